What follows belongs to an exercise in optimizing a design on an open flow for small area; a production flow would make more cautious choices.
RTL that was checked went through simulation tests only; none was proved equivalent to the original.
Order is by start time. A run may have started before the one above it ended, and the first run may already hold edits.
The series may have gaps, and a smaller design here may also do less where the tests do not look.
The RTL of runs 2 to 6 and 8 was laid out without a check of its function.
Power figures rest on the tool's default switching activity, not on a simulated workload.

[design/flow/config.mk]
export PLATFORM = sky130hd
export DESIGN_NAME = i2c_regs
export DESIGN_NICKNAME = i2c_regs
export VERILOG_FILES = /design/flow/design.v
export SDC_FILE = /design/flow/constraint.sdc
export NUM_CORES = 4
export LEC_CHECK = 0
export CAP_MARGIN = 20
export CORE_MARGIN = 2
export CORE_UTILIZATION = 40
export SLEW_MARGIN = 20
[design/flow/constraint.sdc]
create_clock -name core_clock -period 10.0 [get_ports {clk}]
set_input_delay 2.0000 -clock core_clock [delete_from_list [all_inputs] [get_ports {clk}]]
set_output_delay 2.0000 -clock core_clock [all_outputs]
set_load 0.01 [all_outputs]
[design/flow/design.v]
`timescale 1ns / 1ps
module i2c_slave #(
    parameter FILTER_LEN = 4
)
(
    input wire         clk,
    input wire         rst,
    input  wire        release_bus,
    input  wire [7:0]  s_axis_data_tdata,
    input  wire        s_axis_data_tvalid,
    output wire        s_axis_data_tready,
    input  wire        s_axis_data_tlast,
    output wire [7:0]  m_axis_data_tdata,
    output wire        m_axis_data_tvalid,
    input  wire        m_axis_data_tready,
    output wire        m_axis_data_tlast,
    input  wire        scl_i,
    output wire        scl_o,
    output wire        scl_t,
    input  wire        sda_i,
    output wire        sda_o,
    output wire        sda_t,
    output wire        busy,
    output wire [6:0]  bus_address,
    output wire        bus_addressed,
    output wire        bus_active,
    input  wire        enable,
    input  wire [6:0]  device_address,
    input  wire [6:0]  device_address_mask
);
localparam [4:0]
    STATE_IDLE = 4'd0,
    STATE_ADDRESS = 4'd1,
    STATE_ACK = 4'd2,
    STATE_WRITE_1 = 4'd3,
    STATE_WRITE_2 = 4'd4,
    STATE_READ_1 = 4'd5,
    STATE_READ_2 = 4'd6,
    STATE_READ_3 = 4'd7;
reg [4:0] state_reg, state_next;
reg [6:0] addr_reg, addr_next;
reg [7:0] data_reg, data_next;
reg data_valid_reg, data_valid_next;
reg data_out_reg_valid_reg, data_out_reg_valid_next;
reg last_reg, last_next;
reg mode_read_reg, mode_read_next;
reg [3:0] bit_count_reg, bit_count_next;
reg s_axis_data_tready_reg, s_axis_data_tready_next;
reg [7:0] m_axis_data_tdata_reg, m_axis_data_tdata_next;
reg m_axis_data_tvalid_reg, m_axis_data_tvalid_next;
reg m_axis_data_tlast_reg, m_axis_data_tlast_next;
reg [FILTER_LEN-1:0] scl_i_filter;
reg [FILTER_LEN-1:0] sda_i_filter;
reg scl_i_reg;
reg sda_i_reg;
reg scl_o_reg, scl_o_next;
reg sda_o_reg, sda_o_next;
reg last_scl_i_reg;
reg last_sda_i_reg;
reg busy_reg;
reg bus_active_reg;
reg bus_addressed_reg, bus_addressed_next;
assign bus_address = addr_reg;
assign s_axis_data_tready = s_axis_data_tready_reg;
assign m_axis_data_tdata = m_axis_data_tdata_reg;
assign m_axis_data_tvalid = m_axis_data_tvalid_reg;
assign m_axis_data_tlast = m_axis_data_tlast_reg;
assign scl_o = scl_o_reg;
assign scl_t = scl_o_reg;
assign sda_o = sda_o_reg;
assign sda_t = sda_o_reg;
assign busy = busy_reg;
assign bus_active = bus_active_reg;
assign bus_addressed = bus_addressed_reg;
wire scl_posedge, scl_negedge, sda_posedge, sda_negedge, start_bit, stop_bit;
assign scl_posedge = scl_i_reg && !last_scl_i_reg;
assign scl_negedge = !scl_i_reg && last_scl_i_reg;
assign sda_posedge = sda_i_reg && !last_sda_i_reg;
assign sda_negedge = !sda_i_reg && last_sda_i_reg;
assign start_bit = sda_negedge && scl_i_reg;
assign stop_bit = sda_posedge && scl_i_reg;
always @* begin
    state_next = STATE_IDLE;
    addr_next = addr_reg;
    data_next = data_reg;
    data_valid_next = data_valid_reg;
    data_out_reg_valid_next = data_out_reg_valid_reg;
    last_next = last_reg;
    mode_read_next = mode_read_reg;
    bit_count_next = bit_count_reg;
    s_axis_data_tready_next = 1'b0;
    m_axis_data_tdata_next = m_axis_data_tdata_reg;
    m_axis_data_tvalid_next = m_axis_data_tvalid_reg && !m_axis_data_tready;
    m_axis_data_tlast_next = m_axis_data_tlast_reg;
    scl_o_next = scl_o_reg;
    sda_o_next = sda_o_reg;
    bus_addressed_next = bus_addressed_reg;
    if (start_bit) begin
        data_valid_next = 1'b0;
        data_out_reg_valid_next = 1'b0;
        bit_count_next = 4'd7;
        m_axis_data_tlast_next = 1'b1;
        m_axis_data_tvalid_next = data_out_reg_valid_reg;
        bus_addressed_next = 1'b0;
        state_next = STATE_ADDRESS;
    end else if (release_bus || stop_bit) begin
        data_valid_next = 1'b0;
        data_out_reg_valid_next = 1'b0;
        m_axis_data_tlast_next = 1'b1;
        m_axis_data_tvalid_next = data_out_reg_valid_reg;
        bus_addressed_next = 1'b0;
        state_next = STATE_IDLE;
    end else begin
        case (state_reg)
            STATE_IDLE: begin
                data_valid_next = 1'b0;
                data_out_reg_valid_next = 1'b0;
                bus_addressed_next = 1'b0;
                state_next = STATE_IDLE;
            end
            STATE_ADDRESS: begin
                if (scl_posedge) begin
                    if (bit_count_reg > 0) begin
                        bit_count_next = bit_count_reg-1;
                        data_next = {data_reg[6:0], sda_i_reg};
                        state_next = STATE_ADDRESS;
                    end else begin
                        if (enable && (device_address & device_address_mask) == (data_reg[6:0] & device_address_mask)) begin
                            addr_next = data_reg[6:0];
                            mode_read_next = sda_i_reg;
                            bus_addressed_next = 1'b1;
                            state_next = STATE_ACK;
                        end else begin
                            state_next = STATE_IDLE;
                        end
                    end
                end else begin
                    state_next = STATE_ADDRESS;
                end
            end
            STATE_ACK: begin
                if (scl_negedge) begin
                    sda_o_next = 1'b0;
                    bit_count_next = 4'd7;
                    if (mode_read_reg) begin
                        s_axis_data_tready_next = 1'b1;
                        data_valid_next = 1'b0;
                        state_next = STATE_READ_1;
                    end else begin
                        state_next = STATE_WRITE_1;
                    end
                end else begin
                    state_next = STATE_ACK;
                end
            end
            STATE_WRITE_1: begin
                if (scl_negedge || !scl_o_reg) begin
                    sda_o_next = 1'b1;
                    if (m_axis_data_tvalid && !m_axis_data_tready) begin
                        scl_o_next = 1'b0;
                        state_next = STATE_WRITE_1;
                    end else begin
                        scl_o_next = 1'b1;
                        if (data_valid_reg) begin
                            m_axis_data_tdata_next = data_reg;
                            m_axis_data_tlast_next = 1'b0;
                        end
                        data_valid_next = 1'b0;
                        data_out_reg_valid_next = data_valid_reg;
                        state_next = STATE_WRITE_2;
                    end
                end else begin
                    state_next = STATE_WRITE_1;
                end
            end
            STATE_WRITE_2: begin
                if (scl_posedge) begin
                    data_next = {data_reg[6:0], sda_i_reg};
                    if (bit_count_reg > 0) begin
                        bit_count_next = bit_count_reg-1;
                        state_next = STATE_WRITE_2;
                    end else begin
                        m_axis_data_tvalid_next = data_out_reg_valid_reg;
                        data_out_reg_valid_next = 1'b0;
                        data_valid_next = 1'b1;
                        state_next = STATE_ACK;
                    end
                end else begin
                    state_next = STATE_WRITE_2;
                end
            end
            STATE_READ_1: begin
                if (s_axis_data_tready && s_axis_data_tvalid) begin
                    s_axis_data_tready_next = 1'b0;
                    data_next = s_axis_data_tdata;
                    data_valid_next = 1'b1;
                end else begin
                    s_axis_data_tready_next = !data_valid_reg;
                end
                if (scl_negedge || !scl_o_reg) begin
                    if (!data_valid_reg) begin
                        scl_o_next = 1'b0;
                        state_next = STATE_READ_1;
                    end else begin
                        scl_o_next = 1'b1;
                        {sda_o_next, data_next} = {data_reg, 1'b0};
                        if (bit_count_reg > 0) begin
                            bit_count_next = bit_count_reg-1;
                            state_next = STATE_READ_1;
                        end else begin
                            state_next = STATE_READ_2;
                        end
                    end
                end else begin
                    state_next = STATE_READ_1;
                end
            end
            STATE_READ_2: begin
                if (scl_negedge) begin
                    sda_o_next = 1'b1;
                    state_next = STATE_READ_3;
                end else begin
                    state_next = STATE_READ_2;
                end
            end
            STATE_READ_3: begin
                if (scl_posedge) begin
                    if (sda_i_reg) begin
                        state_next = STATE_IDLE;
                    end else begin
                        bit_count_next = 4'd7;
                        s_axis_data_tready_next = 1'b1;
                        data_valid_next = 1'b0;
                        state_next = STATE_READ_1;
                    end
                end else begin
                    state_next = STATE_READ_3;
                end
            end
        endcase
    end
end
always @(posedge clk) begin
    state_reg <= state_next;
    addr_reg <= addr_next;
    data_reg <= data_next;
    data_valid_reg <= data_valid_next;
    data_out_reg_valid_reg <= data_out_reg_valid_next;
    last_reg <= last_next;
    mode_read_reg <= mode_read_next;
    bit_count_reg <= bit_count_next;
    s_axis_data_tready_reg <= s_axis_data_tready_next;
    m_axis_data_tdata_reg <= m_axis_data_tdata_next;
    m_axis_data_tvalid_reg <= m_axis_data_tvalid_next;
    m_axis_data_tlast_reg <= m_axis_data_tlast_next;
    scl_i_filter <= (scl_i_filter << 1) | scl_i;
    sda_i_filter <= (sda_i_filter << 1) | sda_i;
    if (scl_i_filter == {FILTER_LEN{1'b1}}) begin
        scl_i_reg <= 1'b1;
    end else if (scl_i_filter == {FILTER_LEN{1'b0}}) begin
        scl_i_reg <= 1'b0;
    end
    if (sda_i_filter == {FILTER_LEN{1'b1}}) begin
        sda_i_reg <= 1'b1;
    end else if (sda_i_filter == {FILTER_LEN{1'b0}}) begin
        sda_i_reg <= 1'b0;
    end
    scl_o_reg <= scl_o_next;
    sda_o_reg <= sda_o_next;
    last_scl_i_reg <= scl_i_reg;
    last_sda_i_reg <= sda_i_reg;
    busy_reg <= !(state_reg == STATE_IDLE);
    if (start_bit) begin
        bus_active_reg <= 1'b1;
    end else if (stop_bit) begin
        bus_active_reg <= 1'b0;
    end else begin
        bus_active_reg <= bus_active_reg;
    end
    bus_addressed_reg <= bus_addressed_next;
    if (rst) begin
        state_reg <= STATE_IDLE;
        addr_reg <= 7'd0;
        data_reg <= 8'd0;
        data_valid_reg <= 1'b0;
        data_out_reg_valid_reg <= 1'b0;
        last_reg <= 1'b0;
        mode_read_reg <= 1'b0;
        bit_count_reg <= 4'd0;
        s_axis_data_tready_reg <= 1'b0;
        m_axis_data_tdata_reg <= 8'd0;
        m_axis_data_tvalid_reg <= 1'b0;
        m_axis_data_tlast_reg <= 1'b0;
        scl_i_filter <= {FILTER_LEN{1'b1}};
        sda_i_filter <= {FILTER_LEN{1'b1}};
        scl_i_reg <= 1'b1;
        sda_i_reg <= 1'b1;
        scl_o_reg <= 1'b1;
        sda_o_reg <= 1'b1;
        last_scl_i_reg <= 1'b1;
        last_sda_i_reg <= 1'b1;
        busy_reg <= 1'b0;
        bus_active_reg <= 1'b0;
        bus_addressed_reg <= 1'b0;
    end
end
endmodule
`timescale 1ns / 1ps
module i2c_slave_wbm #
(
    parameter FILTER_LEN = 4,
    parameter WB_DATA_WIDTH = 32,                   
    parameter WB_ADDR_WIDTH = 32,                   
    parameter WB_SELECT_WIDTH = (WB_DATA_WIDTH/8)   
)
(
    input wire                        clk,
    input wire                        rst,
    input  wire                       i2c_scl_i,
    output wire                       i2c_scl_o,
    output wire                       i2c_scl_t,
    input  wire                       i2c_sda_i,
    output wire                       i2c_sda_o,
    output wire                       i2c_sda_t,
    output wire [WB_ADDR_WIDTH-1:0]   wb_adr_o,    
    input  wire [WB_DATA_WIDTH-1:0]   wb_dat_i,    
    output wire [WB_DATA_WIDTH-1:0]   wb_dat_o,    
    output wire                       wb_we_o,     
    output wire [WB_SELECT_WIDTH-1:0] wb_sel_o,    
    output wire                       wb_stb_o,    
    input  wire                       wb_ack_i,    
    input  wire                       wb_err_i,    
    output wire                       wb_cyc_o,    
    output wire                       busy,
    output wire                       bus_addressed,
    output wire                       bus_active,
    input  wire                       enable,
    input  wire [6:0]                 device_address
);
parameter WB_VALID_ADDR_WIDTH = WB_ADDR_WIDTH - $clog2(WB_SELECT_WIDTH);
parameter WB_WORD_WIDTH = WB_SELECT_WIDTH;
parameter WB_WORD_SIZE = WB_DATA_WIDTH/WB_WORD_WIDTH;
parameter WORD_PART_ADDR_WIDTH = $clog2(WB_WORD_SIZE/8);
parameter ADDR_WIDTH_ADJ = WB_ADDR_WIDTH+WORD_PART_ADDR_WIDTH;
parameter ADDR_WORD_WIDTH = (ADDR_WIDTH_ADJ+7)/8;
localparam [2:0]
    STATE_IDLE = 3'd0,
    STATE_ADDRESS = 3'd1,
    STATE_READ_1 = 3'd2,
    STATE_READ_2 = 3'd3,
    STATE_WRITE_1 = 3'd4,
    STATE_WRITE_2 = 3'd5;
reg [2:0] state_reg, state_next;
reg [7:0] count_reg, count_next;
reg last_cycle_reg;
reg [ADDR_WIDTH_ADJ-1:0] addr_reg, addr_next;
reg [WB_DATA_WIDTH-1:0] data_reg, data_next;
reg wb_we_o_reg, wb_we_o_next;
reg [WB_SELECT_WIDTH-1:0] wb_sel_o_reg, wb_sel_o_next;
reg wb_stb_o_reg, wb_stb_o_next;
reg wb_cyc_o_reg, wb_cyc_o_next;
reg busy_reg;
reg [7:0] data_in_reg, data_in_next;
reg data_in_valid_reg, data_in_valid_next;
wire data_in_ready;
wire [7:0] data_out;
wire data_out_valid;
wire data_out_last;
reg data_out_ready_reg, data_out_ready_next;
assign wb_adr_o = {addr_reg[ADDR_WIDTH_ADJ-1:ADDR_WIDTH_ADJ-WB_VALID_ADDR_WIDTH], {WB_ADDR_WIDTH-WB_VALID_ADDR_WIDTH{1'b0}}};
assign wb_dat_o = data_reg;
assign wb_we_o = wb_we_o_reg;
assign wb_sel_o = wb_sel_o_reg;
assign wb_stb_o = wb_stb_o_reg;
assign wb_cyc_o = wb_cyc_o_reg;
assign busy = busy_reg;
always @* begin
    state_next = STATE_IDLE;
    count_next = count_reg;
    data_in_next = 8'd0;
    data_in_valid_next = 1'b0;
    data_out_ready_next = 1'b0;
    addr_next = addr_reg;
    data_next = data_reg;
    wb_we_o_next = wb_we_o_reg;
    wb_sel_o_next = wb_sel_o_reg;
    wb_stb_o_next = 1'b0;
    wb_cyc_o_next = 1'b0;
    case (state_reg)
        STATE_IDLE: begin
            wb_we_o_next = 1'b0;
            if (data_out_valid) begin
                count_next = ADDR_WORD_WIDTH-1;
                state_next = STATE_ADDRESS;
            end else if (data_in_ready & ~data_in_valid_reg) begin
                wb_cyc_o_next = 1'b1;
                wb_stb_o_next = 1'b1;
                wb_sel_o_next = {WB_SELECT_WIDTH{1'b1}};
                state_next = STATE_READ_1;
            end
        end
        STATE_ADDRESS: begin
            data_out_ready_next = 1'b1;
            if (data_out_ready_reg & data_out_valid) begin
                addr_next[8*count_reg +: 8] = data_out;
                count_next = count_reg - 1;
                if (count_reg == 0) begin
                    if (WB_ADDR_WIDTH == WB_VALID_ADDR_WIDTH && WORD_PART_ADDR_WIDTH == 0) begin
                        count_next = 0;
                    end else begin
                        count_next = addr_next[ADDR_WIDTH_ADJ-WB_VALID_ADDR_WIDTH-1:0];
                    end
                    wb_sel_o_next = {WB_SELECT_WIDTH{1'b0}};
                    data_next = {WB_DATA_WIDTH{1'b0}};
                    if (data_out_last) begin
                        state_next = STATE_IDLE;
                    end else begin
                        state_next = STATE_WRITE_1;
                    end
                end else begin
                    if (data_out_last) begin
                        state_next = STATE_IDLE;
                    end else begin
                        state_next = STATE_ADDRESS;
                    end
                end
            end else begin
                state_next = STATE_ADDRESS;
            end
        end
        STATE_READ_1: begin
            wb_cyc_o_next = 1'b1;
            wb_stb_o_next = 1'b1;
            if (wb_ack_i || wb_err_i) begin
                data_next = wb_dat_i;
                addr_next = addr_reg + (1 << (WB_ADDR_WIDTH-WB_VALID_ADDR_WIDTH+WORD_PART_ADDR_WIDTH));
                wb_cyc_o_next = 1'b0;
                wb_stb_o_next = 1'b0;
                wb_sel_o_next = {WB_SELECT_WIDTH{1'b0}};
                state_next = STATE_READ_2;
            end else begin
                state_next = STATE_READ_1;
            end
        end
        STATE_READ_2: begin
            if (data_out_valid | !bus_addressed) begin
                state_next = STATE_IDLE;
            end else if (data_in_ready & ~data_in_valid_reg) begin
                data_in_next = data_reg[8*count_reg +: 8];
                data_in_valid_next = 1'b1;
                count_next = count_reg + 1;
                if (count_reg == (WB_SELECT_WIDTH*WB_WORD_SIZE/8)-1) begin
                    count_next = 0;
                    state_next = STATE_IDLE;
                end else begin
                    state_next = STATE_READ_2;
                end
            end else begin
                state_next = STATE_READ_2;
            end
        end
        STATE_WRITE_1: begin
            data_out_ready_next = 1'b1;
            if (data_out_ready_reg & data_out_valid) begin
                data_next[8*count_reg +: 8] = data_out;
                count_next = count_reg + 1;
                wb_sel_o_next[count_reg >> ((WB_WORD_SIZE/8)-1)] = 1'b1;
                if (count_reg == (WB_SELECT_WIDTH*WB_WORD_SIZE/8)-1 || data_out_last) begin
                    count_next = 0;
                    wb_we_o_next = 1'b1;
                    wb_cyc_o_next = 1'b1;
                    wb_stb_o_next = 1'b1;
                    state_next = STATE_WRITE_2;
                end else begin
                    state_next = STATE_WRITE_1;
                end
            end else begin
                state_next = STATE_WRITE_1;
            end
        end
        STATE_WRITE_2: begin
            wb_cyc_o_next = 1'b1;
            wb_stb_o_next = 1'b1;
            if (wb_ack_i || wb_err_i) begin
                data_next = {WB_DATA_WIDTH{1'b0}};
                addr_next = addr_reg + (1 << (WB_ADDR_WIDTH-WB_VALID_ADDR_WIDTH+WORD_PART_ADDR_WIDTH));
                wb_cyc_o_next = 1'b0;
                wb_stb_o_next = 1'b0;
                wb_sel_o_next = {WB_SELECT_WIDTH{1'b0}};
                if (last_cycle_reg) begin
                    state_next = STATE_IDLE;
                end else begin
                    state_next = STATE_WRITE_1;
                end
            end else begin
                state_next = STATE_WRITE_2;
            end
        end
    endcase
end
always @(posedge clk) begin
    state_reg <= state_next;
    count_reg <= count_next;
    if (data_out_ready_reg & data_out_valid) begin
        last_cycle_reg <= data_out_last;
    end
    addr_reg <= addr_next;
    data_reg <= data_next;
    wb_we_o_reg <= wb_we_o_next;
    wb_sel_o_reg <= wb_sel_o_next;
    wb_stb_o_reg <= wb_stb_o_next;
    wb_cyc_o_reg <= wb_cyc_o_next;
    busy_reg <= state_next != STATE_IDLE;
    data_in_reg <= data_in_next;
    data_in_valid_reg <= data_in_valid_next;
    data_out_ready_reg <= data_out_ready_next;
    if (rst) begin
        state_reg <= STATE_IDLE;
        count_reg <= 8'd0;
        last_cycle_reg <= 1'b0;
        addr_reg <= {ADDR_WIDTH_ADJ{1'b0}};
        data_reg <= {WB_DATA_WIDTH{1'b0}};
        wb_we_o_reg <= 1'b0;
        wb_sel_o_reg <= {WB_SELECT_WIDTH{1'b0}};
        data_in_reg <= 8'd0;
        data_in_valid_reg <= 1'b0;
        data_out_ready_reg <= 1'b0;
        wb_stb_o_reg <= 1'b0;
        wb_cyc_o_reg <= 1'b0;
        busy_reg <= 1'b0;
    end
end
i2c_slave #(
    .FILTER_LEN(FILTER_LEN)
)
i2c_slave_inst (
    .clk(clk),
    .rst(rst),
    .release_bus(1'b0),
    .s_axis_data_tdata(data_in_reg),
    .s_axis_data_tvalid(data_in_valid_reg),
    .s_axis_data_tready(data_in_ready),
    .s_axis_data_tlast(1'b0),
    .m_axis_data_tdata(data_out),
    .m_axis_data_tvalid(data_out_valid),
    .m_axis_data_tready(data_out_ready_reg),
    .m_axis_data_tlast(data_out_last),
    .scl_i(i2c_scl_i),
    .scl_o(i2c_scl_o),
    .scl_t(i2c_scl_t),
    .sda_i(i2c_sda_i),
    .sda_o(i2c_sda_o),
    .sda_t(i2c_sda_t),
    .busy(),
    .bus_address(),
    .bus_addressed(bus_addressed),
    .bus_active(bus_active),
    .enable(enable),
    .device_address(device_address),
    .device_address_mask(7'h7f)
);
endmodule
`timescale 1ns / 1ps
module i2c_regs (
	input  wire        clk,
	input  wire        rst_n,               
	input  wire        scl_i,
	output wire        scl_o,
	output wire        scl_t,
	input  wire        sda_i,
	output wire        sda_o,
	output wire        sda_t,
	input  wire        pll_lock,
	input  wire        second_pll_lock,
	input  wire        subg_delay_cflag,
	output wire        i2c_busy,
	output wire        i2c_addressed,
	output wire        i2c_bus_active,
	output reg         internal_rst,
	output reg         led_rst,
	output reg  [7:0]  ufl_p7_sel,
	output reg  [7:0]  ufl_p8_sel,
	output reg         subg_rx_invert,
	output reg         wifi_rx_invert,
	output reg         subg_sync_check_enable,
	output reg         wifi_sync_check_enable,
	output reg  [15:0] spi1_test_pattern,
	output reg  [15:0] spi2_test_pattern,
	output reg  [15:0] spi3_test_pattern,
	output reg  [15:0] spi4_test_pattern,
	output reg  [3:0]  spi_test_pattern_enable,
	output reg  [31:0] tx_lvds_test_pattern,
	output reg         tx_lvds_test_pattern_enable,
	output reg         subg_delay_loadn,
	output reg         subg_delay_move,
	output reg         subg_delay_direction
);
wire [7:0] wb_dat_o;
wire [15:0] wb_adr_o;
wire wb_we_o, wb_stb_o, wb_cyc_o, wb_sel_o;
reg [7:0] wb_dat_i;
reg wb_ack_i;
wire wb_err_i = 1'b0;
i2c_slave_wbm  #(
	.FILTER_LEN(4),
	.WB_DATA_WIDTH(8),
	.WB_ADDR_WIDTH(16),
	.WB_SELECT_WIDTH(1)
	) i2c_slave (
	.clk(clk),
	.rst(!rst_n),
	.i2c_scl_i(scl_i),
	.i2c_scl_o(scl_o),
	.i2c_scl_t(scl_t),
	.i2c_sda_i(sda_i),
	.i2c_sda_o(sda_o),
	.i2c_sda_t(sda_t),
    .wb_adr_o(wb_adr_o),    
    .wb_dat_i(wb_dat_i),    
    .wb_dat_o(wb_dat_o),    
    .wb_we_o(wb_we_o),     
    .wb_sel_o(wb_sel_o),    
    .wb_stb_o(wb_stb_o),    
    .wb_ack_i(wb_ack_i),    
    .wb_err_i(wb_err_i),    
    .wb_cyc_o(wb_cyc_o),    
    .busy(i2c_busy),
    .bus_addressed(i2c_addressed),
    .bus_active(i2c_bus_active),
    .enable(1'b1),
    .device_address(7'h10)
);
reg [7:0] reg0,reg1,reg2;
always @(posedge clk) begin
	if (!rst_n) begin
	  reg0 <= 8'h00;
	  reg1 <= 8'h00;
	  reg2 <= 8'h00;
	  internal_rst <= 1'b0;
	  led_rst <= 1'b0;  
	  ufl_p7_sel <= 8'd7;
	  ufl_p8_sel <= 8'd8;
	  subg_rx_invert <= 1'b1;
	  wifi_rx_invert <= 1'b1;
	  spi1_test_pattern <= 16'hdead;
	  spi2_test_pattern <= 16'hbeef;
	  spi3_test_pattern <= 16'ha5a5;
	  spi4_test_pattern <= 16'h5a5a;
	  spi_test_pattern_enable <= 4'd0;
	  tx_lvds_test_pattern <= { 2'b10, 14'h3ffe, 2'b01, 14'h3fff };
	  tx_lvds_test_pattern_enable <= 1'b1;
	  subg_sync_check_enable <= 1'b1;
	  wifi_sync_check_enable <= 1'b1;
	  subg_delay_loadn <= 1'b0;
	  subg_delay_move <= 1'b0;
	  subg_delay_direction <= 1'b0;
	end
	else if (wb_cyc_o && wb_stb_o && wb_we_o) begin
	  case (wb_adr_o)
		16'h0000: reg0 <= wb_dat_o;
		16'h0001: reg1 <= wb_dat_o;
		16'h0002: reg2 <= wb_dat_o;
		16'h0004: begin
			internal_rst <= wb_dat_o[0];
			led_rst <= wb_dat_o[1];
		end
		16'h0005: ufl_p7_sel <= wb_dat_o;
		16'h0006: ufl_p8_sel <= wb_dat_o;
		16'h0007: begin
			subg_rx_invert <= wb_dat_o[0];
			wifi_rx_invert <= wb_dat_o[1];
			subg_sync_check_enable <= wb_dat_o[2];
			wifi_sync_check_enable <= wb_dat_o[3];
		end
		16'h0008: spi1_test_pattern[15:8] <= wb_dat_o;
		16'h0009: spi1_test_pattern[7:0] <= wb_dat_o;
		16'h000A: spi2_test_pattern[15:8] <= wb_dat_o;
		16'h000B: spi2_test_pattern[7:0] <= wb_dat_o;
		16'h000C: spi3_test_pattern[15:8] <= wb_dat_o;
		16'h000D: spi3_test_pattern[7:0] <= wb_dat_o;
		16'h000E: spi4_test_pattern[15:8] <= wb_dat_o;
		16'h000F: spi4_test_pattern[7:0] <= wb_dat_o;
		16'h0010: spi_test_pattern_enable <= wb_dat_o[3:0];
		16'h0011: tx_lvds_test_pattern[31:24] <= wb_dat_o;
		16'h0012: tx_lvds_test_pattern[23:16] <= wb_dat_o;
		16'h0013: tx_lvds_test_pattern[15:8] <= wb_dat_o;
		16'h0014: tx_lvds_test_pattern[7:0] <= wb_dat_o;
		16'h0015: tx_lvds_test_pattern_enable <= wb_dat_o[0];
		16'h0016: begin
			subg_delay_loadn <= wb_dat_o[0];
			subg_delay_move <= wb_dat_o[1];
			subg_delay_direction <= wb_dat_o[2];
		end
		default: ;  
	  endcase
	end
end
reg [7:0] data_mux;
always @* begin
	case (wb_adr_o)
	  16'h0000: data_mux = reg0;
	  16'h0001: data_mux = reg1;
	  16'h0002: data_mux = reg2;
	  16'h0003: data_mux = { 6'b0, second_pll_lock, pll_lock };
	  16'h0004: data_mux = { 6'b0, led_rst, internal_rst };
	  16'h0005: data_mux = ufl_p7_sel;
	  16'h0006: data_mux = ufl_p8_sel;
	  16'h0007: data_mux = { 4'b0, wifi_sync_check_enable, subg_sync_check_enable, wifi_rx_invert, subg_rx_invert };
	  16'h0008: data_mux = spi1_test_pattern[15:8];
	  16'h0009: data_mux = spi1_test_pattern[7:0];
	  16'h000A: data_mux = spi2_test_pattern[15:8];
	  16'h000B: data_mux = spi2_test_pattern[7:0];
	  16'h000C: data_mux = spi3_test_pattern[15:8];
	  16'h000D: data_mux = spi3_test_pattern[7:0];
	  16'h000E: data_mux = spi4_test_pattern[15:8];
	  16'h000F: data_mux = spi4_test_pattern[7:0];
	  16'h0010: data_mux = { 4'b0, spi_test_pattern_enable };
	  16'h0011: data_mux = tx_lvds_test_pattern[31:24];
	  16'h0012: data_mux = tx_lvds_test_pattern[23:16];
	  16'h0013: data_mux = tx_lvds_test_pattern[15:8];
	  16'h0014: data_mux = tx_lvds_test_pattern[7:0];
	  16'h0015: data_mux = {7'b0, tx_lvds_test_pattern_enable};
	  16'h0016: data_mux = {4'b0, subg_delay_cflag, subg_delay_direction, subg_delay_move, subg_delay_loadn};
	  default: data_mux = 8'hFF;  
	endcase
end
always @(posedge clk) begin
	if (!rst_n) begin
	  wb_dat_i <= 8'h00;
	  wb_ack_i <= 1'b0;
	end
	else begin
	  wb_dat_i <= data_mux;
	  wb_ack_i <= (wb_cyc_o && wb_stb_o);
	end
end
endmodule
[design/flow/run.sh]
#!/bin/bash
# synth_recipe.tcl (not shown) runs the flow's synth.tcl, then flattens the netlist and writes it again
# the make line also repeats each setting of config.mk as NAME=value (left out here)
make -C /OpenROAD-flow-scripts/flow DESIGN_CONFIG=/design/flow/config.mk WORK_HOME=/design/flow/orfs CLKGATE_MAP_FILE= SYNTH_SCRIPT=/design/flow/synth_recipe.tcl finish
==> results of run 1 <==
[critical path, cell delays in order]
cell                       delay (ns)
sky130_fd_sc_hd__buf_4           0.46
sky130_fd_sc_hd__clkinv_2        0.77
sky130_fd_sc_hd__buf_4           0.60
sky130_fd_sc_hd__a211o_1         0.33
sky130_fd_sc_hd__a311oi_1        0.20
[cell families after synthesis]
| group | count (synthesis) | share of synthesized area |
|---|---|---|
| AOI/OAI and AO/OA | 367 | 0.195 |
| xor gates and xnor gates | 5 | 0.00348 |
| adders and majority gates | 9 | 0.00895 |
| buffers and inverters | 150 | 0.0520 |
| DFF | 253 | 0.402 |
| muxes | 56 | 0.0450 |
| and+or+nand+nor | 737 | 0.293 |
[final timing paths]
kind	from	endpoint	slack, ns	depth (start not counted)
max	rst_n	i2c_slave.addr_reg[1]$_SDFFE_PN0P_	6.01	5
min	i2c_slave.i2c_slave_inst.scl_i_filter[1]$_SDFF_PN1_	i2c_slave.i2c_slave_inst.scl_i_filter[2]$_SDFF_PN1_	0.45	1
max reg2reg	i2c_slave.addr_reg[3]$_SDFFE_PN0P_	tx_lvds_test_pattern[10]$_SDFFE_PN1P_	6.62	7
min reg2reg	i2c_slave.i2c_slave_inst.scl_i_filter[1]$_SDFF_PN1_	i2c_slave.i2c_slave_inst.scl_i_filter[2]$_SDFF_PN1_	0.45	1
[routing by layer]
metal	up-vias	GRT usage	wire length (um)
met1	6018	0.381	20300
li1	5818	-	-
met4	0	0.0702	1120
met5	-	0	0
met2	636	0.412	20100
met3	79	0.0493	3950
[stage by stage]
stage | hold slack [ns] | instances | utilization | setup slack [ns]
6_report | 0.450 | 2052 | 0.490 | 6.01
5_1_grt | 0.474 | 2052 | 0.490 | 5.84
4_1_cts | 0.453 | 2051 | 0.489 | 6.04
3_5_place_dp | 0.435 | 1999 | 0.456 | 5.48
3_3_place_gp | 0.428 | 1999 | 0.456 | 5.49
2_1_floorplan | 0.412 | 1577 | - | 6.92
[layout make-up]
class / instances / area, um2
Inverter: 17 / 65.1
Multi-Input combinational cell: 1174 / 6870
Clock inverter: 13 / 223
Tap cell: 396 / 495
Sequential cell: 253 / 5070
Clock buffer: 39 / 792
Timing Repair Buffer: 160 / 1540
Fill cell: 3032 / 15700
[layout by cell type (no fill, tap or decap), types with 21 or more instances in the layout]
| cell | instances |
|---|---|
| sky130_fd_sc_hd__nand2b_1 | 27 |
| sky130_fd_sc_hd__o21ai_0 | 48 |
| sky130_fd_sc_hd__nand4_1 | 21 |
| sky130_fd_sc_hd__buf_4 | 21 |
| sky130_fd_sc_hd__dfxtp_1 | 251 |
| sky130_fd_sc_hd__clkbuf_16 | 28 |
| sky130_fd_sc_hd__clkdlybuf4s50_1 | 138 |
| sky130_fd_sc_hd__a21oi_1 | 105 |
| sky130_fd_sc_hd__mux2i_1 | 51 |
| sky130_fd_sc_hd__nor3_1 | 29 |
| sky130_fd_sc_hd__nand2_1 | 291 |
| sky130_fd_sc_hd__a22oi_1 | 47 |
| sky130_fd_sc_hd__nor2_1 | 88 |
| sky130_fd_sc_hd__nand3_1 | 149 |
==> impl.org, run 1 <==
** Run status
- Status :: timing/DRC/antenna clean

** Timing
- Setup TNS :: 0 ns
- The worst pin sits at a relative slew slack of 0.222.
- Number of max-slew violations in the final report :: 0
- Setup repair after global routing left no endpoint under its margin.
- The hold violation count in the final report was 0.
- Crit share post-route :: 0.399
- Subtracting the final worst setup slack from the clock period gives between 3 and 4 ns.
- Final setup viols :: 0
- On the final layout, the worst clock skew is 0.0528 ns.
- Based on the critical path, the design can be clocked at up to 251 MHz.
- For the pin with the worst max-slew slack, the measured transition is roughly 1.2 ns.

** Routing
- The first detailed-routing pass took 5 iterations.
- Detailed router's first-iteration violation count :: 1290
- Using the TritonRoute via totals, the vias-per-cell ratio works out to a little over 6.
- After detailed routing, the number of remaining DRC violations is 0.
- Dividing the detail-routed wire length by the instance count gives about 22 um.
- For this block, the routed nets add up to between 40000 and 50000 um of wire.
- Remaining number of nets flagged by the antenna check after routing :: 0
- Across all layers, the routed design uses about 13k vias.

** Synthesis
- The synthesized netlist contains between 80 and 90 unique library cells.
- Synthesized cell area :: 0.0126 mm2
- Mean post-synth cell area :: between 7 and 8 um2
- Most area-consuming cells after synthesis :: sky130_fd_sc_hd__dfxtp_1, sky130_fd_sc_hd__nand2_1, sky130_fd_sc_hd__nand3_1
- In this run, synthesis inferred 0 flip-flops with an integrated enable.
- Share of the yosys chip area belonging to registers :: 0.402
- During synthesis, Yosys emitted a total of 3 warnings.
- Primary flip-flop cell chosen by synthesis mapping :: sky130_fd_sc_hd__dfxtp_1
- sky130_fd_sc_hd__nand2_1 is the most common cell in the netlist.
- Counting flops with an async set or reset pin after synthesis yields a share of 0.
- Post-synthesis net count :: roughly 1.6k
- Ranking of synthesized cells by instance count :: sky130_fd_sc_hd__nand2_1, sky130_fd_sc_hd__dfxtp_1, sky130_fd_sc_hd__nand3_1
- After technology mapping, the gate count stands at ~1.6k.
- Area share of the leading cell type in the synthesized netlist :: 0.402
- sky130_fd_sc_hd__dfxtp_1 takes more of the synthesized area than any other cell.
- Post-synthesis sequential element count :: approximately 250

** Placement
- RePlAce Congestion :: about 0.92
- Post-Place Cell Area :: 0.0140 mm2
- Detailed placement ended at an HPWL of slightly above 30000 um.
- IO Port Bufs :: between 100 and 150

** Finish
- In the final layout, the share of cells above drive strength 1 is 0.0610.
- The area growth from synthesis to layout is 19.6%.
- At the end of the flow, the number of nets in the layout was between 1.5k and 2k.
- Largest register FFs :: 32
- Register containing the most flip-flops in the final layout :: tx_lvds_test_pattern
- The repair_antennas step left the layout with diodes totalling 0.
- The finished cells cover roughly 0.015 mm2.

** Floorplan
- Floorplan row count :: 64
- The core region is roughly 0.031 mm2.
- Count of pins on the block boundary :: 140
- Initial Utilization :: 0.409
- Die extent in y :: between 150 and 200 um
- In this run the horizontal extent of the chip is around 180 um.
- The die covers 0.0329 mm2.

** Clocking
- Hold buffers post-CTS :: 0
- At the later pin of the worst-skew pair, clock insertion delay measures roughly 0.59 ns.
- Number of clock sinks seen by CTS :: 253
- CTS placed an instance of sky130_fd_sc_hd__clkbuf_16 at the clock tree root.
- Post-CTS repair changed the size of 0 cells.
- Number of buffers created by CTS :: 28
- TritonCTS built the clock tree.
- CTS H-Tree Depth :: 1
- In this run the post-CTS setup repair buffer count came out at 0.
- Clk slew on worst S/H paths :: 0.06 ns
- Number of buffers on the longest clock path :: 3

** Critical path
- Data required time of the worst path :: 10.44 ns
- Worst Setup Start Kind :: input port
- Worst Path Max Fanout :: between 60 and 70
- The worst setup path is captured at a flip-flop.
- Critical path type :: in2reg
- Critical path data arrival time :: 4.43 ns

** GRT
- For this run, the total global-route usage over all layers was measured as 0.267.
- Maximum number of pins on one net before global-route repair :: slightly above 90
- Summed over all layers, the global routing overflow is 0.
- Wire length of the first global-routing pass :: approximately 70000 um
- Number of global-route vias before repair :: between 10k and 15k
- The initial antenna violation count is 0.

** Hold path
- The tightest min-delay check is of the reg2reg type.

** Flow run
- The tool flagged a number of max-cap violations equal to 0.
Power of run 1 is not shown: the default activity estimate is doubtful for this run.
==> run 2, diff against run 1 <==
==> design/flow/design.v (replaced) <==
`timescale 1ns / 1ps
module i2c_regs (
	input  wire        clk,
	input  wire        rst_n,               
	input  wire        scl_i,
	output wire        scl_o,
	output wire        scl_t,
	input  wire        sda_i,
	output wire        sda_o,
	output wire        sda_t,
	input  wire        pll_lock,
	input  wire        second_pll_lock,
	input  wire        subg_delay_cflag,
	output wire        i2c_busy,
	output wire        i2c_addressed,
	output wire        i2c_bus_active,
	output reg         internal_rst,
	output reg         led_rst,
	output reg  [7:0]  ufl_p7_sel,
	output reg  [7:0]  ufl_p8_sel,
	output reg         subg_rx_invert,
	output reg         wifi_rx_invert,
	output reg         subg_sync_check_enable,
	output reg         wifi_sync_check_enable,
	output reg  [15:0] spi1_test_pattern,
	output reg  [15:0] spi2_test_pattern,
	output reg  [15:0] spi3_test_pattern,
	output reg  [15:0] spi4_test_pattern,
	output reg  [3:0]  spi_test_pattern_enable,
	output reg  [31:0] tx_lvds_test_pattern,
	output reg         tx_lvds_test_pattern_enable,
	output reg         subg_delay_loadn,
	output reg         subg_delay_move,
	output reg         subg_delay_direction
);
wire rst = !rst_n;
localparam [2:0]
    S_IDLE    = 3'd0,
    S_ADDRESS = 3'd1,
    S_ACK     = 3'd2,
    S_WRITE_1 = 3'd3,
    S_WRITE_2 = 3'd4,
    S_READ_1  = 3'd5,
    S_READ_2  = 3'd6,
    S_READ_3  = 3'd7;
reg [2:0] s_state, s_state_next;
reg [7:0] s_data, s_data_next;
reg s_data_valid, s_data_valid_next;
reg s_out_valid, s_out_valid_next;        
reg s_mode_read, s_mode_read_next;
reg [2:0] s_bit_count, s_bit_count_next;
reg s_tready, s_tready_next;              
reg [7:0] m_tdata, m_tdata_next;          
reg m_tvalid, m_tvalid_next;
reg m_tlast, m_tlast_next;
reg [3:0] scl_filter, sda_filter;
reg scl_reg, sda_reg, last_scl_reg, last_sda_reg;
reg scl_o_reg, scl_o_next, sda_o_reg, sda_o_next;
reg bus_active_reg;
reg bus_addressed_reg, bus_addressed_next;
assign scl_o = scl_o_reg;
assign scl_t = scl_o_reg;
assign sda_o = sda_o_reg;
assign sda_t = sda_o_reg;
assign i2c_bus_active = bus_active_reg;
assign i2c_addressed = bus_addressed_reg;
wire scl_posedge = scl_reg && !last_scl_reg;
wire scl_negedge = !scl_reg && last_scl_reg;
wire start_bit = !sda_reg && last_sda_reg && scl_reg;
wire stop_bit = sda_reg && !last_sda_reg && scl_reg;
wire       m_tready;      
wire       rd_valid;      
wire [7:0] rd_data;
always @* begin
    s_state_next = S_IDLE;
    s_data_next = s_data;
    s_data_valid_next = s_data_valid;
    s_out_valid_next = s_out_valid;
    s_mode_read_next = s_mode_read;
    s_bit_count_next = s_bit_count;
    s_tready_next = 1'b0;
    m_tdata_next = m_tdata;
    m_tvalid_next = m_tvalid && !m_tready;
    m_tlast_next = m_tlast;
    scl_o_next = scl_o_reg;
    sda_o_next = sda_o_reg;
    bus_addressed_next = bus_addressed_reg;
    if (start_bit || stop_bit) begin
        s_data_valid_next = 1'b0;
        s_out_valid_next = 1'b0;
        if (start_bit) s_bit_count_next = 3'd7;
        m_tlast_next = 1'b1;
        m_tvalid_next = s_out_valid;
        bus_addressed_next = 1'b0;
        s_state_next = start_bit ? S_ADDRESS : S_IDLE;
    end else begin
        case (s_state)
            S_IDLE: begin
                s_data_valid_next = 1'b0;
                s_out_valid_next = 1'b0;
                bus_addressed_next = 1'b0;
                s_state_next = S_IDLE;
            end
            S_ADDRESS: begin
                if (scl_posedge) begin
                    if (s_bit_count != 0) begin
                        s_bit_count_next = s_bit_count - 1;
                        s_data_next = {s_data[6:0], sda_reg};
                        s_state_next = S_ADDRESS;
                    end else if (s_data[6:0] == 7'h10) begin
                        s_mode_read_next = sda_reg;
                        bus_addressed_next = 1'b1;
                        s_state_next = S_ACK;
                    end else begin
                        s_state_next = S_IDLE;
                    end
                end else begin
                    s_state_next = S_ADDRESS;
                end
            end
            S_ACK: begin
                if (scl_negedge) begin
                    sda_o_next = 1'b0;
                    s_bit_count_next = 3'd7;
                    if (s_mode_read) begin
                        s_tready_next = 1'b1;
                        s_data_valid_next = 1'b0;
                        s_state_next = S_READ_1;
                    end else begin
                        s_state_next = S_WRITE_1;
                    end
                end else begin
                    s_state_next = S_ACK;
                end
            end
            S_WRITE_1: begin
                if (scl_negedge || !scl_o_reg) begin
                    sda_o_next = 1'b1;
                    if (m_tvalid && !m_tready) begin
                        scl_o_next = 1'b0;
                        s_state_next = S_WRITE_1;
                    end else begin
                        scl_o_next = 1'b1;
                        if (s_data_valid) begin
                            m_tdata_next = s_data;
                            m_tlast_next = 1'b0;
                        end
                        s_data_valid_next = 1'b0;
                        s_out_valid_next = s_data_valid;
                        s_state_next = S_WRITE_2;
                    end
                end else begin
                    s_state_next = S_WRITE_1;
                end
            end
            S_WRITE_2: begin
                if (scl_posedge) begin
                    s_data_next = {s_data[6:0], sda_reg};
                    if (s_bit_count != 0) begin
                        s_bit_count_next = s_bit_count - 1;
                        s_state_next = S_WRITE_2;
                    end else begin
                        m_tvalid_next = s_out_valid;
                        s_out_valid_next = 1'b0;
                        s_data_valid_next = 1'b1;
                        s_state_next = S_ACK;
                    end
                end else begin
                    s_state_next = S_WRITE_2;
                end
            end
            S_READ_1: begin
                if (s_tready && rd_valid) begin
                    s_data_next = rd_data;
                    s_data_valid_next = 1'b1;
                end else begin
                    s_tready_next = !s_data_valid;
                end
                if (scl_negedge || !scl_o_reg) begin
                    if (!s_data_valid) begin
                        scl_o_next = 1'b0;
                        s_state_next = S_READ_1;
                    end else begin
                        scl_o_next = 1'b1;
                        {sda_o_next, s_data_next} = {s_data, 1'b0};
                        if (s_bit_count != 0) begin
                            s_bit_count_next = s_bit_count - 1;
                            s_state_next = S_READ_1;
                        end else begin
                            s_state_next = S_READ_2;
                        end
                    end
                end else begin
                    s_state_next = S_READ_1;
                end
            end
            S_READ_2: begin
                if (scl_negedge) begin
                    sda_o_next = 1'b1;
                    s_state_next = S_READ_3;
                end else begin
                    s_state_next = S_READ_2;
                end
            end
            S_READ_3: begin
                if (scl_posedge) begin
                    if (sda_reg) begin
                        s_state_next = S_IDLE;
                    end else begin
                        s_bit_count_next = 3'd7;
                        s_tready_next = 1'b1;
                        s_data_valid_next = 1'b0;
                        s_state_next = S_READ_1;
                    end
                end else begin
                    s_state_next = S_READ_3;
                end
            end
        endcase
    end
end
always @(posedge clk) begin
    s_state <= s_state_next;
    s_data <= s_data_next;
    s_data_valid <= s_data_valid_next;
    s_out_valid <= s_out_valid_next;
    s_mode_read <= s_mode_read_next;
    s_bit_count <= s_bit_count_next;
    s_tready <= s_tready_next;
    m_tdata <= m_tdata_next;
    m_tvalid <= m_tvalid_next;
    m_tlast <= m_tlast_next;
    scl_filter <= {scl_filter[2:0], scl_i};
    sda_filter <= {sda_filter[2:0], sda_i};
    if (scl_filter == 4'b1111) scl_reg <= 1'b1;
    else if (scl_filter == 4'b0000) scl_reg <= 1'b0;
    if (sda_filter == 4'b1111) sda_reg <= 1'b1;
    else if (sda_filter == 4'b0000) sda_reg <= 1'b0;
    last_scl_reg <= scl_reg;
    last_sda_reg <= sda_reg;
    scl_o_reg <= scl_o_next;
    sda_o_reg <= sda_o_next;
    if (start_bit) bus_active_reg <= 1'b1;
    else if (stop_bit) bus_active_reg <= 1'b0;
    bus_addressed_reg <= bus_addressed_next;
    if (rst) begin
        s_state <= S_IDLE;
        s_data <= 8'd0;
        s_data_valid <= 1'b0;
        s_out_valid <= 1'b0;
        s_mode_read <= 1'b0;
        s_bit_count <= 3'd0;
        s_tready <= 1'b0;
        m_tdata <= 8'd0;
        m_tvalid <= 1'b0;
        m_tlast <= 1'b0;
        scl_filter <= 4'b1111;
        sda_filter <= 4'b1111;
        scl_reg <= 1'b1;
        sda_reg <= 1'b1;
        scl_o_reg <= 1'b1;
        sda_o_reg <= 1'b1;
        last_scl_reg <= 1'b1;
        last_sda_reg <= 1'b1;
        bus_active_reg <= 1'b0;
        bus_addressed_reg <= 1'b0;
    end
end
localparam [2:0]
    B_IDLE     = 3'd0,
    B_ADDRESS  = 3'd1,
    B_READ_1A  = 3'd2,    
    B_READ_1B  = 3'd3,    
    B_READ_2   = 3'd4,
    B_WRITE_1  = 3'd5,
    B_WRITE_2A = 3'd6,    
    B_WRITE_2B = 3'd7;    
reg [2:0] b_state, b_state_next;
reg b_count, b_count_next;                
reg b_last;
reg [15:0] b_addr, b_addr_next;
reg [7:0] b_data, b_data_next;
reg b_ready, b_ready_next;
reg b_rd_valid, b_rd_valid_next;
reg [7:0] data_mux;
assign m_tready = b_ready;
assign rd_valid = b_rd_valid;
assign rd_data = b_data;
assign i2c_busy = b_state != B_IDLE;
wire b_take = b_ready && m_tvalid;
always @* begin
    b_state_next = B_IDLE;
    b_count_next = b_count;
    b_rd_valid_next = 1'b0;
    b_ready_next = 1'b0;
    b_addr_next = b_addr;
    b_data_next = b_data;
    case (b_state)
        B_IDLE: begin
            if (m_tvalid) begin
                b_count_next = 1'b1;
                b_state_next = B_ADDRESS;
            end else if (s_tready && !b_rd_valid) begin
                b_state_next = B_READ_1A;
            end
        end
        B_ADDRESS: begin
            b_ready_next = 1'b1;
            if (b_take) begin
                if (b_count) b_addr_next[15:8] = m_tdata;
                else b_addr_next[7:0] = m_tdata;
                b_count_next = 1'b0;
                if (!b_count) b_data_next = 8'd0;
                if (m_tlast) b_state_next = B_IDLE;
                else if (!b_count) b_state_next = B_WRITE_1;
                else b_state_next = B_ADDRESS;
            end else begin
                b_state_next = B_ADDRESS;
            end
        end
        B_READ_1A: begin
            b_data_next = data_mux;
            b_state_next = B_READ_1B;
        end
        B_READ_1B: begin
            b_addr_next = b_addr + 16'd1;
            b_state_next = B_READ_2;
        end
        B_READ_2: begin
            if (m_tvalid || !bus_addressed_reg) begin
                b_state_next = B_IDLE;
            end else if (s_tready && !b_rd_valid) begin
                b_rd_valid_next = 1'b1;
                b_state_next = B_IDLE;
            end else begin
                b_state_next = B_READ_2;
            end
        end
        B_WRITE_1: begin
            b_ready_next = 1'b1;
            if (b_take) begin
                b_data_next = m_tdata;
                b_state_next = B_WRITE_2A;
            end else begin
                b_state_next = B_WRITE_1;
            end
        end
        B_WRITE_2A: begin
            b_state_next = B_WRITE_2B;
        end
        B_WRITE_2B: begin
            b_data_next = 8'd0;
            b_addr_next = b_addr + 16'd1;
            b_state_next = b_last ? B_IDLE : B_WRITE_1;
        end
    endcase
end
always @(posedge clk) begin
    b_state <= b_state_next;
    b_count <= b_count_next;
    if (b_take) b_last <= m_tlast;
    b_addr <= b_addr_next;
    b_data <= b_data_next;
    b_ready <= b_ready_next;
    b_rd_valid <= b_rd_valid_next;
    if (rst) begin
        b_state <= B_IDLE;
        b_count <= 1'b0;
        b_last <= 1'b0;
        b_addr <= 16'd0;
        b_data <= 8'd0;
        b_ready <= 1'b0;
        b_rd_valid <= 1'b0;
    end
end
reg [7:0] reg0, reg1, reg2;
wire wr = (b_state == B_WRITE_2A) || (b_state == B_WRITE_2B);
wire [7:0] wdat = b_data;
always @(posedge clk) begin
	if (rst) begin
	  reg0 <= 8'h00;
	  reg1 <= 8'h00;
	  reg2 <= 8'h00;
	  internal_rst <= 1'b0;
	  led_rst <= 1'b0;
	  ufl_p7_sel <= 8'd7;
	  ufl_p8_sel <= 8'd8;
	  subg_rx_invert <= 1'b1;
	  wifi_rx_invert <= 1'b1;
	  spi1_test_pattern <= 16'hdead;
	  spi2_test_pattern <= 16'hbeef;
	  spi3_test_pattern <= 16'ha5a5;
	  spi4_test_pattern <= 16'h5a5a;
	  spi_test_pattern_enable <= 4'd0;
	  tx_lvds_test_pattern <= { 2'b10, 14'h3ffe, 2'b01, 14'h3fff };
	  tx_lvds_test_pattern_enable <= 1'b1;
	  subg_sync_check_enable <= 1'b1;
	  wifi_sync_check_enable <= 1'b1;
	  subg_delay_loadn <= 1'b0;
	  subg_delay_move <= 1'b0;
	  subg_delay_direction <= 1'b0;
	end
	else if (wr) begin
	  case (b_addr)
		16'h0000: reg0 <= wdat;
		16'h0001: reg1 <= wdat;
		16'h0002: reg2 <= wdat;
		16'h0004: begin
			internal_rst <= wdat[0];
			led_rst <= wdat[1];
		end
		16'h0005: ufl_p7_sel <= wdat;
		16'h0006: ufl_p8_sel <= wdat;
		16'h0007: begin
			subg_rx_invert <= wdat[0];
			wifi_rx_invert <= wdat[1];
			subg_sync_check_enable <= wdat[2];
			wifi_sync_check_enable <= wdat[3];
		end
		16'h0008: spi1_test_pattern[15:8] <= wdat;
		16'h0009: spi1_test_pattern[7:0] <= wdat;
		16'h000A: spi2_test_pattern[15:8] <= wdat;
		16'h000B: spi2_test_pattern[7:0] <= wdat;
		16'h000C: spi3_test_pattern[15:8] <= wdat;
		16'h000D: spi3_test_pattern[7:0] <= wdat;
		16'h000E: spi4_test_pattern[15:8] <= wdat;
		16'h000F: spi4_test_pattern[7:0] <= wdat;
		16'h0010: spi_test_pattern_enable <= wdat[3:0];
		16'h0011: tx_lvds_test_pattern[31:24] <= wdat;
		16'h0012: tx_lvds_test_pattern[23:16] <= wdat;
		16'h0013: tx_lvds_test_pattern[15:8] <= wdat;
		16'h0014: tx_lvds_test_pattern[7:0] <= wdat;
		16'h0015: tx_lvds_test_pattern_enable <= wdat[0];
		16'h0016: begin
			subg_delay_loadn <= wdat[0];
			subg_delay_move <= wdat[1];
			subg_delay_direction <= wdat[2];
		end
		default: ;
	  endcase
	end
end
always @* begin
	case (b_addr)
	  16'h0000: data_mux = reg0;
	  16'h0001: data_mux = reg1;
	  16'h0002: data_mux = reg2;
	  16'h0003: data_mux = { 6'b0, second_pll_lock, pll_lock };
	  16'h0004: data_mux = { 6'b0, led_rst, internal_rst };
	  16'h0005: data_mux = ufl_p7_sel;
	  16'h0006: data_mux = ufl_p8_sel;
	  16'h0007: data_mux = { 4'b0, wifi_sync_check_enable, subg_sync_check_enable, wifi_rx_invert, subg_rx_invert };
	  16'h0008: data_mux = spi1_test_pattern[15:8];
	  16'h0009: data_mux = spi1_test_pattern[7:0];
	  16'h000A: data_mux = spi2_test_pattern[15:8];
	  16'h000B: data_mux = spi2_test_pattern[7:0];
	  16'h000C: data_mux = spi3_test_pattern[15:8];
	  16'h000D: data_mux = spi3_test_pattern[7:0];
	  16'h000E: data_mux = spi4_test_pattern[15:8];
	  16'h000F: data_mux = spi4_test_pattern[7:0];
	  16'h0010: data_mux = { 4'b0, spi_test_pattern_enable };
	  16'h0011: data_mux = tx_lvds_test_pattern[31:24];
	  16'h0012: data_mux = tx_lvds_test_pattern[23:16];
	  16'h0013: data_mux = tx_lvds_test_pattern[15:8];
	  16'h0014: data_mux = tx_lvds_test_pattern[7:0];
	  16'h0015: data_mux = {7'b0, tx_lvds_test_pattern_enable};
	  16'h0016: data_mux = {4'b0, subg_delay_cflag, subg_delay_direction, subg_delay_move, subg_delay_loadn};
	  default: data_mux = 8'hFF;
	endcase
end
endmodule
==> impl.org, run 2 <==
** Synthesis
- The adder and majority gate portion of the synthesized area was 0.00914 (+0.000195).
- The xor/xnor share of the synthesized area was 0.000800 (-0.00268).
- Synthesized cell area :: 0.0109 mm2 (-13%)
- The commonest cells after synthesis are sky130_fd_sc_hd__nand2_1, sky130_fd_sc_hd__dfxtp_1, sky130_fd_sc_hd__nand3_1.
- After synthesis, the largest family of logic cells by area is simple AND/OR/NAND/NOR gates.
- Post-synthesis net count :: 1396 (-12%)
- The post-synthesis async set-or-reset flop share was 0 (unchanged).
- The number of synthesis warnings came to 1 (-2).
- The number of instances in the synthesized netlist is 1381 (-12%).
- Share of the yosys chip area belonging to registers :: 0.411 (+0.00900)
- The post-synthesis simple-gate area fraction came to 0.279 (-0.0140).
- Among all cell types in the netlist, the one instantiated most often is sky130_fd_sc_hd__nand2_1.
- Area fraction in compound gates after synthesis :: 0.198 (+0.00279)
- The multiplexer fraction of the synthesized cell area came to 0.0541 (+0.00902).
- Post-synthesis sequential element count :: 225 (-11%)
- Most area-consuming cells after synthesis :: sky130_fd_sc_hd__dfxtp_1, sky130_fd_sc_hd__nand2_1, sky130_fd_sc_hd__nand3_1
- Primary flip-flop cell chosen by synthesis mapping :: sky130_fd_sc_hd__dfxtp_1
- The number of synthesized flops with an enable pin is 0 (unchanged).
- The synthesized design spends more area on one cell type than any other, namely sky130_fd_sc_hd__dfxtp_1.
- Count of unique library cells instantiated by Yosys :: 76 (-7.3%)
- The post-synthesis average cell area came to 7.93 um2 (-0.67%).
- Area share of the leading cell type in the synthesized netlist :: 0.411 (+0.00900)

** Placement
- The count of buffers from port buffering is 139 (unchanged).
- RePlAce Congestion :: 0.910 (-1.5%)
- The sum of net half-perimeters after detailed placement is 27000 um (-12%).

** Timing
- Max Clock Freq :: 254 MHz (+1.4%)
- Final setup viols :: 0 (unchanged)
- The post-route clock period utilization was 0.393 (-0.00538).
- Final worst clock skew :: 0.0333 ns (-0.0195 ns)
- The total count of max-transition violations in the final report is 0 (unchanged).
- Setup repair after global routing left no endpoint under its margin.
- Relative slew margins :: 0.214 (-0.00757)
- Time the worst path needs with I/O delays and setup :: 3.93 ns (-0.0538 ns)
- Actual slew at the worst max-slew pin :: 1.18 ns (+0.0113 ns)
- The final total negative setup slack is 0 ns (unchanged).
- Final Hold Violating Endpoints :: 0 (unchanged)

** Critical path
- The critical-path maximum fanout came to 20 (-69%).
- Cell class contributing the biggest share of worst-path delay :: flip-flops
- Data required time of the worst path :: 8.00 ns (-2.44 ns)
- The arrival time at the worst endpoint was 1.93 ns (-2.50 ns).
- The number of buffers and inverters on the critical path is 1 (-2).
- STA classifies the critical path endpoint as an output port.
- Critical path type :: reg2out
- The critical path goes through or3_1, clkdlybuf4s50_1.
- The worst setup path is launched from a flip-flop.
- The slowest stage of the critical path belongs to the cell sky130_fd_sc_hd__dfxtp_1.
- The delay of the slowest critical-path stage is 0.68 ns (-0.09 ns).

** Routing
- The total number of vias came to 11.1k (-12%).
- The count of antenna-violating nets left after detailed routing is 0 (unchanged).
- The total detailed-routing wirelength was 40200 um (-11%).
- The average vias per placed instance was 6.12 (+0.12%).
- The remaining design rule violation count was 0 (unchanged).
- The wire length per cell after detailed routing is 22.3 um (+0.62%).
- Detailed router's first-iteration violation count :: 1425 (+10%)
- First drt pass iteration count :: 8 (+3)

** Floorplan
- Initial Utilization :: 0.406 (-0.00308)
- Floorplan row count :: 60 (-6.3%)
- DIE WIDTH :: 169 um (-6.6%)
- Core area :: 0.0270 mm2 (-12%)
- The overall die area was 0.0287 mm2 (-13%).
- The number of top-level design ports came to 140 (unchanged).
- Die extent in y :: 169 um (-6.6%)

** Clocking
- The clock sink count was 225 (-11%).
- Clk slew on worst S/H paths :: 0.07 ns (about the same)
- The hold buffer count at cts came to 0 (unchanged).
- Number of buffers created by CTS :: 25 (-11%)
- Clock tree from TritonCTS :: yes
- Post-CTS resize count :: 0 (unchanged)
- Library cell used as clock root buffer :: sky130_fd_sc_hd__clkbuf_16
- The CTS H-tree depth came to 1 (unchanged).
- Buffers inserted during post-CTS setup optimization :: 0 (unchanged)
- The clock latency of the later-clocked register in the worst-skew pair was 0.55 ns (-0.04 ns).
- The maximum buffer depth of the clock tree was 3 (unchanged).

** Run status
- The flow ran to the end and the layout has no timing, DRC or antenna violations.

** Finish
- Net count of the finished layout :: 1463 (-11%)
- The top cell types in the final layout, fill and taps aside, are sky130_fd_sc_hd__nand2_1, sky130_fd_sc_hd__dfxtp_1, sky130_fd_sc_hd__clkdlybuf4s50_1.
- Compared with the post-synthesis result, the final layout area differs by 21.0%.
- The proportion of layout cells with a drive suffix above 1 was 0.0574 (-0.00361).
- Number of inserted filler cells in the final layout :: 2586 (-15%)
- The register with the most flip-flops in the final layout is tx_lvds_test_pattern.
- The count of antenna diodes in the layout was 0 (unchanged).
- Largest register FFs :: 32 (unchanged)
- Leading cell type in the layout, fill and taps excluded :: sky130_fd_sc_hd__nand2_1

** GRT
- The initial antenna violation count was 1 (+1).
- The global-route wire length before repair came to 61300 um (-12%).
- GRT Overall Usage :: 0.273 (+0.00691)
- Number of global-route vias before repair :: 10.1k (-13%)
- The largest net degree at the start of global routing is 88 (-3.3%).
- The leftover overflow at the end of global routing came to 0 (unchanged).

** Flow run
- Max-cap violation count :: 0 (unchanged)

** Hold path
- The path class of the tightest hold or removal check is reg2reg.
## run 2: changes by cell type after synthesis, moves of 10 or more
cell,change
sky130_fd_sc_hd__o21ai_0,+10
sky130_fd_sc_hd__buf_2,-15
sky130_fd_sc_hd__nand4_1,-10
sky130_fd_sc_hd__and3_1,-10
sky130_fd_sc_hd__nand2_1,-28
sky130_fd_sc_hd__a22oi_1,-14
sky130_fd_sc_hd__nand3_1,-29
sky130_fd_sc_hd__dfxtp_1,-28
sky130_fd_sc_hd__nor3_1,-12
## run 2: area by class of cell
type	instances	area (um2)	area share
inverter	11	42.5	0.00321
multi-input combinational	1026	5950	0.449
sequential	225	4510	0.340
tap	341	427	0.0322
clock inverter	8	71.3	0.00538
clock buffer	35	713	0.0538
timing repair buffer	159	1540	0.116
## run 2: metal layers
metal	routed length (um)	track usage	vias up
met5	0	0	-
met4	1040	0.0773	0
met3	3840	0.0532	82
met2	17600	0.412	611
met1	17800	0.397	5241
li1	-	-	5120
## run 2: metrics by stage
stage | instances | cell area (um2) | worst slack, ns | hold slack [ns] | util
after floorplan | 1381 | 10900 | 6.93 | 0.412 | -
after global placement | 1762 | 12500 | 6.11 | 0.428 | 0.462
after detailed placement | 1762 | 12500 | 6.08 | 0.428 | 0.462
after CTS | 1805 | 13200 | 6.06 | 0.452 | 0.492
after global routing | 1805 | 13200 | 5.99 | 0.471 | 0.492
final | 1805 | 13200 | 6.07 | 0.454 | 0.492
## run 2: worst paths after layout
| check | from | depth (start not counted) | end | slack, ns |
|---|---|---|---|---|
| hold / removal | reg1[5]$_SDFFE_PN0P_ | 2 | reg1[5]$_SDFFE_PN0P_ | 0.45 |
| hold reg to reg | reg1[5]$_SDFFE_PN0P_ | 2 | reg1[5]$_SDFFE_PN0P_ | 0.45 |
| setup / recovery | b_state[1]$_SDFF_PN0_ | 2 | i2c_busy | 6.07 |
| setup reg to reg | b_addr[12]$_SDFFE_PN0P_ | 6 | spi3_test_pattern[7]$_SDFFE_PN1P_ | 6.50 |
## run 2: worst register-to-register path, cell delays in order, from the launching register on
cell                      delay, ns
sky130_fd_sc_hd__dfxtp_1       0.35
sky130_fd_sc_hd__or4_1         0.86
sky130_fd_sc_hd__or3_1         0.78
sky130_fd_sc_hd__nor2_4        0.67
sky130_fd_sc_hd__nand3_1       0.44
sky130_fd_sc_hd__nand2_1       0.17
sky130_fd_sc_hd__nand3_1       0.09
## run 2: cells by family after synthesis
group,after synthesis
AO/OA/AOI/OAI,329
XOR/XNOR,1
adder cells (fa/ha/maj),8
buffers and inverters,130
flip-flops,225
multiplexers,59
AND/OR/NAND/NOR,629
Power of run 2 is not shown: the default activity estimate is doubtful for this run.
==> run 3, diff against run 2 <==
==> design/flow/flow/run.sh (new file) <==
#!/bin/bash
# Standard ORFS layout (standard synthesis unchanged), with smaller port
# buffers and a clock tree without dummy loads. Each tool's output is kept
# in a log file in the work folder.
set -euo pipefail
bash standard.sh \
  "BUFFER_PORTS_ARGS=-buffer_cell sky130_fd_sc_hd__buf_1" \
  "CTS_ARGS=-sink_clustering_enable -repair_clock_nets -buf_list sky130_fd_sc_hd__clkbuf_8 -dont_use_dummy_load" \
  finish > flow_make.log 2>&1
cp -r orfs/logs/. logs_orfs 2>/dev/null || true
==> design/flow/standard.sh (new file) <==
#!/bin/bash
# synth_recipe.tcl (not shown) runs the flow's synth.tcl, then flattens the netlist and writes it again
# the make line also repeats each setting of config.mk as NAME=value (left out here)
make -C /OpenROAD-flow-scripts/flow DESIGN_CONFIG=/design/flow/config.mk WORK_HOME=/design/flow/orfs CLKGATE_MAP_FILE= SYNTH_SCRIPT=/design/flow/synth_recipe.tcl "${@:-finish}"
removed: design/flow/run.sh
==> impl.org, run 3 <==
** Run status
- Status :: timing/DRC/antenna clean

** Finish
- The total area of multi-input combinational cells was 0.00595 mm2 (unchanged).
- Sequential cell area :: 0.00451 mm2 (unchanged)
- Compared with the post-synthesis result, the final layout area differs by 11.0%.
- In the layout the commonest cells are sky130_fd_sc_hd__nand2_1, sky130_fd_sc_hd__dfxtp_1, sky130_fd_sc_hd__buf_1.
- The number of nets in the finished design is 1479 (+1.1%).
- Largest register FFs :: 32 (unchanged)
- The count of fill cells added during filler insertion came to 2721 (+5.2%).
- Leaving out fill and tap cells, the most frequent cell in the layout is sky130_fd_sc_hd__nand2_1.
- The area of all placed cells without fillers came to 0.0122 mm2 (-8.2%).
- Count of inserted antenna diode cells :: 0 (unchanged)
- The register with the most flip-flops in the final layout is tx_lvds_test_pattern.
- The proportion of layout cells with a drive suffix above 1 was 0.0595 (+0.00213).
- The final standard cell utilization of the core was 0.451 (-0.0404).

** GRT
- Overflow after GRT :: 0 (unchanged)
- The global-route wire length before repair is 60000 um (-2.1%).
- Maximum number of pins on one net before global-route repair :: 65 (-26%)
- The global-route total usage across every layer was 0.267 (-0.00633).
- Number of global-route vias before repair :: 10.2k (+0.82%)
- The initial antenna violation count came to 0 (-1).

** Synthesis
- The register area share after synthesis is 0.411 (unchanged).
- The synthesized area came to 0.0109 mm2 (unchanged).
- The commonest cells after synthesis are sky130_fd_sc_hd__nand2_1, sky130_fd_sc_hd__dfxtp_1, sky130_fd_sc_hd__nand3_1.
- Primary flip-flop cell chosen by synthesis mapping :: sky130_fd_sc_hd__dfxtp_1
- Post-synthesis net count :: 1396 (unchanged)
- The number of synthesized flops with an enable pin was 0 (unchanged).
- Area share of the leading cell type in the synthesized netlist :: 0.411 (unchanged)
- Of all cell types, the one taking the most synthesized area is sky130_fd_sc_hd__dfxtp_1.
- The post-synthesis async set-or-reset flop share was 0 (unchanged).
- The post-synthesis average cell area came to 7.93 um2 (unchanged).
- The number of synthesis warnings is 1 (unchanged).
- The number of instances in the synthesized netlist came to 1381 (unchanged).
- Yosys instantiated no cell more often than sky130_fd_sc_hd__nand2_1.
- The flop and latch count out of synthesis is 225 (unchanged).
- The distinct cell type count of the synthesized netlist was 76 (unchanged).
- Sorting the synthesized cells by area gives the leading types as sky130_fd_sc_hd__dfxtp_1, sky130_fd_sc_hd__nand2_1, sky130_fd_sc_hd__nand3_1.

** Routing
- The met2 wire length was 16800 um (-4.4%).
- The total number of vias came to 11.0k (-0.063%).
- The remaining design rule violation count is 0 (unchanged).
- The count of antenna-violating nets left after detailed routing came to 0 (unchanged).
- Total wirelength of the detailed-routed design :: 39100 um (-2.9%)
- Vias/cell :: 6.13 (about the same)
- Met3 wire length :: 3930 um (+2.2%)
- The number of detailed-route iterations in the first pass came to 6 (-2).
- Detailed router's first-iteration violation count :: 1350 (-5.3%)
- The detailed router used layers up to and including met4.
- The wire length per cell after detailed routing is 21.7 um (-2.8%).
- The routed length on met1 was 17000 um (-4.3%).

** Clocking
- Buffers inserted during post-CTS setup optimization :: 0 (unchanged)
- Post-CTS resize count :: 0 (unchanged)
- The CTS H-tree depth is 2 (+1).
- The maximum buffer depth of the clock tree was 3 (unchanged).
- The hold buffer count at cts was 0 (unchanged).
- The clock sink count was 225 (unchanged).
- Number of buffers created by CTS :: 40 (+60%)
- The clock latency of the later-clocked register in the worst-skew pair is 0.54 ns (about the same).
- Clock tree from TritonCTS :: yes
- Clk slew on worst S/H paths :: 0.06 ns (about the same)
- Library cell used as clock root buffer :: sky130_fd_sc_hd__clkbuf_8

** Timing
- The total count of max-transition violations in the final report is 0 (unchanged).
- Setup repair after global routing left no endpoint under its margin.
- The worst hold margin is 0.439 ns (-0.0148 ns).
- Max Clock Freq :: 248 MHz (-2.4%)
- Final worst clock skew :: 0.0481 ns (+0.0148 ns)
- The post-route clock period utilization is 0.403 (+0.00987).
- Final Hold Violating Endpoints :: 0 (unchanged)
- The time the worst path needs with I/O delays and setup was 4.03 ns (+0.0987 ns).
- The relative max-transition margin came to 0.236 (+0.0217).
- Final setup viols :: 0 (unchanged)
- The transition at the pin with the smallest max-transition slack is 1.14 ns (-0.0326 ns).
- The final total negative setup slack is 0 ns (unchanged).

** Flow run
- Max-cap violation count :: 0 (unchanged)

** Critical path
- The critical-path maximum fanout is 61 (+200%).
- Nature of the critical path endpoint :: flip-flop
- STA classifies the critical path startpoint as an input port.
- Critical path data arrival time :: 4.47 ns (+2.54 ns)
- Data required time of the worst path :: 10.44 ns (+2.44 ns)
- Critical path type :: in2reg
- The cell count of the worst reg-to-reg path is 7 (+1).

** Placement
- The placed standard-cell area came to 0.0116 mm2 (-6.9%).
- RePlAce Congestion :: 0.923 (+1.4%)
- The sum of net half-perimeters after detailed placement came to 26200 um (-2.9%).
- The count of buffers from port buffering came to 139 (unchanged).

** Floorplan
- Die extent in y :: 169 um (unchanged)
- The die span in x is 169 um (unchanged).
- Count of pins on the block boundary :: 140 (unchanged)
- Core area :: 0.0270 mm2 (unchanged)
- The overall die area is 0.0287 mm2 (unchanged).
- The effective utilization at floorplan was 0.406 (unchanged).
- Floorplan row count :: 60 (unchanged)

** Hold path
- The path class of the tightest hold or removal check is reg2reg.
- Hold path cells :: 1 (-1)
## run 3: cell counts after synthesis
No cell type changed its count.
## run 3: logic make-up after synthesis
family	synth area share
multiplexers	0.0541
XOR/XNOR	0.000800
flip-flops	0.411
AO/OA/AOI/OAI	0.198
AND/OR/NAND/NOR	0.279
buffers and inverters	0.0477
adder cells (fa/ha/maj)	0.00914
## run 3: through the flow
stage,cells,worst slack (ns)
after floorplan,1381,6.93
final,1803,5.97
after CTS,1803,6.04
after detailed placement,1763,5.49
after global routing,1803,5.88
after global placement,1763,5.50
## run 3: per-layer routing
| layer | vias to the layer above | global-route usage |
|---|---|---|
| met4 | 0 | 0.0951 |
| met1 | 5255 | 0.378 |
| li1 | 5110 | - |
| met5 | - | 0 |
| met3 | 98 | 0.0637 |
| met2 | 584 | 0.396 |
## run 3: cell type report
type	instances	area share
inverters	11	0.00350
well taps	341	0.0351
repair buffers	160	0.0562
multi-input cells	1026	0.489
flip-flops and latches	225	0.371
clock buffers	40	0.0453
## run 3: worst paths after layout
| kind | slack [ns] | startpoint | endpoint |
|---|---|---|---|
| max | 5.97 | rst_n | b_state[2]$_SDFF_PN0_ |
| min | 0.44 | sda_filter[1]$_SDFF_PN1_ | sda_filter[2]$_SDFF_PN1_ |
| max reg2reg | 6.51 | b_addr[12]$_SDFFE_PN0P_ | ufl_p7_sel[7]$_SDFFE_PN0P_ |
| min reg2reg | 0.44 | sda_filter[1]$_SDFF_PN1_ | sda_filter[2]$_SDFF_PN1_ |
## run 3: critical path, stage by stage
cell                       delay (ns)
sky130_fd_sc_hd__clkbuf_4        0.45
sky130_fd_sc_hd__clkinv_2        0.84
sky130_fd_sc_hd__buf_4           0.62
sky130_fd_sc_hd__a311o_1         0.35
sky130_fd_sc_hd__a21oi_1         0.11
Power of run 3 is not shown: the default activity estimate is doubtful for this run.
==> run 4, diff against run 3 <==
--- a/design/flow/design.v
+++ b/design/flow/design.v
@@ -375,2 +375,10 @@
 end
+wire hi_zero = b_addr[15:5] == 11'd0;
+wire [22:0] dec;
+genvar gi;
+generate
+	for (gi = 0; gi < 23; gi = gi + 1) begin : g_dec
+		assign dec[gi] = hi_zero && b_addr[4:0] == gi;
+	end
+endgenerate
 reg [7:0] reg0, reg1, reg2;
@@ -403,39 +411,24 @@
 	else if (wr) begin
-	  case (b_addr)
-		16'h0000: reg0 <= wdat;
-		16'h0001: reg1 <= wdat;
-		16'h0002: reg2 <= wdat;
-		16'h0004: begin
-			internal_rst <= wdat[0];
-			led_rst <= wdat[1];
-		end
-		16'h0005: ufl_p7_sel <= wdat;
-		16'h0006: ufl_p8_sel <= wdat;
-		16'h0007: begin
-			subg_rx_invert <= wdat[0];
-			wifi_rx_invert <= wdat[1];
-			subg_sync_check_enable <= wdat[2];
-			wifi_sync_check_enable <= wdat[3];
-		end
-		16'h0008: spi1_test_pattern[15:8] <= wdat;
-		16'h0009: spi1_test_pattern[7:0] <= wdat;
-		16'h000A: spi2_test_pattern[15:8] <= wdat;
-		16'h000B: spi2_test_pattern[7:0] <= wdat;
-		16'h000C: spi3_test_pattern[15:8] <= wdat;
-		16'h000D: spi3_test_pattern[7:0] <= wdat;
-		16'h000E: spi4_test_pattern[15:8] <= wdat;
-		16'h000F: spi4_test_pattern[7:0] <= wdat;
-		16'h0010: spi_test_pattern_enable <= wdat[3:0];
-		16'h0011: tx_lvds_test_pattern[31:24] <= wdat;
-		16'h0012: tx_lvds_test_pattern[23:16] <= wdat;
-		16'h0013: tx_lvds_test_pattern[15:8] <= wdat;
-		16'h0014: tx_lvds_test_pattern[7:0] <= wdat;
-		16'h0015: tx_lvds_test_pattern_enable <= wdat[0];
-		16'h0016: begin
-			subg_delay_loadn <= wdat[0];
-			subg_delay_move <= wdat[1];
-			subg_delay_direction <= wdat[2];
-		end
-		default: ;
-	  endcase
+		if (dec[0]) reg0 <= wdat;
+		if (dec[1]) reg1 <= wdat;
+		if (dec[2]) reg2 <= wdat;
+		if (dec[4]) {led_rst, internal_rst} <= wdat[1:0];
+		if (dec[5]) ufl_p7_sel <= wdat;
+		if (dec[6]) ufl_p8_sel <= wdat;
+		if (dec[7]) {wifi_sync_check_enable, subg_sync_check_enable, wifi_rx_invert, subg_rx_invert} <= wdat[3:0];
+		if (dec[8]) spi1_test_pattern[15:8] <= wdat;
+		if (dec[9]) spi1_test_pattern[7:0] <= wdat;
+		if (dec[10]) spi2_test_pattern[15:8] <= wdat;
+		if (dec[11]) spi2_test_pattern[7:0] <= wdat;
+		if (dec[12]) spi3_test_pattern[15:8] <= wdat;
+		if (dec[13]) spi3_test_pattern[7:0] <= wdat;
+		if (dec[14]) spi4_test_pattern[15:8] <= wdat;
+		if (dec[15]) spi4_test_pattern[7:0] <= wdat;
+		if (dec[16]) spi_test_pattern_enable <= wdat[3:0];
+		if (dec[17]) tx_lvds_test_pattern[31:24] <= wdat;
+		if (dec[18]) tx_lvds_test_pattern[23:16] <= wdat;
+		if (dec[19]) tx_lvds_test_pattern[15:8] <= wdat;
+		if (dec[20]) tx_lvds_test_pattern[7:0] <= wdat;
+		if (dec[21]) tx_lvds_test_pattern_enable <= wdat[0];
+		if (dec[22]) {subg_delay_direction, subg_delay_move, subg_delay_loadn} <= wdat[2:0];
 	end
@@ -443,28 +436,26 @@
 always @* begin
-	case (b_addr)
-	  16'h0000: data_mux = reg0;
-	  16'h0001: data_mux = reg1;
-	  16'h0002: data_mux = reg2;
-	  16'h0003: data_mux = { 6'b0, second_pll_lock, pll_lock };
-	  16'h0004: data_mux = { 6'b0, led_rst, internal_rst };
-	  16'h0005: data_mux = ufl_p7_sel;
-	  16'h0006: data_mux = ufl_p8_sel;
-	  16'h0007: data_mux = { 4'b0, wifi_sync_check_enable, subg_sync_check_enable, wifi_rx_invert, subg_rx_invert };
-	  16'h0008: data_mux = spi1_test_pattern[15:8];
-	  16'h0009: data_mux = spi1_test_pattern[7:0];
-	  16'h000A: data_mux = spi2_test_pattern[15:8];
-	  16'h000B: data_mux = spi2_test_pattern[7:0];
-	  16'h000C: data_mux = spi3_test_pattern[15:8];
-	  16'h000D: data_mux = spi3_test_pattern[7:0];
-	  16'h000E: data_mux = spi4_test_pattern[15:8];
-	  16'h000F: data_mux = spi4_test_pattern[7:0];
-	  16'h0010: data_mux = { 4'b0, spi_test_pattern_enable };
-	  16'h0011: data_mux = tx_lvds_test_pattern[31:24];
-	  16'h0012: data_mux = tx_lvds_test_pattern[23:16];
-	  16'h0013: data_mux = tx_lvds_test_pattern[15:8];
-	  16'h0014: data_mux = tx_lvds_test_pattern[7:0];
-	  16'h0015: data_mux = {7'b0, tx_lvds_test_pattern_enable};
-	  16'h0016: data_mux = {4'b0, subg_delay_cflag, subg_delay_direction, subg_delay_move, subg_delay_loadn};
-	  default: data_mux = 8'hFF;
-	endcase
+	data_mux = ({8{dec[0]}} & reg0)
+	         | ({8{dec[1]}} & reg1)
+	         | ({8{dec[2]}} & reg2)
+	         | ({8{dec[3]}} & { 6'b0, second_pll_lock, pll_lock })
+	         | ({8{dec[4]}} & { 6'b0, led_rst, internal_rst })
+	         | ({8{dec[5]}} & ufl_p7_sel)
+	         | ({8{dec[6]}} & ufl_p8_sel)
+	         | ({8{dec[7]}} & { 4'b0, wifi_sync_check_enable, subg_sync_check_enable, wifi_rx_invert, subg_rx_invert })
+	         | ({8{dec[8]}} & spi1_test_pattern[15:8])
+	         | ({8{dec[9]}} & spi1_test_pattern[7:0])
+	         | ({8{dec[10]}} & spi2_test_pattern[15:8])
+	         | ({8{dec[11]}} & spi2_test_pattern[7:0])
+	         | ({8{dec[12]}} & spi3_test_pattern[15:8])
+	         | ({8{dec[13]}} & spi3_test_pattern[7:0])
+	         | ({8{dec[14]}} & spi4_test_pattern[15:8])
+	         | ({8{dec[15]}} & spi4_test_pattern[7:0])
+	         | ({8{dec[16]}} & { 4'b0, spi_test_pattern_enable })
+	         | ({8{dec[17]}} & tx_lvds_test_pattern[31:24])
+	         | ({8{dec[18]}} & tx_lvds_test_pattern[23:16])
+	         | ({8{dec[19]}} & tx_lvds_test_pattern[15:8])
+	         | ({8{dec[20]}} & tx_lvds_test_pattern[7:0])
+	         | ({8{dec[21]}} & {7'b0, tx_lvds_test_pattern_enable})
+	         | ({8{dec[22]}} & {4'b0, subg_delay_cflag, subg_delay_direction, subg_delay_move, subg_delay_loadn})
+	         | {8{~|dec}};
 end
==> design/flow/flow/run.sh (replaced) <==
#!/bin/bash
# Own layout flow: the standard synthesis, unchanged; then the
# combinational logic between the registers is re-mapped for area with ABC
# (registers, their names and cell types are kept; the new netlist is
# proven combinationally equivalent to the standard one with Yosys before it
# is used); then the standard ORFS layout with small port buffers and a
# clock tree with larger sink clusters and no dummy loads.
# Each tool's full output goes to a log file of its own in this folder.
set -euo pipefail
WORK=$(pwd)
FLOWDIR=$WORK/flow
YOSYS=$(command -v yosys || echo /OpenROAD-flow-scripts/tools/install/yosys/bin/yosys)
LIB=$FLOW_HOME/platforms/sky130hd/lib/sky130_fd_sc_hd__tt_025C_1v80.lib
RES=$WORK/orfs/results/$FLOW_PLATFORM/i2c_regs/base
source $FLOWDIR/knobs.sh

# 1. standard synthesis
bash standard.sh synth > log_1_synth.log 2>&1

# 2. area re-mapping of the combinational logic
cp $RES/1_2_yosys.v $WORK/std_synth.v
sed -e "s#@LIB@#$LIB#g" -e "s#@IN@#$WORK/std_synth.v#g" -e "s#@OUT@#$WORK/remap.v#g" \
    -e "s#@ABC@#$FLOWDIR/remap.abc#g" $FLOWDIR/remap.ys > $WORK/remap_run.ys
sed -e "s#@LIB@#$LIB#g" -e "s#@A@#$WORK/std_synth.v#g" -e "s#@B@#$WORK/remap.v#g" \
    $FLOWDIR/cec.ys > $WORK/cec_run.ys
if timeout 2400 $YOSYS -s $WORK/remap_run.ys > log_2_remap.log 2>&1 \
   && timeout 1200 $YOSYS -s $WORK/cec_run.ys > log_3_cec.log 2>&1; then
  echo "remapped netlist proven equivalent; using it" > remap_status.txt
  cp $WORK/remap.v $RES/1_2_yosys.v
  rm -f $RES/1_synth.odb
else
  echo "remap failed or not proven; keeping the standard netlist" > remap_status.txt
fi

# 3. layout
bash standard.sh "${KNOBS[@]}" finish > log_4_layout.log 2>&1
==> design/flow/flow/cec.ys (new file) <==
# Combinational equivalence of the re-mapped netlist with the standard one,
# with the flip-flops (same names in both) as cut points.
read_liberty -ignore_miss_func @LIB@
read_verilog @A@
rename i2c_regs gold
read_verilog @B@
rename i2c_regs gate
hierarchy -check
flatten -noscopeinfo
opt_clean
rename -hide w:_*
equiv_make gold gate equiv
hierarchy -top equiv
equiv_simple
equiv_status -assert
==> design/flow/flow/knobs.sh (new file) <==
KNOBS=(
  "BUFFER_PORTS_ARGS=-buffer_cell sky130_fd_sc_hd__buf_1"
  "CTS_ARGS=-sink_clustering_enable -repair_clock_nets -buf_list sky130_fd_sc_hd__clkbuf_16 -dont_use_dummy_load -sink_clustering_size 24 -sink_clustering_max_diameter 70"
)
==> design/flow/flow/remap.abc (new file) <==
strash
&get -n
&deepsyn -T 120
&put
&get -n
&dch -f
&nf -p -R 1000
&put
topo
==> design/flow/flow/remap.ys (new file) <==
# Re-map the combinational cells of the standard synthesis for area.
# Flip-flop cells are black boxes, so they keep their instance names and types.
read_liberty -ignore_miss_func @LIB@
read_verilog @IN@
hierarchy -top i2c_regs
blackbox sky130_fd_sc_hd__dfxtp_1 sky130_fd_sc_hd__dfxtp_2 sky130_fd_sc_hd__dfxtp_4 sky130_fd_sc_hd__edfxtp_1 sky130_fd_sc_hd__dfrtp_1 sky130_fd_sc_hd__dfstp_1 sky130_fd_sc_hd__dfxbp_1 sky130_fd_sc_hd__sdfxtp_1
flatten -noscopeinfo
opt_clean
abc -liberty @LIB@ -dont_use sky130_fd_sc_hd__probe_p_8 -dont_use sky130_fd_sc_hd__probec_p_8 -dont_use *lpflow* -script @ABC@ -D 10000
splitnets
opt_clean -purge
hilomap -singleton -hicell sky130_fd_sc_hd__conb_1 HI -locell sky130_fd_sc_hd__conb_1 LO
insbuf -buf sky130_fd_sc_hd__buf_4 A X
check -assert
tee -o remap_stat.txt stat -liberty @LIB@
write_verilog -noattr -nohex -nodec @OUT@
==> impl.org, run 4 <==
** Run status
- The flow ran to the end and the layout has no timing, DRC or antenna violations.

** Routing
- The average vias per placed instance is 6.05 (-1.2%).
- Number of design rule violations left after detail routing :: 0 (unchanged)
- The total detailed-routing wirelength is 37600 um (-3.7%).
- Routed len/inst :: 21.7 um (+0.39%)
- Remaining number of nets flagged by the antenna check after routing :: 0 (unchanged)
- The count of routing violations after the opening detailed-route iteration came to 946 (-30%).
- The total number of vias came to 10.5k (-5.2%).
- The number of detailed-route iterations in the first pass is 5 (-1).

** Clocking
- Number of buffers on the longest clock path :: 3 (unchanged)
- Buffers inserted during post-CTS setup optimization :: 0 (unchanged)
- Number of buffers created by CTS :: 15 (-63%)
- The clock sink count is 225 (unchanged).
- Worst-Skew Late Latency :: 0.51 ns (-0.03 ns)
- Hold buffers post-CTS :: 0 (unchanged)
- Clock tree from TritonCTS :: yes
- CTS H-Tree Depth :: 1 (-1)
- The quantity of gates resized following cts is 0 (unchanged).
- Clock tree synthesis selected as its root buffer the cell sky130_fd_sc_hd__clkbuf_16.
- Clk slew on worst S/H paths :: 0.08 ns (+0.02 ns)

** Critical path
- The required time at the worst-slack endpoint was 10.39 ns (-0.05 ns).
- The setup path with the least slack is of type in2reg.
- The critical-path maximum fanout was 66 (+8.2%).
- Worst Setup Start Kind :: input port
- Traced cell by cell, the critical path runs through clkbuf_4, clkinv_2, buf_4, or3_1, nor4b_1.
- The delay of the slowest critical-path stage was 0.57 ns (-0.27 ns).
- The most critical setup path has its startpoint at rst_n.
- Slowest stage cell on the critical path :: sky130_fd_sc_hd__buf_4
- Critical path data arrival time :: 4.13 ns (-0.34 ns)
- STA classifies the critical path endpoint as a flip-flop.
- In this run the critical register-to-register path is launched from b_addr[14]$_SDFFE_PN0P_.

** Synthesis
- Area share of the leading cell type in the synthesized netlist :: 0.414 (+0.00241)
- Number of warnings issued by yosys :: 1 (unchanged)
- Cell count after synthesis :: 1332 (-3.5%)
- The post-synthesis async set-or-reset flop share is 0 (unchanged).
- Most area-consuming cells after synthesis :: sky130_fd_sc_hd__dfxtp_1, sky130_fd_sc_hd__nand2_1, sky130_fd_sc_hd__mux2i_1
- Share of the yosys chip area belonging to registers :: 0.414 (+0.00241)
- The distinct cell type count of the synthesized netlist was 80 (+5.3%).
- For this run, the leading register cell type out of synthesis is sky130_fd_sc_hd__dfxtp_1.
- Synthesized cell area :: 0.0109 mm2 (-0.58%)
- The synthesized net count was 1346 (-3.6%).
- Yosys top cell by area :: sky130_fd_sc_hd__dfxtp_1
- The number of synthesized flops with an enable pin was 0 (unchanged).
- Mean post-synth cell area :: 8.17 um2 (+3.1%)
- Yosys instantiated no cell more often than sky130_fd_sc_hd__nand2_1.
- Ranking of synthesized cells by instance count :: sky130_fd_sc_hd__nand2_1, sky130_fd_sc_hd__dfxtp_1, sky130_fd_sc_hd__nand3_1
- The flop and latch count out of synthesis is 225 (unchanged).

** GRT
- GRT Overall Usage :: 0.256 (-0.0110)
- Number of global-route vias before repair :: 9594 (-5.9%)
- Overflow after GRT :: 0 (unchanged)
- Wire length of the first global-routing pass :: 57700 um (-3.8%)
- Maximum number of pins on one net before global-route repair :: 101 (+55%)
- Antenna violations before repair :: 0 (unchanged)

** Timing
- Crit share post-route :: 0.374 (-0.0292)
- Relative slew margins :: 0.229 (-0.00670)
- The final total negative setup slack is 0 ns (unchanged).
- Max Clock Freq :: 267 MHz (+7.8%)
- Final worst clock skew :: 0.0663 ns (+0.0182 ns)
- Final setup viols :: 0 (unchanged)
- The time the worst path needs with I/O delays and setup was 3.74 ns (-0.292 ns).
- Unrepaired setup endpoints after global routing :: no
- The transition at the pin with the smallest max-transition slack came to 1.15 ns (+0.0100 ns).
- The hold violation count in the final report is 0 (unchanged).
- The total count of max-transition violations in the final report came to 0 (unchanged).

** Placement
- The final RePlAce weighted congestion was 0.928 (+0.54%).
- The count of buffers from port buffering is 139 (unchanged).
- Post-Place Cell Area :: 0.0115 mm2 (-1.1%)
- The sum of net half-perimeters after detailed placement came to 25500 um (-2.6%).

** Flow run
- The number of maximum-capacitance violations came to 0 (unchanged).

** Floorplan
- The vertical die dimension is 169 um (-0.29%).
- The overall die area was 0.0285 mm2 (-0.57%).
- The number of top-level design ports is 140 (unchanged).
- Initial Utilization :: 0.406 (about the same)
- The number of rows created at floorplan came to 60 (unchanged).
- The core footprint was 0.0268 mm2 (-0.56%).
- DIE WIDTH :: 169 um (-0.29%)

** Finish
- Largest register FFs :: 32 (unchanged)
- The number of nets in the finished design was 1405 (-5.0%).
- Area growth syn-to-layout :: 8.93%
- Cell area after layout :: 0.0119 mm2 (-2.5%)
- Count of inserted antenna diode cells :: 0 (unchanged)
- In the layout the commonest cells are sky130_fd_sc_hd__nand2_1, sky130_fd_sc_hd__dfxtp_1, sky130_fd_sc_hd__buf_1.
- The library cell used most frequently in the layout, excluding fill and tap cells, is sky130_fd_sc_hd__nand2_1.
- Register containing the most flip-flops in the final layout :: tx_lvds_test_pattern
- Proportion of layout cells with a drive suffix above 1 :: 0.0490 (-0.0106)
- Final design utilization :: 0.442 (-0.00863)

** Hold path
- The path class of the tightest hold or removal check is reg2reg.
- The worst hold path begins at scl_filter[1]$_SDFF_PN1_.
[run 4: cell count changes after synthesis, moves of 6 or more]
cell,change
sky130_fd_sc_hd__clkbuf_1,-18
sky130_fd_sc_hd__nor3_1,-8
sky130_fd_sc_hd__mux2i_1,+14
sky130_fd_sc_hd__nand2_1,-29
sky130_fd_sc_hd__a21oi_1,-11
sky130_fd_sc_hd__buf_2,+7
sky130_fd_sc_hd__o22ai_1,+9
sky130_fd_sc_hd__a32o_1,+6
sky130_fd_sc_hd__o211ai_1,-9
sky130_fd_sc_hd__a22oi_1,-16
[run 4: worst paths after layout]
path / end / slack [ns] / cells after the start
min: scl_filter[2]$_SDFF_PN1_ / 0.45 / 1
min reg2reg: scl_filter[2]$_SDFF_PN1_ / 0.45 / 1
max: b_rd_valid$_SDFF_PP0_ / 6.26 / 5
max reg2reg: spi2_test_pattern[13]$_SDFFE_PN1P_ / 6.50 / 6
[run 4: cell type report]
cell class              count  area, um2
clock buffers              15        375
fillers                  2707      14900
inverters                  15       57.6
multi-input cells         979       5850
flip-flops and latches    225       4510
well taps                 341        427
repair buffers            155        646
[run 4: per-stage QoR]
step                hold slack [ns]  setup WS, ns  cells
finish                        0.450          6.26   1730
global placement              0.426          5.78   1715
detailed placement            0.429          5.76   1715
floorplan                     0.412          6.78   1332
global route                  0.477          6.09   1730
CTS                           0.449          6.26   1730
[run 4: cell families after synthesis]
logic type / Yosys count / share of synthesized area
xor+xnor: 4 / 0.00322
compound gates: 307 / 0.189
simple gates: 587 / 0.266
buf+inv: 128 / 0.0515
fa+ha+maj: 7 / 0.00805
flops: 225 / 0.414
mux: 74 / 0.0683
[run 4: layer usage]
layer | vias up | track usage | wire length [um]
met5 | - | 0 | 0
met4 | 0 | 0.0933 | 1370
met3 | 71 | 0.0337 | 2690
met2 | 476 | 0.413 | 17200
met1 | 5046 | 0.351 | 16400
li1 | 4877 | - | -
[run 4: critical path: cells and delay by family]
family	cells	cell delay [ns]
buffers and inverters	3	1.33
AND/OR/NAND/NOR	2	0.73
Power of run 4 is not shown: the default activity estimate is doubtful for this run.
==> run 5, diff against run 4 <==
==> design/flow/flow/knobs.sh (replaced) <==
KNOBS=(
  "BUFFER_PORTS_ARGS=-buffer_cell sky130_fd_sc_hd__buf_1"
  "CTS_ARGS=-sink_clustering_enable -repair_clock_nets -buf_list sky130_fd_sc_hd__clkbuf_8 -dont_use_dummy_load -sink_clustering_size 16 -sink_clustering_max_diameter 60"
)
==> impl.org, run 5 <==
** Finish
- The post-layout instance count excluding filler cells is 1734 (+0.23%).
- The number of flip-flops under the largest register name came to 32 (unchanged).
- In the layout the commonest cells are sky130_fd_sc_hd__nand2_1, sky130_fd_sc_hd__dfxtp_1, sky130_fd_sc_hd__buf_1.
- From synthesis to final layout, the design area changed by 7.89%.
- Register containing the most flip-flops in the final layout :: tx_lvds_test_pattern
- Leading cell type in the layout, fill and taps excluded :: sky130_fd_sc_hd__nand2_1
- Net count of the finished layout :: 1409 (+0.28%)
- Count of inserted antenna diode cells :: 0 (unchanged)
- The proportion of layout cells with a drive suffix above 1 was 0.0517 (+0.00273).

** Floorplan
- Initial Utilization :: 0.406 (unchanged)
- The core footprint was 0.0268 mm2 (unchanged).
- DIE WIDTH :: 169 um (unchanged)
- Die Area :: 0.0285 mm2 (unchanged)
- The number of rows created at floorplan is 60 (unchanged).
- The number of top-level design ports was 140 (unchanged).
- Die extent in y :: 169 um (unchanged)

** Synthesis
- The synthesized area came to 0.0109 mm2 (unchanged).
- Area share of the leading cell type in the synthesized netlist :: 0.414 (unchanged)
- Adder-cell area share of the yosys netlist :: 0.00805 (unchanged)
- Post-synthesis sequential element count :: 225 (unchanged)
- The xor/xnor share of the synthesized area was 0.00322 (unchanged).
- Mux share of post-synthesis cell area :: 0.0683 (unchanged)
- Yosys top cell by area :: sky130_fd_sc_hd__dfxtp_1
- The distinct cell type count of the synthesized netlist came to 80 (unchanged).
- Number of warnings issued by yosys :: 1 (unchanged)
- Ranking of synthesized cells by instance count :: sky130_fd_sc_hd__nand2_1, sky130_fd_sc_hd__dfxtp_1, sky130_fd_sc_hd__nand3_1
- The number of instances in the synthesized netlist was 1332 (unchanged).
- The synthesized-area fraction occupied by ao, oa, aoi and oai cells came to 0.189 (unchanged).
- Number of synthesized flops with an enable pin :: 0 (unchanged)
- The most used flip-flop cell after synthesis is sky130_fd_sc_hd__dfxtp_1.
- The post-synthesis average cell area is 8.17 um2 (unchanged).
- The post-synthesis simple-gate area fraction came to 0.266 (unchanged).
- The post-synthesis async set-or-reset flop share is 0 (unchanged).
- Most area-consuming cells after synthesis :: sky130_fd_sc_hd__dfxtp_1, sky130_fd_sc_hd__nand2_1, sky130_fd_sc_hd__mux2i_1
- By area, the combinational part of the netlist is dominated by simple AND/OR/NAND/NOR gates.
- The register area share after synthesis came to 0.414 (unchanged).
- Post-synthesis net count :: 1346 (unchanged)
- By instance count, the leading cell after synthesis is sky130_fd_sc_hd__nand2_1.

** Critical path
- The number of stages on the worst setup path is 3 (-2).
- The critical-path maximum fanout came to 16 (-76%).
- Cell class contributing the biggest share of worst-path delay :: flip-flops
- Critical path data arrival time :: 1.77 ns (-2.36 ns)
- The cell count of the worst reg-to-reg path is 6 (unchanged).
- Data required time of the worst path :: 8.00 ns (-2.39 ns)
- Nature of the critical path endpoint :: output port
- Worst setup slack for register-to-register paths :: 6.50 ns (about the same)
- Capture instance of the worst register-to-register path :: spi2_test_pattern[10]$_SDFFE_PN1P_
- Cells along the critical path :: inv_1, nand2_1, buf_1
- The delay of the slowest critical-path stage was 0.65 ns (+0.08 ns).
- The worst setup path is launched from a flip-flop.
- The setup path with the least slack is of type reg2out.
- Launch instance of the worst register-to-register path :: b_addr[14]$_SDFFE_PN0P_
- Slowest stage cell on the critical path :: sky130_fd_sc_hd__dfxtp_1
- Number of buffer and inverter stages on the critical path :: 2 (-1)

** Clocking
- Buffers inserted during post-CTS setup optimization :: 0 (unchanged)
- The clock latency of the later-clocked register in the worst-skew pair came to 0.54 ns (+0.03 ns).
- Library cell used as clock root buffer :: sky130_fd_sc_hd__clkbuf_8
- Clk slew on worst S/H paths :: 0.10 ns (+0.02 ns)
- Post-CTS resize count :: 0 (unchanged)
- TritonCTS built the clock tree.
- Number of buffers created by CTS :: 19 (+4)
- Hold buffers post-CTS :: 0 (unchanged)
- The clock sink count was 225 (unchanged).
- The maximum buffer depth of the clock tree was 3 (unchanged).
- CTS H-Tree Depth :: 1 (unchanged)

** Timing
- The setup clock skew after layout came to 0.0352 ns (-0.0311 ns).
- Final setup viols :: 0 (unchanged)
- Final Hold Violating Endpoints :: 0 (unchanged)
- Max Clock Freq :: 265 MHz (-0.79%)
- Number of max-slew violations in the final report :: 0 (unchanged)
- Unrepaired setup endpoints after global routing :: no
- The transition at the pin with the smallest max-transition slack is 1.15 ns (-0.00673 ns).
- The relative max-transition margin is 0.234 (+0.00449).
- PnR worst setup slack :: 6.23 ns (-0.0298 ns)
- The final total negative setup slack is 0 ns (unchanged).
- Time the worst path needs with I/O delays and setup :: 3.77 ns (+0.0298 ns)
- The post-route clock period utilization came to 0.377 (+0.00298).

** GRT
- Antenna violations before repair :: 0 (unchanged)
- The global-route wire length before repair is 57700 um (about the same).
- Overflow after GRT :: 0 (unchanged)
- Number of global-route vias before repair :: 9602 (+0.083%)
- GRT Overall Usage :: 0.257 (+0.000513)
- The largest net degree at the start of global routing was 101 (unchanged).

** Hold path
- Endpoint of the worst hold path :: scl_filter[2]$_SDFF_PN1_
- Hold path cells :: 1 (unchanged)
- Worst hold path startpoint :: scl_filter[1]$_SDFF_PN1_
- The worst hold path belongs to the class reg2reg.

** Run status
- The flow ran to the end and the layout has no timing, DRC or antenna violations.

** Routing
- Number of design rule violations left after detail routing :: 0 (unchanged)
- Via count of the routed design :: 10.5k (-0.11%)
- Routed len/inst :: 21.8 um (+0.20%)
- Detailed router's first-iteration violation count :: 926 (-2.1%)
- The number of detailed-route iterations in the first pass was 8 (+3).
- The count of antenna-violating nets left after detailed routing was 0 (unchanged).
- The average vias per placed instance was 6.03 (-0.35%).
- Total wirelength of the detailed-routed design :: 37800 um (+0.44%)

** Placement
- The count of buffers from port buffering was 139 (unchanged).
- RePlAce Congestion :: 0.928 (unchanged)
- Pre-CTS setup slack :: 5.76 ns (unchanged)
- Number of placed instances with taps included :: 1715 (unchanged)
- The sum of net half-perimeters after detailed placement was 25500 um (unchanged).

** Flow run
- Max-cap violation count :: 0 (unchanged)
-- run 5: changes by cell type in the layout (fill, tap and decap cells not counted) --
cell	delta
sky130_fd_sc_hd__clkbuf_16	-15
sky130_fd_sc_hd__clkbuf_8	+19
-- run 5: kinds of logic (layout without fill, tap and decap cells) --
| family | count (synthesis) | count (layout) |
|---|---|---|
| flops | 225 | 225 |
| buf+inv | 128 | 189 |
| xor+xnor | 4 | 4 |
| mux | 74 | 74 |
| compound gates | 307 | 307 |
| fa+ha+maj | 7 | 7 |
| simple gates | 587 | 587 |
-- run 5: metrics by stage --
stage / instance area (um2) / utilization / hold slack (ns)
2_1_floorplan: 10900 / - / 0.412
3_3_place_gp: 11500 / 0.428 / 0.426
3_5_place_dp: 11500 / 0.428 / 0.429
4_1_cts: 11700 / 0.438 / 0.448
5_1_grt: 11700 / 0.438 / 0.480
6_report: 11700 / 0.438 / 0.443
-- run 5: cell type report --
class / instances / area, um2
fillers: 2711 / 15100
multi-input cells: 979 / 5850
flip-flops and latches: 225 / 4510
repair buffers: 155 / 646
well taps: 341 / 427
clock buffers: 19 / 262
inverters: 15 / 57.6
-- run 5: metal layers --
| layer | up-vias | routed length (um) | track usage |
|---|---|---|---|
| li1 | 4896 | - | - |
| met1 | 5017 | 16300 | 0.348 |
| met4 | 0 | 1480 | 0.102 |
| met5 | - | 0 | 0 |
| met3 | 82 | 2870 | 0.0402 |
| met2 | 463 | 17200 | 0.410 |
-- run 5: worst max path at each step --
stage | slack (ns) | endpoint | startpoint
after global routing | 6.10 | i2c_busy | b_state[1]$_SDFF_PN0_
after global placement | 5.78 | b_rd_valid$_SDFF_PP0_ | rst_n
after CTS | 6.23 | i2c_busy | b_state[1]$_SDFF_PN0_
final | 6.23 | i2c_busy | b_state[1]$_SDFF_PN0_
after detailed placement | 5.76 | b_rd_valid$_SDFF_PP0_ | rst_n
after floorplan | 6.78 | b_data[1]$_SDFFE_PN0P_ | second_pll_lock
Power of run 5 is not shown: the default activity estimate is doubtful for this run.
==> run 6, diff against run 5 <==
--- a/design/flow/flow/remap.ys
+++ b/design/flow/flow/remap.ys
@@ -7,3 +7,8 @@
 flatten -noscopeinfo
-opt_clean
+rename -hide w:*.*
+opt_clean -purge
+# library cells back to black boxes with port directions for the mapped netlist
+delete =sky130_fd_sc_hd__*
+read_liberty -lib -ignore_miss_func @LIB@
+hierarchy -top i2c_regs
 abc -liberty @LIB@ -dont_use sky130_fd_sc_hd__probe_p_8 -dont_use sky130_fd_sc_hd__probec_p_8 -dont_use *lpflow* -script @ABC@ -D 10000
==> impl.org, run 6 <==
** Run status
- Status :: timing/DRC/antenna clean

** Critical path
- Worst Path Max Fanout :: 60 (+44)
- The cell count of the worst reg-to-reg path is 11 (+5).
- Cells along the critical path :: clkbuf_2, buf_4, clkinv_1, nor2_1, nand2_1, nor3_1, nor3_1, a222oi_1, clkinv_1
- Data required time of the worst path :: 10.40 ns (+2.40 ns)
- Capture instance of the worst register-to-register path :: b_addr[15]$_SDFFE_PN0P_
- Nature of the critical path endpoint :: flip-flop
- The largest individual stage delay along the critical path comes from the cell sky130_fd_sc_hd__clkinv_1.
- Critical path type :: in2reg
- The flop-to-flop setup slack is 6.59 ns (+0.09 ns).
- Critical path data arrival time :: 5.80 ns (+4.03 ns)
- Worst Setup Start Kind :: input port
- Launch instance of the worst register-to-register path :: b_addr[0]$_SDFFE_PN0P_
- Largest stage delay on the critical path :: 1.05 ns (+0.40 ns)

** Finish
- The area used by sequential logic in the layout came to 0.00450 mm2 (about the same).
- Multi-input gate area :: 0.00410 mm2 (-30%)
- Net count of the finished layout :: 1199 (-15%)
- The number of flip-flops under the largest register name was 32 (unchanged).
- The count of fill cells added during filler insertion came to 2186 (-19%).
- Count of inserted antenna diode cells :: 0 (unchanged)
- Relative to the synthesized area, the layout overhead comes to 13.5%.
- Register containing the most flip-flops in the final layout :: tx_lvds_test_pattern
- The final standard cell utilization of the core was 0.466 (+0.0276).
- The proportion of layout cells with a drive suffix above 1 came to 0.0235 (-0.0282).
- In the layout the commonest cells are sky130_fd_sc_hd__dfxtp_1, sky130_fd_sc_hd__nor2_1, sky130_fd_sc_hd__nand2_1.
- Leading cell type in the layout, fill and taps excluded :: sky130_fd_sc_hd__dfxtp_1

** Routing
- Number of design rule violations left after detail routing :: 0 (unchanged)
- Detailed-routing wirelength on met1 :: 14400 um (-11%)
- Vias/cell :: 6.05 (+0.38%)
- Detailed router's first-iteration violation count :: 1076 (+16%)
- First drt pass iteration count :: 7 (-1)
- The met2 wire length is 14400 um (-16%).
- Via count of the routed design :: 8869 (-15%)
- Total wirelength of the detailed-routed design :: 32700 um (-13%)
- Highest metal used :: met4
- Routed len/inst :: 22.3 um (+2.5%)
- The count of antenna-violating nets left after detailed routing came to 0 (unchanged).
- Met3 wire length :: 3120 um (+8.5%)

** Pwr
- Clock Power Share :: 0.326
- The analysis attributes to net switching a power of 316 uW.
- Of the total power, the share spent switching nets is 0.229.
- Pwr/cell area :: between 100 and 150 mW/mm2
- Internal power component :: approximately 1100 uW
- LEAKAGE :: ~0.0033 uW
- Combinational Power Share :: 0.024
- The worst-case IR drop observed on VDD is 0.0914 mV.
- Sequential cell fraction of total power :: 0.650
- After layout, the design draws a total of ~1400 uW.

** Flow run
- Max-cap violation count :: 0 (unchanged)

** Placement
- Dpl hpwl :: 23500 um (-8.1%)
- The count of buffers from port buffering came to 139 (unchanged).
- The final RePlAce weighted congestion is 0.943 (+1.6%).

** Timing
- Time the worst path needs with I/O delays and setup :: 5.40 ns (+1.63 ns)
- The final total negative setup slack was 0 ns (unchanged).
- Unrepaired setup endpoints after global routing :: no
- Relative slew margins :: 0.205 (-0.0286)
- The maximum clock frequency came to 185 MHz (-30%).
- Final Hold Violating Endpoints :: 0 (unchanged)
- The final-report setup violation count came to 0 (unchanged).
- Final worst clock skew :: 0.0288 ns (-0.00647 ns)
- The worst hold margin came to 0.463 ns (+0.0200 ns).
- Number of max-slew violations in the final report :: 0 (unchanged)
- Crit share post-route :: 0.540 (+0.163)
- The transition at the pin with the smallest max-transition slack was 1.19 ns (+0.0401 ns).

** Clocking
- Clk slew on worst S/H paths :: 0.09 ns (about the same)
- Buffers inserted during post-CTS setup optimization :: 0 (unchanged)
- Library cell used as clock root buffer :: sky130_fd_sc_hd__clkbuf_8
- CTS H-Tree Depth :: 1 (unchanged)
- The number of CTS-inserted buffers came to 18 (-1).
- The clock latency of the later-clocked register in the worst-skew pair was 0.52 ns (-0.02 ns).
- The maximum buffer depth of the clock tree came to 3 (unchanged).
- Clock tree from TritonCTS :: yes
- The hold buffer count at cts came to 0 (unchanged).
- The quantity of gates resized following cts is 0 (unchanged).
- The clock sink count is 225 (unchanged).

** Floorplan
- The number of top-level design ports came to 140 (unchanged).
- The effective utilization at floorplan was 0.410 (+0.00414).
- Floorplan row count :: 53 (-12%)
- Die Area :: 0.0229 mm2 (-20%)
- Die extent in y :: 151 um (-10%)
- The core footprint is 0.0212 mm2 (-21%).
- The die span in x came to 151 um (-10%).

** GRT
- The global-route wire length before repair is 48600 um (-16%).
- The largest net degree at the start of global routing was 61 (-40%).
- The initial antenna violation count came to 0 (unchanged).
- GRT Overall Usage :: 0.281 (+0.0246)
- The leftover overflow at the end of global routing is 0 (unchanged).
- The number of global-route vias before repair is 7926 (-17%).

** Hold path
- Hold Crit Class :: reg2reg
- The number of instances on the worst hold path is 2 (+1).
- Endpoint of the worst hold path :: reg1[6]$_SDFFE_PN0P_
- In this run the most critical hold path is launched from reg1[6]$_SDFFE_PN0P_.

** Synthesis
- Cell count after synthesis :: 1028 (-23%)
- The number of synthesis warnings was 1 (unchanged).
- The post-synthesis average cell area was 8.44 um2 (+3.3%).
- The synthesized net count came to 1035 (-23%).
- The synthesized area was 0.00868 mm2 (-20%).
==> run 6: worst max-delay path: cells and delay by family <==
kind	cells	cell delay [ns]
buf+inv	4	1.76
simple gates	4	1.58
compound gates	1	0.40
==> run 6: layout make-up <==
class,instances,area share
inverters,21,0.00800
well taps,275,0.0349
clock buffers,18,0.0251
repair buffers,146,0.0584
flip-flops and latches,225,0.457
multi-input cells,780,0.416
==> run 6: per-stage QoR <==
stage	instance area [um2]	cells	setup slack (ns)
detailed placement	9590	1447	4.23
global placement	9590	1447	4.34
floorplan	8680	1028	5.91
CTS	9840	1465	4.79
finish	9850	1465	4.60
global route	9850	1465	4.30
==> run 6: how the worst max path moves through the flow <==
| stage | slack [ns] | depth (start not counted) | start | end |
|---|---|---|---|---|
| final | 4.60 | 9 | rst_n | s_data[3]$_SDFFE_PN0P_ |
| after global routing | 4.30 | 9 | rst_n | s_data[7]$_SDFFE_PN0P_ |
| after CTS | 4.79 | 9 | rst_n | s_data[1]$_SDFFE_PN0P_ |
| after detailed placement | 4.23 | 9 | rst_n | s_data[1]$_SDFFE_PN0P_ |
| after global placement | 4.34 | 9 | rst_n | s_data[5]$_SDFFE_PN0P_ |
| after floorplan | 5.91 | 7 | rst_n | s_data[1]$_SDFFE_PN0P_ |
==> run 6: power by group through the flow <==
stage / Clock, uW / Combinational, uW / Sequential (uW)
floorplan: 0 / 15.6 / 918
global placement: 0 / 32.3 / 918
detailed placement: 0 / 32.4 / 918
CTS: 458 / 32.6 / 897
global route: 494 / 35.2 / 897
finish: 450 / 33.5 / 897
==> run 6: routing by layer <==
| layer | global-route usage | vias up |
|---|---|---|
| met5 | 0 | - |
| met1 | 0.413 | 4220 |
| met3 | 0.0437 | 62 |
| li1 | - | 4087 |
| met2 | 0.429 | 500 |
| met4 | 0.0766 | 0 |
==> run 7, diff against run 6 <==
--- a/design/flow/design.v
+++ b/design/flow/design.v
@@ -37,2 +37,12 @@
 localparam [2:0]
+    B_IDLE     = 3'd0,
+    B_ADDRESS  = 3'd1,
+    B_READ_1A  = 3'd2,    
+    B_READ_1B  = 3'd3,    
+    B_READ_2   = 3'd4,
+    B_WRITE_1  = 3'd5,
+    B_WRITE_2A = 3'd6,    
+    B_WRITE_2B = 3'd7;    
+reg [2:0] b_state, b_state_next;
+localparam [2:0]
     S_IDLE    = 3'd0,
@@ -70,2 +80,3 @@
 wire stop_bit = sda_reg && !last_sda_reg && scl_reg;
+reg [7:0] data_mux;                       
 wire       m_tready;      
@@ -229,3 +240,3 @@
     s_tready <= s_tready_next;
-    m_tdata <= m_tdata_next;
+    m_tdata <= (b_state == B_READ_1A) ? data_mux : m_tdata_next;
     m_tvalid <= m_tvalid_next;
@@ -268,12 +279,2 @@
 end
-localparam [2:0]
-    B_IDLE     = 3'd0,
-    B_ADDRESS  = 3'd1,
-    B_READ_1A  = 3'd2,    
-    B_READ_1B  = 3'd3,    
-    B_READ_2   = 3'd4,
-    B_WRITE_1  = 3'd5,
-    B_WRITE_2A = 3'd6,    
-    B_WRITE_2B = 3'd7;    
-reg [2:0] b_state, b_state_next;
 reg b_count, b_count_next;                
@@ -281,9 +282,7 @@
 reg [15:0] b_addr, b_addr_next;
-reg [7:0] b_data, b_data_next;
 reg b_ready, b_ready_next;
 reg b_rd_valid, b_rd_valid_next;
-reg [7:0] data_mux;
 assign m_tready = b_ready;
 assign rd_valid = b_rd_valid;
-assign rd_data = b_data;
+assign rd_data = m_tdata;
 assign i2c_busy = b_state != B_IDLE;
@@ -296,3 +295,2 @@
     b_addr_next = b_addr;
-    b_data_next = b_data;
     case (b_state)
@@ -312,3 +310,2 @@
                 b_count_next = 1'b0;
-                if (!b_count) b_data_next = 8'd0;
                 if (m_tlast) b_state_next = B_IDLE;
@@ -321,3 +318,2 @@
         B_READ_1A: begin
-            b_data_next = data_mux;
             b_state_next = B_READ_1B;
@@ -341,3 +337,2 @@
             if (b_take) begin
-                b_data_next = m_tdata;
                 b_state_next = B_WRITE_2A;
@@ -351,3 +346,2 @@
         B_WRITE_2B: begin
-            b_data_next = 8'd0;
             b_addr_next = b_addr + 16'd1;
@@ -362,3 +356,2 @@
     b_addr <= b_addr_next;
-    b_data <= b_data_next;
     b_ready <= b_ready_next;
@@ -370,3 +363,2 @@
         b_addr <= 16'd0;
-        b_data <= 8'd0;
         b_ready <= 1'b0;
@@ -385,3 +377,3 @@
 wire wr = (b_state == B_WRITE_2A) || (b_state == B_WRITE_2B);
-wire [7:0] wdat = b_data;
+wire [7:0] wdat = m_tdata;
 always @(posedge clk) begin
==> impl.org, run 7 <==
** Synthesis
- The synthesized area was 0.00842 mm2 (-3.0%).
- The post-synthesis average cell area is 8.77 um2 (+3.9%).
- The synthesized net count is 967 (-6.6%).
- Number of warnings issued by yosys :: 1 (unchanged)
- Cell count after synthesis :: 960 (-6.6%)

** Finish
- The number of flip-flops under the largest register name came to 32 (unchanged).
- Sequential cell area :: 0.00434 mm2 (-3.6%)
- The final standard cell utilization of the core is 0.463 (-0.00322).
- The post-layout instance count excluding filler cells came to 1401 (-4.4%).
- The count of fill cells added during filler insertion is 2141 (-2.1%).
- Compared with the post-synthesis result, the final layout area differs by 14.3%.
- Proportion of layout cells with a drive suffix above 1 :: 0.0266 (+0.00311)
- Multi-input gate area :: 0.00401 mm2 (-2.2%)
- Register containing the most flip-flops in the final layout :: tx_lvds_test_pattern
- Leaving out fill and tap cells, the most frequent cell in the layout is sky130_fd_sc_hd__dfxtp_1.
- Leaving out fill and tap cells, the most frequent cells in the layout are sky130_fd_sc_hd__dfxtp_1, sky130_fd_sc_hd__buf_1, sky130_fd_sc_hd__nor2_1.
- The number of nets in the finished design was 1135 (-5.3%).
- The count of antenna diodes in the layout is 0 (unchanged).

** Pwr
- The leakage component of the power came to 0.00316 uW (-4.1%).
- Total power after layout :: 1350 uW (-2.0%)
- VDD IR-drop max :: 0.115 mV (+26%)
- Pwr/cell area :: 140 mW/mm2 (+0.26%)

** Timing
- The setup clock skew after layout was 0.0494 ns (+0.0206 ns).
- The hold violation count in the final report came to 0 (unchanged).
- Actual slew at the worst max-slew pin :: 0.990 ns (-0.198 ns)
- The post-route clock period utilization is 0.362 (-0.177).
- The relative max-transition margin was 0.335 (+0.130).
- The time the worst path needs with I/O delays and setup is 3.62 ns (-1.77 ns).
- Max Clock Freq :: 276 MHz (+49%)
- The final-report setup violation count is 0 (unchanged).
- Setup repair after global routing left no endpoint under its margin.
- Setup TNS :: 0 ns (unchanged)
- Number of max-slew violations in the final report :: 0 (unchanged)

** Routing
- The average vias per placed instance was 5.99 (-1.1%).
- Number of design rule violations left after detail routing :: 0 (unchanged)
- The wire length per cell after detailed routing is 21.2 um (-4.9%).
- The count of routing violations after the opening detailed-route iteration is 877 (-18%).
- Via count of the routed design :: 8385 (-5.5%)
- The count of antenna-violating nets left after detailed routing came to 0 (unchanged).
- The number of detailed-route iterations in the first pass came to 5 (-2).
- Total wirelength of the detailed-routed design :: 29700 um (-9.1%)

** Placement
- IO Port Bufs :: 139 (unchanged)
- The total placed cells including tap cells came to 1381 (-4.6%).
- RePlAce Congestion :: 0.905 (-4.0%)
- The sum of net half-perimeters after detailed placement was 21600 um (-8.0%).

** Floorplan
- Die Area :: 0.0222 mm2 (-2.9%)
- Floorplan row count :: 53 (unchanged)
- Initial Utilization :: 0.405 (-0.00578)
- The die span in x was 149 um (-1.5%).
- Die extent in y :: 149 um (-1.5%)
- Core area :: 0.0208 mm2 (-1.6%)
- Count of pins on the block boundary :: 140 (unchanged)

** Clocking
- The quantity of gates resized following cts is 0 (unchanged).
- Number of buffers created by CTS :: 19 (+1)
- CTS placed an instance of sky130_fd_sc_hd__clkbuf_8 at the clock tree root.
- Buffers inserted during post-CTS setup optimization :: 0 (unchanged)
- The CTS H-tree depth was 1 (unchanged).
- Clk slew on worst S/H paths :: 0.10 ns (about the same)
- The hold buffer count at cts was 0 (unchanged).
- The clock sink count came to 217 (-3.6%).
- Clock tree from TritonCTS :: yes
- Number of buffers on the longest clock path :: 3 (unchanged)
- The clock latency of the later-clocked register in the worst-skew pair came to 0.53 ns (about the same).

** Critical path
- Nature of the critical path endpoint :: output port
- Data required time of the worst path :: 8.00 ns (-2.40 ns)
- Worst Path Max Fanout :: 10 (-83%)
- Worst Setup Start Kind :: flip-flop
- By startpoint and endpoint, the worst setup path is classified as reg2out.
- Critical path data arrival time :: 1.62 ns (-4.18 ns)

** GRT
- GRT Overall Usage :: 0.258 (-0.0228)
- Maximum number of pins on one net before global-route repair :: 79 (+30%)
- The initial antenna violation count came to 0 (unchanged).
- Number of global-route vias before repair :: 7566 (-4.5%)
- Overflow after GRT :: 0 (unchanged)
- Wire length of the first global-routing pass :: 44700 um (-8.1%)

** Hold path
- The worst hold path belongs to the class reg2reg.

** Run status
- Status :: timing/DRC/antenna clean

** Flow run
- Max-cap violation count :: 0 (unchanged)
run 7: metrics by stage:
step                      setup slack (ns)  hold WS [ns]  cell area (um2)
after floorplan                       6.64         0.420             8420
after global placement                5.79         0.435             9340
after detailed placement              5.74         0.442             9340
after CTS                             6.29         0.454             9600
after global routing                  6.22         0.482             9630
final                                 6.38         0.462             9630
run 7: layer usage:
layer	GRT usage	vias up	wire length, um
met5	0	-	0
met4	0.0852	0	969
met3	0.0373	58	2280
met2	0.417	398	13800
met1	0.357	4008	12700
li1	-	3921	-
run 7: final cells by class:
class	instances	area share
flip-flops and latches	217	0.451
multi-input cells	727	0.416
repair buffers	149	0.0642
well taps	275	0.0357
clock buffers	19	0.0271
inverters	14	0.00546
run 7: report_power, final:
group          switching (uW)  total (uW)  leakage [uW]  internal, uW
combinational            26.7        34.0       0.00127          7.37
clock                     282         453      0.000137           171
sequential               1.08         866       0.00175           865
run 7: path summary, 6_finish.rpt:
check                          from                 endpoint  slack [ns]  cells after the start
max           b_state[2]$_SDFF_PN0_                 i2c_busy        6.38                      3
min            reg2[0]$_SDFFE_PN0P_     reg2[0]$_SDFFE_PN0P_        0.46                      2
max reg2reg  b_addr[0]$_SDFFE_PN0P_  b_addr[15]$_SDFFE_PN0P_        6.81                     12
min reg2reg    reg2[0]$_SDFFE_PN0P_     reg2[0]$_SDFFE_PN0P_        0.46                      2
run 7: worst max-delay path, cell delays in order (launching register included):
cell                       delay, ns
sky130_fd_sc_hd__dfxtp_1        0.42
sky130_fd_sc_hd__nor3_1         0.41
sky130_fd_sc_hd__clkinv_1       0.14
sky130_fd_sc_hd__buf_1          0.15
==> run 8, diff against run 7 <==
--- a/design/flow/design.v
+++ b/design/flow/design.v
@@ -376,52 +376,29 @@
 reg [7:0] reg0, reg1, reg2;
-wire wr = (b_state == B_WRITE_2A) || (b_state == B_WRITE_2B);
-wire [7:0] wdat = m_tdata;
+wire wr = b_state == B_WRITE_2A;
+wire [7:0] dz = m_tdata & {8{rst_n}};    
+wire [7:0] dn = m_tdata | {8{rst}};      
+wire [22:0] ld = {23{rst}} | ({23{wr}} & dec);
 always @(posedge clk) begin
-	if (rst) begin
-	  reg0 <= 8'h00;
-	  reg1 <= 8'h00;
-	  reg2 <= 8'h00;
-	  internal_rst <= 1'b0;
-	  led_rst <= 1'b0;
-	  ufl_p7_sel <= 8'd7;
-	  ufl_p8_sel <= 8'd8;
-	  subg_rx_invert <= 1'b1;
-	  wifi_rx_invert <= 1'b1;
-	  spi1_test_pattern <= 16'hdead;
-	  spi2_test_pattern <= 16'hbeef;
-	  spi3_test_pattern <= 16'ha5a5;
-	  spi4_test_pattern <= 16'h5a5a;
-	  spi_test_pattern_enable <= 4'd0;
-	  tx_lvds_test_pattern <= { 2'b10, 14'h3ffe, 2'b01, 14'h3fff };
-	  tx_lvds_test_pattern_enable <= 1'b1;
-	  subg_sync_check_enable <= 1'b1;
-	  wifi_sync_check_enable <= 1'b1;
-	  subg_delay_loadn <= 1'b0;
-	  subg_delay_move <= 1'b0;
-	  subg_delay_direction <= 1'b0;
-	end
-	else if (wr) begin
-		if (dec[0]) reg0 <= wdat;
-		if (dec[1]) reg1 <= wdat;
-		if (dec[2]) reg2 <= wdat;
-		if (dec[4]) {led_rst, internal_rst} <= wdat[1:0];
-		if (dec[5]) ufl_p7_sel <= wdat;
-		if (dec[6]) ufl_p8_sel <= wdat;
-		if (dec[7]) {wifi_sync_check_enable, subg_sync_check_enable, wifi_rx_invert, subg_rx_invert} <= wdat[3:0];
-		if (dec[8]) spi1_test_pattern[15:8] <= wdat;
-		if (dec[9]) spi1_test_pattern[7:0] <= wdat;
-		if (dec[10]) spi2_test_pattern[15:8] <= wdat;
-		if (dec[11]) spi2_test_pattern[7:0] <= wdat;
-		if (dec[12]) spi3_test_pattern[15:8] <= wdat;
-		if (dec[13]) spi3_test_pattern[7:0] <= wdat;
-		if (dec[14]) spi4_test_pattern[15:8] <= wdat;
-		if (dec[15]) spi4_test_pattern[7:0] <= wdat;
-		if (dec[16]) spi_test_pattern_enable <= wdat[3:0];
-		if (dec[17]) tx_lvds_test_pattern[31:24] <= wdat;
-		if (dec[18]) tx_lvds_test_pattern[23:16] <= wdat;
-		if (dec[19]) tx_lvds_test_pattern[15:8] <= wdat;
-		if (dec[20]) tx_lvds_test_pattern[7:0] <= wdat;
-		if (dec[21]) tx_lvds_test_pattern_enable <= wdat[0];
-		if (dec[22]) {subg_delay_direction, subg_delay_move, subg_delay_loadn} <= wdat[2:0];
-	end
+	if (ld[0]) reg0 <= dz;
+	if (ld[1]) reg1 <= dz;
+	if (ld[2]) reg2 <= dz;
+	if (ld[4]) {led_rst, internal_rst} <= dz[1:0];
+	if (ld[5]) ufl_p7_sel <= {dz[7:3], dn[2:0]};   
+	if (ld[6]) ufl_p8_sel <= {dz[7:4], dn[3], dz[2:0]};   
+	if (ld[7]) {wifi_sync_check_enable, subg_sync_check_enable, wifi_rx_invert, subg_rx_invert} <= dn[3:0];
+	if (ld[8]) spi1_test_pattern[15:8] <= {dn[7:6], dz[5], dn[4:1], dz[0]};   
+	if (ld[9]) spi1_test_pattern[7:0] <= {dn[7], dz[6], dn[5], dz[4], dn[3:2], dz[1], dn[0]};   
+	if (ld[10]) spi2_test_pattern[15:8] <= {dn[7], dz[6], dn[5:1], dz[0]};   
+	if (ld[11]) spi2_test_pattern[7:0] <= {dn[7:5], dz[4], dn[3:0]};   
+	if (ld[12]) spi3_test_pattern[15:8] <= {dn[7], dz[6], dn[5], dz[4:3], dn[2], dz[1], dn[0]};   
+	if (ld[13]) spi3_test_pattern[7:0] <= {dn[7], dz[6], dn[5], dz[4:3], dn[2], dz[1], dn[0]};   
+	if (ld[14]) spi4_test_pattern[15:8] <= {dz[7], dn[6], dz[5], dn[4:3], dz[2], dn[1], dz[0]};   
+	if (ld[15]) spi4_test_pattern[7:0] <= {dz[7], dn[6], dz[5], dn[4:3], dz[2], dn[1], dz[0]};   
+	if (ld[16]) spi_test_pattern_enable <= dz[3:0];
+	if (ld[17]) tx_lvds_test_pattern[31:24] <= {dn[7], dz[6], dn[5:0]};   
+	if (ld[18]) tx_lvds_test_pattern[23:16] <= {dn[7:1], dz[0]};   
+	if (ld[19]) tx_lvds_test_pattern[15:8] <= {dz[7], dn[6:0]};   
+	if (ld[20]) tx_lvds_test_pattern[7:0] <= dn[7:0];   
+	if (ld[21]) tx_lvds_test_pattern_enable <= dn[0];
+	if (ld[22]) {subg_delay_direction, subg_delay_move, subg_delay_loadn} <= dz[2:0];
 end
==> impl.org, run 8 <==
** GRT
- Maximum number of pins on one net before global-route repair :: 73 (-7.6%)
- The leftover overflow at the end of global routing was 0 (unchanged).
- The initial antenna violation count was 0 (unchanged).
- Number of global-route vias before repair :: 6251 (-17%)
- The global-route wire length before repair came to 37700 um (-16%).
- GRT Overall Usage :: 0.226 (-0.0325)

** Pwr
- The fraction of power spent switching nets came to 0.225 (-0.00377).
- Pwr/cell area :: 155 mW/mm2 (+10%)
- LEAKAGE :: 0.00331 uW (+4.6%)
- Internal power component :: 1170 uW (+12%)
- The net switching power is 340 uW (+9.8%).
- VDD IR-drop max :: 0.0788 mV (-32%)
- The part of the total power dissipated in combinational logic was 0.047 (+0.022).
- The clock share of power is 0.285 (-0.050).
- The sequential cell fraction of total power came to 0.668 (+0.028).

** Timing
- The setup clock skew after layout was 0.0618 ns (+0.0124 ns).
- The final-report setup violation count came to 0 (unchanged).
- The time the worst path needs with I/O delays and setup came to 3.52 ns (-0.0982 ns).
- The post-route clock period utilization came to 0.352 (-0.00982).
- Actual slew at the worst max-slew pin :: 1.09 ns (+0.100 ns)
- Final Hold Violating Endpoints :: 0 (unchanged)
- PnR worst setup slack :: 6.48 ns (+0.0982 ns)
- The relative max-transition margin is 0.270 (-0.0645).
- The total count of max-transition violations in the final report is 0 (unchanged).
- Setup repair after global routing left no endpoint under its margin.
- Setup TNS :: 0 ns (unchanged)
- The maximum clock frequency was 284 MHz (+2.8%).

** Finish
- Count of inserted antenna diode cells :: 0 (unchanged)
- Multi-input gate area :: 0.00258 mm2 (-36%)
- The count of fill cells added during filler insertion is 1914 (-11%).
- Counting flops per register, the top entry is tx_lvds_test_pattern.
- The post-layout instance count excluding filler cells came to 1117 (-20%).
- Net count of the finished layout :: 851 (-25%)
- The area growth from synthesis to layout is 15.0%.
- The number of flip-flops under the largest register name is 32 (unchanged).
- The area used by sequential logic in the layout is 0.00585 mm2 (+35%).
- Cell area after layout :: 0.00974 mm2 (+1.2%)
- Leading cell type in the layout, fill and taps excluded :: sky130_fd_sc_hd__edfxtp_1
- The proportion of layout cells with a drive suffix above 1 came to 0.0475 (+0.0209).
- The library cells used most frequently in the layout, excluding fill and tap cells, are sky130_fd_sc_hd__edfxtp_1, sky130_fd_sc_hd__buf_1, sky130_fd_sc_hd__nand2_1.

** Critical path
- The signal on the critical path passes through clkbuf_2, and2_0, o21ai_0, nor3_1, nor3b_1, nand2_1, nand2_1.
- Among the stages of the critical path, the cell type that occurs most often is sky130_fd_sc_hd__nand2_1.
- The most critical setup path has its startpoint at rst_n.
- The arrival time at the worst endpoint was 3.92 ns (+2.30 ns).
- Capture instance of the worst register-to-register path :: b_addr[15]$_SDFFE_PN0P_
- Launch instance of the worst register-to-register path :: b_state[0]$_SDFF_PN0_
- Data required time of the worst path :: 10.40 ns (+2.40 ns)
- The slowest stage of the critical path belongs to the cell sky130_fd_sc_hd__nor3_1.
- The cell count of the worst reg-to-reg path is 12 (unchanged).
- The flop-to-flop setup slack is 6.60 ns (-0.21 ns).
- Critical Path Sink :: s_data[0]$_SDFFE_PN0P_
- Critical path type :: in2reg
- The delay of the slowest critical-path stage was 0.87 ns (+0.45 ns).
- STA classifies the critical path startpoint as an input port.
- The worst setup path is captured at a flip-flop.
- The critical-path maximum fanout was 9 (-1).

** Synthesis
- Cell count after synthesis :: 667 (-31%)
- The post-synthesis average cell area was 12.7 um2 (+45%).
- Number of warnings issued by yosys :: 1 (unchanged)
- Post-synthesis net count :: 674 (-30%)
- The synthesized area is 0.00847 mm2 (+0.61%).

** Placement
- Post-Place Cell Area :: 0.00950 mm2 (+1.6%)
- Number of placed instances with taps included :: 1099 (-20%)
- The sum of net half-perimeters after detailed placement is 18300 um (-15%).
- Pre-CTS setup slack :: 5.97 ns (+0.231 ns)
- The count of buffers from port buffering was 139 (unchanged).
- RePlAce Congestion :: 0.898 (-0.74%)

** Floorplan
- The overall die area was 0.0224 mm2 (+0.60%).
- The die span in x was 150 um (+0.30%).
- Initial Utilization :: 0.406 (+0.00117)
- Core area :: 0.0209 mm2 (+0.32%)
- The number of rows created at floorplan was 53 (unchanged).
- Count of pins on the block boundary :: 140 (unchanged)
- Die extent in y :: 150 um (+0.30%)

** Clocking
- Clock tree synthesis selected as its root buffer the cell sky130_fd_sc_hd__clkbuf_8.
- Clock tree from TritonCTS :: yes
- The CTS H-tree depth is 1 (unchanged).
- Number of buffers created by CTS :: 18 (-1)
- Buffers inserted during post-CTS setup optimization :: 0 (unchanged)
- Hold buffers post-CTS :: 0 (unchanged)
- The clock latency of the later-clocked register in the worst-skew pair was 0.49 ns (-0.04 ns).
- Post-CTS resize count :: 0 (unchanged)
- The clock transition time at the flip-flop clock pins of the worst setup and hold paths came to 0.10 ns (about the same).
- The clock sink count came to 217 (unchanged).
- Number of buffers on the longest clock path :: 3 (unchanged)

** Routing
- Total wirelength of the detailed-routed design :: 25800 um (-13%)
- The remaining design rule violation count came to 0 (unchanged).
- Via count of the routed design :: 6600 (-21%)
- The number of detailed-route iterations in the first pass came to 6 (+1).
- The count of antenna-violating nets left after detailed routing was 0 (unchanged).
- The count of routing violations after the opening detailed-route iteration came to 724 (-17%).
- The wire length per cell after detailed routing was 23.1 um (+9.0%).
- Vias/cell :: 5.91 (-1.3%)

** Hold path
- The tightest min-delay check is of the reg2reg type.

** Run status
- Status :: timing/DRC/antenna clean

** Flow run
- Max-cap violation count :: 0 (unchanged)
run 8: cell count changes in the layout (fill, tap and decap cells not counted), sizes merged, moves of 10 or more:
| cell | previous run | this run |
|---|---|---|
| dfxtp | 217 | 67 |
| a22o | 24 | 13 |
| o22ai | 25 | 9 |
| a21oi | 78 | 24 |
| o21ai | 95 | 43 |
| a22oi | 12 | 26 |
| nand3 | 29 | 17 |
| nor2 | 133 | 43 |
| buf | 148 | 158 |
| nand2 | 105 | 70 |
| edfxtp | 0 | 150 |
| nor3 | 30 | 11 |
| o22a | 32 | 0 |
run 8: layout make-up:
| cell class | instances | share of cell area |
|---|---|---|
| Clock buffer | 18 | 0.0254 |
| Inverter | 15 | 0.00578 |
| Sequential cell | 217 | 0.600 |
| Timing Repair Buffer | 159 | 0.0691 |
| Tap cell | 275 | 0.0353 |
| Multi-Input combinational cell | 433 | 0.264 |
run 8: worst min path at each step:
stage / cells past startpoint / to / startpoint / slack [ns]
3_5_place_dp: 1 / sda_filter[3]$_SDFF_PN1_ / sda_filter[2]$_SDFF_PN1_ / 0.46
2_1_floorplan: 2 / s_data[7]$_SDFFE_PN0P_ / s_data[7]$_SDFFE_PN0P_ / 0.43
4_1_cts: 2 / sda_reg$_SDFFE_PP1N_ / sda_filter[3]$_SDFF_PN1_ / 0.41
5_1_grt: 2 / sda_reg$_SDFFE_PP1N_ / sda_filter[3]$_SDFF_PN1_ / 0.42
3_3_place_gp: 1 / sda_filter[1]$_SDFF_PN1_ / sda_filter[0]$_SDFF_PN1_ / 0.45
6_report: 2 / sda_reg$_SDFFE_PP1N_ / sda_filter[3]$_SDFF_PN1_ / 0.40
run 8: through the flow:
step	util	total power [uW]	hold WS, ns
floorplan	-	1050	0.428
finish	0.466	1510	0.404
CTS	0.466	1520	0.407
global placement	0.454	1100	0.452
global route	0.466	1560	0.422
detailed placement	0.455	1100	0.456
run 8: layer usage:
| metal | up-vias | global-route usage | routed length (um) |
|---|---|---|---|
| li1 | 2968 | - | - |
| met1 | 3221 | 0.328 | 11100 |
| met2 | 365 | 0.346 | 11700 |
| met3 | 46 | 0.0421 | 2370 |
| met4 | 0 | 0.0671 | 599 |
| met5 | - | 0 | 0 |
run 8: critical path, delay by kind of cell:
kind                   cells  cell delay (ns)
and+or+nand+nor            5             1.61
buffers and inverters      1             0.11
AOI/OAI and AO/OA          1             0.18
run 8: power by group through the flow:
| stage | registers [uW] | clock network (uW) | logic (uW) |
|---|---|---|---|
| 2_1_floorplan | 1030 | 0 | 17.7 |
| 3_3_place_gp | 1030 | 0 | 69.3 |
| 3_5_place_dp | 1030 | 0 | 70.0 |
| 4_1_cts | 1010 | 438 | 70.6 |
| 5_1_grt | 1010 | 470 | 76.4 |
| 6_report | 1010 | 430 | 70.7 |
==> run 9, diff against run 8 <==
--- a/design/flow/design.v
+++ b/design/flow/design.v
@@ -61,3 +61,2 @@
 reg [2:0] s_bit_count, s_bit_count_next;
-reg s_tready, s_tready_next;              
 reg [7:0] m_tdata, m_tdata_next;          
@@ -65,4 +64,5 @@
 reg m_tlast, m_tlast_next;
-reg [3:0] scl_filter, sda_filter;
-reg scl_reg, sda_reg, last_scl_reg, last_sda_reg;
+reg scl_reg, sda_reg;
+reg scl_n, sda_n;
+reg [1:0] scl_c, sda_c;
 reg scl_o_reg, scl_o_next, sda_o_reg, sda_o_next;
@@ -76,7 +76,12 @@
 assign i2c_addressed = bus_addressed_reg;
-wire scl_posedge = scl_reg && !last_scl_reg;
-wire scl_negedge = !scl_reg && last_scl_reg;
-wire start_bit = !sda_reg && last_sda_reg && scl_reg;
-wire stop_bit = sda_reg && !last_sda_reg && scl_reg;
+wire scl_new = scl_n && !scl_c[1];
+wire sda_new = sda_n && !sda_c[1];
+wire scl_posedge = scl_reg && scl_new;
+wire scl_negedge = !scl_reg && scl_new;
+wire start_bit = !sda_reg && sda_new && scl_reg;
+wire stop_bit = sda_reg && sda_new && scl_reg;
+wire scl_e = scl_i ^ scl_reg, scl_sw = scl_n && scl_c[1];
+wire sda_e = sda_i ^ sda_reg, sda_sw = sda_n && sda_c[1];
 reg [7:0] data_mux;                       
+wire s_tready = s_state == S_READ_1 && !s_data_valid;
 wire       m_tready;      
@@ -91,3 +96,2 @@
     s_bit_count_next = s_bit_count;
-    s_tready_next = 1'b0;
     m_tdata_next = m_tdata;
@@ -136,3 +140,2 @@
                     if (s_mode_read) begin
-                        s_tready_next = 1'b1;
                         s_data_valid_next = 1'b0;
@@ -186,4 +189,2 @@
                     s_data_valid_next = 1'b1;
-                end else begin
-                    s_tready_next = !s_data_valid;
                 end
@@ -221,3 +222,2 @@
                         s_bit_count_next = 3'd7;
-                        s_tready_next = 1'b1;
                         s_data_valid_next = 1'b0;
@@ -239,3 +239,2 @@
     s_bit_count <= s_bit_count_next;
-    s_tready <= s_tready_next;
     m_tdata <= (b_state == B_READ_1A) ? data_mux : m_tdata_next;
@@ -243,10 +242,8 @@
     m_tlast <= m_tlast_next;
-    scl_filter <= {scl_filter[2:0], scl_i};
-    sda_filter <= {sda_filter[2:0], sda_i};
-    if (scl_filter == 4'b1111) scl_reg <= 1'b1;
-    else if (scl_filter == 4'b0000) scl_reg <= 1'b0;
-    if (sda_filter == 4'b1111) sda_reg <= 1'b1;
-    else if (sda_filter == 4'b0000) sda_reg <= 1'b0;
-    last_scl_reg <= scl_reg;
-    last_sda_reg <= sda_reg;
+    scl_reg <= scl_reg ^ scl_sw;
+    scl_n <= scl_sw || (scl_e && scl_c == 2'b11);
+    scl_c <= {!scl_sw && scl_e && scl_c != 2'b00, scl_sw ? !scl_e : scl_e && !scl_c[0]};
+    sda_reg <= sda_reg ^ sda_sw;
+    sda_n <= sda_sw || (sda_e && sda_c == 2'b11);
+    sda_c <= {!sda_sw && sda_e && sda_c != 2'b00, sda_sw ? !sda_e : sda_e && !sda_c[0]};
     scl_o_reg <= scl_o_next;
@@ -263,3 +260,2 @@
         s_bit_count <= 3'd0;
-        s_tready <= 1'b0;
         m_tdata <= 8'd0;
@@ -267,10 +263,10 @@
         m_tlast <= 1'b0;
-        scl_filter <= 4'b1111;
-        sda_filter <= 4'b1111;
         scl_reg <= 1'b1;
         sda_reg <= 1'b1;
+        scl_n <= 1'b0;
+        sda_n <= 1'b0;
+        scl_c <= 2'b00;
+        sda_c <= 2'b00;
         scl_o_reg <= 1'b1;
         sda_o_reg <= 1'b1;
-        last_scl_reg <= 1'b1;
-        last_sda_reg <= 1'b1;
         bus_active_reg <= 1'b0;
@@ -376,29 +372,52 @@
 reg [7:0] reg0, reg1, reg2;
-wire wr = b_state == B_WRITE_2A;
-wire [7:0] dz = m_tdata & {8{rst_n}};    
-wire [7:0] dn = m_tdata | {8{rst}};      
-wire [22:0] ld = {23{rst}} | ({23{wr}} & dec);
+wire wr = (b_state == B_WRITE_2A) || (b_state == B_WRITE_2B);
+wire [7:0] wdat = m_tdata;
 always @(posedge clk) begin
-	if (ld[0]) reg0 <= dz;
-	if (ld[1]) reg1 <= dz;
-	if (ld[2]) reg2 <= dz;
-	if (ld[4]) {led_rst, internal_rst} <= dz[1:0];
-	if (ld[5]) ufl_p7_sel <= {dz[7:3], dn[2:0]};   
-	if (ld[6]) ufl_p8_sel <= {dz[7:4], dn[3], dz[2:0]};   
-	if (ld[7]) {wifi_sync_check_enable, subg_sync_check_enable, wifi_rx_invert, subg_rx_invert} <= dn[3:0];
-	if (ld[8]) spi1_test_pattern[15:8] <= {dn[7:6], dz[5], dn[4:1], dz[0]};   
-	if (ld[9]) spi1_test_pattern[7:0] <= {dn[7], dz[6], dn[5], dz[4], dn[3:2], dz[1], dn[0]};   
-	if (ld[10]) spi2_test_pattern[15:8] <= {dn[7], dz[6], dn[5:1], dz[0]};   
-	if (ld[11]) spi2_test_pattern[7:0] <= {dn[7:5], dz[4], dn[3:0]};   
-	if (ld[12]) spi3_test_pattern[15:8] <= {dn[7], dz[6], dn[5], dz[4:3], dn[2], dz[1], dn[0]};   
-	if (ld[13]) spi3_test_pattern[7:0] <= {dn[7], dz[6], dn[5], dz[4:3], dn[2], dz[1], dn[0]};   
-	if (ld[14]) spi4_test_pattern[15:8] <= {dz[7], dn[6], dz[5], dn[4:3], dz[2], dn[1], dz[0]};   
-	if (ld[15]) spi4_test_pattern[7:0] <= {dz[7], dn[6], dz[5], dn[4:3], dz[2], dn[1], dz[0]};   
-	if (ld[16]) spi_test_pattern_enable <= dz[3:0];
-	if (ld[17]) tx_lvds_test_pattern[31:24] <= {dn[7], dz[6], dn[5:0]};   
-	if (ld[18]) tx_lvds_test_pattern[23:16] <= {dn[7:1], dz[0]};   
-	if (ld[19]) tx_lvds_test_pattern[15:8] <= {dz[7], dn[6:0]};   
-	if (ld[20]) tx_lvds_test_pattern[7:0] <= dn[7:0];   
-	if (ld[21]) tx_lvds_test_pattern_enable <= dn[0];
-	if (ld[22]) {subg_delay_direction, subg_delay_move, subg_delay_loadn} <= dz[2:0];
+	if (rst) begin
+	  reg0 <= 8'h00;
+	  reg1 <= 8'h00;
+	  reg2 <= 8'h00;
+	  internal_rst <= 1'b0;
+	  led_rst <= 1'b0;
+	  ufl_p7_sel <= 8'd7;
+	  ufl_p8_sel <= 8'd8;
+	  subg_rx_invert <= 1'b1;
+	  wifi_rx_invert <= 1'b1;
+	  spi1_test_pattern <= 16'hdead;
+	  spi2_test_pattern <= 16'hbeef;
+	  spi3_test_pattern <= 16'ha5a5;
+	  spi4_test_pattern <= 16'h5a5a;
+	  spi_test_pattern_enable <= 4'd0;
+	  tx_lvds_test_pattern <= { 2'b10, 14'h3ffe, 2'b01, 14'h3fff };
+	  tx_lvds_test_pattern_enable <= 1'b1;
+	  subg_sync_check_enable <= 1'b1;
+	  wifi_sync_check_enable <= 1'b1;
+	  subg_delay_loadn <= 1'b0;
+	  subg_delay_move <= 1'b0;
+	  subg_delay_direction <= 1'b0;
+	end
+	else if (wr) begin
+		if (dec[0]) reg0 <= wdat;
+		if (dec[1]) reg1 <= wdat;
+		if (dec[2]) reg2 <= wdat;
+		if (dec[4]) {led_rst, internal_rst} <= wdat[1:0];
+		if (dec[5]) ufl_p7_sel <= wdat;
+		if (dec[6]) ufl_p8_sel <= wdat;
+		if (dec[7]) {wifi_sync_check_enable, subg_sync_check_enable, wifi_rx_invert, subg_rx_invert} <= wdat[3:0];
+		if (dec[8]) spi1_test_pattern[15:8] <= wdat;
+		if (dec[9]) spi1_test_pattern[7:0] <= wdat;
+		if (dec[10]) spi2_test_pattern[15:8] <= wdat;
+		if (dec[11]) spi2_test_pattern[7:0] <= wdat;
+		if (dec[12]) spi3_test_pattern[15:8] <= wdat;
+		if (dec[13]) spi3_test_pattern[7:0] <= wdat;
+		if (dec[14]) spi4_test_pattern[15:8] <= wdat;
+		if (dec[15]) spi4_test_pattern[7:0] <= wdat;
+		if (dec[16]) spi_test_pattern_enable <= wdat[3:0];
+		if (dec[17]) tx_lvds_test_pattern[31:24] <= wdat;
+		if (dec[18]) tx_lvds_test_pattern[23:16] <= wdat;
+		if (dec[19]) tx_lvds_test_pattern[15:8] <= wdat;
+		if (dec[20]) tx_lvds_test_pattern[7:0] <= wdat;
+		if (dec[21]) tx_lvds_test_pattern_enable <= wdat[0];
+		if (dec[22]) {subg_delay_direction, subg_delay_move, subg_delay_loadn} <= wdat[2:0];
+	end
 end
==> impl.org, run 9 <==
** Finish
- Largest register FFs :: 32 (unchanged)
- The number of nets in the finished design is 1139 (+34%).
- Register containing the most flip-flops in the final layout :: tx_lvds_test_pattern
- Leading cell type in the layout, fill and taps excluded :: sky130_fd_sc_hd__dfxtp_1
- In the layout the commonest cells are sky130_fd_sc_hd__dfxtp_1, sky130_fd_sc_hd__buf_1, sky130_fd_sc_hd__nor2_1.
- The final standard cell utilization of the core was 0.465 (-0.00105).
- Count of inserted antenna diode cells :: 0 (unchanged)
- Relative to the synthesized area, the layout overhead comes to 14.3%.
- The proportion of layout cells with a drive suffix above 1 was 0.0265 (-0.0210).
- Cell Count, Final, Fillers Out :: 1400 (+25%)
- Number of inserted filler cells in the final layout :: 2084 (+8.9%)

** Critical path
- Critical path data arrival time :: 4.25 ns (+0.33 ns)
- Worst Reg-to-Reg Cells :: 11 (-1)
- The cell that appears most often on the critical path is sky130_fd_sc_hd__and3_1.
- Launch instance of the worst register-to-register path :: b_addr[0]$_SDFFE_PN0P_
- The delay of the slowest critical-path stage came to 0.60 ns (-0.27 ns).
- The critical path in this run is classified as reg2reg.
- The most critical setup path has its startpoint at b_addr[0]$_SDFFE_PN0P_.
- The required time at the worst-slack endpoint is 10.42 ns (+0.02 ns).
- Capture instance of the worst register-to-register path :: b_addr[15]$_SDFFE_PN0P_
- Worst setup slack for register-to-register paths :: 6.17 ns (-0.43 ns)
- The slowest stage of the critical path is the sky130_fd_sc_hd__dfxtp_1 cell.
- Nature of the critical path endpoint :: flip-flop
- Worst Setup Start Kind :: flip-flop
- Critical Path Sink :: b_addr[15]$_SDFFE_PN0P_
- Worst Path Max Fanout :: 17 (+8)
- Cells along the critical path :: nand2_1, nor3_1, and3_1, and2_0, and3_1, and2_0, and3_1, and2_0, and3_1, nor3_1, a221oi_1

** GRT
- GRT Overall Usage :: 0.280 (+0.0538)
- The number of global-route vias before repair was 7768 (+24%).
- Wire length of the first global-routing pass :: 47400 um (+26%)
- The largest net degree at the start of global routing was 79 (+8.2%).
- The initial antenna violation count came to 0 (unchanged).
- Overflow after GRT :: 0 (unchanged)

** Timing
- The final total negative setup slack came to 0 ns (unchanged).
- Actual slew at the worst max-slew pin :: 1.22 ns (+0.128 ns)
- Final worst clock skew :: 0.0645 ns (+0.00267 ns)
- PnR worst setup slack :: 6.17 ns (-0.305 ns)
- The maximum clock frequency was 261 MHz (-8.0%).
- Crit share post-route :: 0.383 (+0.0305)
- Time the worst path needs with I/O delays and setup :: 3.83 ns (+0.305 ns)
- The final-report setup violation count came to 0 (unchanged).
- Number of max-slew violations in the final report :: 0 (unchanged)
- The hold violation count in the final report came to 0 (unchanged).
- Unrepaired setup endpoints after global routing :: no
- Relative slew margins :: 0.179 (-0.0913)

** Placement
- The total placed cells including tap cells came to 1381 (+26%).
- The count of buffers from port buffering was 139 (unchanged).
- The sum of net half-perimeters after detailed placement was 22000 um (+20%).
- Pre-CTS setup slack :: 5.70 ns (-0.267 ns)
- The final RePlAce weighted congestion came to 0.923 (+2.8%).

** Synthesis
- The synthesized net count came to 973 (+44%).
- The synthesized area was 0.00824 mm2 (-2.8%).
- Cell count after synthesis :: 966 (+45%)
- The post-synthesis average cell area was 8.53 um2 (-33%).
- Number of warnings issued by yosys :: 1 (unchanged)

** Clocking
- The tree is rooted in a sky130_fd_sc_hd__clkbuf_8.
- The clock latency of the later-clocked register in the worst-skew pair came to 0.56 ns (+0.07 ns).
- The buffers inserted during post-CTS setup optimization is 0 (unchanged).
- The quantity of gates resized following cts is 0 (unchanged).
- The CTS H-tree depth was 1 (unchanged).
- Number of buffers created by CTS :: 19 (+1)
- Number of buffers on the longest clock path :: 3 (unchanged)
- The clock sink count is 212 (-2.3%).
- Clock tree from TritonCTS :: yes
- The clock transition time at the flip-flop clock pins of the worst setup and hold paths was 0.09 ns (about the same).
- Hold buffers post-CTS :: 0 (unchanged)

** Routing
- Number of design rule violations left after detail routing :: 0 (unchanged)
- Via count of the routed design :: 8584 (+30%)
- The count of antenna-violating nets left after detailed routing came to 0 (unchanged).
- Total wirelength of the detailed-routed design :: 31500 um (+22%)
- Routed len/inst :: 22.5 um (-2.6%)
- The number of detailed-route iterations in the first pass is 6 (unchanged).
- The count of routing violations after the opening detailed-route iteration came to 1040 (+44%).
- The average vias per placed instance came to 6.13 (+3.8%).

** Pwr
- Total power after layout :: 1380 uW (-8.8%)
- The highest ir drop seen on vdd was 0.0944 mV (+20%).
- The power density relative to cell area is 146 mW/mm2 (-5.6%).
- The part of the total power dissipated in combinational logic came to 0.046 (about the same).
- The leakage component of the power was 0.00309 uW (-6.5%).
- Internal power component :: 1030 uW (-12%)
- The sequential cell fraction of total power came to 0.621 (-0.047).
- Switching Share :: 0.250 (+0.0250)
- The clock share of power is 0.333 (+0.048).
- Total net switching power :: 344 uW (+1.4%)

** Flow run
- The number of maximum-capacitance violations was 0 (unchanged).

** Floorplan
- The number of rows created at floorplan came to 52 (-1.9%).
- The vertical die dimension was 148 um (-1.4%).
- Die Area :: 0.0218 mm2 (-2.7%)
- The die span in x is 148 um (-1.4%).
- The effective utilization at floorplan was 0.407 (+0.00149).
- Core area :: 0.0202 mm2 (-3.1%)
- The number of top-level design ports was 140 (unchanged).

** Run status
- Status :: timing/DRC/antenna clean

** Hold path
- In this run the worst hold path is classified as reg2reg.
run 9: cell count changes in the layout (fill, tap and decap cells not counted), moves of 9 or more:
cell / previous run / this run
sky130_fd_sc_hd__nor2_1: 43 / 130
sky130_fd_sc_hd__nand2_1: 70 / 126
sky130_fd_sc_hd__a21oi_1: 24 / 106
sky130_fd_sc_hd__buf_4: 20 / 8
sky130_fd_sc_hd__nor3_1: 11 / 21
sky130_fd_sc_hd__o22ai_1: 9 / 21
sky130_fd_sc_hd__o31ai_1: 12 / 3
sky130_fd_sc_hd__nand2b_1: 26 / 15
sky130_fd_sc_hd__o21ai_0: 43 / 93
sky130_fd_sc_hd__dfxtp_1: 67 / 212
sky130_fd_sc_hd__edfxtp_1: 150 / 0
run 9: final cells by class:
cell class / count / area (um2) / area share
clock buffer: 19 / 262 / 0.0278
inverter: 18 / 67.6 / 0.00718
multi-input combinational: 734 / 3920 / 0.417
sequential: 212 / 4240 / 0.451
tap: 270 / 338 / 0.0359
timing repair buffer: 147 / 583 / 0.0619
run 9: how the worst min path moves through the flow:
stage	start	end	cells past startpoint
final	scl_c[0]$_SDFF_PN0_	scl_c[0]$_SDFF_PN0_	1
after global routing	scl_c[0]$_SDFF_PN0_	scl_c[0]$_SDFF_PN0_	1
after CTS	scl_c[0]$_SDFF_PN0_	scl_c[0]$_SDFF_PN0_	1
after detailed placement	sda_c[0]$_SDFF_PN0_	sda_c[0]$_SDFF_PN0_	1
after global placement	reg0[2]$_SDFFE_PN0P_	reg0[2]$_SDFFE_PN0P_	2
after floorplan	reg0[0]$_SDFFE_PN0P_	reg0[0]$_SDFFE_PN0P_	2
run 9: worst max-delay path, delay by kind of cell, from the launching register on:
family | cells | cell delay, ns
DFF | 1 | 0.60
and+or+nand+nor | 10 | 2.92
AOI/OAI and AO/OA | 1 | 0.19
run 9: through the flow:
| stage | hold WS [ns] | cell area (um2) |
|---|---|---|
| after global routing | 0.475 | 9420 |
| final | 0.463 | 9420 |
| after CTS | 0.463 | 9410 |
| after global placement | 0.435 | 9150 |
| after detailed placement | 0.443 | 9150 |
| after floorplan | 0.424 | 8240 |
run 9: power by group through the flow:
| stage | sequential, uW | combinational, uW | clock (uW) |
|---|---|---|---|
| after floorplan | 872 | 30.8 | 0 |
| after global routing | 856 | 65.3 | 492 |
| after detailed placement | 875 | 60.6 | 0 |
| after CTS | 856 | 60.7 | 460 |
| after global placement | 875 | 60.5 | 0 |
| final | 856 | 63.1 | 458 |
run 9: metal layers:
metal | GRT usage | share of wire
met2 | 0.411 | 0.43
met5 | 0 | 0
met1 | 0.423 | 0.44
met3 | 0.0414 | 0.099
met4 | 0.0841 | 0.030
==> run 10, diff against run 9 <==
--- a/design/flow/design.v
+++ b/design/flow/design.v
@@ -372,3 +372,3 @@
 reg [7:0] reg0, reg1, reg2;
-wire wr = (b_state == B_WRITE_2A) || (b_state == B_WRITE_2B);
+wire wr = b_state == B_WRITE_2A;
 wire [7:0] wdat = m_tdata;
==> design/flow/flow/run.sh (replaced) <==
#!/bin/bash
# Own layout flow: the standard synthesis, unchanged; then the
# combinational logic between the registers is re-mapped for area with ABC,
# several scripts in parallel (registers, their names and cell types are
# kept; each new netlist is proven combinationally equivalent to the
# standard one with Yosys, and the smallest proven one is used); then the
# standard ORFS layout with small port buffers and a clock tree with larger
# sink clusters and no dummy loads.
# Each tool's full output goes to a log file of its own in this folder.
set -euo pipefail
WORK=$(pwd)
FLOWDIR=$WORK/flow
YOSYS=$(command -v yosys || echo /OpenROAD-flow-scripts/tools/install/yosys/bin/yosys)
LIB=$FLOW_HOME/platforms/sky130hd/lib/sky130_fd_sc_hd__tt_025C_1v80.lib
RES=$WORK/orfs/results/$FLOW_PLATFORM/i2c_regs/base
source $FLOWDIR/knobs.sh

# 1. standard synthesis
bash standard.sh synth > log_1_synth.log 2>&1
cp $RES/1_2_yosys.v $WORK/std_synth.v

# 2. area re-mapping of the combinational logic, one ABC script per job
remap_one() {
  local i=$1
  sed -e "s#@LIB@#$LIB#g" -e "s#@IN@#$WORK/std_synth.v#g" -e "s#@OUT@#$WORK/remap_$i.v#g" \
      -e "s#@ABC@#$FLOWDIR/remap_$i.abc#g" -e "s#@STAT@#$WORK/remap_stat_$i.txt#g" \
      $FLOWDIR/remap.ys > $WORK/remap_run_$i.ys
  sed -e "s#@LIB@#$LIB#g" -e "s#@A@#$WORK/std_synth.v#g" -e "s#@B@#$WORK/remap_$i.v#g" \
      $FLOWDIR/cec.ys > $WORK/cec_run_$i.ys
  if timeout 1800 $YOSYS -s $WORK/remap_run_$i.ys > log_2_remap_$i.log 2>&1 \
     && timeout 1200 $YOSYS -s $WORK/cec_run_$i.ys > log_3_cec_$i.log 2>&1; then
    awk '/Chip area/ {print $NF}' $WORK/remap_stat_$i.txt > $WORK/remap_area_$i.txt
  fi
}
for i in 1 2 3 4; do remap_one $i & done
wait
best=""; best_area=""
for i in 1 2 3 4; do
  if [[ -s $WORK/remap_area_$i.txt ]]; then
    a=$(cat $WORK/remap_area_$i.txt)
    if [[ -z "$best" ]] || awk -v a="$a" -v b="$best_area" 'BEGIN {exit !(a < b)}'; then
      best=$i; best_area=$a
    fi
  fi
done
if [[ -n "$best" ]]; then
  echo "using remap_$best.v (area $best_area), proven equivalent" > remap_status.txt
  cp $WORK/remap_$best.v $RES/1_2_yosys.v
  rm -f $RES/1_synth.odb
else
  echo "no remap proven; keeping the standard netlist" > remap_status.txt
fi

# 3. layout
bash standard.sh "${KNOBS[@]}" finish > log_4_layout.log 2>&1
--- a/design/flow/flow/remap.ys
+++ b/design/flow/flow/remap.ys
@@ -19,3 +19,3 @@
 check -assert
-tee -o remap_stat.txt stat -liberty @LIB@
+tee -o @STAT@ stat -liberty @LIB@
 write_verilog -noattr -nohex -nodec @OUT@
==> design/flow/flow/remap_1.abc (new file) <==
strash
&get -n
&deepsyn -T 150 -S 1
&put
&get -n
&dch -f
&nf -p -R 1000
&put
topo
==> design/flow/flow/remap_2.abc (new file) <==
strash
dc2
&get -n
&deepsyn -T 150 -S 7
&put
&get -n
&dch -f
&nf -p -R 1000
&put
topo
==> design/flow/flow/remap_3.abc (new file) <==
strash
&get -n
&deepsyn -T 150 -S 13
&put
dch -f
amap -m
topo
==> design/flow/flow/remap_4.abc (new file) <==
strash
&get -n
&deepsyn -T 150 -S 21
&put
&get -n
&dch -f
&nf -p -a -R 1000
&put
topo
removed: design/flow/flow/remap.abc
==> impl.org, run 10 <==
** Pwr
- The clock share of power is 0.327 (-0.006).
- The fraction of power spent switching nets was 0.239 (-0.0114).
- VDD IR-drop max :: 0.106 mV (+12%)
- Sequential cell fraction of total power :: 0.642 (+0.021)
- The power density relative to cell area is 140 mW/mm2 (-4.2%).
- LEAKAGE :: 0.00307 uW (-0.65%)
- Internal power component :: 1010 uW (-2.5%)
- Total net switching power :: 316 uW (-8.3%)
- The part of the total power dissipated in combinational logic is 0.030 (-0.016).

** Floorplan
- Die extent in y :: 148 um (+0.37%)
- Die Area :: 0.0219 mm2 (+0.74%)
- DIE WIDTH :: 148 um (+0.37%)
- The number of top-level design ports came to 140 (unchanged).
- Initial Utilization :: 0.409 (+0.00178)
- The core footprint came to 0.0203 mm2 (+0.32%).
- Floorplan row count :: 52 (unchanged)

** Timing
- The relative max-transition margin was 0.181 (+0.00221).
- Final setup viols :: 0 (unchanged)
- Actual slew at the worst max-slew pin :: 1.22 ns (+0.00504 ns)
- Setup TNS :: 0 ns (unchanged)
- Max Clock Freq :: 261 MHz (about the same)
- Number of max-slew violations in the final report :: 0 (unchanged)
- Crit share post-route :: 0.383 (about the same)
- Unrepaired setup endpoints after global routing :: no
- Final Hold Violating Endpoints :: 0 (unchanged)
- Final worst clock skew :: 0.0484 ns (-0.0161 ns)
- Time the worst path needs with I/O delays and setup :: 3.83 ns (-0.000740 ns)

** Run status
- The run finished with no timing, DRC or antenna violations.

** Routing
- The count of routing violations after the opening detailed-route iteration came to 818 (-21%).
- Total wirelength of the detailed-routed design :: 32200 um (+2.0%)
- First drt pass iteration count :: 7 (+1)
- The average vias per placed instance came to 6.19 (+0.96%).
- Routed len/inst :: 23.5 um (+4.1%)
- The remaining design rule violation count is 0 (unchanged).
- The total number of vias was 8493 (-1.1%).
- Remaining number of nets flagged by the antenna check after routing :: 0 (unchanged)

** Critical path
- Critical path type :: reg2reg
- STA classifies the critical path endpoint as a flip-flop.
- Number of buffer and inverter stages on the critical path :: 0 (unchanged)
- Most Frequent Cell on Critical Path :: sky130_fd_sc_hd__and3_1
- Cell class contributing the biggest share of worst-path delay :: simple AND/OR/NAND/NOR gates
- Launch instance of the worst register-to-register path :: b_addr[1]$_SDFFE_PN0P_
- The flop-to-flop setup slack was 6.17 ns (about the same).
- Critical path data arrival time :: 4.24 ns (about the same)
- The delay of the slowest critical-path stage came to 0.62 ns (+0.02 ns).
- Worst Path Max Fanout :: 15 (-2)
- Startpoint of the most critical setup path :: b_addr[1]$_SDFFE_PN0P_
- Traced cell by cell, the critical path runs through nand2_1, nor3_1, and3_1, and2_0, and3_1, and2_0, and3_1, and3_1, and2_0, nor3_1, a221oi_1.
- The required time at the worst-slack endpoint came to 10.41 ns (about the same).
- Slowest stage cell on the critical path :: sky130_fd_sc_hd__dfxtp_1
- STA classifies the critical path startpoint as a flip-flop.

** Placement
- The final RePlAce weighted congestion was 0.957 (+3.6%).
- IO Port Bufs :: 139 (unchanged)
- The sum of net half-perimeters after detailed placement was 22600 um (+2.7%).
- Number of placed instances with taps included :: 1355 (-1.9%)

** GRT
- The largest net degree at the start of global routing is 71 (-10%).
- The global-route wire length before repair was 47700 um (+0.51%).
- The global-route total usage across every layer is 0.284 (+0.00466).
- Antenna violations before repair :: 0 (unchanged)
- The leftover overflow at the end of global routing came to 0 (unchanged).
- The number of global-route vias before repair is 7709 (-0.76%).

** Finish
- Largest register FFs :: 32 (unchanged)
- The count of fill cells added during filler insertion was 2106 (+1.1%).
- The count of antenna diodes in the layout came to 0 (unchanged).
- Leaving out fill and tap cells, the most frequent cell in the layout is sky130_fd_sc_hd__dfxtp_1.
- Area growth syn-to-layout :: 13.8%
- Net count of the finished layout :: 1111 (-2.5%)
- The proportion of layout cells with a drive suffix above 1 is 0.0245 (-0.00205).
- The top cell types in the final layout, fill and taps aside, are sky130_fd_sc_hd__dfxtp_1, sky130_fd_sc_hd__nand2_1, sky130_fd_sc_hd__buf_1.
- Final design utilization :: 0.465 (about the same)
- The post-layout instance count excluding filler cells is 1372 (-2.0%).
- Register containing the most flip-flops in the final layout :: tx_lvds_test_pattern

** Clocking
- The clock transition time at the flip-flop clock pins of the worst setup and hold paths was 0.11 ns (+0.02 ns).
- Clock tree from TritonCTS :: yes
- Buffers inserted during post-CTS setup optimization :: 0 (unchanged)
- Hold buffers post-CTS :: 0 (unchanged)
- Library cell used as clock root buffer :: sky130_fd_sc_hd__clkbuf_8
- Number of buffers created by CTS :: 17 (-2)
- Number of clock sinks seen by CTS :: 212 (unchanged)
- The maximum buffer depth of the clock tree is 3 (unchanged).
- The CTS H-tree depth came to 1 (unchanged).
- The quantity of gates resized following cts came to 0 (unchanged).
- The clock latency of the later-clocked register in the worst-skew pair is 0.54 ns (-0.02 ns).

** Synthesis
- The number of instances in the synthesized netlist came to 939 (-2.8%).
- Number of warnings issued by yosys :: 1 (unchanged)
- The synthesized net count came to 946 (-2.8%).
- Synthesized cell area :: 0.00830 mm2 (+0.76%)
- Mean post-synth cell area :: 8.84 um2 (+3.7%)

** Hold path
- Worst hold path startpoint :: reg0[2]$_SDFFE_PN0P_
- Hold Crit Class :: reg2reg

** Flow run
- The number of maximum-capacitance violations was 0 (unchanged).
-- run 10: cell count changes in the layout (fill, tap and decap cells not counted), moves of 8 or more --
cell,before,now
sky130_fd_sc_hd__a21oi_1,106,70
sky130_fd_sc_hd__a22o_1,12,2
sky130_fd_sc_hd__a22oi_1,23,15
sky130_fd_sc_hd__and2_0,17,8
sky130_fd_sc_hd__nand2_1,126,148
sky130_fd_sc_hd__nand4_1,13,4
sky130_fd_sc_hd__nor2_1,130,76
sky130_fd_sc_hd__o21ai_0,93,105
sky130_fd_sc_hd__o22a_1,0,69
-- run 10: metrics by stage --
stage / cell area [um2] / power, uW / setup slack, ns / hold WS [ns]
4_1_cts: 9450 / 1330 / 6.22 / 0.464
2_1_floorplan: 8300 / 888 / 6.60 / 0.420
3_5_place_dp: 9220 / 908 / 5.86 / 0.442
6_report: 9450 / 1320 / 6.17 / 0.465
5_1_grt: 9450 / 1360 / 5.78 / 0.485
3_3_place_gp: 9220 / 908 / 5.91 / 0.431
-- run 10: path summary, 6_finish.rpt --
check                            endpoint  cells past startpoint
setup / recovery  b_addr[15]$_SDFFE_PN0P_                     11
hold / removal       reg0[2]$_SDFFE_PN0P_                      2
setup reg to reg  b_addr[15]$_SDFFE_PN0P_                     11
hold reg to reg      reg0[2]$_SDFFE_PN0P_                      2
-- run 10: cell type report --
cell class	instances	area, um2	area share
flip-flops and latches	212	4240	0.449
well taps	270	338	0.0358
multi-input cells	706	3970	0.420
inverters	19	71.3	0.00755
repair buffers	148	591	0.0625
clock buffers	17	234	0.0248
-- run 10: per-layer routing --
| layer | up-vias | wire length (um) | GRT usage |
|---|---|---|---|
| met1 | 4052 | 13500 | 0.390 |
| met4 | 0 | 1220 | 0.0967 |
| met3 | 86 | 3620 | 0.0853 |
| li1 | 3877 | - | - |
| met2 | 478 | 13800 | 0.429 |
| met5 | - | 0 | 0 |
-- run 10: worst min-delay path: stages, from the launching register on --
cell	delay [ns]
sky130_fd_sc_hd__dfxtp_1	0.34
sky130_fd_sc_hd__nand2_1	0.05
sky130_fd_sc_hd__o21ai_0	0.05
-- run 10: power by group through the flow --
stage               registers (uW)  logic (uW)  clock network [uW]
finish                         850        40.0                 433
CTS                            850        38.6                 437
floorplan                      869        19.2                   0
detailed placement             869        38.6                   0
global placement               869        38.8                   0
global route                   851        42.6                 466
==> run 11, diff against run 10 <==
--- a/design/flow/design.v
+++ b/design/flow/design.v
@@ -372,3 +372,3 @@
 reg [7:0] reg0, reg1, reg2;
-wire wr = b_state == B_WRITE_2A;
+wire wr = (b_state == B_WRITE_2A) || (b_state == B_WRITE_2B);
 wire [7:0] wdat = m_tdata;
==> design/flow/flow/run.sh (replaced) <==
#!/bin/bash
# Own layout flow: the standard synthesis, unchanged; then the
# combinational logic between the registers is re-mapped for area with ABC
# (registers, their names and cell types are kept; the new netlist is
# proven combinationally equivalent to the standard one with Yosys before it
# is used); then the standard ORFS layout with small port buffers and a
# clock tree with larger sink clusters and no dummy loads.
# Each tool's full output goes to a log file of its own in this folder.
set -euo pipefail
WORK=$(pwd)
FLOWDIR=$WORK/flow
YOSYS=$(command -v yosys || echo /OpenROAD-flow-scripts/tools/install/yosys/bin/yosys)
LIB=$FLOW_HOME/platforms/sky130hd/lib/sky130_fd_sc_hd__tt_025C_1v80.lib
RES=$WORK/orfs/results/$FLOW_PLATFORM/i2c_regs/base
source $FLOWDIR/knobs.sh

# 1. standard synthesis
bash standard.sh synth > log_1_synth.log 2>&1

# 2. area re-mapping of the combinational logic
cp $RES/1_2_yosys.v $WORK/std_synth.v
sed -e "s#@LIB@#$LIB#g" -e "s#@IN@#$WORK/std_synth.v#g" -e "s#@OUT@#$WORK/remap.v#g" \
    -e "s#@ABC@#$FLOWDIR/remap.abc#g" $FLOWDIR/remap.ys > $WORK/remap_run.ys
sed -e "s#@LIB@#$LIB#g" -e "s#@A@#$WORK/std_synth.v#g" -e "s#@B@#$WORK/remap.v#g" \
    $FLOWDIR/cec.ys > $WORK/cec_run.ys
if timeout 2400 $YOSYS -s $WORK/remap_run.ys > log_2_remap.log 2>&1 \
   && timeout 1200 $YOSYS -s $WORK/cec_run.ys > log_3_cec.log 2>&1; then
  echo "remapped netlist proven equivalent; using it" > remap_status.txt
  cp $WORK/remap.v $RES/1_2_yosys.v
  rm -f $RES/1_synth.odb
else
  echo "remap failed or not proven; keeping the standard netlist" > remap_status.txt
fi

# 3. layout
bash standard.sh "${KNOBS[@]}" finish > log_4_layout.log 2>&1
==> design/flow/flow/knobs.sh (replaced) <==
KNOBS=(
  "BUFFER_PORTS_ARGS=-buffer_cell sky130_fd_sc_hd__buf_1"
  "CTS_ARGS=-sink_clustering_enable -repair_clock_nets -buf_list sky130_fd_sc_hd__clkbuf_16 -dont_use_dummy_load -sink_clustering_size 30 -sink_clustering_max_diameter 60"
)
==> design/flow/flow/remap.abc (new file) <==
strash
&get -n
&deepsyn -T 120
&put
&get -n
&dch -f
&nf -p -R 1000
&put
topo
--- a/design/flow/flow/remap.ys
+++ b/design/flow/flow/remap.ys
@@ -19,3 +19,3 @@
 check -assert
-tee -o @STAT@ stat -liberty @LIB@
+tee -o remap_stat.txt stat -liberty @LIB@
 write_verilog -noattr -nohex -nodec @OUT@
removed: design/flow/flow/remap_1.abc
removed: design/flow/flow/remap_2.abc
removed: design/flow/flow/remap_3.abc
removed: design/flow/flow/remap_4.abc
==> impl.org, run 11 <==
** Finish
- Most used cells in the layout excluding fill and tap cells :: sky130_fd_sc_hd__dfxtp_1, sky130_fd_sc_hd__buf_1, sky130_fd_sc_hd__nor2_1
- The area used by sequential logic in the layout was 0.00424 mm2 (unchanged).
- Proportion of layout cells with a drive suffix above 1 :: 0.0257 (+0.00119)
- The area growth from synthesis to layout is 16.6%.
- Largest register FFs :: 32 (unchanged)
- Count of inserted antenna diode cells :: 0 (unchanged)
- The count of fill cells added during filler insertion is 2068 (-1.8%).
- Net count of the finished layout :: 1138 (+2.4%)
- The library cell used most frequently in the layout, excluding fill and tap cells, is sky130_fd_sc_hd__dfxtp_1.
- The area of all placed cells without fillers was 0.00961 mm2 (+1.7%).
- Register containing the most flip-flops in the final layout :: tx_lvds_test_pattern
- Multi-input gate area :: 0.00392 mm2 (-1.2%)

** Critical path
- Critical path data arrival time :: 4.21 ns (-0.03 ns)
- Worst Path Max Fanout :: 17 (+2)
- STA classifies the critical path endpoint as a flip-flop.
- The worst setup path is launched from a flip-flop.
- The cell count of the worst reg-to-reg path was 11 (unchanged).
- The required time at the worst-slack endpoint is 10.38 ns (-0.03 ns).
- The critical path is of the reg2reg type.

** Pwr
- The leakage component of the power came to 0.00317 uW (+3.4%).
- The highest ir drop seen on vdd came to 0.0938 mV (-11%).
- Pwr/cell area :: 161 mW/mm2 (+15%)

** Routing
- The count of antenna-violating nets left after detailed routing is 0 (unchanged).
- The total detailed-routing wirelength was 31600 um (-1.9%).
- Vias/cell :: 6.10 (-1.4%)
- The wire length per cell after detailed routing came to 22.6 um (-3.8%).
- The remaining design rule violation count was 0 (unchanged).
- The count of routing violations after the opening detailed-route iteration is 1048 (+28%).
- The total number of vias came to 8536 (+0.51%).
- First drt pass iteration count :: 6 (-1)

** GRT
- Number of global-route vias before repair :: 7759 (+0.65%)
- Wire length of the first global-routing pass :: 47700 um (about the same)
- GRT Overall Usage :: 0.282 (-0.00271)
- The leftover overflow at the end of global routing came to 0 (unchanged).
- The initial antenna violation count came to 0 (unchanged).
- Maximum number of pins on one net before global-route repair :: 79 (+11%)

** Clocking
- Clk slew on worst S/H paths :: 0.07 ns (-0.04 ns)
- CTS H-Tree Depth :: 1 (unchanged)
- The buffers inserted during post-CTS setup optimization is 0 (unchanged).
- The clock sink count was 212 (unchanged).
- The tree is rooted in a sky130_fd_sc_hd__clkbuf_16.
- TritonCTS built the clock tree.
- Number of buffers on the longest clock path :: 3 (unchanged)
- The quantity of gates resized following cts is 0 (unchanged).
- Number of buffers created by CTS :: 18 (+1)
- The hold buffer count at cts came to 0 (unchanged).
- Worst-Skew Late Latency :: 0.53 ns (about the same)

** Flow run
- Max-cap violation count :: 0 (unchanged)

** Synthesis
- Post-synthesis net count :: 973 (+2.9%)
- Cell count after synthesis :: 966 (+2.9%)
- Number of warnings issued by yosys :: 1 (unchanged)
- The synthesized area was 0.00824 mm2 (-0.75%).
- The post-synthesis average cell area is 8.53 um2 (-3.5%).

** Timing
- Setup repair after global routing left no endpoint under its margin.
- The hold violation count in the final report is 0 (unchanged).
- The relative max-transition margin is 0.187 (+0.00608).
- The final-report setup violation count is 0 (unchanged).
- Crit share post-route :: 0.383 (about the same)
- The final setup slack of the worst path came to 6.17 ns (-0.00164 ns).
- Final worst clock skew :: 0.0615 ns (+0.0131 ns)
- The maximum clock frequency came to 261 MHz (about the same).
- The time the worst path needs with I/O delays and setup came to 3.83 ns (+0.00164 ns).
- Number of max-slew violations in the final report :: 0 (unchanged)
- The final total negative setup slack is 0 ns (unchanged).
- The transition at the pin with the smallest max-transition slack came to 1.21 ns (-0.0174 ns).

** Hold path
- The number of instances on the worst hold path came to 1 (-1).
- Hold Crit Class :: reg2reg

** Placement
- The final RePlAce weighted congestion is 0.923 (-3.5%).
- Pre-CTS setup slack :: 5.70 ns (-0.159 ns)
- The count of buffers from port buffering was 139 (unchanged).
- The placed standard-cell area is 0.00915 mm2 (-0.76%).
- The sum of net half-perimeters after detailed placement was 22000 um (-2.6%).

** Floorplan
- Count of pins on the block boundary :: 140 (unchanged)
- The number of rows created at floorplan is 52 (unchanged).
- DIE WIDTH :: 148 um (-0.37%)
- The overall die area came to 0.0218 mm2 (-0.73%).
- The core footprint was 0.0202 mm2 (-0.32%).
- The vertical die dimension came to 148 um (-0.37%).
- The effective utilization at floorplan came to 0.407 (-0.00178).

** Run status
- Status :: timing/DRC/antenna clean
==> run 11: final cells by class <==
class                   instances  area share
flip-flops and latches        212       0.442
multi-input cells             734       0.408
repair buffers                147      0.0607
clock buffers                  18      0.0469
well taps                     270      0.0352
inverters                      18     0.00703
==> run 11: through the flow <==
stage	power (uW)	std cells	util	hold slack [ns]
global placement	936	1381	0.452	0.435
global route	1580	1399	0.475	0.471
detailed placement	936	1381	0.452	0.443
floorplan	903	966	-	0.424
CTS	1550	1399	0.474	0.459
finish	1540	1399	0.475	0.460
==> run 11: worst paths after layout <==
check	start	slack, ns	to
worst min register to register	scl_c[0]$_SDFF_PN0_	0.46	scl_c[0]$_SDFF_PN0_
worst max register to register	b_addr[0]$_SDFFE_PN0P_	6.17	b_addr[15]$_SDFFE_PN0P_
worst max-delay path	b_addr[0]$_SDFFE_PN0P_	6.17	b_addr[15]$_SDFFE_PN0P_
worst min-delay path	scl_c[0]$_SDFF_PN0_	0.46	scl_c[0]$_SDFF_PN0_
==> run 11: layer usage <==
metal	track usage	share of wire
met5	0	0
met4	0.0899	0.031
met3	0.0466	0.098
met2	0.411	0.43
met1	0.423	0.44
==> run 11: critical path: stages, from the launching register on <==
cell	delay, ns
sky130_fd_sc_hd__dfxtp_1	0.58
sky130_fd_sc_hd__nand2_1	0.59
sky130_fd_sc_hd__nor3_1	0.59
sky130_fd_sc_hd__and3_1	0.26
sky130_fd_sc_hd__and2_0	0.25
sky130_fd_sc_hd__and3_1	0.23
sky130_fd_sc_hd__and2_0	0.26
sky130_fd_sc_hd__and3_1	0.23
sky130_fd_sc_hd__and2_0	0.25
sky130_fd_sc_hd__and3_1	0.24
sky130_fd_sc_hd__nor3_1	0.06
sky130_fd_sc_hd__a221oi_1	0.19
==> run 11: report_power, final <==
part	internal, uW	leakage [uW]	switching [uW]
clock	319	0.000222	308
combinational	13.4	0.00124	49.1
sequential	849	0.00171	7.14
total	1180	0.00317	364
==> run 12, diff against run 11 <==
==> design/flow/flow/knobs.sh (replaced) <==
KNOBS=(
  "BUFFER_PORTS_ARGS=-buffer_cell sky130_fd_sc_hd__buf_1"
  "CTS_ARGS=-sink_clustering_enable -repair_clock_nets -buf_list sky130_fd_sc_hd__clkbuf_8 -dont_use_dummy_load -sink_clustering_size 18 -sink_clustering_max_diameter 60"
)
==> impl.org, run 12 <==
** Run status
- The flow ran to the end and the layout has no timing, DRC or antenna violations.

** Timing
- Final worst clock skew :: 0.0740 ns (+0.0125 ns)
- Actual slew at the worst max-slew pin :: 1.18 ns (-0.0217 ns)
- Unrepaired setup endpoints after global routing :: no
- Relative slew margins :: 0.202 (+0.0146)
- The final total negative setup slack was 0 ns (unchanged).
- The time the worst path needs with I/O delays and setup was 3.83 ns (+0.00537 ns).
- Number of max-slew violations in the final report :: 0 (unchanged)
- The final-report setup violation count came to 0 (unchanged).
- The maximum clock frequency was 261 MHz (-0.14%).
- Crit share post-route :: 0.383 (+0.000537)
- The hold violation count in the final report is 0 (unchanged).
- The final setup slack of the worst path is 6.17 ns (-0.00537 ns).

** Placement
- The sum of net half-perimeters after detailed placement was 22000 um (unchanged).
- The final RePlAce weighted congestion was 0.923 (unchanged).
- Number of placed instances with taps included :: 1381 (unchanged)
- The count of buffers from port buffering is 139 (unchanged).
- Pre-CTS setup slack :: 5.70 ns (unchanged)
- Post-Place Cell Area :: 0.00915 mm2 (unchanged)

** Finish
- The count of fill cells added during filler insertion came to 2086 (+0.87%).
- The area of all placed cells without fillers is 0.00940 mm2 (-2.1%).
- Count of inserted antenna diode cells :: 0 (unchanged)
- Cell Count, Final, Fillers Out :: 1399 (unchanged)
- The number of nets in the finished design came to 1138 (unchanged).
- Compared with the post-synthesis result, the final layout area differs by 14.1%.
- Leaving out fill and tap cells, the most frequent cell in the layout is sky130_fd_sc_hd__dfxtp_1.
- Proportion of layout cells with a drive suffix above 1 :: 0.0257 (unchanged)
- The number of flip-flops under the largest register name is 32 (unchanged).
- In the layout the commonest cells are sky130_fd_sc_hd__dfxtp_1, sky130_fd_sc_hd__buf_1, sky130_fd_sc_hd__nor2_1.
- The register with the most flip-flops in the final layout is tx_lvds_test_pattern.

** Critical path
- Nature of the critical path endpoint :: flip-flop
- Critical path data arrival time :: 4.23 ns (+0.02 ns)
- The critical-path maximum fanout was 17 (unchanged).
- The cell count of the worst reg-to-reg path is 11 (unchanged).
- Data required time of the worst path :: 10.40 ns (+0.02 ns)
- Worst setup slack for register-to-register paths :: 6.17 ns (about the same)
- Worst Setup Start Kind :: flip-flop
- Critical path type :: reg2reg

** Routing
- The total detailed-routing wirelength was 31500 um (-0.18%).
- Remaining number of nets flagged by the antenna check after routing :: 0 (unchanged)
- The wire length per cell after detailed routing was 22.5 um (-0.18%).
- The average vias per placed instance came to 6.16 (+0.93%).
- Detailed router's first-iteration violation count :: 983 (-6.2%)
- First drt pass iteration count :: 7 (+1)
- The remaining design rule violation count is 0 (unchanged).
- Via count of the routed design :: 8615 (+0.93%)

** Floorplan
- Core area :: 0.0202 mm2 (unchanged)
- DIE WIDTH :: 148 um (unchanged)
- The effective utilization at floorplan is 0.407 (unchanged).
- The number of rows created at floorplan is 52 (unchanged).
- Die Area :: 0.0218 mm2 (unchanged)
- The vertical die dimension was 148 um (unchanged).
- The number of top-level design ports is 140 (unchanged).

** GRT
- Maximum number of pins on one net before global-route repair :: 79 (unchanged)
- The global-route total usage across every layer was 0.280 (-0.00143).
- The initial antenna violation count was 0 (unchanged).
- The leftover overflow at the end of global routing came to 0 (unchanged).
- The global-route wire length before repair came to 47500 um (-0.30%).
- Number of global-route vias before repair :: 7764 (+0.064%)

** Clocking
- The CTS H-tree depth was 1 (unchanged).
- The maximum buffer depth of the clock tree came to 3 (unchanged).
- Clock tree from TritonCTS :: yes
- CTS placed an instance of sky130_fd_sc_hd__clkbuf_8 at the clock tree root.
- The buffers inserted during post-CTS setup optimization is 0 (unchanged).
- The clock latency of the later-clocked register in the worst-skew pair was 0.56 ns (+0.03 ns).
- The clock sink count came to 212 (unchanged).
- Hold buffers post-CTS :: 0 (unchanged)
- Post-CTS resize count :: 0 (unchanged)
- Clk slew on worst S/H paths :: 0.09 ns (+0.02 ns)
- The number of CTS-inserted buffers is 18 (unchanged).

** Synthesis
- The post-synthesis average cell area was 8.53 um2 (unchanged).
- Post-synthesis net count :: 973 (unchanged)
- The number of synthesis warnings came to 1 (unchanged).
- The number of instances in the synthesized netlist is 966 (unchanged).
- Synthesized cell area :: 0.00824 mm2 (unchanged)

** Flow run
- Max-cap violation count :: 0 (unchanged)

** Pwr
- The power density relative to cell area is 145 mW/mm2 (-9.8%).
- The leakage component of the power is 0.00308 uW (-2.9%).
- VDD IR-drop max :: 0.0832 mV (-11%)

** Hold path
- Hold Crit Class :: reg2reg
- The number of instances on the worst hold path came to 1 (unchanged).
==> run 12: routing by layer <==
metal  GRT usage  vias up  routed length [um]
met5           0        -                   0
met4      0.0889        0                 960
met3      0.0407       75                3100
met2       0.411      466               13600
met1       0.423     4188               13900
li1            -     3886                   -
==> run 12: report_power, final <==
part / switching [uW] / leakage (uW) / total, uW / internal, uW
clock: 283 / 0.000129 / 445 / 162
sequential: 7.02 / 0.00171 / 856 / 849
combinational: 49.2 / 0.00124 / 62.6 / 13.4
total: 339 / 0.00308 / 1360 / 1020
==> run 12: critical path, stage by stage (launching register included) <==
cell and delay (ns):
sky130_fd_sc_hd__dfxtp_1 0.59, sky130_fd_sc_hd__nand2_1 0.58, sky130_fd_sc_hd__nor3_1 0.59, sky130_fd_sc_hd__and3_1 0.26, sky130_fd_sc_hd__and2_0 0.25, sky130_fd_sc_hd__and3_1 0.23
sky130_fd_sc_hd__and2_0 0.26, sky130_fd_sc_hd__and3_1 0.23, sky130_fd_sc_hd__and2_0 0.26, sky130_fd_sc_hd__and3_1 0.24, sky130_fd_sc_hd__nor3_1 0.06, sky130_fd_sc_hd__a221oi_1 0.19
==> run 12: layout make-up <==
cell class | count | area (um2) | area share
clock buffer | 18 | 248 | 0.0263
inverter | 18 | 67.6 | 0.00719
multi-input combinational | 734 | 3920 | 0.417
sequential | 212 | 4240 | 0.451
tap | 270 | 338 | 0.0359
timing repair buffer | 147 | 583 | 0.0620
==> run 12: final timing paths <==
check	startpoint	to
setup / recovery	b_addr[0]$_SDFFE_PN0P_	b_addr[15]$_SDFFE_PN0P_
hold reg to reg	scl_c[0]$_SDFF_PN0_	scl_c[0]$_SDFF_PN0_
hold / removal	scl_c[0]$_SDFF_PN0_	scl_c[0]$_SDFF_PN0_
setup reg to reg	b_addr[0]$_SDFFE_PN0P_	b_addr[15]$_SDFFE_PN0P_
==> run 12: per-stage QoR <==
step,total power (uW),util,hold slack (ns)
floorplan,903,-,0.424
global placement,936,0.452,0.435
detailed placement,936,0.452,0.443
CTS,1370,0.464,0.463
global route,1400,0.465,0.475
finish,1360,0.465,0.463
==> run 13, diff against run 12 <==
--- a/design/flow/design.v
+++ b/design/flow/design.v
@@ -196,3 +196,4 @@
                         scl_o_next = 1'b1;
-                        {sda_o_next, s_data_next} = {s_data, 1'b0};
+                        sda_o_next = s_data[7];
+                        s_data_next = {s_data[6:0], sda_reg};
                         if (s_bit_count != 0) begin
@@ -372,3 +373,3 @@
 reg [7:0] reg0, reg1, reg2;
-wire wr = (b_state == B_WRITE_2A) || (b_state == B_WRITE_2B);
+wire wr = b_state == B_WRITE_2A;
 wire [7:0] wdat = m_tdata;
==> design/flow/flow/run.sh (replaced) <==
#!/bin/bash
# Own layout flow: the standard synthesis, unchanged; then the
# combinational logic between the registers is re-mapped for area with ABC,
# eight scripts, four at a time (registers, their names and cell types are
# kept; each new netlist is proven combinationally equivalent to the
# standard one with Yosys, and the smallest proven one is used); then the
# standard ORFS layout with small port buffers and a clock tree with larger
# sink clusters and no dummy loads.
# Each tool's full output goes to a log file of its own in this folder.
set -euo pipefail
WORK=$(pwd)
FLOWDIR=$WORK/flow
YOSYS=$(command -v yosys || echo /OpenROAD-flow-scripts/tools/install/yosys/bin/yosys)
LIB=$FLOW_HOME/platforms/sky130hd/lib/sky130_fd_sc_hd__tt_025C_1v80.lib
RES=$WORK/orfs/results/$FLOW_PLATFORM/i2c_regs/base
source $FLOWDIR/knobs.sh

# 1. standard synthesis
bash standard.sh synth > log_1_synth.log 2>&1
cp $RES/1_2_yosys.v $WORK/std_synth.v

# 2. area re-mapping of the combinational logic, one ABC script per job
remap_one() {
  local i=$1
  sed -e "s#@LIB@#$LIB#g" -e "s#@IN@#$WORK/std_synth.v#g" -e "s#@OUT@#$WORK/remap_$i.v#g" \
      -e "s#@ABC@#$FLOWDIR/remap_$i.abc#g" -e "s#@STAT@#$WORK/remap_stat_$i.txt#g" \
      $FLOWDIR/remap.ys > $WORK/remap_run_$i.ys
  sed -e "s#@LIB@#$LIB#g" -e "s#@A@#$WORK/std_synth.v#g" -e "s#@B@#$WORK/remap_$i.v#g" \
      $FLOWDIR/cec.ys > $WORK/cec_run_$i.ys
  if timeout 1800 $YOSYS -s $WORK/remap_run_$i.ys > log_2_remap_$i.log 2>&1 \
     && timeout 1200 $YOSYS -s $WORK/cec_run_$i.ys > log_3_cec_$i.log 2>&1; then
    awk '/Chip area/ {print $NF}' $WORK/remap_stat_$i.txt > $WORK/remap_area_$i.txt
  fi
}
for i in 1 2 3 4; do remap_one $i & done
wait
for i in 5 6 7 8; do remap_one $i & done
wait
best=""; best_area=""
for i in 1 2 3 4 5 6 7 8; do
  if [[ -s $WORK/remap_area_$i.txt ]]; then
    a=$(cat $WORK/remap_area_$i.txt)
    if [[ -z "$best" ]] || awk -v a="$a" -v b="$best_area" 'BEGIN {exit !(a < b)}'; then
      best=$i; best_area=$a
    fi
  fi
done
if [[ -n "$best" ]]; then
  echo "using remap_$best.v (area $best_area), proven equivalent" > remap_status.txt
  cp $WORK/remap_$best.v $RES/1_2_yosys.v
  rm -f $RES/1_synth.odb
else
  echo "no remap proven; keeping the standard netlist" > remap_status.txt
fi

# 3. layout
bash standard.sh "${KNOBS[@]}" finish > log_4_layout.log 2>&1
==> design/flow/flow/knobs.sh (replaced) <==
KNOBS=(
  "BUFFER_PORTS_ARGS=-buffer_cell sky130_fd_sc_hd__buf_1"
  "CTS_ARGS=-sink_clustering_enable -repair_clock_nets -buf_list sky130_fd_sc_hd__clkbuf_8 -dont_use_dummy_load -sink_clustering_size 16 -sink_clustering_max_diameter 60"
)
--- a/design/flow/flow/remap.ys
+++ b/design/flow/flow/remap.ys
@@ -17,5 +17,5 @@
 hilomap -singleton -hicell sky130_fd_sc_hd__conb_1 HI -locell sky130_fd_sc_hd__conb_1 LO
-insbuf -buf sky130_fd_sc_hd__buf_4 A X
+insbuf -buf sky130_fd_sc_hd__buf_1 A X
 check -assert
-tee -o remap_stat.txt stat -liberty @LIB@
+tee -o @STAT@ stat -liberty @LIB@
 write_verilog -noattr -nohex -nodec @OUT@
==> design/flow/flow/remap_1.abc (new file) <==
strash
&get -n
&deepsyn -T 150 -S 11
&put
&get -n
&dch -f
&nf -p -R 1000
&put
topo
==> design/flow/flow/remap_2.abc (new file) <==
strash
dc2
&get -n
&deepsyn -T 150 -S 22
&put
&get -n
&dch -f
&nf -p -R 1000
&put
topo
==> design/flow/flow/remap_3.abc (new file) <==
strash
&get -n
&deepsyn -T 150 -S 33
&put
&get -n
&dch -f
&nf -p -R 1000
&put
topo
==> design/flow/flow/remap_4.abc (new file) <==
strash
dc2
&get -n
&deepsyn -T 150 -S 44
&put
&get -n
&dch -f
&nf -p -R 1000
&put
topo
==> design/flow/flow/remap_5.abc (new file) <==
strash
&get -n
&deepsyn -T 150 -S 55
&put
&get -n
&dch -f
&nf -p -R 1000
&put
topo
==> design/flow/flow/remap_6.abc (new file) <==
strash
dc2
&get -n
&deepsyn -T 150 -S 66
&put
&get -n
&dch -f
&nf -p -R 1000
&put
topo
==> design/flow/flow/remap_7.abc (new file) <==
strash
&get -n
&deepsyn -T 150 -S 77
&put
&get -n
&dch -f
&nf -p -R 1000
&put
topo
==> design/flow/flow/remap_8.abc (new file) <==
strash
dc2
&get -n
&deepsyn -T 150 -S 88
&put
&get -n
&dch -f
&nf -p -R 1000
&put
topo
removed: design/flow/flow/remap.abc
==> impl.org, run 13 <==
** Run status
- The run finished with no timing, DRC or antenna violations.

** Finish
- Leaving out fill and tap cells, the most frequent cell in the layout is sky130_fd_sc_hd__dfxtp_1.
- Number of inserted filler cells in the final layout :: 2084 (-0.096%)
- Largest register FFs :: 32 (unchanged)
- The number of nets in the finished design came to 1151 (+1.1%).
- Most used cells in the layout excluding fill and tap cells :: sky130_fd_sc_hd__dfxtp_1, sky130_fd_sc_hd__nor2_1, sky130_fd_sc_hd__buf_1
- Count of inserted antenna diode cells :: 0 (unchanged)
- From synthesis to final layout, the design area changed by 14.7%.
- Multi-input gate area :: 0.00388 mm2 (-0.96%)
- The post-layout instance count excluding filler cells came to 1412 (+0.93%).
- Sequential cell area :: 0.00424 mm2 (unchanged)
- tx_lvds_test_pattern holds more flip-flops than any other register.
- Proportion of layout cells with a drive suffix above 1 :: 0.0280 (+0.00233)

** Clocking
- The quantity of gates resized following cts came to 0 (unchanged).
- Number of clock sinks seen by CTS :: 212 (unchanged)
- Library cell used as clock root buffer :: sky130_fd_sc_hd__clkbuf_8
- Clock tree from TritonCTS :: yes
- Number of buffers on the longest clock path :: 3 (unchanged)
- CTS H-Tree Depth :: 1 (unchanged)
- The hold buffer count at cts is 0 (unchanged).
- Buffers inserted during post-CTS setup optimization :: 0 (unchanged)
- The clock latency of the later-clocked register in the worst-skew pair is 0.53 ns (-0.03 ns).
- Number of buffers created by CTS :: 19 (+1)
- Clk slew on worst S/H paths :: 0.10 ns (about the same)

** Critical path
- Data required time of the worst path :: 10.32 ns (-0.08 ns)
- Critical path data arrival time :: 4.16 ns (-0.07 ns)
- The flop-to-flop setup slack is 6.64 ns (+0.47 ns).
- Capture instance of the worst register-to-register path :: m_tdata[7]$_SDFFE_PN0P_
- In this run the critical register-to-register path is launched from b_addr[1]$_SDFFE_PN0P_.
- STA classifies the critical path startpoint as an input port.
- The most critical setup path has its endpoint at wifi_sync_check_enable$_SDFFE_PN1P_.
- The cell count of the worst reg-to-reg path is 8 (-3).
- Nature of the critical path endpoint :: flip-flop
- Startpoint of the most critical setup path :: rst_n
- Worst Path Max Fanout :: 24 (+7)
- The critical path is of the in2reg type.

** GRT
- GRT Overall Usage :: 0.282 (+0.00161)
- Overflow after GRT :: 0 (unchanged)
- The global-route wire length before repair was 47400 um (-0.23%).
- The initial antenna violation count is 0 (unchanged).
- Number of global-route vias before repair :: 7775 (+0.14%)
- Maximum number of pins on one net before global-route repair :: 42 (-47%)

** Timing
- The final-report setup violation count was 0 (unchanged).
- Final worst clock skew :: 0.0500 ns (-0.0240 ns)
- Max Clock Freq :: 260 MHz (-0.32%)
- Setup TNS :: 0 ns (unchanged)
- The total count of max-transition violations in the final report came to 0 (unchanged).
- Relative slew margins :: 0.164 (-0.0385)
- The transition at the pin with the smallest max-transition slack came to 1.25 ns (+0.0656 ns).
- Crit share post-route :: 0.385 (+0.00123)
- Unrepaired setup endpoints after global routing :: no
- The hold violation count in the final report is 0 (unchanged).
- The time the worst path needs with I/O delays and setup is 3.85 ns (+0.0123 ns).

** Synthesis
- The number of synthesis warnings came to 1 (unchanged).
- Post-synthesis net count :: 984 (+1.1%)
- The number of instances in the synthesized netlist came to 977 (+1.1%).
- Mean post-synth cell area :: 8.38 um2 (-1.7%)
- Synthesized cell area :: 0.00819 mm2 (-0.59%)

** Flow run
- Max-cap violation count :: 0 (unchanged)

** Floorplan
- The number of top-level design ports came to 140 (unchanged).
- The number of rows created at floorplan was 52 (unchanged).
- Core area :: 0.0202 mm2 (-0.32%)
- Initial Utilization :: 0.406 (-0.00111)
- Die extent in y :: 147 um (-0.29%)
- The die span in x came to 147 um (-0.29%).
- The overall die area was 0.0216 mm2 (-0.58%).

** Routing
- The total number of vias came to 8511 (-1.2%).
- Number of design rule violations left after detail routing :: 0 (unchanged)
- First drt pass iteration count :: 5 (-2)
- Routed len/inst :: 22.2 um (-1.5%)
- The average vias per placed instance came to 6.03 (-2.1%).
- Total wirelength of the detailed-routed design :: 31300 um (-0.56%)
- The count of routing violations after the opening detailed-route iteration is 953 (-3.1%).
- The count of antenna-violating nets left after detailed routing is 0 (unchanged).

** Pwr
- Pwr/cell area :: 142 mW/mm2 (-1.9%)
- The leakage component of the power came to 0.00310 uW (+0.58%).
- The highest ir drop seen on vdd came to 0.0847 mV (+1.8%).

** Placement
- IO Port Bufs :: 139 (unchanged)
- The sum of net half-perimeters after detailed placement came to 22500 um (+2.2%).
- The final RePlAce weighted congestion is 0.928 (+0.53%).
- Number of placed instances with taps included :: 1392 (+0.80%)

** Hold path
- In this run the worst hold path is classified as reg2reg.
- The number of instances on the worst hold path is 2 (+1).
-- run 13: cell types whose count changed in the layout (fill, tap and decap cells not counted), sizes merged, moves of 4 or more --
cell	change
and2	-12
o21ai	-9
nor4	+4
nor2b	-10
a222oi	-4
o22ai	+4
nor3	+4
nand3	+4
nor2	+34
-- run 13: area by class of cell --
type | count | area share
Sequential cell | 212 | 0.452
Multi-Input combinational cell | 745 | 0.414
Timing Repair Buffer | 148 | 0.0633
Tap cell | 270 | 0.0360
Clock buffer | 19 | 0.0278
Inverter | 18 | 0.00720
-- run 13: worst min-delay path by stage --
stage / from / to / slack, ns
4_1_cts: b_last$_SDFFE_PN0P_ / b_last$_SDFFE_PN0P_ / 0.47
6_report: reg0[7]$_SDFFE_PN0P_ / reg0[7]$_SDFFE_PN0P_ / 0.47
3_3_place_gp: reg2[2]$_SDFFE_PN0P_ / reg2[2]$_SDFFE_PN0P_ / 0.44
2_1_floorplan: reg1[3]$_SDFFE_PN0P_ / reg1[3]$_SDFFE_PN0P_ / 0.42
3_5_place_dp: reg1[4]$_SDFFE_PN0P_ / reg1[4]$_SDFFE_PN0P_ / 0.45
5_1_grt: b_last$_SDFFE_PN0P_ / b_last$_SDFFE_PN0P_ / 0.48
-- run 13: where the power goes --
part           total (uW)  internal, uW  switching (uW)
sequential            847           845            1.71
combinational        34.6          6.43            28.2
clock                 455           171             284
-- run 13: worst max-delay path: stages --
cell	delay (ns)
sky130_fd_sc_hd__clkbuf_2	0.40
sky130_fd_sc_hd__clkinv_1	0.52
sky130_fd_sc_hd__nor2_1	1.09
sky130_fd_sc_hd__a21oi_1	0.12
-- run 13: stage by stage --
stage	instance area (um2)	hold slack [ns]	total power, uW	util	setup WS [ns]
floorplan	8190	0.424	883	-	6.76
global placement	9110	0.437	900	0.452	5.77
detailed placement	9110	0.446	899	0.452	5.71
CTS	9370	0.469	1340	0.465	6.24
global route	9390	0.481	1370	0.466	6.06
finish	9390	0.469	1340	0.466	6.15
-- run 13: routing by layer --
metal,GRT usage,routed length (um),up-vias,part of all wire
met1,0.406,13300,4052,0.43
met2,0.428,13800,484,0.44
met5,0,0,-,0
li1,-,-,3912,-
met3,0.0590,3450,63,0.11
met4,0.0808,801,0,0.026
==> run 14, diff against run 13 <==
--- a/design/flow/design.v
+++ b/design/flow/design.v
@@ -196,4 +196,3 @@
                         scl_o_next = 1'b1;
-                        sda_o_next = s_data[7];
-                        s_data_next = {s_data[6:0], sda_reg};
+                        {sda_o_next, s_data_next} = {s_data, 1'b0};
                         if (s_bit_count != 0) begin
@@ -373,3 +372,3 @@
 reg [7:0] reg0, reg1, reg2;
-wire wr = b_state == B_WRITE_2A;
+wire wr = (b_state == B_WRITE_2A) || (b_state == B_WRITE_2B);
 wire [7:0] wdat = m_tdata;
==> design/flow/flow/run.sh (replaced) <==
#!/bin/bash
# Own layout flow: the standard synthesis, unchanged; then the
# combinational logic between the registers is re-mapped for area with ABC
# (registers, their names and cell types are kept; the new netlist is
# proven combinationally equivalent to the standard one with Yosys before it
# is used); then the standard ORFS layout with small port buffers and a
# clock tree with larger sink clusters and no dummy loads.
# Each tool's full output goes to a log file of its own in this folder.
set -euo pipefail
WORK=$(pwd)
FLOWDIR=$WORK/flow
YOSYS=$(command -v yosys || echo /OpenROAD-flow-scripts/tools/install/yosys/bin/yosys)
LIB=$FLOW_HOME/platforms/sky130hd/lib/sky130_fd_sc_hd__tt_025C_1v80.lib
RES=$WORK/orfs/results/$FLOW_PLATFORM/i2c_regs/base
source $FLOWDIR/knobs.sh

# 1. standard synthesis
bash standard.sh synth > log_1_synth.log 2>&1

# 2. area re-mapping of the combinational logic
cp $RES/1_2_yosys.v $WORK/std_synth.v
sed -e "s#@LIB@#$LIB#g" -e "s#@IN@#$WORK/std_synth.v#g" -e "s#@OUT@#$WORK/remap.v#g" \
    -e "s#@ABC@#$FLOWDIR/remap.abc#g" $FLOWDIR/remap.ys > $WORK/remap_run.ys
sed -e "s#@LIB@#$LIB#g" -e "s#@A@#$WORK/std_synth.v#g" -e "s#@B@#$WORK/remap.v#g" \
    $FLOWDIR/cec.ys > $WORK/cec_run.ys
if timeout 2400 $YOSYS -s $WORK/remap_run.ys > log_2_remap.log 2>&1 \
   && timeout 1200 $YOSYS -s $WORK/cec_run.ys > log_3_cec.log 2>&1; then
  echo "remapped netlist proven equivalent; using it" > remap_status.txt
  cp $WORK/remap.v $RES/1_2_yosys.v
  rm -f $RES/1_synth.odb
else
  echo "remap failed or not proven; keeping the standard netlist" > remap_status.txt
fi

# 3. layout
bash standard.sh "${KNOBS[@]}" finish > log_4_layout.log 2>&1
==> design/flow/flow/knobs.sh (replaced) <==
KNOBS=(
  "BUFFER_PORTS_ARGS=-buffer_cell sky130_fd_sc_hd__buf_1"
  "CTS_ARGS=-sink_clustering_enable -repair_clock_nets -buf_list sky130_fd_sc_hd__clkbuf_8 -dont_use_dummy_load -sink_clustering_size 16 -sink_clustering_max_diameter 60"
  "GPL_TIMING_DRIVEN=0"
  "SLEW_MARGIN=10"
  "CAP_MARGIN=10"
)
==> design/flow/flow/remap.abc (new file) <==
strash
&get -n
&deepsyn -T 120
&put
&get -n
&dch -f
&nf -p -R 1000
&put
topo
--- a/design/flow/flow/remap.ys
+++ b/design/flow/flow/remap.ys
@@ -17,5 +17,5 @@
 hilomap -singleton -hicell sky130_fd_sc_hd__conb_1 HI -locell sky130_fd_sc_hd__conb_1 LO
-insbuf -buf sky130_fd_sc_hd__buf_1 A X
+insbuf -buf sky130_fd_sc_hd__buf_4 A X
 check -assert
-tee -o @STAT@ stat -liberty @LIB@
+tee -o remap_stat.txt stat -liberty @LIB@
 write_verilog -noattr -nohex -nodec @OUT@
removed: design/flow/flow/remap_1.abc
removed: design/flow/flow/remap_2.abc
removed: design/flow/flow/remap_3.abc
removed: design/flow/flow/remap_4.abc
removed: design/flow/flow/remap_5.abc
removed: design/flow/flow/remap_6.abc
removed: design/flow/flow/remap_7.abc
removed: design/flow/flow/remap_8.abc
==> impl.org, run 14 <==
** Clocking
- The buffers inserted during post-CTS setup optimization is 0 (unchanged).
- Number of buffers created by CTS :: 18 (-1)
- Clk slew on worst S/H paths :: 0.10 ns (about the same)
- The CTS H-tree depth is 1 (unchanged).
- The clock sink count came to 212 (unchanged).
- The quantity of gates resized following cts came to 0 (unchanged).
- Library cell used as clock root buffer :: sky130_fd_sc_hd__clkbuf_8
- Clock tree from TritonCTS :: yes
- Hold buffers post-CTS :: 0 (unchanged)
- Worst-Skew Late Latency :: 0.53 ns (about the same)
- Number of buffers on the longest clock path :: 3 (unchanged)

** Timing
- The hold violation count in the final report came to 0 (unchanged).
- Actual slew at the worst max-slew pin :: 1.35 ns (+0.0984 ns)
- The final-report setup violation count came to 0 (unchanged).
- The worst hold margin was 0.467 ns (-0.00121 ns).
- Setup TNS :: 0 ns (unchanged)
- The setup clock skew after layout came to 0.0310 ns (-0.0190 ns).
- Setup repair after global routing left no endpoint under its margin.
- The time the worst path needs with I/O delays and setup was 4.17 ns (+0.327 ns).
- Number of max-slew violations in the final report :: 0 (unchanged)
- The post-route clock period utilization is 0.417 (+0.0327).
- The relative max-transition margin is 0.0992 (-0.0644).
- The maximum clock frequency came to 240 MHz (-7.8%).

** Finish
- Leaving out fill and tap cells, the most frequent cells in the layout are sky130_fd_sc_hd__dfxtp_1, sky130_fd_sc_hd__buf_1, sky130_fd_sc_hd__nor2_1.
- Register containing the most flip-flops in the final layout :: tx_lvds_test_pattern
- Count of inserted antenna diode cells :: 0 (unchanged)
- Leading cell type in the layout, fill and taps excluded :: sky130_fd_sc_hd__dfxtp_1
- The number of nets in the finished design was 1137 (-1.2%).
- Area growth syn-to-layout :: 14.4%
- The proportion of layout cells with a drive suffix above 1 came to 0.0266 (-0.00143).
- The number of flip-flops under the largest register name came to 32 (unchanged).

** Pwr
- Internal power component :: 1030 uW (+0.28%)
- Combinational Power Share :: 0.048 (+0.022)
- Clock Power Share :: 0.323 (-0.017)
- Sequential cell fraction of total power :: 0.629 (-0.005)
- Switching Share :: 0.245 (+0.0105)
- The leakage component of the power was 0.00309 uW (-0.36%).
- The highest ir drop seen on vdd came to 0.115 mV (+36%).
- Total net switching power :: 333 uW (+6.2%)
- Pwr/cell area :: 144 mW/mm2 (+1.3%)

** Floorplan
- Die Area :: 0.0218 mm2 (+0.58%)
- DIE WIDTH :: 148 um (+0.29%)
- The number of top-level design ports is 140 (unchanged).
- The effective utilization at floorplan was 0.407 (+0.00111).
- Floorplan row count :: 52 (unchanged)
- The core footprint came to 0.0202 mm2 (+0.32%).
- Die extent in y :: 148 um (+0.29%)

** GRT
- The largest net degree at the start of global routing came to 47 (+12%).
- Wire length of the first global-routing pass :: 46600 um (-1.6%)
- GRT Overall Usage :: 0.278 (-0.00423)
- The initial antenna violation count came to 0 (unchanged).
- Overflow after GRT :: 0 (unchanged)
- The number of global-route vias before repair came to 7545 (-3.0%).

** Routing
- The wire length per cell after detailed routing is 22.3 um (+0.48%).
- Remaining number of nets flagged by the antenna check after routing :: 0 (unchanged)
- The average vias per placed instance came to 6.02 (-0.15%).
- The count of routing violations after the opening detailed-route iteration is 1162 (+22%).
- First drt pass iteration count :: 7 (+2)
- Number of design rule violations left after detail routing :: 0 (unchanged)
- Total wirelength of the detailed-routed design :: 31200 um (-0.52%)
- Via count of the routed design :: 8414 (-1.1%)

** Critical path
- The arrival time at the worst endpoint is 4.56 ns (+0.40 ns).
- Worst setup slack for register-to-register paths :: 6.24 ns (-0.40 ns)
- Nature of the critical path endpoint :: flip-flop
- The startpoint identified for the worst register-to-register timing path is b_addr[0]$_SDFFE_PN0P_.
- The cell count of the worst reg-to-reg path was 11 (+3).
- Capture instance of the worst register-to-register path :: b_addr[15]$_SDFFE_PN0P_
- The worst setup path is launched from an input port.
- The critical-path maximum fanout came to 34 (+42%).
- The required time at the worst-slack endpoint came to 10.38 ns (+0.06 ns).
- The worst setup path is of the in2reg kind.

** Synthesis
- Mean post-synth cell area :: 8.53 um2 (+1.7%)
- The number of instances in the synthesized netlist came to 966 (-1.1%).
- The synthesized net count came to 973 (-1.1%).
- The synthesized area was 0.00824 mm2 (+0.60%).
- Number of warnings issued by yosys :: 1 (unchanged)

** Flow run
- The number of maximum-capacitance violations came to 0 (unchanged).

** Hold path
- The number of instances on the worst hold path was 2 (unchanged).
- Hold Crit Class :: reg2reg
- Worst hold path startpoint :: reg1[4]$_SDFFE_PN0P_
- For hold timing, the worst endpoint is reg1[4]$_SDFFE_PN0P_.

** Placement
- The final RePlAce weighted congestion was 0.917 (-1.2%).
- The sum of net half-perimeters after detailed placement was 22100 um (-1.8%).
- IO Port Bufs :: 139 (unchanged)

** Run status
- The flow ran to the end and the layout has no timing, DRC or antenna violations.
[run 14: worst max-delay path by stage]
stage | to | cells past startpoint | slack, ns | from
CTS | s_data[1]$_SDFFE_PN0P_ | 7 | 5.57 | rst_n
finish | s_data[5]$_SDFFE_PN0P_ | 7 | 5.83 | rst_n
global placement | s_data[7]$_SDFFE_PN0P_ | 7 | 3.08 | rst_n
detailed placement | s_data[1]$_SDFFE_PN0P_ | 7 | 5.08 | rst_n
global route | s_data[5]$_SDFFE_PN0P_ | 7 | 5.64 | rst_n
floorplan | s_data[1]$_SDFFE_PN0P_ | 6 | 6.33 | rst_n
[run 14: worst max-delay path, cell delays in order]
cell,delay (ns)
sky130_fd_sc_hd__buf_2,0.53
sky130_fd_sc_hd__nor2b_1,0.46
sky130_fd_sc_hd__o21ai_0,0.17
sky130_fd_sc_hd__nor2_1,0.57
sky130_fd_sc_hd__nor3b_1,0.32
sky130_fd_sc_hd__a222oi_1,0.38
sky130_fd_sc_hd__clkinv_1,0.11
[run 14: area by class of cell]
cell class / count / area (um2)
Buffer: 2 / 15.0
Clock buffer: 18 / 248
Fill cell: 2091 / 10800
Inverter: 18 / 67.6
Multi-Input combinational cell: 734 / 3930
Sequential cell: 212 / 4240
Tap cell: 270 / 338
Timing Repair Buffer: 144 / 586
[run 14: power by group through the flow]
stage          clock network, uW  registers (uW)  logic (uW)
2_1_floorplan                  0             872        30.8
3_3_place_gp                   0             874        60.6
3_5_place_dp                   0             874        63.0
4_1_cts                      446             855        63.2
5_1_grt                      473             856        68.5
6_report                     439             855        65.2
[run 14: metal layers]
layer  up-vias  global-route usage  share of wire
li1       3881                   -              -
met2       455               0.411           0.43
met3        71              0.0512          0.099
met1      4007               0.410           0.44
met4         0              0.0846          0.034
met5         -                   0              0
[run 14: stage by stage]
step	instances	setup WS, ns	utilization	area [um2]	total power [uW]
2_1_floorplan	966	6.33	-	8240	903
3_3_place_gp	1375	3.08	0.450	9100	935
3_5_place_dp	1379	5.08	0.453	9170	937
4_1_cts	1397	5.57	0.465	9420	1360
5_1_grt	1398	5.64	0.466	9420	1400
6_report	1398	5.83	0.466	9420	1360
==> run 15, diff against run 14 <==
--- a/design/flow/design.v
+++ b/design/flow/design.v
@@ -88,3 +88,2 @@
 wire       rd_valid;      
-wire [7:0] rd_data;
 always @* begin
@@ -187,3 +186,2 @@
                 if (s_tready && rd_valid) begin
-                    s_data_next = rd_data;
                     s_data_valid_next = 1'b1;
@@ -196,3 +194,4 @@
                         scl_o_next = 1'b1;
-                        {sda_o_next, s_data_next} = {s_data, 1'b0};
+                        sda_o_next = s_data[7];
+                        s_data_next = {s_data[6:0], sda_reg};
                         if (s_bit_count != 0) begin
@@ -234,3 +233,3 @@
     s_state <= s_state_next;
-    s_data <= s_data_next;
+    s_data <= (b_state == B_READ_1A) ? data_mux : s_data_next;
     s_data_valid <= s_data_valid_next;
@@ -239,3 +238,3 @@
     s_bit_count <= s_bit_count_next;
-    m_tdata <= (b_state == B_READ_1A) ? data_mux : m_tdata_next;
+    m_tdata <= m_tdata_next;
     m_tvalid <= m_tvalid_next;
@@ -282,3 +281,2 @@
 assign rd_valid = b_rd_valid;
-assign rd_data = m_tdata;
 assign i2c_busy = b_state != B_IDLE;
@@ -372,3 +370,3 @@
 reg [7:0] reg0, reg1, reg2;
-wire wr = (b_state == B_WRITE_2A) || (b_state == B_WRITE_2B);
+wire wr = b_state == B_WRITE_2A;
 wire [7:0] wdat = m_tdata;
==> design/flow/flow/run.sh (replaced) <==
#!/bin/bash
# Own layout flow: the standard synthesis, unchanged; then the
# combinational logic between the registers is re-mapped for area with ABC,
# eight scripts, four at a time (registers, their names and cell types are
# kept; each new netlist is proven combinationally equivalent to the
# standard one with Yosys, and the smallest proven one is used); then the
# standard ORFS layout with small port buffers and a clock tree with larger
# sink clusters and no dummy loads.
# Each tool's full output goes to a log file of its own in this folder.
set -euo pipefail
WORK=$(pwd)
FLOWDIR=$WORK/flow
YOSYS=$(command -v yosys || echo /OpenROAD-flow-scripts/tools/install/yosys/bin/yosys)
LIB=$FLOW_HOME/platforms/sky130hd/lib/sky130_fd_sc_hd__tt_025C_1v80.lib
RES=$WORK/orfs/results/$FLOW_PLATFORM/i2c_regs/base
source $FLOWDIR/knobs.sh

# 1. standard synthesis
bash standard.sh synth > log_1_synth.log 2>&1
cp $RES/1_2_yosys.v $WORK/std_synth.v

# 2. area re-mapping of the combinational logic, one ABC script per job
remap_one() {
  local i=$1
  sed -e "s#@LIB@#$LIB#g" -e "s#@IN@#$WORK/std_synth.v#g" -e "s#@OUT@#$WORK/remap_$i.v#g" \
      -e "s#@ABC@#$FLOWDIR/remap_$i.abc#g" -e "s#@STAT@#$WORK/remap_stat_$i.txt#g" \
      $FLOWDIR/remap.ys > $WORK/remap_run_$i.ys
  sed -e "s#@LIB@#$LIB#g" -e "s#@A@#$WORK/std_synth.v#g" -e "s#@B@#$WORK/remap_$i.v#g" \
      $FLOWDIR/cec.ys > $WORK/cec_run_$i.ys
  if timeout 1800 $YOSYS -s $WORK/remap_run_$i.ys > log_2_remap_$i.log 2>&1 \
     && timeout 1200 $YOSYS -s $WORK/cec_run_$i.ys > log_3_cec_$i.log 2>&1; then
    awk '/Chip area/ {print $NF}' $WORK/remap_stat_$i.txt > $WORK/remap_area_$i.txt
  fi
}
for i in 1 2 3 4; do remap_one $i & done
wait
for i in 5 6 7 8; do remap_one $i & done
wait
best=""; best_area=""
for i in 1 2 3 4 5 6 7 8; do
  if [[ -s $WORK/remap_area_$i.txt ]]; then
    a=$(cat $WORK/remap_area_$i.txt)
    if [[ -z "$best" ]] || awk -v a="$a" -v b="$best_area" 'BEGIN {exit !(a < b)}'; then
      best=$i; best_area=$a
    fi
  fi
done
if [[ -n "$best" ]]; then
  echo "using remap_$best.v (area $best_area), proven equivalent" > remap_status.txt
  cp $WORK/remap_$best.v $RES/1_2_yosys.v
  rm -f $RES/1_synth.odb
else
  echo "no remap proven; keeping the standard netlist" > remap_status.txt
fi

# 3. layout
bash standard.sh "${KNOBS[@]}" finish > log_4_layout.log 2>&1
==> design/flow/flow/knobs.sh (replaced) <==
KNOBS=(
  "BUFFER_PORTS_ARGS=-buffer_cell sky130_fd_sc_hd__buf_1"
  "CTS_ARGS=-sink_clustering_enable -repair_clock_nets -buf_list sky130_fd_sc_hd__clkbuf_8 -dont_use_dummy_load -sink_clustering_size 16 -sink_clustering_max_diameter 60"
)
--- a/design/flow/flow/remap.ys
+++ b/design/flow/flow/remap.ys
@@ -17,5 +17,5 @@
 hilomap -singleton -hicell sky130_fd_sc_hd__conb_1 HI -locell sky130_fd_sc_hd__conb_1 LO
-insbuf -buf sky130_fd_sc_hd__buf_4 A X
+insbuf -buf sky130_fd_sc_hd__buf_1 A X
 check -assert
-tee -o remap_stat.txt stat -liberty @LIB@
+tee -o @STAT@ stat -liberty @LIB@
 write_verilog -noattr -nohex -nodec @OUT@
==> design/flow/flow/remap_1.abc (new file) <==
strash
&get -n
&deepsyn -T 150 -S 11
&put
&get -n
&dch -f
&nf -p -R 1000
&put
topo
==> design/flow/flow/remap_2.abc (new file) <==
strash
dc2
&get -n
&deepsyn -T 150 -S 22
&put
&get -n
&dch -f
&nf -p -R 1000
&put
topo
==> design/flow/flow/remap_3.abc (new file) <==
strash
&get -n
&deepsyn -T 150 -S 33
&put
&get -n
&dch -f
&nf -p -R 1000
&put
topo
==> design/flow/flow/remap_4.abc (new file) <==
strash
dc2
&get -n
&deepsyn -T 150 -S 44
&put
&get -n
&dch -f
&nf -p -R 1000
&put
topo
==> design/flow/flow/remap_5.abc (new file) <==
strash
&get -n
&deepsyn -T 150 -S 55
&put
&get -n
&dch -f
&nf -p -R 1000
&put
topo
==> design/flow/flow/remap_6.abc (new file) <==
strash
dc2
&get -n
&deepsyn -T 150 -S 66
&put
&get -n
&dch -f
&nf -p -R 1000
&put
topo
==> design/flow/flow/remap_7.abc (new file) <==
strash
&get -n
&deepsyn -T 150 -S 77
&put
&get -n
&dch -f
&nf -p -R 1000
&put
topo
==> design/flow/flow/remap_8.abc (new file) <==
strash
dc2
&get -n
&deepsyn -T 150 -S 88
&put
&get -n
&dch -f
&nf -p -R 1000
&put
topo
removed: design/flow/flow/remap.abc
==> impl.org, run 15 <==
** Critical path
- Worst Reg-to-Reg Cells :: 11 (unchanged)
- In this run the critical register-to-register path is launched from b_addr[0]$_SDFFE_PN0P_.
- The delay of the slowest critical-path stage is 0.52 ns (-0.05 ns).
- Data required time of the worst path :: 10.37 ns (about the same)
- Worst Setup Start Kind :: input port
- Walking the worst path, the cells encountered are buf_2, buf_4, buf_4, and2_0, and3_1, o21ai_0.
- Number of buffer and inverter stages on the critical path :: 3 (+1)
- Most Frequent Cell on Critical Path :: sky130_fd_sc_hd__buf_4
- The setup path with the least slack is of type in2reg.
- STA classifies the critical path endpoint as a flip-flop.
- Worst Path Max Fanout :: 50 (+47%)
- Among all stages on the critical path, the largest delay is contributed by sky130_fd_sc_hd__buf_4.
- Cell class contributing the biggest share of worst-path delay :: buffers and inverters
- Worst setup slack for register-to-register paths :: 6.39 ns (+0.15 ns)
- Capture instance of the worst register-to-register path :: b_addr[15]$_SDFFE_PN0P_
- Critical path data arrival time :: 4.00 ns (-0.56 ns)

** Timing
- Final setup viols :: 0 (unchanged)
- Max Clock Freq :: 276 MHz (+15%)
- Crit share post-route :: 0.362 (-0.0551)
- Final worst clock skew :: 0.0263 ns (-0.00463 ns)
- Setup TNS :: 0 ns (unchanged)
- Unrepaired setup endpoints after global routing :: no
- The transition at the pin with the smallest max-transition slack was 0.926 ns (-0.423 ns).
- Time the worst path needs with I/O delays and setup :: 3.62 ns (-0.551 ns)
- The relative max-transition margin was 0.376 (+0.277).
- Final Hold Violating Endpoints :: 0 (unchanged)
- Number of max-slew violations in the final report :: 0 (unchanged)

** Routing
- The total detailed-routing wirelength is 28600 um (-8.2%).
- The total number of vias is 7879 (-6.4%).
- Detailed router's first-iteration violation count :: 699 (-40%)
- Routed len/inst :: 21.6 um (-3.1%)
- The remaining design rule violation count was 0 (unchanged).
- The number of detailed-route iterations in the first pass was 5 (-2).
- Remaining number of nets flagged by the antenna check after routing :: 0 (unchanged)
- Vias/cell :: 5.95 (-1.2%)

** GRT
- Overflow after GRT :: 0 (unchanged)
- GRT Overall Usage :: 0.255 (-0.0231)
- The largest net degree at the start of global routing was 51 (+8.5%).
- The number of global-route vias before repair came to 7296 (-3.3%).
- The initial antenna violation count is 1 (+1).
- Wire length of the first global-routing pass :: 42700 um (-8.3%)

** Finish
- Multi-input gate area :: 0.00388 mm2 (-1.1%)
- The proportion of layout cells with a drive suffix above 1 is 0.0218 (-0.00479).
- The number of flip-flops under the largest register name came to 32 (unchanged).
- tx_lvds_test_pattern holds more flip-flops than any other register.
- Final design utilization :: 0.461 (-0.00427)
- Relative to the synthesized area, the layout overhead comes to 13.8%.
- Leaving out fill and tap cells, the most frequent cell in the layout is sky130_fd_sc_hd__dfxtp_1.
- The number of nets in the finished design is 1064 (-6.4%).
- The count of antenna diodes in the layout is 0 (unchanged).
- Leaving out fill and tap cells, the most frequent cells in the layout are sky130_fd_sc_hd__dfxtp_1, sky130_fd_sc_hd__nand2_1, sky130_fd_sc_hd__buf_1.
- The area used by sequential logic in the layout is 0.00424 mm2 (unchanged).
- The count of fill cells added during filler insertion is 2061 (-1.4%).

** Synthesis
- Post-synthesis net count :: 903 (-7.2%)
- The number of instances in the synthesized netlist is 896 (-7.2%).
- The synthesized area was 0.00815 mm2 (-1.0%).
- Number of warnings issued by yosys :: 1 (unchanged)
- The post-synthesis average cell area was 9.10 um2 (+6.7%).

** Floorplan
- The vertical die dimension is 147 um (-0.51%).
- Core area :: 0.0201 mm2 (-0.64%)
- Count of pins on the block boundary :: 140 (unchanged)
- Die Area :: 0.0215 mm2 (-1.0%)
- The effective utilization at floorplan came to 0.406 (-0.00166).
- Floorplan row count :: 52 (unchanged)
- The die span in x was 147 um (-0.51%).

** Flow run
- Max-cap violation count :: 0 (unchanged)

** Pwr
- The highest ir drop seen on vdd came to 0.0663 mV (-42%).
- LEAKAGE :: 0.00305 uW (-1.3%)
- Pwr/cell area :: 142 mW/mm2 (-1.5%)

** Hold path
- For hold timing, the worst endpoint is reg0[3]$_SDFFE_PN0P_.
- In this run the worst hold path is classified as reg2reg.
- Hold path cells :: 2 (unchanged)
- Worst hold path startpoint :: reg0[3]$_SDFFE_PN0P_

** Clocking
- CTS H-Tree Depth :: 1 (unchanged)
- The clock latency of the later-clocked register in the worst-skew pair is 0.52 ns (about the same).
- The clock sink count came to 212 (unchanged).
- The clock transition time at the flip-flop clock pins of the worst setup and hold paths came to 0.10 ns (about the same).
- The maximum buffer depth of the clock tree came to 3 (unchanged).
- Buffers inserted during post-CTS setup optimization :: 0 (unchanged)
- Post-CTS resize count :: 0 (unchanged)
- The root buffer cell chosen for the clock tree is sky130_fd_sc_hd__clkbuf_8.
- Clock tree from TritonCTS :: yes
- Hold buffers post-CTS :: 0 (unchanged)
- Number of buffers created by CTS :: 17 (-1)

** Placement
- The sum of net half-perimeters after detailed placement is 20200 um (-8.4%).
- RePlAce Congestion :: 0.896 (-2.3%)
- The count of buffers from port buffering is 139 (unchanged).

** Run status
- The run finished with no timing, DRC or antenna violations.
==> run 15: how the worst max path moves through the flow <==
stage	startpoint	endpoint	slack, ns	cells after the start
global placement	rst_n	m_tdata[1]$_SDFFE_PN0P_	5.97	6
global route	b_addr[0]$_SDFFE_PN0P_	b_addr[15]$_SDFFE_PN0P_	5.96	11
floorplan	subg_delay_cflag	s_data[3]$_SDFFE_PN0P_	7.13	5
detailed placement	rst_n	m_tdata[1]$_SDFFE_PN0P_	5.85	6
CTS	b_state[2]$_SDFF_PN0_	i2c_busy	6.35	3
finish	rst_n	m_tdata[1]$_SDFFE_PN0P_	6.38	6
==> run 15: cell type report <==
type | count | share of cell area
Sequential cell | 212 | 0.457
Multi-Input combinational cell | 677 | 0.418
Timing Repair Buffer | 144 | 0.0604
Tap cell | 270 | 0.0364
Clock buffer | 17 | 0.0252
Inverter | 5 | 0.00202
==> run 15: metal layers <==
metal	global-route usage	share of wire
met3	0.0416	0.079
met5	0	0.00038
met4	0.119	0.045
met2	0.398	0.45
met1	0.345	0.43
==> run 15: power by group <==
part / leakage (uW) / switching (uW) / internal (uW)
Combinational: 0.00122 / 32.4 / 9.80
Sequential: 0.00171 / 4.21 / 846
Clock: 0.000122 / 271 / 154
Total: 0.00305 / 308 / 1010
==> run 15: per-stage QoR <==
stage	cell area, um2	setup WS [ns]	std cells	total power, uW	hold slack, ns
finish	9280	6.38	1325	1320	0.463
detailed placement	9040	5.85	1308	912	0.444
floorplan	8150	7.13	896	892	0.420
global placement	9040	5.97	1308	912	0.435
global route	9280	5.96	1325	1360	0.485
CTS	9280	6.35	1325	1330	0.467
==> run 15: tightest hold or removal path: stages (launching register included) <==
cell	delay [ns]
sky130_fd_sc_hd__dfxtp_1	0.33
sky130_fd_sc_hd__nand2_1	0.04
sky130_fd_sc_hd__o21ai_0	0.06
==> run 16, diff against run 15 <==
--- a/design/flow/design.v
+++ b/design/flow/design.v
@@ -88,2 +88,3 @@
 wire       rd_valid;      
+wire [7:0] rd_data;
 always @* begin
@@ -186,2 +187,3 @@
                 if (s_tready && rd_valid) begin
+                    s_data_next = rd_data;
                     s_data_valid_next = 1'b1;
@@ -194,4 +196,3 @@
                         scl_o_next = 1'b1;
-                        sda_o_next = s_data[7];
-                        s_data_next = {s_data[6:0], sda_reg};
+                        {sda_o_next, s_data_next} = {s_data, 1'b0};
                         if (s_bit_count != 0) begin
@@ -233,3 +234,3 @@
     s_state <= s_state_next;
-    s_data <= (b_state == B_READ_1A) ? data_mux : s_data_next;
+    s_data <= s_data_next;
     s_data_valid <= s_data_valid_next;
@@ -238,3 +239,3 @@
     s_bit_count <= s_bit_count_next;
-    m_tdata <= m_tdata_next;
+    m_tdata <= (b_state == B_READ_1A) ? data_mux : m_tdata_next;
     m_tvalid <= m_tvalid_next;
@@ -281,2 +282,3 @@
 assign rd_valid = b_rd_valid;
+assign rd_data = m_tdata;
 assign i2c_busy = b_state != B_IDLE;
@@ -370,3 +372,3 @@
 reg [7:0] reg0, reg1, reg2;
-wire wr = b_state == B_WRITE_2A;
+wire wr = (b_state == B_WRITE_2A) || (b_state == B_WRITE_2B);
 wire [7:0] wdat = m_tdata;
==> design/flow/flow/run.sh (replaced) <==
#!/bin/bash
# Own layout flow: the standard synthesis, unchanged; then the
# combinational logic between the registers is re-mapped for area with ABC
# (registers, their names and cell types are kept; the new netlist is
# proven combinationally equivalent to the standard one with Yosys before it
# is used); then the standard ORFS layout with small port buffers and a
# clock tree with larger sink clusters and no dummy loads.
# Each tool's full output goes to a log file of its own in this folder.
set -euo pipefail
WORK=$(pwd)
FLOWDIR=$WORK/flow
YOSYS=$(command -v yosys || echo /OpenROAD-flow-scripts/tools/install/yosys/bin/yosys)
LIB=$FLOW_HOME/platforms/sky130hd/lib/sky130_fd_sc_hd__tt_025C_1v80.lib
RES=$WORK/orfs/results/$FLOW_PLATFORM/i2c_regs/base
source $FLOWDIR/knobs.sh

# 1. standard synthesis
bash standard.sh synth > log_1_synth.log 2>&1

# 2. area re-mapping of the combinational logic
cp $RES/1_2_yosys.v $WORK/std_synth.v
sed -e "s#@LIB@#$LIB#g" -e "s#@IN@#$WORK/std_synth.v#g" -e "s#@OUT@#$WORK/remap.v#g" \
    -e "s#@ABC@#$FLOWDIR/remap.abc#g" $FLOWDIR/remap.ys > $WORK/remap_run.ys
sed -e "s#@LIB@#$LIB#g" -e "s#@A@#$WORK/std_synth.v#g" -e "s#@B@#$WORK/remap.v#g" \
    $FLOWDIR/cec.ys > $WORK/cec_run.ys
if timeout 2400 $YOSYS -s $WORK/remap_run.ys > log_2_remap.log 2>&1 \
   && timeout 1200 $YOSYS -s $WORK/cec_run.ys > log_3_cec.log 2>&1; then
  echo "remapped netlist proven equivalent; using it" > remap_status.txt
  cp $WORK/remap.v $RES/1_2_yosys.v
  rm -f $RES/1_synth.odb
else
  echo "remap failed or not proven; keeping the standard netlist" > remap_status.txt
fi

# 3. layout
bash standard.sh "${KNOBS[@]}" finish > log_4_layout.log 2>&1
==> design/flow/flow/knobs.sh (replaced) <==
KNOBS=(
  "BUFFER_PORTS_ARGS=-buffer_cell sky130_fd_sc_hd__buf_1"
  "CTS_ARGS=-sink_clustering_enable -repair_clock_nets -buf_list sky130_fd_sc_hd__clkbuf_8 -dont_use_dummy_load -sink_clustering_size 17 -sink_clustering_max_diameter 50"
  "CORE_UTILIZATION=60"
  "PLACE_DENSITY=0.75"
)
==> design/flow/flow/remap.abc (new file) <==
strash
&get -n
&deepsyn -T 120
&put
&get -n
&dch -f
&nf -p -R 1000
&put
topo
--- a/design/flow/flow/remap.ys
+++ b/design/flow/flow/remap.ys
@@ -17,5 +17,5 @@
 hilomap -singleton -hicell sky130_fd_sc_hd__conb_1 HI -locell sky130_fd_sc_hd__conb_1 LO
-insbuf -buf sky130_fd_sc_hd__buf_1 A X
+insbuf -buf sky130_fd_sc_hd__buf_4 A X
 check -assert
-tee -o @STAT@ stat -liberty @LIB@
+tee -o remap_stat.txt stat -liberty @LIB@
 write_verilog -noattr -nohex -nodec @OUT@
removed: design/flow/flow/remap_1.abc
removed: design/flow/flow/remap_2.abc
removed: design/flow/flow/remap_3.abc
removed: design/flow/flow/remap_4.abc
removed: design/flow/flow/remap_5.abc
removed: design/flow/flow/remap_6.abc
removed: design/flow/flow/remap_7.abc
removed: design/flow/flow/remap_8.abc
==> impl.org, run 16 <==
** Run status
- The run finished with no timing, DRC or antenna violations.

** Finish
- The area growth from synthesis to layout is 12.6%.
- Register containing the most flip-flops in the final layout :: tx_lvds_test_pattern
- The proportion of layout cells with a drive suffix above 1 was 0.0248 (+0.00302).
- The number of flip-flops under the largest register name was 32 (unchanged).
- Count of inserted antenna diode cells :: 0 (unchanged)
- Leaving out fill and tap cells, the most frequent cells in the layout are sky130_fd_sc_hd__dfxtp_1, sky130_fd_sc_hd__buf_1, sky130_fd_sc_hd__nor2_1.
- The number of nets in the finished design was 1137 (+6.9%).
- Leading cell type in the layout, fill and taps excluded :: sky130_fd_sc_hd__dfxtp_1

** GRT
- Number of global-route vias before repair :: 7717 (+5.8%)
- The global-route wire length before repair came to 43200 um (+1.1%).
- GRT Overall Usage :: 0.383 (+0.129)
- The leftover overflow at the end of global routing is 0 (unchanged).
- Antenna violations before repair :: 0 (-1)
- The largest net degree at the start of global routing was 80 (+57%).

** Timing
- Setup TNS :: 0 ns (unchanged)
- Unrepaired setup endpoints after global routing :: no
- The hold violation count in the final report was 0 (unchanged).
- The final-report setup violation count was 0 (unchanged).
- PnR worst setup slack :: 5.43 ns (-0.946 ns)
- Number of max-slew violations in the final report :: 0 (unchanged)
- Relative slew margins :: 0.223 (-0.153)
- The time the worst path needs with I/O delays and setup came to 4.57 ns (+0.946 ns).
- Actual slew at the worst max-slew pin :: 1.16 ns (+0.237 ns)
- Final worst clock skew :: 0.0464 ns (+0.0200 ns)
- Hold Slack :: 0.463 ns (-0.000107 ns)
- The maximum clock frequency was 219 MHz (-21%).
- Crit share post-route :: 0.457 (+0.0946)

** Pwr
- Clock Power Share :: 0.328 (+0.005)
- The net switching power came to 329 uW (+6.9%).
- The part of the total power dissipated in combinational logic is 0.043 (+0.011).
- The overall power after layout was 1360 uW (+3.3%).
- Switching Share :: 0.242 (+0.00827)
- LEAKAGE :: 0.00308 uW (+1.1%)
- The cell-internal power was 1030 uW (+2.2%).
- Pwr/cell area :: 147 mW/mm2 (+3.3%)
- Sequential cell fraction of total power :: 0.629 (-0.016)
- VDD IR-drop max :: 0.110 mV (+66%)

** Critical path
- Capture instance of the worst register-to-register path :: b_addr[15]$_SDFFE_PN0P_
- The worst setup path is captured at a flip-flop.
- Cell class contributing the biggest share of worst-path delay :: simple AND/OR/NAND/NOR gates
- Critical path type :: in2reg
- Data required time of the worst path :: 10.37 ns (about the same)
- Largest stage delay on the critical path :: 0.81 ns (+0.29 ns)
- The cell count of the worst reg-to-reg path came to 11 (unchanged).
- Slowest stage cell on the critical path :: sky130_fd_sc_hd__nor3_1
- The worst setup path is launched from an input port.
- Cells along the critical path :: clkbuf_2, buf_4, nor2b_1, nand2_1, nor3_1, nor3b_1, a222oi_1, clkinv_1
- In this run the critical register-to-register path is launched from b_addr[0]$_SDFFE_PN0P_.
- The critical-path maximum fanout is 79 (+58%).
- The number of buffers and inverters on the critical path is 3 (unchanged).
- The flop-to-flop setup slack was 6.23 ns (-0.16 ns).
- The arrival time at the worst endpoint was 4.94 ns (+0.94 ns).

** Floorplan
- DIE WIDTH :: 121 um (-17%)
- The overall die area was 0.0147 mm2 (-32%).
- The number of top-level design ports is 140 (unchanged).
- The number of rows created at floorplan came to 42 (-19%).
- Core area :: 0.0133 mm2 (-34%)
- The effective utilization at floorplan is 0.617 (+0.212).
- Die extent in y :: 121 um (-17%)

** Hold path
- Hold path cells :: 2 (unchanged)
- The min-delay analysis places its worst path in the category reg2reg.
- Worst hold path startpoint :: sda_c[0]$_SDFF_PN0_
- Endpoint of the worst hold path :: sda_c[1]$_SDFF_PN0_

** Placement
- The post-placement setup slack came to 5.10 ns (-0.757 ns).
- The sum of net half-perimeters after detailed placement is 20100 um (-0.44%).
- IO Port Bufs :: 139 (unchanged)
- The final RePlAce weighted congestion was 0.953 (+6.4%).

** Routing
- The count of antenna-violating nets left after detailed routing came to 0 (unchanged).
- The count of routing violations after the opening detailed-route iteration was 1379 (+97%).
- Vias/cell :: 6.69 (+12%)
- The wire length per cell after detailed routing was 22.1 um (+2.2%).
- The total number of vias came to 8721 (+11%).
- Total wirelength of the detailed-routed design :: 28800 um (+0.60%)
- The number of detailed-route iterations in the first pass was 5 (unchanged).
- Number of design rule violations left after detail routing :: 0 (unchanged)

** Clocking
- CTS H-Tree Depth :: 1 (unchanged)
- The quantity of gates resized following cts came to 0 (unchanged).
- Library cell used as clock root buffer :: sky130_fd_sc_hd__clkbuf_8
- Buffers inserted during post-CTS setup optimization :: 0 (unchanged)
- The clock transition time at the flip-flop clock pins of the worst setup and hold paths came to 0.10 ns (about the same).
- Number of buffers created by CTS :: 19 (+2)
- The clock latency of the later-clocked register in the worst-skew pair is 0.53 ns (about the same).
- TritonCTS built the clock tree.
- The hold buffer count at cts is 0 (unchanged).
- The clock sink count came to 212 (unchanged).
- The maximum buffer depth of the clock tree is 3 (unchanged).

** Synthesis
- Synthesized cell area :: 0.00824 mm2 (+1.1%)
- Cell count after synthesis :: 966 (+7.8%)
- Post-synthesis net count :: 973 (+7.8%)
- Mean post-synth cell area :: 8.53 um2 (-6.3%)
- Number of warnings issued by yosys :: 1 (unchanged)

** Flow run
- Max-cap violation count :: 0 (unchanged)
run 16: power groups by stage:
| stage | registers (uW) | clock network (uW) | logic (uW) |
|---|---|---|---|
| floorplan | 872 | 0 | 30.8 |
| global placement | 875 | 0 | 56.1 |
| detailed placement | 875 | 0 | 56.1 |
| CTS | 855 | 443 | 56.3 |
| global route | 857 | 472 | 62.5 |
| finish | 856 | 446 | 59.1 |
run 16: through the flow:
| stage | area (um2) | std cells | utilization |
|---|---|---|---|
| floorplan | 8240 | 966 | - |
| global placement | 9010 | 1285 | 0.675 |
| detailed placement | 9010 | 1285 | 0.675 |
| CTS | 9270 | 1304 | 0.695 |
| global route | 9280 | 1304 | 0.695 |
| finish | 9280 | 1304 | 0.695 |
run 16: worst reg2reg max path, cell delays in order (launching register included):
cell and delay, ns:
sky130_fd_sc_hd__dfxtp_1 0.53, sky130_fd_sc_hd__nand2_1 0.54, sky130_fd_sc_hd__nor3_1 0.60, sky130_fd_sc_hd__and3_1 0.28, sky130_fd_sc_hd__and2_0 0.26, sky130_fd_sc_hd__and3_1 0.23, sky130_fd_sc_hd__and2_0 0.26, sky130_fd_sc_hd__and3_1 0.24
sky130_fd_sc_hd__and2_0 0.24, sky130_fd_sc_hd__and3_1 0.23, sky130_fd_sc_hd__nor3_1 0.06, sky130_fd_sc_hd__a221oi_1 0.20
run 16: worst max-delay path by stage:
| stage | start | to | slack, ns | depth (start not counted) |
|---|---|---|---|---|
| 3_5_place_dp | rst_n | s_data[2]$_SDFFE_PN0P_ | 5.10 | 8 |
| 2_1_floorplan | rst_n | s_data[1]$_SDFFE_PN0P_ | 6.33 | 6 |
| 6_report | rst_n | s_data[3]$_SDFFE_PN0P_ | 5.43 | 8 |
| 4_1_cts | rst_n | s_data[4]$_SDFFE_PN0P_ | 5.62 | 8 |
| 5_1_grt | rst_n | s_data[5]$_SDFFE_PN0P_ | 5.24 | 8 |
| 3_3_place_gp | rst_n | s_data[7]$_SDFFE_PN0P_ | 5.17 | 8 |
run 16: cell type report:
| class | count | area [um2] |
|---|---|---|
| clock buffers | 19 | 262 |
| fillers | 1155 | 4070 |
| inverters | 18 | 67.6 |
| multi-input cells | 734 | 3920 |
| flip-flops and latches | 212 | 4240 |
| well taps | 176 | 220 |
| repair buffers | 145 | 568 |
run 16: layer usage:
layer | track usage | vias up | share of wire
met4 | 0.162 | 0 | 0.048
met5 | 0 | - | 0
met1 | 0.542 | 4079 | 0.40
met3 | 0.0888 | 112 | 0.13
li1 | - | 3881 | -
met2 | 0.563 | 649 | 0.42
==> run 17, diff against run 16 <==
--- a/design/flow/design.v
+++ b/design/flow/design.v
@@ -88,3 +88,2 @@
 wire       rd_valid;      
-wire [7:0] rd_data;
 always @* begin
@@ -152,15 +151,10 @@
                     sda_o_next = 1'b1;
-                    if (m_tvalid && !m_tready) begin
-                        scl_o_next = 1'b0;
-                        s_state_next = S_WRITE_1;
-                    end else begin
-                        scl_o_next = 1'b1;
-                        if (s_data_valid) begin
-                            m_tdata_next = s_data;
-                            m_tlast_next = 1'b0;
-                        end
-                        s_data_valid_next = 1'b0;
-                        s_out_valid_next = s_data_valid;
-                        s_state_next = S_WRITE_2;
+                    scl_o_next = 1'b1;
+                    if (s_data_valid) begin
+                        m_tdata_next = s_data;
+                        m_tlast_next = 1'b0;
                     end
+                    s_data_valid_next = 1'b0;
+                    s_out_valid_next = s_data_valid;
+                    s_state_next = S_WRITE_2;
                 end else begin
@@ -186,4 +180,3 @@
             S_READ_1: begin
-                if (s_tready && rd_valid) begin
-                    s_data_next = rd_data;
+                if (rd_valid) begin
                     s_data_valid_next = 1'b1;
@@ -196,3 +189,4 @@
                         scl_o_next = 1'b1;
-                        {sda_o_next, s_data_next} = {s_data, 1'b0};
+                        sda_o_next = s_data[7];
+                        s_data_next = {s_data[6:0], sda_reg};
                         if (s_bit_count != 0) begin
@@ -234,3 +228,3 @@
     s_state <= s_state_next;
-    s_data <= s_data_next;
+    s_data <= (b_state == B_READ_1A) ? data_mux : s_data_next;
     s_data_valid <= s_data_valid_next;
@@ -239,3 +233,3 @@
     s_bit_count <= s_bit_count_next;
-    m_tdata <= (b_state == B_READ_1A) ? data_mux : m_tdata_next;
+    m_tdata <= m_tdata_next;
     m_tvalid <= m_tvalid_next;
@@ -282,3 +276,2 @@
 assign rd_valid = b_rd_valid;
-assign rd_data = m_tdata;
 assign i2c_busy = b_state != B_IDLE;
@@ -321,10 +314,4 @@
         B_READ_2: begin
-            if (m_tvalid || !bus_addressed_reg) begin
-                b_state_next = B_IDLE;
-            end else if (s_tready && !b_rd_valid) begin
-                b_rd_valid_next = 1'b1;
-                b_state_next = B_IDLE;
-            end else begin
-                b_state_next = B_READ_2;
-            end
+            b_rd_valid_next = !m_tvalid && bus_addressed_reg;
+            b_state_next = B_IDLE;
         end
@@ -372,3 +359,3 @@
 reg [7:0] reg0, reg1, reg2;
-wire wr = (b_state == B_WRITE_2A) || (b_state == B_WRITE_2B);
+wire wr = b_state == B_WRITE_2A;
 wire [7:0] wdat = m_tdata;
==> design/flow/flow/run.sh (replaced) <==
#!/bin/bash
# Own layout flow: the standard synthesis, unchanged; then the
# combinational logic between the registers is re-mapped for area with ABC,
# eight scripts, four at a time (registers, their names and cell types are
# kept; each new netlist is proven combinationally equivalent to the
# standard one with Yosys, and the smallest proven one is used); then the
# standard ORFS layout with small port buffers and a clock tree with larger
# sink clusters and no dummy loads.
# Each tool's full output goes to a log file of its own in this folder.
set -euo pipefail
WORK=$(pwd)
FLOWDIR=$WORK/flow
YOSYS=$(command -v yosys || echo /OpenROAD-flow-scripts/tools/install/yosys/bin/yosys)
LIB=$FLOW_HOME/platforms/sky130hd/lib/sky130_fd_sc_hd__tt_025C_1v80.lib
RES=$WORK/orfs/results/$FLOW_PLATFORM/i2c_regs/base
source $FLOWDIR/knobs.sh

# 1. standard synthesis
bash standard.sh synth > log_1_synth.log 2>&1
cp $RES/1_2_yosys.v $WORK/std_synth.v

# 2. area re-mapping of the combinational logic, one ABC script per job
remap_one() {
  local i=$1
  sed -e "s#@LIB@#$LIB#g" -e "s#@IN@#$WORK/std_synth.v#g" -e "s#@OUT@#$WORK/remap_$i.v#g" \
      -e "s#@ABC@#$FLOWDIR/remap_$i.abc#g" -e "s#@STAT@#$WORK/remap_stat_$i.txt#g" \
      $FLOWDIR/remap.ys > $WORK/remap_run_$i.ys
  sed -e "s#@LIB@#$LIB#g" -e "s#@A@#$WORK/std_synth.v#g" -e "s#@B@#$WORK/remap_$i.v#g" \
      $FLOWDIR/cec.ys > $WORK/cec_run_$i.ys
  if timeout 1800 $YOSYS -s $WORK/remap_run_$i.ys > log_2_remap_$i.log 2>&1 \
     && timeout 1200 $YOSYS -s $WORK/cec_run_$i.ys > log_3_cec_$i.log 2>&1; then
    awk '/Chip area/ {print $NF}' $WORK/remap_stat_$i.txt > $WORK/remap_area_$i.txt
  fi
}
for i in 1 2 3 4; do remap_one $i & done
wait
for i in 5 6 7 8; do remap_one $i & done
wait
best=""; best_area=""
for i in 1 2 3 4 5 6 7 8; do
  if [[ -s $WORK/remap_area_$i.txt ]]; then
    a=$(cat $WORK/remap_area_$i.txt)
    if [[ -z "$best" ]] || awk -v a="$a" -v b="$best_area" 'BEGIN {exit !(a < b)}'; then
      best=$i; best_area=$a
    fi
  fi
done
if [[ -n "$best" ]]; then
  echo "using remap_$best.v (area $best_area), proven equivalent" > remap_status.txt
  cp $WORK/remap_$best.v $RES/1_2_yosys.v
  rm -f $RES/1_synth.odb
else
  echo "no remap proven; keeping the standard netlist" > remap_status.txt
fi

# 3. layout
bash standard.sh "${KNOBS[@]}" finish > log_4_layout.log 2>&1
--- a/design/flow/flow/remap.ys
+++ b/design/flow/flow/remap.ys
@@ -17,5 +17,5 @@
 hilomap -singleton -hicell sky130_fd_sc_hd__conb_1 HI -locell sky130_fd_sc_hd__conb_1 LO
-insbuf -buf sky130_fd_sc_hd__buf_4 A X
+insbuf -buf sky130_fd_sc_hd__buf_1 A X
 check -assert
-tee -o remap_stat.txt stat -liberty @LIB@
+tee -o @STAT@ stat -liberty @LIB@
 write_verilog -noattr -nohex -nodec @OUT@
==> design/flow/flow/remap_1.abc (new file) <==
strash
&get -n
&deepsyn -T 150 -S 11
&put
&get -n
&dch -f
&nf -p -R 1000
&put
topo
==> design/flow/flow/remap_2.abc (new file) <==
strash
dc2
&get -n
&deepsyn -T 150 -S 22
&put
&get -n
&dch -f
&nf -p -R 1000
&put
topo
==> design/flow/flow/remap_3.abc (new file) <==
strash
&get -n
&deepsyn -T 150 -S 33
&put
&get -n
&dch -f
&nf -p -R 1000
&put
topo
==> design/flow/flow/remap_4.abc (new file) <==
strash
dc2
&get -n
&deepsyn -T 150 -S 44
&put
&get -n
&dch -f
&nf -p -R 1000
&put
topo
==> design/flow/flow/remap_5.abc (new file) <==
strash
&get -n
&deepsyn -T 150 -S 55
&put
&get -n
&dch -f
&nf -p -R 1000
&put
topo
==> design/flow/flow/remap_6.abc (new file) <==
strash
dc2
&get -n
&deepsyn -T 150 -S 66
&put
&get -n
&dch -f
&nf -p -R 1000
&put
topo
==> design/flow/flow/remap_7.abc (new file) <==
strash
&get -n
&deepsyn -T 150 -S 77
&put
&get -n
&dch -f
&nf -p -R 1000
&put
topo
==> design/flow/flow/remap_8.abc (new file) <==
strash
dc2
&get -n
&deepsyn -T 150 -S 88
&put
&get -n
&dch -f
&nf -p -R 1000
&put
topo
removed: design/flow/flow/remap.abc
==> impl.org, run 17 <==
** Finish
- Area growth syn-to-layout :: 12.5% (about the same)
- Proportion of layout cells with a drive suffix above 1 :: 0.0222 (-0.00260)
- The count of antenna diodes in the layout is 0 (unchanged).
- The area of all placed cells without fillers was 0.00911 mm2 (-1.8%).
- Register containing the most flip-flops in the final layout :: tx_lvds_test_pattern
- The final standard cell utilization of the core came to 0.691 (-0.00421).
- Leaving out fill and tap cells, the most frequent cell in the layout is sky130_fd_sc_hd__dfxtp_1.
- The number of flip-flops under the largest register name is 32 (unchanged).
- Net count of the finished layout :: 1089 (-4.2%)
- Most used cells in the layout excluding fill and tap cells :: sky130_fd_sc_hd__dfxtp_1, sky130_fd_sc_hd__buf_1, sky130_fd_sc_hd__nand2_1

** Synthesis
- The number of synthesis warnings is 1 (unchanged).
- The post-synthesis average cell area is 8.79 um2 (+3.1%).
- The synthesized area was 0.00810 mm2 (-1.7%).
- The synthesized net count is 928 (-4.6%).
- The number of instances in the synthesized netlist came to 921 (-4.7%).

** Clocking
- The clock latency of the later-clocked register in the worst-skew pair was 0.50 ns (-0.03 ns).
- Buffers inserted during post-CTS setup optimization :: 0 (unchanged)
- Clock tree from TritonCTS :: yes
- Hold buffers post-CTS :: 0 (unchanged)
- Post-CTS resize count :: 0 (unchanged)
- Library cell used as clock root buffer :: sky130_fd_sc_hd__clkbuf_8
- Number of buffers created by CTS :: 18 (-1)
- The maximum buffer depth of the clock tree was 3 (unchanged).
- Number of clock sinks seen by CTS :: 212 (unchanged)
- The clock transition time at the flip-flop clock pins of the worst setup and hold paths is 0.09 ns (about the same).
- The CTS H-tree depth came to 1 (unchanged).

** Floorplan
- The number of top-level design ports came to 140 (unchanged).
- The number of rows created at floorplan came to 42 (unchanged).
- Die extent in y :: 120 um (-0.83%)
- Core area :: 0.0132 mm2 (-1.2%)
- The overall die area came to 0.0144 mm2 (-1.7%).
- DIE WIDTH :: 120 um (-0.83%)
- Initial Utilization :: 0.614 (-0.00334)

** Routing
- Total wirelength of the detailed-routed design :: 28100 um (-2.5%)
- The total number of vias was 8259 (-5.3%).
- Routed len/inst :: 22.3 um (+1.2%)
- Remaining number of nets flagged by the antenna check after routing :: 0 (unchanged)
- The average vias per placed instance came to 6.58 (-1.7%).
- Number of design rule violations left after detail routing :: 0 (unchanged)
- The number of detailed-route iterations in the first pass was 6 (+1).
- The count of routing violations after the opening detailed-route iteration came to 1558 (+13%).

** GRT
- The initial antenna violation count is 0 (unchanged).
- GRT Overall Usage :: 0.376 (-0.00697)
- Number of global-route vias before repair :: 7239 (-6.2%)
- The leftover overflow at the end of global routing is 0 (unchanged).
- The global-route wire length before repair came to 41800 um (-3.3%).
- Maximum number of pins on one net before global-route repair :: 54 (-33%)

** Critical path
- Walking the worst path, the cells encountered are clkbuf_2, buf_4, buf_4, clkinv_1, a21oi_1, nand2_1, o21ai_0.
- Nature of the critical path endpoint :: flip-flop
- Slowest stage cell on the critical path :: sky130_fd_sc_hd__a21oi_1
- The arrival time at the worst endpoint was 4.47 ns (-0.47 ns).
- Largest stage delay on the critical path :: 0.65 ns (-0.16 ns)
- Critical path type :: in2reg
- STA classifies the critical path startpoint as an input port.
- The most numerous cell type found on the critical path is sky130_fd_sc_hd__buf_4.
- The required time at the worst-slack endpoint is 10.41 ns (+0.04 ns).
- Worst Path Max Fanout :: 53 (-33%)

** Timing
- Unrepaired setup endpoints after global routing :: no
- The final-report setup violation count is 0 (unchanged).
- Final Hold Violating Endpoints :: 0 (unchanged)
- Relative slew margins :: 0.255 (+0.0324)
- The final total negative setup slack was 0 ns (unchanged).
- Max Clock Freq :: 246 MHz (+12%)
- Final worst clock skew :: 0.0490 ns (+0.00262 ns)
- Time the worst path needs with I/O delays and setup :: 4.06 ns (-0.505 ns)
- The post-route clock period utilization came to 0.406 (-0.0505).
- The transition at the pin with the smallest max-transition slack was 1.12 ns (-0.0463 ns).
- The total count of max-transition violations in the final report came to 0 (unchanged).

** Pwr
- The power density relative to cell area is 145 mW/mm2 (-1.0%).
- The highest ir drop seen on vdd came to 0.129 mV (+17%).
- LEAKAGE :: 0.00304 uW (-1.2%)

** Placement
- The final RePlAce weighted congestion came to 0.964 (+1.2%).
- The count of buffers from port buffering was 139 (unchanged).
- Post-Place Cell Area :: 0.00886 mm2 (-1.7%)
- Dpl hpwl :: 20100 um (-0.12%)

** Hold path
- The min-delay analysis places its worst path in the category reg2reg.

** Flow run
- Max-cap violation count :: 0 (unchanged)

** Run status
- The run finished with no timing, DRC or antenna violations.
==> run 17: cell types whose count changed in the layout (fill, tap and decap cells not counted), moves of 5 or more <==
| cell | change |
|---|---|
| sky130_fd_sc_hd__o21ai_0 | +13 |
| sky130_fd_sc_hd__o22ai_1 | -6 |
| sky130_fd_sc_hd__nor2_1 | -22 |
| sky130_fd_sc_hd__and3_1 | -9 |
| sky130_fd_sc_hd__a21oi_1 | -36 |
| sky130_fd_sc_hd__a22o_1 | -10 |
| sky130_fd_sc_hd__nand4b_1 | +5 |
| sky130_fd_sc_hd__clkinv_1 | -11 |
| sky130_fd_sc_hd__o22a_1 | +36 |
| sky130_fd_sc_hd__a221oi_1 | -8 |
| sky130_fd_sc_hd__nand3_1 | +10 |
==> run 17: layout make-up <==
class / instances / area [um2]
inverters: 7 / 26.3
multi-input cells: 700 / 3820
repair buffers: 143 / 553
clock buffers: 18 / 248
fillers: 1143 / 4080
flip-flops and latches: 212 / 4240
well taps: 176 / 220
==> run 17: path summary, 6_finish.rpt <==
check	from	to	slack, ns	cells past startpoint
setup / recovery	rst_n	reg0[0]$_SDFFE_PN0P_	5.94	7
hold / removal	b_last$_SDFFE_PN0P_	b_last$_SDFFE_PN0P_	0.45	2
setup reg to reg	b_addr[1]$_SDFFE_PN0P_	b_addr[15]$_SDFFE_PN0P_	6.29	11
hold reg to reg	b_last$_SDFFE_PN0P_	b_last$_SDFFE_PN0P_	0.45	2
==> run 17: critical path: cells and delay by family <==
| family | cells | cell delay [ns] |
|---|---|---|
| AO/OA/AOI/OAI | 2 | 0.74 |
| AND/OR/NAND/NOR | 1 | 0.12 |
| buffers and inverters | 4 | 1.58 |
==> run 17: report_power, final <==
part	total [uW]	switching, uW	internal [uW]
sequential	853	5.38	848
combinational	41.8	31.7	10.0
clock	428	266	162
total	1320	303	1020
==> run 17: metal layers <==
layer  global-route usage  vias up  share of wire
li1                     -     3765              -
met1                0.507     3808           0.39
met2                0.566      584           0.43
met3               0.0840      102           0.12
met4                0.199        0          0.055
met5                    0        -              0
==> run 17: stage by stage <==
stage / hold slack, ns / std cells / total power (uW) / worst slack, ns
final: 0.452 / 1256 / 1320 / 5.94
after global routing: 0.481 / 1256 / 1350 / 5.77
after CTS: 0.454 / 1256 / 1320 / 6.04
after detailed placement: 0.437 / 1238 / 913 / 5.53
after global placement: 0.428 / 1238 / 913 / 5.61
after floorplan: 0.420 / 921 / 895 / 6.60
==> run 18, diff against run 17 <==
--- a/design/flow/design.v
+++ b/design/flow/design.v
@@ -138,8 +138,3 @@
                     s_bit_count_next = 3'd7;
-                    if (s_mode_read) begin
-                        s_data_valid_next = 1'b0;
-                        s_state_next = S_READ_1;
-                    end else begin
-                        s_state_next = S_WRITE_1;
-                    end
+                    s_state_next = s_mode_read ? S_READ_1 : S_WRITE_1;
                 end else begin
--- a/design/flow/flow/run.sh
+++ b/design/flow/flow/run.sh
@@ -3,7 +3,7 @@
 # combinational logic between the registers is re-mapped for area with ABC,
-# eight scripts, four at a time (registers, their names and cell types are
+# twelve scripts (different ABC seeds), four at a time (registers, their names and cell types are
 # kept; each new netlist is proven combinationally equivalent to the
 # standard one with Yosys, and the smallest proven one is used); then the
-# standard ORFS layout with small port buffers and a clock tree with larger
-# sink clusters and no dummy loads.
+# standard ORFS layout with small port buffers, a denser placement, and a
+# clock tree with larger sink clusters and no dummy loads (knobs.sh).
 # Each tool's full output goes to a log file of its own in this folder.
@@ -34,8 +34,8 @@
 }
-for i in 1 2 3 4; do remap_one $i & done
-wait
-for i in 5 6 7 8; do remap_one $i & done
-wait
+for batch in "1 2 3 4" "5 6 7 8" "9 10 11 12"; do
+  for i in $batch; do remap_one $i & done
+  wait
+done
 best=""; best_area=""
-for i in 1 2 3 4 5 6 7 8; do
+for i in $(seq 1 12); do
   if [[ -s $WORK/remap_area_$i.txt ]]; then
==> design/flow/flow/remap_1.abc (replaced) <==
strash
&get -n
&deepsyn -T 150 -S 10
&put
&get -n
&dch -f
&nf -p -R 1000
&put
topo
==> design/flow/flow/remap_10.abc (new file) <==
strash
dc2
&get -n
&deepsyn -T 150 -S 73
&put
&get -n
&dch -f
&nf -p -R 1000
&put
topo
==> design/flow/flow/remap_11.abc (new file) <==
strash
&get -n
&deepsyn -T 150 -S 80
&put
&get -n
&dch -f
&nf -p -R 1000
&put
topo
==> design/flow/flow/remap_12.abc (new file) <==
strash
dc2
&get -n
&deepsyn -T 150 -S 87
&put
&get -n
&dch -f
&nf -p -R 1000
&put
topo
==> design/flow/flow/remap_2.abc (replaced) <==
strash
dc2
&get -n
&deepsyn -T 150 -S 17
&put
&get -n
&dch -f
&nf -p -R 1000
&put
topo
==> design/flow/flow/remap_3.abc (replaced) <==
strash
&get -n
&deepsyn -T 150 -S 24
&put
&get -n
&dch -f
&nf -p -R 1000
&put
topo
==> design/flow/flow/remap_4.abc (replaced) <==
strash
dc2
&get -n
&deepsyn -T 150 -S 31
&put
&get -n
&dch -f
&nf -p -R 1000
&put
topo
==> design/flow/flow/remap_5.abc (replaced) <==
strash
&get -n
&deepsyn -T 150 -S 38
&put
&get -n
&dch -f
&nf -p -R 1000
&put
topo
==> design/flow/flow/remap_6.abc (replaced) <==
strash
dc2
&get -n
&deepsyn -T 150 -S 45
&put
&get -n
&dch -f
&nf -p -R 1000
&put
topo
==> design/flow/flow/remap_7.abc (replaced) <==
strash
&get -n
&deepsyn -T 150 -S 52
&put
&get -n
&dch -f
&nf -p -R 1000
&put
topo
==> design/flow/flow/remap_8.abc (replaced) <==
strash
dc2
&get -n
&deepsyn -T 150 -S 59
&put
&get -n
&dch -f
&nf -p -R 1000
&put
topo
==> design/flow/flow/remap_9.abc (new file) <==
strash
&get -n
&deepsyn -T 150 -S 66
&put
&get -n
&dch -f
&nf -p -R 1000
&put
topo
==> impl.org, run 18 <==
** Critical path
- Data required time of the worst path :: 10.37 ns (-0.04 ns)
- The worst setup path is launched from an input port.
- The critical-path maximum fanout is 60 (+13%).
- The number of buffers and inverters on the critical path is 4 (unchanged).
- Slowest stage cell on the critical path :: sky130_fd_sc_hd__nor2_1
- Critical path data arrival time :: 4.55 ns (+0.08 ns)
- By startpoint and endpoint, the worst setup path is classified as in2reg.
- The delay of the slowest critical-path stage came to 0.94 ns (+0.29 ns).
- Cell class contributing the biggest share of worst-path delay :: buffers and inverters
- The flop-to-flop setup slack came to 6.73 ns (+0.44 ns).
- Cells along the critical path :: clkbuf_2, buf_4, clkinv_1, buf_4, nor2_1, a31oi_1
- In this design, the critical path's most frequently occurring cell is sky130_fd_sc_hd__buf_4.
- Nature of the critical path endpoint :: flip-flop

** Synthesis
- The synthesized net count is 968 (+4.3%).
- Synthesized cell area :: 0.00811 mm2 (+0.17%)
- The number of instances in the synthesized netlist is 961 (+4.3%).
- Mean post-synth cell area :: 8.44 um2 (-4.0%)
- The number of synthesis warnings came to 1 (unchanged).

** Timing
- The time the worst path needs with I/O delays and setup is 4.18 ns (+0.117 ns).
- Unrepaired setup endpoints after global routing :: no
- The post-route clock period utilization is 0.418 (+0.0117).
- Number of max-slew violations in the final report :: 0 (unchanged)
- The maximum clock frequency was 239 MHz (-2.8%).
- The hold violation count in the final report came to 0 (unchanged).
- Final setup viols :: 0 (unchanged)
- Relative slew margins :: 0.196 (-0.0590)
- Actual slew at the worst max-slew pin :: 1.20 ns (+0.0840 ns)
- Final worst clock skew :: 0.0364 ns (-0.0126 ns)
- Setup TNS :: 0 ns (unchanged)

** GRT
- Maximum number of pins on one net before global-route repair :: 61 (+13%)
- The leftover overflow at the end of global routing came to 0 (unchanged).
- Number of global-route vias before repair :: 7626 (+5.3%)
- The global-route wire length before repair is 43600 um (+4.3%).
- Antenna violations before repair :: 0 (unchanged)
- GRT Overall Usage :: 0.391 (+0.0145)

** Floorplan
- The number of rows created at floorplan is 42 (unchanged).
- Die Area :: 0.0145 mm2 (+0.16%)
- The core footprint came to 0.0132 mm2 (+0.40%).
- Count of pins on the block boundary :: 140 (unchanged)
- Initial Utilization :: 0.613 (-0.00140)
- DIE WIDTH :: 120 um (about the same)
- Die extent in y :: 120 um (about the same)

** Clocking
- Number of clock sinks seen by CTS :: 212 (unchanged)
- The buffers inserted during post-CTS setup optimization was 0 (unchanged).
- The quantity of gates resized following cts came to 0 (unchanged).
- CTS H-Tree Depth :: 1 (unchanged)
- The maximum buffer depth of the clock tree was 3 (unchanged).
- The clock transition time at the flip-flop clock pins of the worst setup and hold paths is 0.09 ns (about the same).
- Library cell used as clock root buffer :: sky130_fd_sc_hd__clkbuf_8
- Number of buffers created by CTS :: 19 (+1)
- The clock latency of the later-clocked register in the worst-skew pair was 0.53 ns (+0.03 ns).
- Hold buffers post-CTS :: 0 (unchanged)
- TritonCTS built the clock tree.

** Routing
- The wire length per cell after detailed routing is 22.3 um (-0.33%).
- Number of design rule violations left after detail routing :: 0 (unchanged)
- First drt pass iteration count :: 5 (-1)
- The met2 wire length came to 12700 um (+4.7%).
- The total detailed-routing wirelength came to 28900 um (+3.2%).
- The count of antenna-violating nets left after detailed routing is 0 (unchanged).
- Met3 wire length :: 3570 um (+3.1%)
- After detailed routing, no signal wire sits above met4.
- Vias/cell :: 6.57 (-0.16%)
- Via count of the routed design :: 8535 (+3.3%)
- The count of routing violations after the opening detailed-route iteration is 1164 (-25%).
- The routed length on met1 was 11500 um (+4.7%).

** Pwr
- VDD IR-drop max :: 0.127 mV (-1.3%)
- The leakage component of the power is 0.00312 uW (+2.6%).
- The power density relative to cell area came to 145 mW/mm2 (-0.16%).

** Finish
- Final design utilization :: 0.692 (+0.00104)
- The count of antenna diodes in the layout was 0 (unchanged).
- The proportion of layout cells with a drive suffix above 1 came to 0.0249 (+0.00269).
- In the layout the commonest cells are sky130_fd_sc_hd__dfxtp_1, sky130_fd_sc_hd__nor2_1, sky130_fd_sc_hd__nand2_1, sky130_fd_sc_hd__buf_1, sky130_fd_sc_hd__a21oi_1.
- Net count of the finished layout :: 1133 (+4.0%)
- Ranked by flip-flop count, first place goes to tx_lvds_test_pattern.
- The number of flip-flops under the largest register name was 32 (unchanged).
- Compared with the post-synthesis result, the final layout area differs by 13.0%.
- The library cell used most frequently in the layout, excluding fill and tap cells, is sky130_fd_sc_hd__dfxtp_1.

** Hold path
- The min-delay analysis places its worst path in the category reg2reg.

** Placement
- RePlAce Congestion :: 0.984 (+2.0%)
- IO Port Bufs :: 139 (unchanged)
- Dpl hpwl :: 19900 um (-0.90%)

** Flow run
- Max-cap violation count :: 0 (unchanged)

** Run status
- The run finished with no timing, DRC or antenna violations.
[run 18: layout make-up]
| cell class | count | area (um2) |
|---|---|---|
| Timing Repair Buffer | 146 | 576 |
| Tap cell | 176 | 220 |
| Sequential cell | 212 | 4240 |
| Fill cell | 1190 | 4080 |
| Multi-Input combinational cell | 736 | 3820 |
| Clock buffer | 19 | 262 |
| Inverter | 11 | 41.3 |
[run 18: path summary, 6_finish.rpt]
| kind | to | depth (start not counted) | startpoint |
|---|---|---|---|
| setup / recovery | ufl_p7_sel[2]$_SDFFE_PN1P_ | 6 | rst_n |
| hold / removal | s_mode_read$_SDFFE_PN0P_ | 2 | s_mode_read$_SDFFE_PN0P_ |
| setup reg to reg | b_addr[15]$_SDFFE_PN0P_ | 11 | b_addr[0]$_SDFFE_PN0P_ |
| hold reg to reg | s_mode_read$_SDFFE_PN0P_ | 2 | s_mode_read$_SDFFE_PN0P_ |
[run 18: worst min-delay path, stage by stage (launching register included)]
cell and delay, ns:
sky130_fd_sc_hd__dfxtp_1 0.32, sky130_fd_sc_hd__clkinv_1 0.04, sky130_fd_sc_hd__a21oi_1 0.04
[run 18: per-layer routing]
layer | global-route usage | vias to the layer above
li1 | - | 3845
met1 | 0.553 | 3975
met2 | 0.583 | 608
met3 | 0.0774 | 107
met4 | 0.169 | 0
met5 | 0 | -
[run 18: power by group]
part | switching, uW | internal (uW)
logic | 27.6 | 5.14
clock network | 279 | 171
registers | 0.902 | 844
total | 308 | 1020
[run 18: per-stage QoR]
stage                     instances  hold WS (ns)  setup WS (ns)  cell area [um2]  total power, uW
after floorplan                 961         0.419           6.47             8110              880
after global placement         1281         0.435           5.48             8900              896
after detailed placement       1281         0.437           5.30             8900              896
after CTS                      1300         0.447           5.84             9160             1320
after global routing           1300         0.481           5.80             9160             1360
final                          1300         0.448           5.82             9160             1330
==> run 19, diff against run 18 <==
==> design/flow/design.v: back to that of run 9 <==
==> design/flow/flow/run.sh (replaced) <==
#!/bin/bash
# Own layout flow: the standard synthesis, unchanged; then the
# combinational logic between the registers is re-mapped for area with ABC
# (registers, their names and cell types are kept; the new netlist is
# proven combinationally equivalent to the standard one with Yosys before it
# is used); then the standard ORFS layout with small port buffers and a
# clock tree with larger sink clusters and no dummy loads.
# Each tool's full output goes to a log file of its own in this folder.
set -euo pipefail
WORK=$(pwd)
FLOWDIR=$WORK/flow
YOSYS=$(command -v yosys || echo /OpenROAD-flow-scripts/tools/install/yosys/bin/yosys)
LIB=$FLOW_HOME/platforms/sky130hd/lib/sky130_fd_sc_hd__tt_025C_1v80.lib
RES=$WORK/orfs/results/$FLOW_PLATFORM/i2c_regs/base
source $FLOWDIR/knobs.sh

# 1. standard synthesis
bash standard.sh synth > log_1_synth.log 2>&1

# 2. area re-mapping of the combinational logic
cp $RES/1_2_yosys.v $WORK/std_synth.v
sed -e "s#@LIB@#$LIB#g" -e "s#@IN@#$WORK/std_synth.v#g" -e "s#@OUT@#$WORK/remap.v#g" \
    -e "s#@ABC@#$FLOWDIR/remap.abc#g" $FLOWDIR/remap.ys > $WORK/remap_run.ys
sed -e "s#@LIB@#$LIB#g" -e "s#@A@#$WORK/std_synth.v#g" -e "s#@B@#$WORK/remap.v#g" \
    $FLOWDIR/cec.ys > $WORK/cec_run.ys
if timeout 2400 $YOSYS -s $WORK/remap_run.ys > log_2_remap.log 2>&1 \
   && timeout 1200 $YOSYS -s $WORK/cec_run.ys > log_3_cec.log 2>&1; then
  echo "remapped netlist proven equivalent; using it" > remap_status.txt
  cp $WORK/remap.v $RES/1_2_yosys.v
  rm -f $RES/1_synth.odb
else
  echo "remap failed or not proven; keeping the standard netlist" > remap_status.txt
fi

# 3. layout
bash standard.sh "${KNOBS[@]}" finish > log_4_layout.log 2>&1
==> design/flow/flow/knobs.sh (replaced) <==
KNOBS=(
  "BUFFER_PORTS_ARGS=-buffer_cell sky130_fd_sc_hd__buf_1"
  "CTS_ARGS=-sink_clustering_enable -repair_clock_nets -buf_list sky130_fd_sc_hd__clkbuf_4 -dont_use_dummy_load -sink_clustering_size 9 -sink_clustering_max_diameter 35"
  "CORE_UTILIZATION=60"
  "PLACE_DENSITY=0.75"
)
==> design/flow/flow/remap.abc (new file) <==
strash
&get -n
&deepsyn -T 120
&put
&get -n
&dch -f
&nf -p -R 1000
&put
topo
--- a/design/flow/flow/remap.ys
+++ b/design/flow/flow/remap.ys
@@ -17,5 +17,5 @@
 hilomap -singleton -hicell sky130_fd_sc_hd__conb_1 HI -locell sky130_fd_sc_hd__conb_1 LO
-insbuf -buf sky130_fd_sc_hd__buf_1 A X
+insbuf -buf sky130_fd_sc_hd__buf_4 A X
 check -assert
-tee -o @STAT@ stat -liberty @LIB@
+tee -o remap_stat.txt stat -liberty @LIB@
 write_verilog -noattr -nohex -nodec @OUT@
removed: design/flow/flow/remap_1.abc
removed: design/flow/flow/remap_10.abc
removed: design/flow/flow/remap_11.abc
removed: design/flow/flow/remap_12.abc
removed: design/flow/flow/remap_2.abc
removed: design/flow/flow/remap_3.abc
removed: design/flow/flow/remap_4.abc
removed: design/flow/flow/remap_5.abc
removed: design/flow/flow/remap_6.abc
removed: design/flow/flow/remap_7.abc
removed: design/flow/flow/remap_8.abc
removed: design/flow/flow/remap_9.abc
==> impl.org, run 19 <==
** Synthesis
- The synthesized area came to 0.00824 mm2 (+1.6%).
- The synthesized net count is 973 (+0.52%).
- Cell count after synthesis :: 966 (+0.52%)
- Mean post-synth cell area :: 8.53 um2 (+1.0%)
- Number of warnings issued by yosys :: 1 (unchanged)

** Clocking
- The quantity of gates resized following cts is 0 (unchanged).
- In this run the clock root is driven by a sky130_fd_sc_hd__clkbuf_4.
- CTS H-Tree Depth :: 2 (+1)
- Number of buffers created by CTS :: 36 (+17)
- The buffers inserted during post-CTS setup optimization came to 0 (unchanged).
- The clock transition time at the flip-flop clock pins of the worst setup and hold paths came to 0.09 ns (about the same).
- TritonCTS built the clock tree.
- Number of clock sinks seen by CTS :: 212 (unchanged)
- The maximum buffer depth of the clock tree was 3 (unchanged).
- The hold buffer count at cts is 0 (unchanged).
- The clock latency of the later-clocked register in the worst-skew pair came to 0.64 ns (+0.11 ns).

** Critical path
- The delay of the slowest critical-path stage is 0.80 ns (-0.14 ns).
- The worst setup path is of the in2reg kind.
- In this run the critical register-to-register path is captured at b_addr[15]$_SDFFE_PN0P_.
- Nature of the critical path endpoint :: flip-flop
- Launch instance of the worst register-to-register path :: b_addr[0]$_SDFFE_PN0P_
- The worst setup path is launched from an input port.
- Worst Reg-to-Reg Cells :: 11 (unchanged)
- Cells along the critical path :: clkbuf_2, buf_4, nor2b_1, nand2_1, nor3_1, nor3b_1, a222oi_1, clkinv_1
- Worst Path Max Fanout :: 79 (+32%)
- Data required time of the worst path :: 10.49 ns (+0.12 ns)
- Critical path data arrival time :: 4.88 ns (+0.33 ns)
- The flop-to-flop setup slack was 6.23 ns (-0.50 ns).
- The largest individual stage delay along the critical path comes from the cell sky130_fd_sc_hd__nor3_1.

** Routing
- Vias/cell :: 6.66 (+1.4%)
- Detailed router's first-iteration violation count :: 1413 (+21%)
- The total detailed-routing wirelength is 28800 um (-0.44%).
- Via count of the routed design :: 8804 (+3.2%)
- The wire length per cell after detailed routing is 21.8 um (-2.1%).
- The number of detailed-route iterations in the first pass is 7 (+2).
- Remaining number of nets flagged by the antenna check after routing :: 0 (unchanged)
- Number of design rule violations left after detail routing :: 0 (unchanged)

** Finish
- The final standard cell utilization of the core is 0.696 (+0.00402).
- The number of flip-flops under the largest register name came to 32 (unchanged).
- Cell area after layout :: 0.00929 mm2 (+1.4%)
- Proportion of layout cells with a drive suffix above 1 :: 0.0393 (+0.0144)
- The number of nets in the finished design came to 1154 (+1.9%).
- The library cells used most frequently in the layout, excluding fill and tap cells, are sky130_fd_sc_hd__dfxtp_1, sky130_fd_sc_hd__buf_1, sky130_fd_sc_hd__nor2_1.
- Number of inserted filler cells in the final layout :: 1168 (-1.8%)
- Area growth syn-to-layout :: 12.8%
- Leaving out fill and tap cells, the most frequent cell in the layout is sky130_fd_sc_hd__dfxtp_1.
- Register containing the most flip-flops in the final layout :: tx_lvds_test_pattern

** Hold path
- In this run the worst hold path is classified as reg2reg.
- The number of instances on the worst hold path was 2 (unchanged).
- Worst hold path startpoint :: reg2[2]$_SDFFE_PN0P_
- Endpoint of the worst hold path :: reg2[2]$_SDFFE_PN0P_

** Floorplan
- Count of pins on the block boundary :: 140 (unchanged)
- Initial Utilization :: 0.617 (+0.00474)
- DIE WIDTH :: 121 um (+0.76%)
- The core footprint is 0.0133 mm2 (+0.79%).
- The vertical die dimension came to 121 um (+0.76%).
- Die Area :: 0.0147 mm2 (+1.5%)
- The number of rows created at floorplan was 42 (unchanged).

** Timing
- The maximum clock frequency was 228 MHz (-4.7%).
- Setup repair after global routing left no endpoint under its margin.
- Number of max-slew violations in the final report :: 0 (unchanged)
- The final-report setup violation count was 0 (unchanged).
- Actual slew at the worst max-slew pin :: 1.23 ns (+0.0327 ns)
- The time the worst path needs with I/O delays and setup came to 4.39 ns (+0.207 ns).
- The setup clock skew after layout was 0.0563 ns (+0.0200 ns).
- The worst hold margin is 0.464 ns (+0.0161 ns).
- Crit share post-route :: 0.439 (+0.0207)
- Setup TNS :: 0 ns (unchanged)
- Relative slew margins :: 0.176 (-0.0206)
- The hold violation count in the final report was 0 (unchanged).

** GRT
- Maximum number of pins on one net before global-route repair :: 80 (+31%)
- Overflow after GRT :: 0 (unchanged)
- The number of global-route vias before repair was 7733 (+1.4%).
- Wire length of the first global-routing pass :: 43500 um (-0.17%)
- GRT Overall Usage :: 0.388 (-0.00237)
- Antenna violations before repair :: 2 (+2)

** Run status
- Status :: timing/DRC/antenna clean

** Flow run
- Max-cap violation count :: 0 (unchanged)

** Placement
- The placed standard-cell area was 0.00901 mm2 (+1.3%).
- Dpl hpwl :: 20100 um (+1.0%)
- RePlAce Congestion :: 0.953 (-3.2%)
- The count of buffers from port buffering is 139 (unchanged).

** Pwr
- LEAKAGE :: 0.00311 uW (-0.43%)
- The power density relative to cell area is 148 mW/mm2 (+1.8%).
- VDD IR-drop max :: 0.109 mV (-14%)
## run 19: routing by layer
layer | up-vias | wire length, um | share of wire | GRT usage
met3 | 100 | 4000 | 0.14 | 0.111
met1 | 4130 | 11400 | 0.39 | 0.547
met2 | 632 | 12200 | 0.42 | 0.559
met5 | - | 10 | 0.00035 | 0
met4 | 2 | 1260 | 0.044 | 0.159
li1 | 3940 | - | - | -
## run 19: final cells by class
class	count	area, um2	share of cell area
Timing Repair Buffer	145	568	0.0611
Tap cell	176	220	0.0237
Antenna cell	1	2.50	0.000269
Clock buffer	36	270	0.0291
Multi-Input combinational cell	734	3920	0.422
Inverter	18	67.6	0.00727
Sequential cell	212	4240	0.457
## run 19: through the flow
step	power [uW]	setup WS (ns)	instances
finish	1370	5.61	1322
global route	1400	5.36	1322
CTS	1360	5.73	1321
detailed placement	931	5.10	1285
global placement	931	5.17	1285
floorplan	903	6.33	966
## run 19: worst max-delay path by stage
stage / slack [ns] / end / depth (start not counted) / start
floorplan: 6.33 / s_data[1]$_SDFFE_PN0P_ / 6 / rst_n
global placement: 5.17 / s_data[7]$_SDFFE_PN0P_ / 8 / rst_n
detailed placement: 5.10 / s_data[2]$_SDFFE_PN0P_ / 8 / rst_n
CTS: 5.73 / s_data[2]$_SDFFE_PN0P_ / 8 / rst_n
global route: 5.36 / s_data[4]$_SDFFE_PN0P_ / 8 / rst_n
finish: 5.61 / s_data[3]$_SDFFE_PN0P_ / 8 / rst_n
## run 19: report_power, final
group / switching [uW] / leakage [uW] / internal (uW)
Clock: 290 / 0.000166 / 166
Sequential: 7.04 / 0.00171 / 848
Combinational: 46.9 / 0.00123 / 12.4
Total: 344 / 0.00311 / 1030
## run 19: critical path, delay by kind of cell
kind | cells | cell delay, ns
compound gates | 1 | 0.38
simple gates | 4 | 1.65
buf+inv | 3 | 0.80

-- re-timing with driven ports --
In the flow no input, the clock included, has a driving cell. The finished layouts below were timed again as built, in two steps. Step 1 sets driving cells, clkbuf_16 on the clock port and buf_2 on the other inputs (assumed; they add their load-dependent delay and slew). Step 2 times the ports against the registers' clock, not the clock port: input delays grow and output delays shrink by t, the midpoint of the rising clock arrivals with the driver on. Slacks: ideal ports / drivers / drivers and shift; pairs: ideal ports / drivers.
run	t (ns)	setup WS [ns]	hold slack, ns	worst setup path at the end	worst data-port slew with drivers (ns)
run 1	0.611	6.011 / 6.035 / 5.424	0.450 / 0.450 / 0.450	input to register	0.05
run 2	0.586	6.065 / 6.013 / 6.047	0.454 / 0.454 / 0.454	input to register	0.03
run 3	0.559	5.967 / 5.988 / 5.429	0.439 / 0.439 / 0.439	input to register	0.03
run 4	0.527	6.258 / 6.216 / 5.759	0.450 / 0.450 / 0.450	input to register	0.03
run 5	0.574	6.228 / 6.182 / 5.715	0.443 / 0.443 / 0.443	input to register	0.04
run 6	0.551	4.603 / 4.626 / 4.075	0.463 / 0.463 / 0.463	input to register	0.07
run 7	0.546	6.378 / 6.336 / 6.129	0.462 / 0.462 / 0.462	input to register	0.04
run 8	0.517	6.476 / 6.496 / 5.979	0.404 / 0.404 / 0.404	input to register	0.04
run 9	0.568	6.172 / 6.172 / 5.904	0.463 / 0.463 / 0.463	input to register	0.03
run 10	0.563	6.172 / 6.172 / 5.779	0.465 / 0.465 / 0.465	input to register	0.03
run 11	0.546	6.171 / 6.171 / 5.890	0.460 / 0.460 / 0.460	input to register	0.03
run 12	0.560	6.165 / 6.165 / 5.908	0.463 / 0.463 / 0.463	input to register	0.03
run 13	0.553	6.153 / 6.176 / 5.623	0.469 / 0.469 / 0.469	input to register	0.03
run 14	0.552	5.826 / 5.846 / 5.293	0.467 / 0.467 / 0.467	input to register	0.03
run 15	0.550	6.377 / 6.337 / 5.846	0.463 / 0.463 / 0.463	input to register	0.03
run 16	0.549	5.431 / 5.450 / 4.901	0.463 / 0.463 / 0.463	input to register	0.03
run 17	0.522	5.936 / 5.951 / 5.428	0.452 / 0.452 / 0.452	input to register	0.03
run 18	0.554	5.819 / 5.835 / 5.281	0.448 / 0.448 / 0.448	input to register	0.04
run 19	0.656	5.612 / 5.629 / 4.973	0.464 / 0.464 / 0.464	input to register	0.03
After both steps setup and hold are still met in every run listed. For run 19, which loses most, drivers alone change the setup slack by +0.017 ns; drivers and shift together by -0.639 ns.
